Context: an optimization exercise on an open-source flow, tuned for small area and a short achievable clock period. The choices shown serve that exercise and are no tape-out recipe. Where RTL was checked, it was by simulation tests only, not by an equivalence proof against the original. Runs are listed by start time; runs that overlapped did not see each other's results, and the first one shown may already differ from the original design. Some runs may be left out. An edit can pass the tests and still lose a function that they never use. No functional check of the RTL was part of runs 6 to 10, 12 to 16 and 18. Power figures rest on the tool's default switching activity, not on a simulated workload.

==> design.v <==
module XOR #(
    parameter WIDTH = 8
)
(
    input [WIDTH - 1:0] in_1,
    input [WIDTH - 1:0] in_2,
    output [WIDTH - 1:0] out
);
assign out = in_1 ^ in_2;
endmodule  
module NOR #(
    parameter WIDTH = 8
)(
    input [WIDTH - 1:0] in,
    output out 
);
assign out = ~(|in) ? 1 : 0;
endmodule  
module memory_cell #(
    parameter CELL_SIZE = 8,
    parameter CELL_ADDR = 0,
    parameter ADDR_SIZE = 3
)(
    input clk,
    input reset,
    input wen,
    input priority_wen,
    input lower_eq,
    input [CELL_SIZE - 1:0] input_data,
    input [CELL_SIZE - 1:0] check_data,
    input [ADDR_SIZE - 1:0] input_addr,
    output eq,
    output [ADDR_SIZE - 1:0] output_addr,
    output reg [CELL_SIZE - 1:0] output_data
);
localparam [ADDR_SIZE - 1:0] cell_addr = CELL_ADDR;
wire [CELL_SIZE - 1:0] temp_data;
XOR #(
    .WIDTH(CELL_SIZE)
) DD1 (
    .in_1(check_data),
    .in_2(output_data),
    .out(temp_data)
);
NOR #(
    .WIDTH(CELL_SIZE)
) DD2 (
    .in(temp_data),
    .out(eq)
);
assign output_addr = (eq && !lower_eq) ? cell_addr : 0;
always @(posedge clk or negedge reset) begin 
    if (!(reset)) output_data <= 0;
    else if (((wen) && (cell_addr <= input_addr)) || priority_wen) output_data <= input_data; 
end
endmodule  
module LU_cache #(
    parameter CELL_SIZE = 8,
    parameter CELL_COUNT = 128,
    parameter CELL_ADDR_SIZE = 7
)
(
    input clk,
    input reset,
    input [CELL_SIZE - 1:0] data_in,
    input new_data,
    output [CELL_COUNT * CELL_SIZE - 1:0] data_out
);
wire [CELL_ADDR_SIZE - 1:0] addr;  
wire [CELL_COUNT - 1:0][CELL_ADDR_SIZE-1:0] addr_array;
wire eq;
wire [CELL_COUNT - 1:0] eq_array;
wire [CELL_COUNT - 1:0] lower_eq_array;
wire priority_wen;
genvar i;
generate 
    for (i = 0; i < CELL_COUNT; i = i + 1) begin : memory_cel_modules
        if (i == 0) begin
            assign lower_eq_array[i] = 1'b0;
            memory_cell #(
                .CELL_SIZE(CELL_SIZE),
                .ADDR_SIZE(CELL_ADDR_SIZE),
                .CELL_ADDR(i)
            ) CELL (
                .clk(clk),
                .reset(reset),
                .wen(new_data),
                .priority_wen(priority_wen),
                .lower_eq(lower_eq_array[i]),
                .input_data(data_in),
                .check_data(data_in),
                .input_addr(addr),
                .eq(eq_array[i]),
                .output_addr(addr_array[i]),
                .output_data(data_out[i*CELL_SIZE +: CELL_SIZE])
            );
        end else begin
            assign lower_eq_array[i] = |eq_array[i-1:0];
            memory_cell #(
                .CELL_SIZE(CELL_SIZE),
                .ADDR_SIZE(CELL_ADDR_SIZE),
                .CELL_ADDR(i)
            ) CELL (
                .clk(clk),
                .reset(reset),
                .wen(new_data),
                .priority_wen(priority_wen),
                .lower_eq(lower_eq_array[i]),
                .input_data(data_out[(i-1)*CELL_SIZE +: CELL_SIZE]),
                .check_data(data_in),
                .input_addr(addr),
                .eq(eq_array[i]),
                .output_addr(addr_array[i]),
                .output_data(data_out[i*CELL_SIZE +: CELL_SIZE])
            );
        end
    end
endgenerate
assign priority_wen = (!eq & new_data) ? 1 : 0;
assign eq = |eq_array;
genvar bit_idx;
generate
    for (bit_idx = 0; bit_idx < CELL_ADDR_SIZE; bit_idx = bit_idx + 1) begin : or_bit
        wire [CELL_COUNT-1:0] or_inputs;
        for (i = 0; i < CELL_COUNT; i = i + 1) begin : collect_bits
            assign or_inputs[i] = addr_array[i][bit_idx];
        end
        assign addr[bit_idx] = |or_inputs;
    end
endgenerate
endmodule  
==> run.sh <==
#!/bin/bash
# synth_recipe.tcl (not shown) runs the flow's synth.tcl, then flattens the netlist and writes it again
# the make line also repeats each setting of config.mk as NAME=value (left out here)
make -C /OpenROAD-flow-scripts/flow DESIGN_CONFIG=/design/flow/config.mk WORK_HOME=/design/flow/orfs CLKGATE_MAP_FILE= SYNTH_SCRIPT=/design/flow/synth_recipe.tcl finish
==> config.mk <==
export PLATFORM = sky130hd
export DESIGN_NAME = LU_cache
export DESIGN_NICKNAME = LU_cache
export VERILOG_FILES = /design/flow/design.v
export SDC_FILE = /design/flow/constraint.sdc
export NUM_CORES = 4
export LEC_CHECK = 0
export CAP_MARGIN = 20
export CORE_MARGIN = 2
export CORE_UTILIZATION = 40
export SLEW_MARGIN = 20
==> constraint.sdc <==
create_clock -name core_clock -period 7.0 [get_ports {clk}]
set_input_delay 1.4000 -clock core_clock [delete_from_list [all_inputs] [get_ports {clk}]]
set_output_delay 1.4000 -clock core_clock [all_outputs]
set_load 0.01 [all_outputs]
==> results.sh, run 1 <==
export IMPL_status="timing/DRC/antenna clean"
export IMPL_drt_iter0_markers=3337
export IMPL_fin_skew_ns=0.04045
export IMPL_pwr_density_cell_mw_per_mm2=401.3
export IMPL_period_minus_slack_ns=6.373
export IMPL_cts_made_buffers=112
export IMPL_wl_met3_um=16470
export IMPL_avgSynthCellArea_um2=12.42
export IMPL_ir_drop_v=0.0002769
export IMPL_place_area_mm2=0.06777
export IMPL_die_w_um=372.7
export IMPL_antenna_found_initial=2
export IMPL_setup_viol=0
export IMPL_arrival_ns=7.01
export IMPL_synth_top_family_by_area="multiplexers"
export IMPL_netlist_top_cells_area="dfrtp_1 (47%), mux2_2 (20%), xor2_1 (9.7%), xnor2_1 (6.8%), nor4_1 (1.8%)"
export IMPL_synth_ff_type="dfrtp_1"
export IMPL_dp_hpwl_um=182600
export IMPL_largest_register="memory_cel_modules.genblk1.CELL.output_data"
export IMPL_slew_headroom_pct=32.92
export IMPL_cts_htree_levels=3
export IMPL_drive_above_1_share_pct=26.24
export IMPL_crit_buf_inv=3
export IMPL_grt_setup_unrepaired="false"
export IMPL_syn_area_mm2=0.05437
export IMPL_largest_register_ffs=1024
export IMPL_ys_ff_latch=1024
export IMPL_yosys_area_share_simple_pct=8.542
export IMPL_ant_nets=0
export IMPL_nets=5555
export IMPL_slowest_delay_ns=0.74
export IMPL_worstMarginPinSlew_ns=0.9994
export IMPL_wirelength_um=233800
export IMPL_start_util_pct=40.24
export IMPL_die_h_um=372.7
export IMPL_vias=41900
export IMPL_cpLargestDelayFamily="simple AND/OR/NAND/NOR gates"
export IMPL_grt_pass1_wl_um=333100
export IMPL_ys_async_sr_fraction_pct=100.0
export IMPL_hold_class="flop to flop"
export IMPL_cp_required_ns=7.64
export IMPL_cts_hold_buf=0
export IMPL_yosys_top_cells_count="dfrtp_1 (1024), mux2_2 (943), xor2_1 (600), xnor2_1 (424), nand2_1 (233)"
export IMPL_via_per_inst=5.645
export IMPL_area_growth_pct=31.76
export IMPL_critPathMaxFanout=30
export IMPL_synth_fa_ha_area_share_pct=0
export IMPL_fp_row_count=135
export IMPL_wl_per_cell_um=31.50
export IMPL_reg_largest_list="memory_cel_modules.genblk1.CELL.output_data x1024"
export IMPL_critPathLaunchType="primary input"
export IMPL_critPathKind="primary input to flop"
export IMPL_critPathLaunch="data_in[2]"
export IMPL_ctsLongestPathBuffers=3
export IMPL_clkTransAtPathRegs_ns=0.06
export IMPL_cts_sink_count=1024
export IMPL_clk_latency_ns=0.76
export IMPL_fmax_mhz=156.9
export IMPL_gp_congestion=0.9464
export IMPL_yosysWarnings=128
export IMPL_postCtsSetupRepairBufs=0
export IMPL_fin_cells=7423
export IMPL_total_leakage_power_uw=0.03170
export IMPL_wirelength_met1_um=94760
export IMPL_pre_cts_ws_ns=-0.04020
export IMPL_path_cells="buf_8 > buf_12 > xnor2_1 > nand4_1 > nor2_1 > or4b_1 > buf_4 > or4_1 > a311oi_1 > o31a_1 > o21ai_0 > and3_2 > o311ai_1 > and2_1 > mux2_2"
export IMPL_io_pins=1035
export IMPL_seq_area_frac_synth_pct=47.13
export IMPL_synthXorXnorAreaFrac_pct=16.50
export IMPL_fin_ws_ns=0.6275
export IMPL_core_area_mm2=0.1351
export IMPL_hold_violations=0
export IMPL_yosys_cell_types_count=105
export IMPL_synth_area_leader_cell="dfrtp_1"
export IMPL_top_layer_used="met5"
export IMPL_die_area_mm2=0.1389
export IMPL_root_buffer="clkbuf_16"
export IMPL_dp_cells=7211
export IMPL_setup_tns_ns=0
export IMPL_yosysMostFrequentCell="dfrtp_1"
export IMPL_synth_compound_area_share_pct=4.536
export IMPL_finalMaxSlewViolations=0
export IMPL_grt_overflow=0
export IMPL_grt_max_degree=152
export IMPL_syn_inst=4379
export IMPL_synthMuxAreaShare_pct=20.48
export IMPL_cts_resized=0
export IMPL_synth_edf_count=0
export IMPL_wl_met2_um=111800
export IMPL_cts_tree="done"
export IMPL_fin_area_mm2=0.07164
export IMPL_syn_nets=4390
export IMPL_end_kind="flop"
export IMPL_drc=0
export IMPL_critical_path_slowest_cell="or4_1"
export IMPL_first_pass_iters=5
export IMPL_power_uw=28750
export IMPL_io_buffers=1034
export IMPL_grt_pass1_vias=42367
export IMPL_yosys_area_top_type_share_pct=47.13
export IMPL_post_route_period_util_pct=91.04
export IMPL_max_cap_violations=0
export IMPL_gr_usage_all_layers_pct=33.01
-- final timing paths --
check	to	slack [ns]	cells after the start
worst max-delay path	flop	0.63	15
worst min-delay path	flop	0.55	2
worst max register to register	flop	1.28	13
worst min register to register	flop	0.55	2
max in group asynchronous	async pin	4.76	2
min in group asynchronous	async pin	0.64	1
-- cell families after synthesis --
kind of cell / Yosys count
xor+xnor: 1024
compound gates: 296
flops: 1024
buf+inv: 209
simple gates: 838
mux: 988
-- layer usage --
layer,up-vias,global-route usage (%)
met3,415,8.069
met1,21945,41.16
met5,-,0
li1,17911,-
met2,1625,54.74
met4,4,13.48
-- cell usage in the layout, fill, tap and decap left out, types with 25 or more instances in the layout --
cell and count:
xnor2_1 424, o21ai_0 45, mux2_1 41, nand3_1 34, clkbuf_1 28, a21oi_1 39, nand2_1 232, nand4_1 137
buf_4 165, mux2_2 943, clkdlybuf4s50_1 1024, and2_1 32, nor4_1 160, xor2_1 600, clkbuf_16 114, dfrtp_1 1024
nor2_1 110, buf_12 49, a21oi_2 25
-- where the power goes --
part | internal [uW] | switching [uW] | total, uW
combinational | 6400 | 6810 | 13200
sequential | 7120 | 2140 | 9270
clock | 3660 | 2610 | 6270
-- per-stage QoR --
stage	hold WS, ns	util [%]
after floorplan	0.5498	-
after global placement	0.5322	50.15
after detailed placement	0.5344	50.15
after CTS	0.5496	53.01
after global routing	0.5863	53.01
final	0.5495	53.01
-- worst register-to-register path, stage by stage (launching register included) --
cell and delay, ns:
dfrtp_1 0.47, xor2_1 0.18, nor4_1 0.08, and2_1 0.14
or4b_1 0.63, buf_4 0.23, or4_1 0.75, a311oi_1 0.72
o31a_1 0.32, o21ai_0 0.23, and3_2 0.34, o311ai_1 0.66
and2_1 0.50, mux2_2 0.39
-- final cells by class --
type / count / area (um2)
inverters: 12 / 45.04
repair buffers: 1248 / 12610
fillers: 12062 / 63490
well taps: 1781 / 2228
diodes: 2 / 5.005
clock buffers: 163 / 3247
flip-flops and latches: 1024 / 25620
multi-input cells: 3146 / 27260
clock inverters: 47 / 618.1
==> inputs of run 2 (changes only) <==
==> design.v (replaced) <==
module prefix_or #(
    parameter N = 128,
    parameter L = 7     
)(
    input  [N - 1:0] in,
    output [N - 1:0] out
);
wire [(L + 1) * N - 1:0] lvl;
assign lvl[N - 1:0] = in;
genvar l, i;
generate
    for (l = 0; l < L; l = l + 1) begin : level
        for (i = 0; i < N; i = i + 1) begin : bitn
            if ((i >> l) & 1)
                assign lvl[(l + 1) * N + i] = lvl[l * N + i] | lvl[l * N + ((i >> l) << l) - 1];
            else
                assign lvl[(l + 1) * N + i] = lvl[l * N + i];
        end
    end
endgenerate
assign out = {lvl[L * N +: N - 1], 1'b0};
endmodule  
module LU_cache #(
    parameter CELL_SIZE = 8,
    parameter CELL_COUNT = 128,
    parameter CELL_ADDR_SIZE = 7
)
(
    input clk,
    input reset,
    input [CELL_SIZE - 1:0] data_in,
    input new_data,
    output [CELL_COUNT * CELL_SIZE - 1:0] data_out
);
reg  [CELL_COUNT * CELL_SIZE - 1:0] cells;
wire [CELL_COUNT - 1:0] eq;
wire [CELL_COUNT - 1:0] below;    
wire [CELL_COUNT * CELL_SIZE - 1:0] shifted = {cells[(CELL_COUNT - 1) * CELL_SIZE - 1:0], data_in};
assign data_out = cells;
genvar j;
generate
    for (j = 0; j < CELL_COUNT; j = j + 1) begin : cmp
        assign eq[j] = cells[j * CELL_SIZE +: CELL_SIZE] == data_in;
    end
endgenerate
prefix_or #(.N(CELL_COUNT), .L(CELL_ADDR_SIZE)) PO (.in(eq), .out(below));
generate
    for (j = 0; j < CELL_COUNT; j = j + 1) begin : cl
        always @(posedge clk or negedge reset) begin
            if (!reset) cells[j * CELL_SIZE +: CELL_SIZE] <= 0;
            else if (new_data && !below[j])
                cells[j * CELL_SIZE +: CELL_SIZE] <= shifted[j * CELL_SIZE +: CELL_SIZE];
        end
    end
endgenerate
endmodule  
==> run 2 against run 1 <==
- wire length decreased by 13%
- highest routed layer is now met4
- synthesized cell count down 12%
- still clean
- first-iteration DRC count down 30%
==> results.sh, run 2 <==
export IMPL_hold_violations=0
export IMPL_yosys_cell_types_count=74
export IMPL_core_area_mm2=0.1292
export IMPL_die_h_um=364.2
export IMPL_avgSynthCellArea_um2=13.49
export IMPL_end_kind="flop"
export IMPL_start_util_pct=40.18
export IMPL_vias=36341
export IMPL_pwr_density_cell_mw_per_mm2=278.1
export IMPL_cts_hold_buf=0
export IMPL_status="timing/DRC/antenna clean"
export IMPL_ctsLongestPathBuffers=3
export IMPL_die_area_mm2=0.1326
export IMPL_synth_area_leader_cell="dfrtp_1"
export IMPL_hold_start="cells[1017]"
export IMPL_synth_ff_type="dfrtp_1"
export IMPL_area_growth_pct=30.53
export IMPL_grt_setup_unrepaired="false"
export IMPL_root_buffer="clkbuf_16"
export IMPL_rrSetupSlack_ns=2.63
export IMPL_final_common_cell="clkdlybuf4s50_1"
export IMPL_syn_inst=3847
export IMPL_cts_htree_levels=3
export IMPL_rr_worst_depth=9
export IMPL_yosysWarnings=1
export IMPL_drt_iter0_markers=2331
export IMPL_clk_latency_ns=0.74
export IMPL_netlist_top_cells_area="dfrtp_1 (49%), mux2_2 (21%), xor2_1 (8.9%), xnor2_1 (8.3%), nor4_1 (1.7%)"
export IMPL_period_minus_slack_ns=5.368
export IMPL_hold_class="flop to flop"
export IMPL_critPathLaunchType="primary input"
export IMPL_ys_ff_latch=1024
export IMPL_max_cap_violations=0
export IMPL_via_per_inst=5.372
export IMPL_hold_path_end="cells[1017]"
export IMPL_wirelength_um=204500
export IMPL_yosysMostFrequentCell="dfrtp_1"
export IMPL_r2r_end="cells[296]"
export IMPL_synth_edf_count=0
export IMPL_setup_tns_ns=0
export IMPL_io_pins=1035
export IMPL_ys_async_sr_fraction_pct=100.0
export IMPL_cts_tree="done"
export IMPL_antenna_found_initial=4
export IMPL_cts_resized=0
export IMPL_die_w_um=364.2
export IMPL_cts_sink_count=1024
export IMPL_reg_largest_list="cells x1024"
export IMPL_arrival_ns=5.99
export IMPL_grt_max_degree=150
export IMPL_dp_hpwl_um=155200
export IMPL_syn_area_mm2=0.05189
export IMPL_nets=4940
export IMPL_clkTransAtPathRegs_ns=0.06
export IMPL_syn_nets=3858
export IMPL_critPathKind="primary input to flop"
export IMPL_gp_congestion=0.9015
export IMPL_cts_made_buffers=116
export IMPL_place_area_mm2=0.06392
export IMPL_hold_slack_ns=0.5038
export IMPL_largest_register="cells"
export IMPL_yosys_top_cells_count="dfrtp_1 (1024), mux2_2 (949), xor2_1 (526), xnor2_1 (490), nor4_1 (144)"
export IMPL_fin_area_mm2=0.06773
export IMPL_yosys_area_top_type_share_pct=49.38
export IMPL_gr_usage_all_layers_pct=30.15
export IMPL_fin_skew_ns=0.04184
export IMPL_cp_required_ns=7.62
export IMPL_io_buffers=1034
export IMPL_worstMarginPinSlew_ns=0.9879
export IMPL_grt_pass1_wl_um=289900
export IMPL_post_route_period_util_pct=76.68
export IMPL_first_pass_iters=7
export IMPL_slew_headroom_pct=33.53
export IMPL_finalMaxSlewViolations=0
export IMPL_final_cell_mix="clkdlybuf4s50_1 (1025), dfrtp_1 (1024), mux2_2 (949)"
export IMPL_total_leakage_power_uw=0.03031
export IMPL_setup_viol=0
export IMPL_critPathMaxFanout=41
export IMPL_ir_drop_v=0.0003366
export IMPL_drc=0
export IMPL_fp_row_count=132
export IMPL_grt_pass1_vias=37423
export IMPL_largest_register_ffs=1024
export IMPL_seq_area_frac_synth_pct=49.38
export IMPL_ant_nets=0
export IMPL_hold_depth=1
export IMPL_rr_startpoint="cells[6]"
export IMPL_grt_overflow=0
export IMPL_wl_per_cell_um=30.23
export IMPL_fmax_mhz=186.3
export IMPL_drive_above_1_share_pct=27.14
export IMPL_postCtsSetupRepairBufs=0
-- run 2: logic make-up (layout without fill, tap and decap cells) --
family | count (synthesis) | in the layout | synth area share (%)
simple gates | 580 | 580 | 7.470
mux | 1016 | 1016 | 22.34
buf+inv | 163 | 1338 | 2.908
other cells | 0 | 1 | 0
compound gates | 48 | 48 | 0.7571
flops | 1024 | 1024 | 49.38
xor+xnor | 1016 | 1016 | 17.15
-- run 2: worst max-delay path, stage by stage --
cell	delay [ns]
buf_8	0.36
buf_12	0.40
xnor2_1	0.12
nand4_1	0.13
o22ai_1	0.33
or4b_1	0.74
nor3_1	0.29
nand4_2	0.59
or4_1	0.98
mux2_4	0.40
-- run 2: final cells by class --
type / instances / area (um2)
Antenna cell: 1 / 2.502
Clock buffer: 174 / 3445
Clock inverter: 37 / 367.9
Fill cell: 11383 / 61420
Inverter: 2 / 7.507
Multi-Input combinational cell: 2660 / 24790
Sequential cell: 1024 / 25620
Tap cell: 1742 / 2180
Timing Repair Buffer: 1125 / 11320
-- run 2: power breakdown --
group | internal [uW] | switching, uW | leakage (uW) | total (uW)
Clock | 3600 | 2580 | 0.00190 | 6170
Sequential | 6480 | 989 | 0.0140 | 7470
Combinational | 2650 | 2540 | 0.0144 | 5190
Total | 12700 | 6110 | 0.0303 | 18800
-- run 2: worst max-delay path by stage --
stage               start    endpoint  slack, ns  cells after the start
2_1_floorplan  data_in[6]  cells[248]       2.66                     12
6_report       data_in[3]  cells[935]       1.63                     10
5_1_grt        data_in[3]  cells[723]       1.59                     10
3_3_place_gp   data_in[3]  cells[724]       0.81                     10
4_1_cts        data_in[3]  cells[721]       1.59                     10
3_5_place_dp   data_in[3]  cells[720]       0.83                     10
-- run 2: metrics by stage --
stage	power, uW	std cells	setup slack [ns]	util (%)
3_5_place_dp	12770	6553	0.8296	49.49
5_1_grt	19580	6764	1.594	52.44
4_1_cts	18990	6764	1.592	52.44
6_report	18840	6765	1.632	52.44
2_1_floorplan	10350	3847	2.664	-
3_3_place_gp	12750	6553	0.8097	49.49
-- run 2: metal layers --
layer	up-vias	wire length, um	GRT usage (%)
met5	-	0	0
li1	15781	-	-
met3	265	13230	7.614
met4	0	7087	9.715
met2	1085	102600	52.18
met1	19210	81610	36.62
==> inputs of run 3 (changes only) <==
==> flow/run.sh (new file) <==
#!/bin/bash
# Standard ORFS layout, but port buffers are the smallest buffer (buf_1)
# instead of the cell buffer_ports picks by default.
set -euo pipefail
bash standard.sh "BUFFER_PORTS_ARGS=-buffer_cell sky130_fd_sc_hd__buf_1" finish > standard.log 2>&1
==> standard.sh (new file) <==
#!/bin/bash
# synth_recipe.tcl (not shown) runs the flow's synth.tcl, then flattens the netlist and writes it again
# the make line also repeats each setting of config.mk as NAME=value (left out here)
make -C /OpenROAD-flow-scripts/flow DESIGN_CONFIG=/design/flow/config.mk WORK_HOME=/design/flow/orfs CLKGATE_MAP_FILE= SYNTH_SCRIPT=/design/flow/synth_recipe.tcl "${@:-finish}"
removed: run.sh
==> run 3 against run 2 <==
- still clean on timing, DRC and antenna
- power decreased by 2.4%
- die area stayed put
- non-clock buffer count is 37 higher
==> results.sh, run 3 <==
export IMPL_final_common_cell="buf_1"
export IMPL_synth_edf_count=0
export IMPL_ctsLongestPathBuffers=3
export IMPL_fin_area_mm2=0.06178
export IMPL_fin_cells=6801
export IMPL_slew_headroom_pct=31.14
export IMPL_drc=0
export IMPL_grt_pass1_wl_um=283100
export IMPL_hold_class="flop to flop"
export IMPL_die_h_um=364.2
export IMPL_grt_setup_unrepaired="false"
export IMPL_cts_hold_buf=0
export IMPL_fmax_mhz=181.9
export IMPL_drt_iter0_markers=2299
export IMPL_netlist_top_cells_area="dfrtp_1 (49%), mux2_2 (21%), xor2_1 (8.9%), xnor2_1 (8.3%), nor4_1 (1.7%)"
export IMPL_arrival_ns=6.11
export IMPL_core_area_mm2=0.1292
export IMPL_ys_async_sr_fraction_pct=100.0
export IMPL_hold_start="cells[1018]"
export IMPL_ys_ff_latch=1024
export IMPL_synth_ff_type="dfrtp_1"
export IMPL_grt_pass1_vias=37256
export IMPL_io_buffers=1034
export IMPL_rr_startpoint="cells[368]"
export IMPL_slowest_delay_ns=0.66
export IMPL_area_growth_pct=19.06
export IMPL_avgSynthCellArea_um2=13.49
export IMPL_wirelength_um=199800
export IMPL_syn_nets=3858
export IMPL_rrSetupSlack_ns=2.56
export IMPL_setup_viol=0
export IMPL_vias=36861
export IMPL_root_buffer="clkbuf_16"
export IMPL_syn_inst=3847
export IMPL_power_uw=18380
export IMPL_status="timing/DRC/antenna clean"
export IMPL_yosys_top_cells_count="dfrtp_1 (1024), mux2_2 (949), xor2_1 (526), xnor2_1 (490), nor4_1 (144)"
export IMPL_yosys_area_top_type_share_pct=49.38
export IMPL_gr_usage_all_layers_pct=29.33
export IMPL_ir_drop_v=0.0002286
export IMPL_end_kind="flop"
export IMPL_cts_sink_count=1024
export IMPL_fin_util_pct=47.84
export IMPL_largest_register_ffs=1024
export IMPL_synth_area_leader_cell="dfrtp_1"
export IMPL_grt_max_degree=170
export IMPL_reg_largest_list="cells x1024"
export IMPL_gp_congestion=0.8942
export IMPL_cts_resized=0
export IMPL_dp_hpwl_um=154200
export IMPL_clkTransAtPathRegs_ns=0.06
export IMPL_die_area_mm2=0.1326
export IMPL_rr_worst_depth=10
export IMPL_wl_per_cell_um=29.37
export IMPL_yosys_cell_types_count=74
export IMPL_via_per_inst=5.420
export IMPL_first_pass_iters=7
export IMPL_period_minus_slack_ns=5.497
export IMPL_hold_depth=1
export IMPL_antenna_found_initial=6
export IMPL_yosysWarnings=1
export IMPL_place_area_mm2=0.05779
export IMPL_critical_path_slowest_cell="a211oi_1"
export IMPL_dp_cells=6590
export IMPL_crit_path_end="cells[786]"
export IMPL_path_cells="clkbuf_4 > buf_4 > xor2_1 > nor4_1 > a22o_1 > a211oi_1 > or4b_4 > nor4_4 > buf_12 > buf_4 > nand4_2 > mux2_2"
export IMPL_cts_htree_levels=3
export IMPL_worstMarginPinSlew_ns=1.033
export IMPL_critPathLaunchType="primary input"
export IMPL_r2r_end="cells[786]"
export IMPL_postCtsSetupRepairBufs=0
export IMPL_start_util_pct=40.18
export IMPL_final_cell_mix="buf_1 (1025), dfrtp_1 (1024), mux2_2 (949)"
export IMPL_cts_made_buffers=112
export IMPL_die_w_um=364.2
export IMPL_cp_common_cell="buf_4"
export IMPL_drive_above_1_share_pct=27.75
export IMPL_fp_row_count=132
export IMPL_total_leakage_power_uw=0.02823
export IMPL_nets=4973
export IMPL_critPathLaunch="data_in[0]"
export IMPL_critPathMaxFanout=37
export IMPL_cts_tree="done"
export IMPL_finalMaxSlewViolations=0
export IMPL_syn_area_mm2=0.05189
export IMPL_hold_violations=0
export IMPL_io_pins=1035
export IMPL_grt_overflow=0
export IMPL_ant_nets=0
export IMPL_max_cap_violations=0
export IMPL_setup_tns_ns=0
export IMPL_clk_latency_ns=0.75
export IMPL_critPathKind="primary input to flop"
export IMPL_largest_register="cells"
export IMPL_seq_area_frac_synth_pct=49.38
export IMPL_pwr_density_cell_mw_per_mm2=297.5
export IMPL_cp_required_ns=7.61
export IMPL_fin_skew_ns=0.04729
export IMPL_post_route_period_util_pct=78.53
export IMPL_yosysMostFrequentCell="dfrtp_1"
-- run 3: report_power, final --
part	switching, uW	leakage, uW	internal [uW]
registers	938	0.0140	6480
clock network	2610	0.00197	3800
logic	2560	0.0123	1990
-- run 3: logic make-up (layout without fill, tap and decap cells) --
logic type | after synthesis | in the layout | synth area share (%)
xor gates and xnor gates | 1016 | 1016 | 17.15
and+or+nand+nor | 580 | 580 | 7.470
AOI/OAI and AO/OA | 48 | 48 | 0.7571
other | 0 | 3 | 0
muxes | 1016 | 1016 | 22.34
buffers and inverters | 163 | 1372 | 2.908
DFF | 1024 | 1024 | 49.38
-- run 3: how the worst min path moves through the flow --
stage | end | slack, ns
floorplan | cells[1016] | 0.55
global placement | cells[1019] | 0.49
detailed placement | cells[1018] | 0.50
CTS | cells[1018] | 0.51
global route | cells[1018] | 0.53
finish | cells[1018] | 0.51
-- run 3: critical path: cells and delay by family --
family | cells | cell delay [ns]
buffers and inverters | 4 | 1.63
AOI/OAI and AO/OA | 2 | 0.96
xor gates and xnor gates | 1 | 0.28
muxes | 1 | 0.39
and+or+nand+nor | 4 | 1.30
-- run 3: metrics by stage --
step,setup WS (ns),hold slack (ns)
final,1.503,0.5133
after global routing,1.349,0.5251
after CTS,1.435,0.5137
after detailed placement,0.6841,0.4998
after global placement,0.6517,0.4913
after floorplan,2.664,0.5500
-- run 3: layer usage --
metal  track usage, %  part of all wire, %  up-vias
li1                 -                    -    15868
met1            35.48                   39    19425
met2            50.56                   50     1250
met3            7.011                  6.7      318
met4            10.91                  4.0        0
met5                0                    0        -
-- run 3: final cells by class --
type | count | area (um2)
repair buffers | 1162 | 5189
fillers | 11940 | 67370
clock buffers | 165 | 3313
flip-flops and latches | 1024 | 25620
clock inverters | 43 | 673.1
diodes | 3 | 7.507
multi-input cells | 2660 | 24790
well taps | 1742 | 2180
inverters | 2 | 7.507
==> inputs of run 4 (changes only) <==
==> run.sh (new file) <==
#!/bin/bash
# synth_recipe.tcl (not shown) runs the flow's synth.tcl, then flattens the netlist and writes it again
# the make line also repeats each setting of config.mk as NAME=value (left out here)
make -C /OpenROAD-flow-scripts/flow DESIGN_CONFIG=/design/flow/config.mk WORK_HOME=/design/flow/orfs CLKGATE_MAP_FILE= SYNTH_SCRIPT=/design/flow/synth_recipe.tcl finish
--- a/config.mk
+++ b/config.mk
@@ -5,7 +5,9 @@
 export SDC_FILE = /design/flow/constraint.sdc
 export NUM_CORES = 4
 export LEC_CHECK = 0
+export ABC_CLOCK_PERIOD_IN_PS = 4000
 export CAP_MARGIN = 20
 export CORE_MARGIN = 2
 export CORE_UTILIZATION = 40
+export CTS_BUF_LIST = sky130_fd_sc_hd__clkbuf_4 sky130_fd_sc_hd__clkbuf_8
 export SLEW_MARGIN = 20
removed: flow/run.sh
removed: standard.sh
==> run 4 against run 3 <==
- largest power group unchanged
- core utilization grew 4.7 points
- final cell count is 1.1% higher
- first-iteration DRC count is 4.3% higher
- sequential share of layout area shrank 3.7 points
- critical path type unchanged
- count of clock-buffer cells in the layout is 131 higher
- still clean on timing, DRC and antenna
==> results.sh, run 4 <==
export IMPL_drc=0
export IMPL_ir_drop_v=0.0002343
export IMPL_yosys_area_top_type_share_pct=49.38
export IMPL_drt_iter0_markers=2399
export IMPL_reg_largest_list="cells x1024"
export IMPL_gr_usage_all_layers_pct=30.36
export IMPL_grt_max_degree=150
export IMPL_synth_ff_type="dfrtp_1"
export IMPL_ys_async_sr_fraction_pct=100.0
export IMPL_final_common_cell="clkdlybuf4s50_1"
export IMPL_hold_slack_ns=0.5041
export IMPL_core_area_mm2=0.1292
export IMPL_nets=5008
export IMPL_via_per_inst=5.348
export IMPL_pwr_share_seq_pct=40.1
export IMPL_max_cap_violations=0
export IMPL_avgSynthCellArea_um2=13.49
export IMPL_path_cells="buf_8 > buf_12 > xnor2_1 > nand4_1 > o22ai_1 > or4b_1 > nor3_1 > nand4_2 > or4_1 > mux2_4"
export IMPL_grt_setup_unrepaired="false"
export IMPL_clk_latency_ns=0.89
export IMPL_grt_pass1_wl_um=291700
export IMPL_drive_above_1_share_pct=29.24
export IMPL_arrival_ns=5.95
export IMPL_setup_tns_ns=0
export IMPL_first_pass_iters=5
export IMPL_fin_util_pct=52.49
export IMPL_vias=36772
export IMPL_seq_area_frac_synth_pct=49.38
export IMPL_root_buffer="clkbuf_8"
export IMPL_finalMaxSlewViolations=0
export IMPL_cts_tree="done"
export IMPL_largest_register="cells"
export IMPL_grt_overflow=0
export IMPL_critPathLaunchType="primary input"
export IMPL_hold_class="flop to flop"
export IMPL_cellInternalPower_uw=12480
export IMPL_io_buffers=1034
export IMPL_cts_sink_count=1024
export IMPL_cp_depth=10
export IMPL_cts_made_buffers=184
export IMPL_fmax_mhz=192.4
export IMPL_fp_row_count=132
export IMPL_crit_buf_inv=2
export IMPL_die_h_um=364.2
export IMPL_clkTransAtPathRegs_ns=0.06
export IMPL_switchingPower_uw=6139
export IMPL_wl_per_cell_um=29.87
export IMPL_gp_congestion=0.9015
export IMPL_start_util_pct=40.18
export IMPL_syn_inst=3847
export IMPL_yosys_top_cells_count="dfrtp_1 (1024), mux2_2 (949), xor2_1 (526), xnor2_1 (490), nor4_1 (144)"
export IMPL_slew_headroom_pct=33.45
export IMPL_setup_viol=0
export IMPL_yosysMostFrequentCell="dfrtp_1"
export IMPL_total_leakage_power_uw=0.03049
export IMPL_p_sw_share_pct=32.96
export IMPL_cts_resized=0
export IMPL_ant_nets=0
export IMPL_hold_depth=1
export IMPL_final_cell_mix="clkdlybuf4s50_1 (1025), dfrtp_1 (1024), mux2_2 (949)"
export IMPL_status="timing/DRC/antenna clean"
export IMPL_pwr_density_cell_mw_per_mm2=274.7
export IMPL_netlist_top_cells_area="dfrtp_1 (49%), mux2_2 (21%), xor2_1 (8.9%), xnor2_1 (8.3%), nor4_1 (1.7%)"
export IMPL_cts_hold_buf=0
export IMPL_antenna_found_initial=8
export IMPL_p_comb_share_pct=27.9
export IMPL_cts_htree_levels=4
export IMPL_cp_required_ns=7.76
export IMPL_cpLargestDelayFamily="simple AND/OR/NAND/NOR gates"
export IMPL_dp_hpwl_um=155200
export IMPL_critPathKind="primary input to flop"
export IMPL_worstMarginPinSlew_ns=0.9900
export IMPL_io_pins=1035
export IMPL_die_area_mm2=0.1326
export IMPL_synth_edf_count=0
export IMPL_critPathMaxFanout=41
export IMPL_synth_area_leader_cell="dfrtp_1"
export IMPL_period_minus_slack_ns=5.199
export IMPL_grt_pass1_vias=38138
export IMPL_post_route_period_util_pct=74.27
export IMPL_fin_skew_ns=0.04646
export IMPL_syn_nets=3858
export IMPL_syn_area_mm2=0.05189
export IMPL_critical_path_slowest_cell="or4_1"
export IMPL_ys_ff_latch=1024
export IMPL_pre_cts_ws_ns=0.8296
export IMPL_yosysWarnings=1
export IMPL_die_w_um=364.2
export IMPL_yosys_cell_types_count=74
export IMPL_pwr_share_clk_pct=32.0
export IMPL_rr_worst_depth=9
export IMPL_slowest_delay_ns=0.98
export IMPL_postCtsSetupRepairBufs=0
export IMPL_wirelength_um=205400
export IMPL_fin_ws_ns=1.801
export IMPL_end_kind="flop"
export IMPL_largest_register_ffs=1024
export IMPL_ctsLongestPathBuffers=3
export IMPL_hold_violations=0
export IMPL_area_growth_pct=30.65
## run 4: changes by cell type in the layout (fill, tap and decap cells not counted), sizes merged
cell,before,now
diode,3,4
bufinv,14,0
clkdlybuf4s50,0,1025
buf,1153,100
clkbuf,174,296
clkinv,23,17
## run 4: power groups by stage
stage               sequential, uW  combinational (uW)  clock (uW)
global placement              7580                5170           0
CTS                           7470                5230        6080
global route                  7530                5540        6340
detailed placement            7560                5200           0
floorplan                     7390                2970           0
finish                        7470                5190        5960
## run 4: layout make-up
cell class                 instances  area, um2
clock inverter                    23      141.4
multi-input combinational       2660      24790
timing repair buffer            1125      11320
clock buffer                     296       3730
tap                             1742       2180
fill                           11478      61360
antenna                            4      10.01
sequential                      1024      25620
inverter                           2      7.507
## run 4: logic make-up after synthesis
kind of cell,synth area share (%)
buffers and inverters,2.908
xor gates and xnor gates,17.15
muxes,22.34
DFF,49.38
AOI/OAI and AO/OA,0.7571
and+or+nand+nor,7.470
## run 4: worst register-to-register path: stages, from the launching register on
cell	delay (ns)
dfrtp_1	0.55
xnor2_1	0.22
nand4_1	0.11
o21ai_2	0.16
a41oi_1	0.61
and4_1	0.44
buf_4	0.26
nand4_1	0.60
nor2_1	0.85
mux2_2	0.42
## run 4: worst paths after layout
kind                              from     endpoint  slack, ns
setup reg to reg              cells[6]   cells[296]       2.67
setup / recovery            data_in[3]   cells[935]       1.80
max in group asynchronous        reset   cells[735]       5.01
hold / removal             cells[1017]  cells[1017]       0.50
min in group asynchronous        reset   cells[868]       0.54
hold reg to reg            cells[1017]  cells[1017]       0.50
## run 4: metrics by stage
| step | instances | total power [uW] | area (um2) |
|---|---|---|---|
| 6_report | 6876 | 18620 | 67800 |
| 5_1_grt | 6874 | 19420 | 67790 |
| 4_1_cts | 6872 | 18790 | 67790 |
| 3_5_place_dp | 6553 | 12770 | 63920 |
| 3_3_place_gp | 6553 | 12750 | 63920 |
| 2_1_floorplan | 3847 | 10350 | 51890 |
## run 4: routing by layer
metal  track usage (%)  share of wire (%)  vias to the layer above
li1                  -                  -                    15937
met1             36.20                 40                    19361
met2             51.74                 49                     1158
met3             8.580                7.0                      316
met4             11.72                4.0                        0
met5                 0                  0                        -
==> inputs of run 5 (changes only) <==
==> flow/run.sh (new file) <==
#!/bin/bash
# Standard ORFS layout with two netlist-level changes:
#  - after the standard synthesis, 2:1 muxes sharing a select are remapped
#    to a22o_1 cells plus one shared select inverter (flow/mux2a22o.py);
#  - port buffers are buf_1 instead of the cell buffer_ports picks by default.
set -euo pipefail
R=orfs/results/sky130hd/LU_cache/base
bash standard.sh synth > synth.log 2>&1
openroad -python -no_init -exit flow/mux2a22o.py $R/1_synth.odb $R/1_synth_a22o.odb > remap.log 2>&1
mv $R/1_synth_a22o.odb $R/1_synth.odb
bash standard.sh "BUFFER_PORTS_ARGS=-buffer_cell sky130_fd_sc_hd__buf_1" finish > layout.log 2>&1
==> flow/mux2a22o.py (new file) <==
# Replace each 2:1 mux cell (mux2_*) whose select drives two or more muxes
# with an a22o_1 (X = S&A1 | Sn&A0), Sn coming from one shared inverter
# per select net.  Usage: openroad -python -no_init mux2a22o.py IN.odb OUT.odb
import sys
import odb

db = odb.dbDatabase.create()
odb.read_db(db, sys.argv[1])
block = db.getChip().getBlock()
a22o = db.findMaster("sky130_fd_sc_hd__a22o_1")
inv = db.findMaster("sky130_fd_sc_hd__inv_1")

groups = {}
for inst in block.getInsts():
    if inst.getMaster().getName().startswith("sky130_fd_sc_hd__mux2_"):
        s = inst.findITerm("S").getNet()
        groups.setdefault(s.getName(), (s, []))[1].append(inst)

n_mux = n_inv = 0
for name, (s, muxes) in groups.items():
    if len(muxes) < 2:
        continue
    sn = None
    for it in s.getITerms():
        m = it.getInst().getMaster().getName()
        if (m.startswith("sky130_fd_sc_hd__inv_") or m.startswith("sky130_fd_sc_hd__clkinv_")) \
                and it.getMTerm().getName() == "A":
            sn = it.getInst().findITerm("Y").getNet()
            break
    if sn is None:
        n_inv += 1
        sn = odb.dbNet.create(block, "mux_seln_%d" % n_inv)
        iv = odb.dbInst.create(block, inv, "mux_selinv_%d" % n_inv)
        iv.findITerm("A").connect(s)
        iv.findITerm("Y").connect(sn)
    for m in muxes:
        a0 = m.findITerm("A0").getNet()
        a1 = m.findITerm("A1").getNet()
        x = m.findITerm("X").getNet()
        nm = m.getName()
        odb.dbInst.destroy(m)
        n_mux += 1
        g = odb.dbInst.create(block, a22o, "a22o_%d" % n_mux)
        g.findITerm("A1").connect(s)
        g.findITerm("A2").connect(a1)
        g.findITerm("B1").connect(sn)
        g.findITerm("B2").connect(a0)
        g.findITerm("X").connect(x)

print("mux2a22o: replaced %d muxes, added %d inverters" % (n_mux, n_inv))
odb.write_db(db, sys.argv[2])
==> standard.sh (new file) <==
#!/bin/bash
# synth_recipe.tcl (not shown) runs the flow's synth.tcl, then flattens the netlist and writes it again
# the make line also repeats each setting of config.mk as NAME=value (left out here)
make -C /OpenROAD-flow-scripts/flow DESIGN_CONFIG=/design/flow/config.mk WORK_HOME=/design/flow/orfs CLKGATE_MAP_FILE= SYNTH_SCRIPT=/design/flow/synth_recipe.tcl "${@:-finish}"
==> config.mk (replaced) <==
export PLATFORM = sky130hd
export DESIGN_NAME = LU_cache
export DESIGN_NICKNAME = LU_cache
export VERILOG_FILES = /design/flow/design.v
export SDC_FILE = /design/flow/constraint.sdc
export NUM_CORES = 4
export LEC_CHECK = 0
export CAP_MARGIN = 20
export CORE_MARGIN = 2
export CORE_UTILIZATION = 55
export SETUP_SLACK_MARGIN = 3.5
export SLEW_MARGIN = 20
removed: run.sh
==> run 5 against run 4 <==
- largest cell class unchanged
- worst setup slack improved by 1.2 ns
- critical path depth up 5
- flip-flop and latch count stayed put
==> results.sh, run 5 <==
export IMPL_fmax_mhz=251.9
export IMPL_gr_usage_all_layers_pct=45.17
export IMPL_fin_skew_ns=0.02689
export IMPL_pwr_share_seq_pct=38.1
export IMPL_avgSynthCellArea_um2=12.50
export IMPL_finalMaxSlewViolations=0
export IMPL_n_antenna_cell=0
export IMPL_drc=0
export IMPL_wirelength_um=218000
export IMPL_grt_pass1_vias=41499
export IMPL_drt_iter0_markers=5303
export IMPL_largest_register_ffs=1024
export IMPL_gp_congestion=0.9188
export IMPL_setup_viol=0
export IMPL_die_w_um=304.5
export IMPL_cts_sink_count=1024
export IMPL_hold_violations=0
export IMPL_grt_pass1_wl_um=307600
export IMPL_antenna_found_initial=0
export IMPL_syn_nets=3985
export IMPL_area_growth_pct=30.78
export IMPL_ant_nets=0
export IMPL_end_kind="flop"
export IMPL_power_uw=18640
export IMPL_worstMarginPinSlew_ns=1.139
export IMPL_die_area_mm2=0.09274
export IMPL_cellInternalPower_uw=12100
export IMPL_cts_tree="done"
export IMPL_total_leakage_power_uw=0.02929
export IMPL_cts_htree_levels=3
export IMPL_core_area_mm2=0.08974
export IMPL_fp_row_count=110
export IMPL_clkTransAtPathRegs_ns=0.06
export IMPL_syn_area_mm2=0.04968
export IMPL_max_cap_violations=0
export IMPL_root_buffer="clkbuf_16"
export IMPL_p_sw_share_pct=35.09
export IMPL_largest_register="cells"
export IMPL_drive_above_1_share_pct=17.27
export IMPL_slew_headroom_pct=23.75
export IMPL_syn_inst=3974
export IMPL_io_pins=1035
export IMPL_ir_drop_v=0.0002520
export IMPL_setup_tns_ns=0
export IMPL_final_cell_mix="buf_1 (1025), dfrtp_1 (1024), a22o_1 (1019)"
export IMPL_grt_setup_unrepaired="true"
export IMPL_grt_max_degree=123
export IMPL_critPathMaxFanout=12
export IMPL_critPathKind="primary input to flop"
export IMPL_cts_hold_buf=0
export IMPL_die_h_um=304.5
export IMPL_grt_overflow=0
export IMPL_dp_hpwl_um=145400
export IMPL_first_pass_iters=7
export IMPL_reg_largest_list="cells x1024"
export IMPL_fill_cells=6482
export IMPL_critPathLaunchType="primary input"
export IMPL_period_minus_slack_ns=3.970
export IMPL_vias=43582
export IMPL_io_buffers=1034
export IMPL_cp_required_ns=7.58
export IMPL_final_common_cell="buf_1"
export IMPL_hold_class="flop to flop"
export IMPL_nets=5395
export IMPL_arrival_ns=4.55
export IMPL_pwr_share_clk_pct=32.3
export IMPL_cts_made_buffers=110
export IMPL_start_util_pct=55.36
export IMPL_post_route_period_util_pct=56.72
export IMPL_clk_latency_ns=0.71
export IMPL_pwr_density_cell_mw_per_mm2=287.0
export IMPL_p_comb_share_pct=29.6
export IMPL_switchingPower_uw=6542
export IMPL_ctsLongestPathBuffers=3
export IMPL_wl_per_cell_um=32.79
export IMPL_via_per_inst=6.557
export IMPL_status="timing/DRC/antenna clean"
export IMPL_yosysWarnings=1
-- run 5: path summary, 6_finish.rpt --
check                            start          end  slack, ns  cells past startpoint
setup / recovery            data_in[2]   cells[578]       3.03                     15
hold / removal             cells[1018]  cells[1018]       0.52                      1
setup reg to reg            cells[388]   cells[578]       3.52                     12
hold reg to reg            cells[1018]  cells[1018]       0.52                      1
max in group asynchronous        reset   cells[164]       4.70                      3
min in group asynchronous        reset  cells[1016]       0.75                      1
-- run 5: power groups by stage --
stage / clock network (uW) / registers [uW] / logic (uW)
after global placement: 0 / 7180 / 3760
after floorplan: 0 / 7110 / 2470
final: 6010 / 7110 / 5520
after CTS: 6030 / 7070 / 5030
after detailed placement: 0 / 7170 / 3800
after global routing: 6270 / 7140 / 5810
-- run 5: metal layers --
| layer | vias up | global-route usage, % | wire length [um] |
|---|---|---|---|
| met5 | - | 0 | 0 |
| met4 | 0 | 29.89 | 18750 |
| met3 | 708 | 12.67 | 21750 |
| met2 | 2656 | 70.91 | 100100 |
| met1 | 22327 | 54.65 | 77360 |
| li1 | 17891 | - | - |
-- run 5: worst max-delay path, stage by stage --
cell and delay [ns]:
clkbuf_16 0.16, buf_4 0.20, buf_12 0.20, xor2_1 0.15, nor4_1 0.10, a22o_1 0.27
a211oi_2 0.22, or4b_4 0.52, nor4_4 0.25, buf_6 0.16, buf_12 0.12, buf_12 0.12
buf_16 0.17, nand4bb_4 0.20, a22o_1 0.29
-- run 5: cell type report --
type	instances	area (um2)	area share, %
repair buffers	1404	8982	13.83
flip-flops and latches	1024	25620	39.44
inverters	129	763.2	1.175
multi-input cells	2715	24410	37.57
well taps	1176	1471	2.265
clock inverters	38	409.1	0.6298
clock buffers	161	3308	5.092
-- run 5: metrics by stage --
stage               std cells  setup slack, ns  hold WS, ns  util, %  cell area [um2]
finish                   6647            3.030       0.5188    72.40            64960
detailed placement       6102            1.080       0.5029    61.04            54770
CTS                      6564            3.099       0.5167    70.90            63620
global route             6647            2.980       0.5395    72.40            64960
floorplan                3974            2.841       0.5461        -            50160
global placement         6102            1.117       0.4935    61.04            54770
-- run 5: timing repair --
action / in CTS / in global routing
setup endpoints to repair: 992 / 870
setup buffers: 183 / 62
gates resized for setup: 412 / 112
pin swaps: 83 / 70
gates cloned: 80 / 21
==> inputs of run 6 (changes only) <==
--- a/design.v
+++ b/design.v
@@ -1,3 +1,14 @@
+module sel_mux #(
+    parameter W = 8
+)(
+    input s,
+    input sn,
+    input [W - 1:0] a,
+    input [W - 1:0] b,
+    output [W - 1:0] x
+);
+assign x = ({W{s}} & a) | ({W{sn}} & b);
+endmodule  
 module prefix_or #(
     parameter N = 128,
     parameter L = 7     
@@ -33,8 +44,11 @@
     output [CELL_COUNT * CELL_SIZE - 1:0] data_out
 );
 reg  [CELL_COUNT * CELL_SIZE - 1:0] cells;
+wire [CELL_COUNT * CELL_SIZE - 1:0] cells_next;
 wire [CELL_COUNT - 1:0] eq;
 wire [CELL_COUNT - 1:0] below;    
+wire [CELL_COUNT - 1:0] shift = {CELL_COUNT{new_data}} & ~below;
+wire [CELL_COUNT - 1:0] hold = ~shift;
 wire [CELL_COUNT * CELL_SIZE - 1:0] shifted = {cells[(CELL_COUNT - 1) * CELL_SIZE - 1:0], data_in};
 assign data_out = cells;
 genvar j;
@@ -45,12 +59,18 @@
 endgenerate
 prefix_or #(.N(CELL_COUNT), .L(CELL_ADDR_SIZE)) PO (.in(eq), .out(below));
 generate
-    for (j = 0; j < CELL_COUNT; j = j + 1) begin : cl
-        always @(posedge clk or negedge reset) begin
-            if (!reset) cells[j * CELL_SIZE +: CELL_SIZE] <= 0;
-            else if (new_data && !below[j])
-                cells[j * CELL_SIZE +: CELL_SIZE] <= shifted[j * CELL_SIZE +: CELL_SIZE];
-        end
+    for (j = 0; j < CELL_COUNT; j = j + 1) begin : nxt
+        sel_mux #(.W(CELL_SIZE)) M (
+            .s(shift[j]),
+            .sn(hold[j]),
+            .a(shifted[j * CELL_SIZE +: CELL_SIZE]),
+            .b(cells[j * CELL_SIZE +: CELL_SIZE]),
+            .x(cells_next[j * CELL_SIZE +: CELL_SIZE])
+        );
     end
 endgenerate
+always @(posedge clk or negedge reset) begin
+    if (!reset) cells <= 0;
+    else cells <= cells_next;
+end
 endmodule  
==> flow/run.sh (replaced) <==
#!/bin/bash
# Standard ORFS layout, except that port buffers are buf_1 instead of the
# cell buffer_ports picks by default.
set -euo pipefail
bash standard.sh "BUFFER_PORTS_ARGS=-buffer_cell sky130_fd_sc_hd__buf_1" finish > layout.log 2>&1
--- a/config.mk
+++ b/config.mk
@@ -8,5 +8,8 @@
 export CAP_MARGIN = 20
 export CORE_MARGIN = 2
 export CORE_UTILIZATION = 55
+export CTS_CLUSTER_DIAMETER = 60
+export CTS_CLUSTER_SIZE = 30
 export SETUP_SLACK_MARGIN = 3.5
 export SLEW_MARGIN = 20
+export SYNTH_HIERARCHICAL = 1
removed: flow/mux2a22o.py
==> run 6 against run 5 <==
- register-to-register slack got worse by 0.33 ns
- via count fell by 3.9%
- area after synthesis rose by 2.8%
- clock power fell by 12%
- global-route usage fell by 3.1 points
- non-clock buffer count fell by 118
- clock skew rose by 0.0057 ns
- still clean
- largest cell class unchanged
- worst setup slack got worse by 0.43 ns
- final cell count barely moved
- critical endpoint is now cells[982]
==> results.sh, run 6 <==
export IMPL_cts_sink_count=1024
export IMPL_wirelength_um=206600
export IMPL_fp_row_count=111
export IMPL_root_buffer="clkbuf_16"
export IMPL_ant_nets=0
export IMPL_rrSetupSlack_ns=3.19
export IMPL_wl_per_cell_um=31.09
export IMPL_first_pass_iters=6
export IMPL_arrival_ns=5.02
export IMPL_ir_drop_v=0.0001799
export IMPL_cts_made_buffers=85
export IMPL_grt_pass1_wl_um=292200
export IMPL_via_per_inst=6.305
export IMPL_fill_cells=7050
export IMPL_critPathKind="primary input to flop"
export IMPL_largest_register_ffs=1024
export IMPL_cts_tree="done"
export IMPL_grt_pass1_vias=39642
export IMPL_avgSynthCellArea_um2=11.86
export IMPL_fin_util_pct=67.95
export IMPL_setup_tns_ns=0
export IMPL_reg_largest_list="cells x1024"
export IMPL_period_minus_slack_ns=4.399
export IMPL_dp_cells=6277
export IMPL_dp_hpwl_um=141800
export IMPL_hold_start="cells[1023]"
export IMPL_fin_cells=6645
export IMPL_fmax_mhz=227.3
export IMPL_cts_htree_levels=3
export IMPL_syn_nets=4319
export IMPL_core_area_mm2=0.09180
export IMPL_max_cap_violations=0
export IMPL_total_leakage_power_uw=0.02629
export IMPL_grt_max_degree=126
export IMPL_fin_skew_ns=0.03256
export IMPL_antenna_found_initial=2
export IMPL_n_antenna_cell=0
export IMPL_status="timing/DRC/antenna clean"
export IMPL_hold_class="flop to flop"
export IMPL_hold_violations=0
export IMPL_rr_worst_depth=13
export IMPL_final_seq_area_mm2=0.02562
export IMPL_nets=5345
export IMPL_ctsLongestPathBuffers=3
export IMPL_drt_iter0_markers=4444
export IMPL_clk_latency_ns=0.70
export IMPL_r2r_end="cells[982]"
export IMPL_die_h_um=308.7
export IMPL_die_w_um=308.7
export IMPL_yosysWarnings=7
export IMPL_syn_inst=4308
export IMPL_cts_hold_buf=0
export IMPL_critPathLaunch="data_in[2]"
export IMPL_setup_viol=0
export IMPL_critPathLaunchType="primary input"
export IMPL_final_cell_mix="a22o_1 (1024), dfrtp_1 (1024), buf_1 (1024)"
export IMPL_drc=0
export IMPL_syn_area_mm2=0.05107
export IMPL_grt_setup_unrepaired="true"
export IMPL_io_pins=1035
export IMPL_clkTransAtPathRegs_ns=0.08
export IMPL_end_kind="flop"
export IMPL_post_route_period_util_pct=62.84
export IMPL_start_util_pct=55.64
export IMPL_drive_above_1_share_pct=14.48
export IMPL_die_area_mm2=0.09531
export IMPL_crit_path_end="cells[982]"
export IMPL_gp_congestion=0.9380
export IMPL_pwr_density_cell_mw_per_mm2=280.6
export IMPL_critPathMaxFanout=10
export IMPL_area_growth_pct=22.13
export IMPL_worstMarginPinSlew_ns=1.265
export IMPL_io_buffers=1034
export IMPL_grt_overflow=0
export IMPL_hold_slack_ns=0.5161
export IMPL_finalMaxSlewViolations=0
export IMPL_multiInputGateArea_mm2=0.02358
export IMPL_slew_headroom_pct=15.69
export IMPL_gr_usage_all_layers_pct=42.07
export IMPL_power_uw=17500
export IMPL_rr_startpoint="cells[367]"
export IMPL_largest_register="cells"
export IMPL_cp_required_ns=7.62
export IMPL_vias=41896
run 6: cell count changes in the layout (fill, tap and decap cells not counted), sizes merged, moves of 30 or more:
cell,delta
xor2,-526
xnor2,+526
inv,+32
nand3,-30
nand2b,+171
nand4,+80
buf,-115
nor2,+88
nand2,-70
clkbuf,-74
nor4,-132
run 6: worst min-delay path by stage:
stage / slack (ns) / cells after the start / end
detailed placement: 0.49 / 1 / cells[1019]
global placement: 0.49 / 1 / cells[1022]
CTS: 0.51 / 1 / cells[1019]
global route: 0.53 / 1 / cells[1017]
finish: 0.52 / 1 / cells[1023]
floorplan: 0.53 / 1 / cells[1016]
run 6: where the power goes:
group          total [uW]  switching, uW  internal (uW)
sequential           7040            710           6330
combinational        5210           3020           2190
clock                5260           2620           2640
run 6: critical path, cell delays in order:
cell and delay [ns]:
clkbuf_16 0.16, bufbuf_16 0.30, xnor2_1 0.12, nand4_1 0.10
nor2_2 0.05, or4_4 0.49, or3_4 0.42, or4_4 0.59
nor3_4 0.17, buf_12 0.16, inv_8 0.05, or4_4 0.42
nand2b_4 0.19, clkinvlp_4 0.21, a22o_1 0.16
run 6: final cells by class:
cell class                      instances  share of cell area [%]
Clock inverter                         63                   1.268
Timing Repair Buffer                 1286                   12.31
Multi-Input combinational cell       2797                   37.79
Sequential cell                      1024                   41.08
Tap cell                             1243                   2.493
Clock buffer                           92                   3.601
Inverter                              140                   1.456
run 6: routing by layer:
| metal | share of wire, % | track usage (%) | up-vias |
|---|---|---|---|
| met5 | 0.013 | 0 | - |
| met4 | 7.9 | 27.59 | 4 |
| met1 | 37 | 52.16 | 21329 |
| met3 | 10 | 12.72 | 612 |
| met2 | 45 | 63.95 | 2277 |
| li1 | - | - | 17674 |
run 6: through the flow:
step | worst slack [ns] | cell area, um2
2_1_floorplan | 2.523 | 52010
3_3_place_gp | 0.8623 | 54900
3_5_place_dp | 0.8021 | 54900
4_1_cts | 2.680 | 61150
5_1_grt | 2.499 | 62380
6_report | 2.601 | 62380
run 6: repair_timing:
item | 4_1_cts | 5_1_grt
gates resized for setup | 393 | 162
cloned | 60 | 23
endpoints found under the setup margin | 970 | 960
pin swaps | 62 | 117
setup buffers | 83 | 47
==> inputs of run 7 (changes only) <==
--- a/design.v
+++ b/design.v
@@ -16,20 +16,38 @@
     input  [N - 1:0] in,
     output [N - 1:0] out
 );
-wire [(L + 1) * N - 1:0] lvl;
-assign lvl[N - 1:0] = in;
-genvar l, i;
+localparam NG = N / 4;     
+localparam NB = N / 16;    
+wire [N - 1:0]  lg;        
+wire [NG - 1:0] g;         
+wire [NG - 1:0] lb;        
+wire [NB - 1:0] b;         
+wire [NB - 1:0] pb;        
+genvar i;
 generate
-    for (l = 0; l < L; l = l + 1) begin : level
-        for (i = 0; i < N; i = i + 1) begin : bitn
-            if ((i >> l) & 1)
-                assign lvl[(l + 1) * N + i] = lvl[l * N + i] | lvl[l * N + ((i >> l) << l) - 1];
-            else
-                assign lvl[(l + 1) * N + i] = lvl[l * N + i];
+    for (i = 0; i < NG; i = i + 1) begin : grp
+        assign lg[4 * i]     = 1'b0;
+        assign lg[4 * i + 1] = in[4 * i];
+        assign lg[4 * i + 2] = in[4 * i] | in[4 * i + 1];
+        assign lg[4 * i + 3] = in[4 * i] | in[4 * i + 1] | in[4 * i + 2];
+        assign g[i] = |in[4 * i +: 4];
+    end
+    for (i = 0; i < NB; i = i + 1) begin : blk
+        assign lb[4 * i]     = 1'b0;
+        assign lb[4 * i + 1] = g[4 * i];
+        assign lb[4 * i + 2] = g[4 * i] | g[4 * i + 1];
+        assign lb[4 * i + 3] = g[4 * i] | g[4 * i + 1] | g[4 * i + 2];
+        assign b[i] = |g[4 * i +: 4];
+        if (i == 0) begin : first
+            assign pb[i] = 1'b0;
+        end else begin : rest
+            assign pb[i] = |b[i - 1:0];
         end
     end
+    for (i = 0; i < N; i = i + 1) begin : o
+        assign out[i] = pb[i / 16] | lb[i / 4] | lg[i];
+    end
 endgenerate
-assign out = {lvl[L * N +: N - 1], 1'b0};
 endmodule  
 module LU_cache #(
     parameter CELL_SIZE = 8,
==> run 7 against run 6 <==
- still clean
- sequential share of layout area up 0.64 points
- clock skew up 0.0035 ns
- global-route usage down 0.97 points
- highest routed layer unchanged
==> results.sh, run 7 <==
export IMPL_final_cell_mix="a22o_1 (1024), dfrtp_1 (1024), buf_1 (1024)"
export IMPL_drive_above_1_share_pct=13.86
export IMPL_max_cap_violations=0
export IMPL_post_route_period_util_pct=59.66
export IMPL_vias=41679
export IMPL_slowest_delay_ns=0.57
export IMPL_root_buffer="clkbuf_16"
export IMPL_ant_nets=0
export IMPL_arrival_ns=4.74
export IMPL_clkTransAtPathRegs_ns=0.07
export IMPL_cts_made_buffers=84
export IMPL_grt_pass1_vias=39053
export IMPL_ctsLongestPathBuffers=3
export IMPL_critical_path_slowest_cell="or4_4"
export IMPL_die_h_um=308.9
export IMPL_gr_usage_all_layers_pct=41.10
export IMPL_start_util_pct=55.61
export IMPL_cpLargestDelayFamily="simple AND/OR/NAND/NOR gates"
export IMPL_syn_nets=4316
export IMPL_cts_htree_levels=3
export IMPL_largest_register_ffs=1024
export IMPL_wirelength_um=204000
export IMPL_end_kind="flop"
export IMPL_antenna_found_initial=4
export IMPL_ir_drop_v=0.0002460
export IMPL_hold_violations=0
export IMPL_syn_area_mm2=0.05113
export IMPL_grt_max_degree=171
export IMPL_grt_pass1_wl_um=286100
export IMPL_reg_largest_list="cells x1024"
export IMPL_fmax_mhz=239.5
export IMPL_cp_common_cell="buf_12"
export IMPL_slew_headroom_pct=12.00
export IMPL_place_area_mm2=0.05512
export IMPL_grt_overflow=0
export IMPL_die_w_um=308.9
export IMPL_path_cells="clkbuf_16 > buf_16 > buf_8 > xnor2_2 > nand4_1 > nor2_2 > or4_4 > nor4_4 > buf_4 > nand4_1 > buf_6 > nor3_4 > buf_12 > buf_12 > buf_12 > buf_4 > nand3_2 > nand2b_4 > a22o_1"
export IMPL_critPathMaxFanout=7
export IMPL_finalMaxSlewViolations=0
export IMPL_cp_required_ns=7.57
export IMPL_period_minus_slack_ns=4.176
export IMPL_cts_sink_count=1024
export IMPL_avgSynthCellArea_um2=11.88
export IMPL_setup_tns_ns=0
export IMPL_fp_row_count=111
export IMPL_drc=0
export IMPL_hold_class="flop to flop"
export IMPL_io_buffers=1034
export IMPL_pwr_density_cell_mw_per_mm2=280.5
export IMPL_via_per_inst=6.310
export IMPL_critPathLaunchType="primary input"
export IMPL_critPathKind="primary input to flop"
export IMPL_io_pins=1035
export IMPL_first_pass_iters=5
export IMPL_fin_area_mm2=0.06142
export IMPL_crit_buf_inv=9
export IMPL_grt_setup_unrepaired="true"
export IMPL_gp_congestion=1.017
export IMPL_setup_viol=0
export IMPL_cts_hold_buf=0
export IMPL_largest_register="cells"
export IMPL_dp_hpwl_um=142700
export IMPL_die_area_mm2=0.09542
export IMPL_clk_latency_ns=0.69
export IMPL_total_leakage_power_uw=0.02576
export IMPL_core_area_mm2=0.09194
export IMPL_nets=5302
export IMPL_drt_iter0_markers=4377
export IMPL_wl_per_cell_um=30.89
export IMPL_area_growth_pct=20.13
export IMPL_cts_tree="done"
export IMPL_worstMarginPinSlew_ns=1.320
export IMPL_status="timing/DRC/antenna clean"
export IMPL_syn_inst=4305
export IMPL_yosysWarnings=7
export IMPL_fin_skew_ns=0.03608
==> run 7: changes by cell type in the layout (fill, tap and decap cells not counted), moves of 8 or more <==
| cell | delta |
|---|---|
| inv_2 | +11 |
| buf_16 | -28 |
| clkinvlp_4 | +22 |
| nand3_2 | +8 |
| nand2b_4 | +8 |
| nor4_1 | +8 |
| inv_6 | -9 |
| nand2b_2 | -13 |
| nand3b_1 | -9 |
| inv_1 | -12 |
| inv_4 | -18 |
| nand3_1 | -9 |
==> run 7: worst paths after layout <==
kind | start | end | slack (ns) | cells after the start
max in group asynchronous | reset | cells[168] | 4.53 | 2
hold / removal | cells[1018] | cells[1018] | 0.51 | 1
min in group asynchronous | reset | cells[693] | 0.89 | 1
setup / recovery | data_in[0] | cells[763] | 2.82 | 19
setup reg to reg | cells[0] | cells[565] | 3.32 | 15
hold reg to reg | cells[1018] | cells[1018] | 0.51 | 1
==> run 7: worst register-to-register path, stage by stage, from the launching register on <==
cell and delay [ns]:
dfrtp_1 0.67, xnor2_4 0.19, nand4_1 0.12, nor2_2 0.06, or4_4 0.59, nor3_4 0.14
buf_6 0.16, inv_8 0.06, nor2_4 0.10, buf_12 0.14, inv_8 0.06, or3_4 0.42
or3_4 0.35, nand2b_4 0.19, clkinvlp_4 0.20, a22o_1 0.17
==> run 7: power breakdown <==
part           internal (uW)  switching (uW)  total, uW
clock                   2600            2550       5150
sequential              6330             760       7090
combinational           2150            2850       5000
total                  11100            6160      17200
==> run 7: cell type report <==
cell class | count | area (um2)
Fill cell | 7314 | 30520
Sequential cell | 1024 | 25620
Multi-Input combinational cell | 2793 | 23540
Timing Repair Buffer | 1255 | 6859
Clock buffer | 99 | 2260
Tap cell | 1243 | 1555
Inverter | 133 | 874.6
Clock inverter | 57 | 713.2
Antenna cell | 1 | 2.502
==> run 7: what timing repair did <==
item                                    4_1_cts  5_1_grt
resized for setup                           299      146
endpoints found under the setup margin      986      970
pin swaps                                    92      114
gates cloned                                 39       24
buffers inserted                             53       51
==> run 7: layer usage <==
layer	wire length (um)	track usage (%)	up-vias
li1	-	-	17582
met1	77890	53.58	21257
met2	90500	60.77	2290
met3	20030	11.12	546
met4	15590	26.29	4
met5	26	0	-
==> run 7: stage by stage <==
stage	hold WS (ns)	setup slack, ns	power (uW)	std cells	util, %
after floorplan	0.5323	2.727	10490	4305	-
after global placement	0.4883	1.033	11060	6281	59.95
after detailed placement	0.4882	0.9370	11090	6281	59.95
after CTS	0.5077	2.874	16760	6529	65.52
after global routing	0.5261	2.778	17880	6605	66.81
final	0.5112	2.824	17230	6605	66.81
==> inputs of run 8 (changes only) <==
==> flow/run.sh (replaced) <==
#!/bin/bash
# Standard ORFS layout, except that port buffers are buf_1 instead of the
# cell buffer_ports picks by default, and timing is repaired after CTS only
# (no second repair after global routing).
set -euo pipefail
bash standard.sh "BUFFER_PORTS_ARGS=-buffer_cell sky130_fd_sc_hd__buf_1" SKIP_INCREMENTAL_REPAIR=1 finish > layout.log 2>&1
--- a/config.mk
+++ b/config.mk
@@ -8,8 +8,6 @@
 export CAP_MARGIN = 20
 export CORE_MARGIN = 2
 export CORE_UTILIZATION = 55
-export CTS_CLUSTER_DIAMETER = 60
-export CTS_CLUSTER_SIZE = 30
-export SETUP_SLACK_MARGIN = 3.5
+export SETUP_SLACK_MARGIN = 2.5
 export SLEW_MARGIN = 20
 export SYNTH_HIERARCHICAL = 1
==> run 8 against run 7 <==
- still clean on timing, DRC and antenna
- first-iteration DRC count shrank 3.6%
- synthesized cell count is the same
- power fell by 1.7%
- register-to-register slack got worse by 0.19 ns
- sequential power about the same
- core utilization is 3.1 points lower
==> results.sh, run 8 <==
export IMPL_path_cells="clkbuf_8 > buf_12 > buf_12 > xnor2_1 > nand4_1 > nor2_1 > nor4_1 > buf_4 > and3_1 > nand4_1 > buf_4 > nor3_4 > buf_6 > nand4b_1 > nand2b_1 > inv_1 > a22o_1"
export IMPL_grt_pass1_vias=38095
export IMPL_multiInputGateArea_mm2=0.02207
export IMPL_core_area_mm2=0.09194
export IMPL_cp_required_ns=7.64
export IMPL_slowest_delay_ns=0.41
export IMPL_nets=5150
export IMPL_start_util_pct=55.61
export IMPL_largest_register_ffs=1024
export IMPL_avgSynthCellArea_um2=11.88
export IMPL_via_per_inst=6.210
export IMPL_critPathKind="primary input to flop"
export IMPL_critPathMaxFanout=28
export IMPL_pwr_density_cell_mw_per_mm2=289.4
export IMPL_end_kind="flop"
export IMPL_hold_violations=0
export IMPL_syn_inst=4305
export IMPL_fin_util_pct=63.66
export IMPL_cts_made_buffers=109
export IMPL_final_cell_mix="a22o_1 (1024), dfrtp_1 (1024), buf_1 (1024)"
export IMPL_ir_drop_v=0.0002361
export IMPL_clk_latency_ns=0.71
export IMPL_worstMarginPinSlew_ns=1.212
export IMPL_post_route_period_util_pct=66.51
export IMPL_die_h_um=308.9
export IMPL_drive_above_1_share_pct=6.631
export IMPL_cts_hold_buf=0
export IMPL_drt_iter0_markers=4219
export IMPL_status="timing/DRC/antenna clean"
export IMPL_cts_resized=71
export IMPL_gr_usage_all_layers_pct=39.11
export IMPL_max_cap_violations=0
export IMPL_clkTransAtPathRegs_ns=0.06
export IMPL_io_pins=1035
export IMPL_fin_skew_ns=0.03111
export IMPL_final_seq_area_mm2=0.02562
export IMPL_cts_tree="done"
export IMPL_grt_pass1_wl_um=275700
export IMPL_total_leakage_power_uw=0.02503
export IMPL_wl_per_cell_um=29.45
export IMPL_die_w_um=308.9
export IMPL_arrival_ns=5.29
export IMPL_setup_tns_ns=0
export IMPL_first_pass_iters=6
export IMPL_cts_htree_levels=3
export IMPL_ctsLongestPathBuffers=3
export IMPL_reg_largest_list="cells x1024"
export IMPL_yosysWarnings=7
export IMPL_period_minus_slack_ns=4.655
export IMPL_root_buffer="clkbuf_16"
export IMPL_syn_nets=4316
export IMPL_grt_overflow=0
export IMPL_finalMaxSlewViolations=0
export IMPL_largest_register="cells"
export IMPL_hold_class="flop to flop"
export IMPL_fp_row_count=111
export IMPL_dp_hpwl_um=142300
export IMPL_io_buffers=1034
export IMPL_critical_path_slowest_cell="nor4_1"
export IMPL_ant_nets=0
export IMPL_critPathLaunchType="primary input"
export IMPL_slew_headroom_pct=19.23
export IMPL_setup_viol=0
export IMPL_syn_area_mm2=0.05113
export IMPL_fmax_mhz=214.8
export IMPL_fill_cells=7614
export IMPL_drc=0
export IMPL_grt_max_degree=150
export IMPL_vias=40222
export IMPL_die_area_mm2=0.09542
export IMPL_wirelength_um=190700
export IMPL_rrSetupSlack_ns=3.13
export IMPL_gp_congestion=0.9382
export IMPL_area_growth_pct=14.48
export IMPL_cts_sink_count=1024
export IMPL_postCtsSetupRepairBufs=5
export IMPL_antenna_found_initial=0
[run 8: power breakdown]
group          switching (uW)  leakage [uW]  internal [uW]
clock                    2470       0.00184           3490
sequential                718        0.0142           6340
combinational            2530       0.00899           1410
total                    5710        0.0250          11200
[run 8: final timing paths]
| check | start | endpoint | cells past startpoint |
|---|---|---|---|
| setup / recovery | data_in[2] | cells[840] | 17 |
| hold reg to reg | cells[940] | cells[948] | 1 |
| setup reg to reg | cells[15] | cells[840] | 14 |
| max in group asynchronous | reset | cells[705] | 3 |
| hold / removal | cells[940] | cells[948] | 1 |
| min in group asynchronous | reset | cells[124] | 1 |
[run 8: through the flow]
step	cell area, um2	power [uW]	instances	hold WS [ns]	worst slack, ns
after floorplan	51160	10150	4305	0.5323	2.508
after global placement	54430	10900	6263	0.5552	0.8173
after detailed placement	54430	10930	6263	0.5501	0.7710
after CTS	58530	16910	6476	0.5642	2.502
after global routing	58530	17610	6476	0.5881	2.146
final	58530	16940	6477	0.5722	2.345
[run 8: final cells by class]
class	count	share of cell area (%)
antenna	1	0.004275
clock buffer	169	5.699
clock inverter	36	0.6178
inverter	133	0.8529
multi-input combinational	2754	37.71
sequential	1024	43.78
tap	1243	2.657
timing repair buffer	1117	8.685
[run 8: critical path: cells and delay by family]
kind | cells | cell delay (ns)
xor gates and xnor gates | 1 | 0.09
and+or+nand+nor | 8 | 1.72
buffers and inverters | 7 | 1.83
AOI/OAI and AO/OA | 1 | 0.20
[run 8: routing by layer]
layer / vias to the layer above / track usage [%] / share of wire, %
met3: 449 / 12.04 / 10
met1: 20669 / 50.24 / 38
li1: 17154 / - / -
met5: - / 0 / 0
met2: 1950 / 58.69 / 45
met4: 0 / 22.62 / 6.6
==> inputs of run 9 (changes only) <==
--- a/config.mk
+++ b/config.mk
@@ -8,6 +8,6 @@
 export CAP_MARGIN = 20
 export CORE_MARGIN = 2
 export CORE_UTILIZATION = 55
-export SETUP_SLACK_MARGIN = 2.5
+export SETUP_SLACK_MARGIN = 3.0
 export SLEW_MARGIN = 20
 export SYNTH_HIERARCHICAL = 1
==> run 9 against run 8 <==
- still clean
- synthesized cell count stayed put
- area after synthesis unchanged
- sequential share of layout area is 0.76 points lower
- clock skew decreased by 0.0031 ns
- sequential power barely moved
- count of clock-buffer cells in the layout shrank 10
==> results.sh, run 9 <==
export IMPL_status="timing/DRC/antenna clean"
export IMPL_cts_tree="done"
export IMPL_syn_nets=4316
export IMPL_gr_usage_all_layers_pct=40.45
export IMPL_critical_path_slowest_cell="or4_4"
export IMPL_power_uw=17150
export IMPL_die_area_mm2=0.09542
export IMPL_slowest_delay_ns=0.61
export IMPL_ir_drop_v=0.0002194
export IMPL_area_growth_pct=16.52
export IMPL_ctsLongestPathBuffers=3
export IMPL_switchingPower_uw=5719
export IMPL_antenna_found_initial=0
export IMPL_grt_pass1_wl_um=281300
export IMPL_critPathLaunchType="primary input"
export IMPL_avgSynthCellArea_um2=11.88
export IMPL_dp_hpwl_um=140700
export IMPL_end_kind="flop"
export IMPL_ant_nets=0
export IMPL_hold_violations=0
export IMPL_setup_viol=0
export IMPL_wl_per_cell_um=30.38
export IMPL_cp_required_ns=7.62
export IMPL_cp_common_cell="buf_4"
export IMPL_clk_latency_ns=0.70
export IMPL_core_area_mm2=0.09194
export IMPL_worstMarginPinSlew_ns=1.061
export IMPL_crit_buf_inv=6
export IMPL_fin_cells=6486
export IMPL_post_route_period_util_pct=60.28
export IMPL_final_cell_mix="a22o_1 (1024), dfrtp_1 (1024), buf_1 (1024)"
export IMPL_clkTransAtPathRegs_ns=0.06
export IMPL_cts_htree_levels=3
export IMPL_cellInternalPower_uw=11430
export IMPL_rr_worst_depth=13
export IMPL_fin_skew_ns=0.02803
export IMPL_critPathKind="primary input to flop"
export IMPL_period_minus_slack_ns=4.220
export IMPL_drt_iter0_markers=4344
export IMPL_first_pass_iters=5
export IMPL_total_leakage_power_uw=0.02546
export IMPL_root_buffer="clkbuf_16"
export IMPL_largest_register_ffs=1024
export IMPL_drc=0
export IMPL_hold_depth=1
export IMPL_pwr_density_cell_mw_per_mm2=287.8
export IMPL_fin_util_pct=64.80
export IMPL_cpLargestDelayFamily="simple AND/OR/NAND/NOR gates"
export IMPL_p_comb_share_pct=24.5
export IMPL_reg_largest_list="cells x1024"
export IMPL_cts_hold_buf=0
export IMPL_pwr_share_clk_pct=34.2
export IMPL_grt_max_degree=150
export IMPL_start_util_pct=55.61
export IMPL_cp_depth=16
export IMPL_finalMaxSlewViolations=0
export IMPL_cts_resized=129
export IMPL_max_cap_violations=0
export IMPL_cts_sink_count=1024
export IMPL_grt_overflow=0
export IMPL_cts_made_buffers=109
export IMPL_path_cells="clkbuf_16 > buf_16 > xnor2_1 > nand4_1 > nor2_1 > or4_4 > nor4_4 > buf_4 > buf_4 > nand2_2 > nor3_4 > buf_4 > nand3b_1 > nand2b_1 > inv_2 > a22o_1"
export IMPL_p_sw_share_pct=33.35
export IMPL_yosysWarnings=7
export IMPL_wirelength_um=197000
export IMPL_grt_pass1_vias=38453
export IMPL_drive_above_1_share_pct=8.451
export IMPL_pwr_share_seq_pct=41.3
export IMPL_io_buffers=1034
export IMPL_nets=5176
export IMPL_postCtsSetupRepairBufs=23
export IMPL_fp_row_count=111
export IMPL_hold_class="flop to flop"
export IMPL_critPathMaxFanout=19
export IMPL_largest_register="cells"
export IMPL_slew_headroom_pct=29.24
export IMPL_dp_cells=6250
export IMPL_die_h_um=308.9
export IMPL_setup_tns_ns=0
export IMPL_arrival_ns=4.84
export IMPL_syn_inst=4305
export IMPL_io_pins=1035
export IMPL_via_per_inst=6.227
export IMPL_fmax_mhz=237.0
export IMPL_gp_congestion=0.9504
export IMPL_syn_area_mm2=0.05113
export IMPL_vias=40387
export IMPL_die_w_um=308.9
run 9: worst reg2reg max path, delay by kind of cell (launching register included):
family | cells | cell delay (ns)
AO/OA/AOI/OAI | 1 | 0.21
XOR/XNOR | 1 | 0.16
buffers and inverters | 3 | 0.63
flip-flops | 1 | 0.45
AND/OR/NAND/NOR | 8 | 2.08
run 9: power groups by stage:
stage               logic (uW)  registers (uW)  clock network [uW]
floorplan                 3320            7090                   0
global placement          3880            7150                   0
detailed placement        3910            7150                   0
CTS                       4160            7050                5910
global route              4520            7110                6170
finish                    4200            7070                5870
run 9: per-layer routing:
metal	GRT usage [%]	up-vias	part of all wire, %	wire length, um
met5	0	-	0	0
met4	27.21	0	8.0	15720
met3	11.41	556	9.7	19080
met2	61.08	2085	45	87990
met1	50.79	20497	38	74230
li1	-	17249	-	-
run 9: cell type report:
class | count | area (um2)
Fill cell | 7452 | 32370
Antenna cell | 1 | 2.502
Multi-Input combinational cell | 2755 | 22530
Clock inverter | 29 | 330.3
Sequential cell | 1024 | 25620
Tap cell | 1243 | 1555
Inverter | 133 | 545.5
Clock buffer | 159 | 3281
Timing Repair Buffer | 1142 | 5710
run 9: path summary, 6_finish.rpt:
path,startpoint,slack (ns),to
max in group asynchronous,reset,4.60,cells[43]
min in group asynchronous,reset,0.87,cells[704]
setup reg to reg,cells[13],3.42,cells[239]
hold reg to reg,cells[1021],0.50,cells[1021]
hold / removal,cells[1021],0.50,cells[1021]
setup / recovery,data_in[0],2.78,cells[680]
run 9: per-stage QoR:
| stage | hold slack [ns] | instance area [um2] | setup slack [ns] |
|---|---|---|---|
| after floorplan | 0.5323 | 51930 | 2.727 |
| after global routing | 0.5170 | 59570 | 2.685 |
| after CTS | 0.5007 | 59570 | 2.949 |
| final | 0.4965 | 59570 | 2.780 |
| after global placement | 0.4831 | 54730 | 0.7480 |
| after detailed placement | 0.4870 | 54730 | 0.7327 |
==> inputs of run 10 (changes only) <==
==> flow/run.sh (replaced) <==
#!/bin/bash
# Standard ORFS layout with these changes:
#  - port buffers are buf_1 instead of the cell buffer_ports picks by default;
#  - the slow AND/OR cells (and*, or*) are added to the don't-use list, so
#    synthesis and repair build logic from NAND/NOR/AOI cells;

set -euo pipefail
DU="sky130_fd_sc_hd__probe_p_8 sky130_fd_sc_hd__probec_p_8 sky130_fd_sc_hd__lpflow_bleeder_1 sky130_fd_sc_hd__lpflow_clkbufkapwr_1 sky130_fd_sc_hd__lpflow_clkbufkapwr_16 sky130_fd_sc_hd__lpflow_clkbufkapwr_2 sky130_fd_sc_hd__lpflow_clkbufkapwr_4 sky130_fd_sc_hd__lpflow_clkbufkapwr_8 sky130_fd_sc_hd__lpflow_clkinvkapwr_1 sky130_fd_sc_hd__lpflow_clkinvkapwr_16 sky130_fd_sc_hd__lpflow_clkinvkapwr_2 sky130_fd_sc_hd__lpflow_clkinvkapwr_4 sky130_fd_sc_hd__lpflow_clkinvkapwr_8 sky130_fd_sc_hd__lpflow_decapkapwr_12 sky130_fd_sc_hd__lpflow_decapkapwr_3 sky130_fd_sc_hd__lpflow_decapkapwr_4 sky130_fd_sc_hd__lpflow_decapkapwr_6 sky130_fd_sc_hd__lpflow_decapkapwr_8 sky130_fd_sc_hd__lpflow_inputiso0n_1 sky130_fd_sc_hd__lpflow_inputiso0p_1 sky130_fd_sc_hd__lpflow_inputiso1n_1 sky130_fd_sc_hd__lpflow_inputiso1p_1 sky130_fd_sc_hd__lpflow_inputisolatch_1 sky130_fd_sc_hd__lpflow_isobufsrc_1 sky130_fd_sc_hd__lpflow_isobufsrc_16 sky130_fd_sc_hd__lpflow_isobufsrc_2 sky130_fd_sc_hd__lpflow_isobufsrc_4 sky130_fd_sc_hd__lpflow_isobufsrc_8 sky130_fd_sc_hd__lpflow_isobufsrckapwr_16 sky130_fd_sc_hd__lpflow_lsbuf_lh_hl_isowell_tap_1 sky130_fd_sc_hd__lpflow_lsbuf_lh_hl_isowell_tap_2 sky130_fd_sc_hd__lpflow_lsbuf_lh_hl_isowell_tap_4 sky130_fd_sc_hd__lpflow_lsbuf_lh_isowell_4 sky130_fd_sc_hd__lpflow_lsbuf_lh_isowell_tap_1 sky130_fd_sc_hd__lpflow_lsbuf_lh_isowell_tap_2 sky130_fd_sc_hd__lpflow_lsbuf_lh_isowell_tap_4"
EX=" sky130_fd_sc_hd__or2_0 sky130_fd_sc_hd__or2_1 sky130_fd_sc_hd__or2_2 sky130_fd_sc_hd__or2_4 sky130_fd_sc_hd__or3_1 sky130_fd_sc_hd__or3_2 sky130_fd_sc_hd__or3_4 sky130_fd_sc_hd__or4_1 sky130_fd_sc_hd__or4_2 sky130_fd_sc_hd__or4_4 sky130_fd_sc_hd__or2b_1 sky130_fd_sc_hd__or2b_2 sky130_fd_sc_hd__or2b_4 sky130_fd_sc_hd__or3b_1 sky130_fd_sc_hd__or3b_2 sky130_fd_sc_hd__or3b_4 sky130_fd_sc_hd__or4b_1 sky130_fd_sc_hd__or4b_2 sky130_fd_sc_hd__or4b_4 sky130_fd_sc_hd__or4bb_1 sky130_fd_sc_hd__or4bb_2 sky130_fd_sc_hd__or4bb_4 sky130_fd_sc_hd__and2_0 sky130_fd_sc_hd__and2_1 sky130_fd_sc_hd__and2_2 sky130_fd_sc_hd__and2_4 sky130_fd_sc_hd__and3_1 sky130_fd_sc_hd__and3_2 sky130_fd_sc_hd__and3_4 sky130_fd_sc_hd__and4_1 sky130_fd_sc_hd__and4_2 sky130_fd_sc_hd__and4_4 sky130_fd_sc_hd__and2b_1 sky130_fd_sc_hd__and2b_2 sky130_fd_sc_hd__and2b_4 sky130_fd_sc_hd__and3b_1 sky130_fd_sc_hd__and3b_2 sky130_fd_sc_hd__and3b_4 sky130_fd_sc_hd__and4b_1 sky130_fd_sc_hd__and4b_2 sky130_fd_sc_hd__and4b_4 sky130_fd_sc_hd__and4bb_1 sky130_fd_sc_hd__and4bb_2 sky130_fd_sc_hd__and4bb_4"
bash standard.sh "BUFFER_PORTS_ARGS=-buffer_cell sky130_fd_sc_hd__buf_1" "DONT_USE_CELLS=$DU $EX" finish > layout.log 2>&1
==> run 10 against run 9 <==
- critical path depth shrank 2
- final area rose by 2.1%
- die area grew 1.2%
- combinational power increased by 7.1%
- first-iteration DRC count is 5.1% higher
- power grew 3.1%
==> results.sh, run 10 <==
export IMPL_dp_hpwl_um=142300
export IMPL_ir_drop_v=0.0002410
export IMPL_grt_pass1_wl_um=283700
export IMPL_largest_register="cells"
export IMPL_syn_nets=4346
export IMPL_arrival_ns=4.57
export IMPL_period_minus_slack_ns=4.002
export IMPL_fill_cells=7630
export IMPL_hold_class="flop to flop"
export IMPL_die_area_mm2=0.09655
export IMPL_avgSynthCellArea_um2=11.94
export IMPL_first_pass_iters=5
export IMPL_cts_made_buffers=110
export IMPL_antenna_found_initial=1
export IMPL_pwr_density_cell_mw_per_mm2=290.5
export IMPL_path_cells="clkbuf_16 > buf_16 > xnor2_1 > nand4_1 > nor2_1 > nor2_1 > nand3_2 > nand4bb_4 > nor3b_4 > buf_6 > buf_12 > nand4b_1 > nand2b_2 > a22o_1"
export IMPL_drc=0
export IMPL_gp_congestion=0.9896
export IMPL_drt_iter0_markers=4565
export IMPL_cp_required_ns=7.57
export IMPL_root_buffer="clkbuf_16"
export IMPL_status="timing/DRC/antenna clean"
export IMPL_grt_pass1_vias=38794
export IMPL_hold_violations=0
export IMPL_reg_largest_list="cells x1024"
export IMPL_fin_skew_ns=0.02777
export IMPL_ctsLongestPathBuffers=3
export IMPL_critPathMaxFanout=22
export IMPL_io_pins=1035
export IMPL_gr_usage_all_layers_pct=39.59
export IMPL_pwr_share_clk_pct=34.3
export IMPL_total_leakage_power_uw=0.02587
export IMPL_syn_inst=4335
export IMPL_critPathKind="primary input to flop"
export IMPL_largest_register_ffs=1024
export IMPL_power_uw=17670
export IMPL_wirelength_um=201700
export IMPL_wl_per_cell_um=30.64
export IMPL_post_route_period_util_pct=57.16
export IMPL_critPathLaunchType="primary input"
export IMPL_die_h_um=310.7
export IMPL_grt_setup_unrepaired="true"
export IMPL_via_per_inst=6.274
export IMPL_fin_ws_ns=2.998
export IMPL_final_cell_mix="a22o_1 (1024), dfrtp_1 (1024), buf_1 (1024)"
export IMPL_pre_cts_ws_ns=0.8419
export IMPL_core_area_mm2=0.09333
export IMPL_setup_tns_ns=0
export IMPL_grt_max_degree=133
export IMPL_start_util_pct=55.44
export IMPL_p_comb_share_pct=25.4
export IMPL_grt_overflow=0
export IMPL_vias=41295
export IMPL_pwr_share_seq_pct=40.3
export IMPL_ant_nets=0
export IMPL_max_cap_violations=0
export IMPL_fmax_mhz=249.9
export IMPL_nets=5253
export IMPL_finalMaxSlewViolations=0
export IMPL_p_sw_share_pct=33.91
export IMPL_slew_headroom_pct=10.37
export IMPL_die_w_um=310.7
export IMPL_worstMarginPinSlew_ns=1.344
export IMPL_area_growth_pct=17.59
export IMPL_yosysWarnings=7
export IMPL_slowest_delay_ns=0.48
export IMPL_clkTransAtPathRegs_ns=0.06
export IMPL_n_antenna_cell=0
export IMPL_end_kind="flop"
export IMPL_switchingPower_uw=5993
export IMPL_critical_path_slowest_cell="nor2_1"
export IMPL_cp_common_cell="nor2_1"
export IMPL_syn_area_mm2=0.05174
export IMPL_drive_above_1_share_pct=10.59
export IMPL_cts_sink_count=1024
export IMPL_fp_row_count=112
export IMPL_cellInternalPower_uw=11680
export IMPL_cts_tree="done"
export IMPL_io_buffers=1034
export IMPL_clk_latency_ns=0.71
export IMPL_cts_htree_levels=3
export IMPL_setup_viol=0
[run 10: path summary, 6_finish.rpt]
kind | startpoint | endpoint | slack, ns | cells past startpoint
worst max-delay path | data_in[3] | cells[797] | 3.00 | 14
worst min-delay path | cells[1021] | cells[1021] | 0.51 | 1
worst max register to register | cells[251] | cells[797] | 3.71 | 12
worst min register to register | cells[1021] | cells[1021] | 0.51 | 1
max in group asynchronous | reset | cells[751] | 4.50 | 3
min in group asynchronous | reset | cells[138] | 0.79 | 1
[run 10: power groups by stage]
stage,Clock [uW],Sequential (uW),Combinational (uW)
3_5_place_dp,0,7180,3850
4_1_cts,6100,7070,4100
3_3_place_gp,0,7180,3810
5_1_grt,6360,7130,4810
2_1_floorplan,0,7090,3210
6_report,6060,7110,4500
[run 10: layout make-up]
class | count | area (um2) | area share, %
clock buffer | 154 | 3201 | 5.260
clock inverter | 44 | 539.3 | 0.8863
timing repair buffer | 1182 | 6284 | 10.33
sequential | 1024 | 25620 | 42.11
multi-input combinational | 2780 | 22910 | 37.65
inverter | 144 | 718.2 | 1.180
tap | 1254 | 1569 | 2.579
[run 10: worst max-delay path: cells and delay by family]
kind | cells | cell delay [ns]
compound gates | 1 | 0.27
simple gates | 8 | 1.97
xor+xnor | 1 | 0.14
buf+inv | 4 | 0.73
[run 10: what timing repair did]
| action | 4_1_cts | 5_1_grt |
|---|---|---|
| cloned | 10 | 24 |
| setup buffers | 26 | 16 |
| gates resized for setup | 165 | 174 |
| hold buffers | 0 | 0 |
| setup endpoints to repair | 917 | 824 |
| pin swaps | 15 | 12 |
[run 10: through the flow]
step	util [%]	hold WS [ns]	area (um2)	cells
finish	65.19	0.5073	60840	6582
global route	65.19	0.5153	60840	6582
CTS	63.99	0.4991	59720	6542
detailed placement	58.82	0.4790	54890	6308
global placement	58.82	0.4787	54890	6308
floorplan	-	0.5323	52120	4335
[run 10: routing by layer]
layer / vias up / track usage, % / part of all wire, %
li1: 17499 / - / -
met2: 2142 / 59.69 / 45
met4: 2 / 22.88 / 6.9
met1: 21153 / 51.70 / 39
met5: - / 0 / 0.0035
met3: 499 / 10.56 / 9.3
==> inputs of run 11 (changes only) <==
==> design.v (replaced) <==
module prefix_or #(
    parameter N = 128,
    parameter L = 7     
)(
    input  [N - 1:0] in,
    output [N - 1:0] out
);
wire [(L + 1) * N - 1:0] lvl;
assign lvl[N - 1:0] = in;
genvar l, i;
generate
    for (l = 0; l < L; l = l + 1) begin : level
        for (i = 0; i < N; i = i + 1) begin : bitn
            if ((i >> l) & 1)
                assign lvl[(l + 1) * N + i] = lvl[l * N + i] | lvl[l * N + ((i >> l) << l) - 1];
            else
                assign lvl[(l + 1) * N + i] = lvl[l * N + i];
        end
    end
endgenerate
assign out = {lvl[L * N +: N - 1], 1'b0};
endmodule  
module LU_cache #(
    parameter CELL_SIZE = 8,
    parameter CELL_COUNT = 128,
    parameter CELL_ADDR_SIZE = 7
)
(
    input clk,
    input reset,
    input [CELL_SIZE - 1:0] data_in,
    input new_data,
    output [CELL_COUNT * CELL_SIZE - 1:0] data_out
);
reg  [CELL_COUNT * CELL_SIZE - 1:0] cells;
wire [CELL_COUNT - 1:0] eq;
wire [CELL_COUNT - 1:0] below;    
wire [CELL_COUNT * CELL_SIZE - 1:0] shifted = {cells[(CELL_COUNT - 1) * CELL_SIZE - 1:0], data_in};
assign data_out = cells;
genvar j;
generate
    for (j = 0; j < CELL_COUNT; j = j + 1) begin : cmp
        assign eq[j] = cells[j * CELL_SIZE +: CELL_SIZE] == data_in;
    end
endgenerate
prefix_or #(.N(CELL_COUNT), .L(CELL_ADDR_SIZE)) PO (.in(eq), .out(below));
generate
    for (j = 0; j < CELL_COUNT; j = j + 1) begin : cl
        always @(posedge clk or negedge reset) begin
            if (!reset) cells[j * CELL_SIZE +: CELL_SIZE] <= 0;
            else if (new_data && !below[j])
                cells[j * CELL_SIZE +: CELL_SIZE] <= shifted[j * CELL_SIZE +: CELL_SIZE];
        end
    end
endgenerate
endmodule  
==> flow/run.sh (replaced) <==
#!/bin/bash
# Standard ORFS layout with two netlist-level changes:
#  - after the standard synthesis, 2:1 muxes sharing a select are remapped
#    to a22o_1 cells plus one shared select inverter (flow/mux2a22o.py);
#  - port buffers are buf_1 instead of the cell buffer_ports picks by default.
set -euo pipefail
R=orfs/results/sky130hd/LU_cache/base
bash standard.sh synth > synth.log 2>&1
openroad -python -no_init -exit flow/mux2a22o.py $R/1_synth.odb $R/1_synth_a22o.odb > remap.log 2>&1
mv $R/1_synth_a22o.odb $R/1_synth.odb
bash standard.sh "BUFFER_PORTS_ARGS=-buffer_cell sky130_fd_sc_hd__buf_1" finish > layout.log 2>&1
==> flow/mux2a22o.py (new file) <==
# Replace each 2:1 mux cell (mux2_*) whose select drives two or more muxes
# with an a22o_1 (X = S&A1 | Sn&A0), Sn coming from one shared inverter
# per select net.  Usage: openroad -python -no_init mux2a22o.py IN.odb OUT.odb
import sys
import odb

db = odb.dbDatabase.create()
odb.read_db(db, sys.argv[1])
block = db.getChip().getBlock()
a22o = db.findMaster("sky130_fd_sc_hd__a22o_1")
inv = db.findMaster("sky130_fd_sc_hd__inv_1")

groups = {}
for inst in block.getInsts():
    if inst.getMaster().getName().startswith("sky130_fd_sc_hd__mux2_"):
        s = inst.findITerm("S").getNet()
        groups.setdefault(s.getName(), (s, []))[1].append(inst)

n_mux = n_inv = 0
for name, (s, muxes) in groups.items():
    if len(muxes) < 2:
        continue
    sn = None
    for it in s.getITerms():
        m = it.getInst().getMaster().getName()
        if (m.startswith("sky130_fd_sc_hd__inv_") or m.startswith("sky130_fd_sc_hd__clkinv_")) \
                and it.getMTerm().getName() == "A":
            sn = it.getInst().findITerm("Y").getNet()
            break
    if sn is None:
        n_inv += 1
        sn = odb.dbNet.create(block, "mux_seln_%d" % n_inv)
        iv = odb.dbInst.create(block, inv, "mux_selinv_%d" % n_inv)
        iv.findITerm("A").connect(s)
        iv.findITerm("Y").connect(sn)
    for m in muxes:
        a0 = m.findITerm("A0").getNet()
        a1 = m.findITerm("A1").getNet()
        x = m.findITerm("X").getNet()
        nm = m.getName()
        odb.dbInst.destroy(m)
        n_mux += 1
        g = odb.dbInst.create(block, a22o, "a22o_%d" % n_mux)
        g.findITerm("A1").connect(s)
        g.findITerm("A2").connect(a1)
        g.findITerm("B1").connect(sn)
        g.findITerm("B2").connect(a0)
        g.findITerm("X").connect(x)

print("mux2a22o: replaced %d muxes, added %d inverters" % (n_mux, n_inv))
odb.write_db(db, sys.argv[2])
--- a/config.mk
+++ b/config.mk
@@ -8,6 +8,5 @@
 export CAP_MARGIN = 20
 export CORE_MARGIN = 2
 export CORE_UTILIZATION = 55
-export SETUP_SLACK_MARGIN = 3.0
+export SETUP_SLACK_MARGIN = 2.5
 export SLEW_MARGIN = 20
-export SYNTH_HIERARCHICAL = 1
==> run 11 against run 10 <==
- combinational power is 15% lower
- area after synthesis is 4.0% lower
- non-clock buffer count is 35 lower
- die area is 3.9% lower
- worst setup slack worse by 0.40 ns
- register-to-register slack worse by 0.37 ns
- synthesized cell count is 8.3% lower
- count of clock-buffer cells in the layout is 9 higher
- core utilization is 0.31 points higher
- flip-flop and latch count stayed put
- critical path depth is 2 lower
- final cell count is 3.9% lower
==> results.sh, run 11 <==
export IMPL_status="timing/DRC/antenna clean"
export IMPL_max_cap_violations=0
export IMPL_cellInternalPower_uw=11070
export IMPL_syn_area_mm2=0.04968
export IMPL_yosysWarnings=1
export IMPL_rr_worst_depth=11
export IMPL_p_comb_share_pct=22.9
export IMPL_die_area_mm2=0.09274
export IMPL_nets=5081
export IMPL_p_sw_share_pct=34.07
export IMPL_n_antenna_cell=0
export IMPL_hold_path_end="cells[1021]"
export IMPL_grt_max_degree=165
export IMPL_fin_cells=6328
export IMPL_pwr_share_clk_pct=34.6
export IMPL_fill_cells=7209
export IMPL_drt_iter0_markers=3936
export IMPL_fmax_mhz=227.4
export IMPL_switchingPower_uw=5717
export IMPL_ctsLongestPathBuffers=3
export IMPL_grt_pass1_vias=38574
export IMPL_r2r_end="cells[815]"
export IMPL_cts_htree_levels=3
export IMPL_critPathMaxFanout=34
export IMPL_ir_drop_v=0.0002977
export IMPL_dp_hpwl_um=146000
export IMPL_grt_setup_unrepaired="true"
export IMPL_die_h_um=304.5
export IMPL_io_buffers=1034
export IMPL_pwr_density_cell_mw_per_mm2=285.5
export IMPL_die_w_um=304.5
export IMPL_final_common_cell="buf_1"
export IMPL_setup_tns_ns=0
export IMPL_wirelength_um=195700
export IMPL_hold_start="cells[1021]"
export IMPL_area_growth_pct=18.32
export IMPL_clk_latency_ns=0.71
export IMPL_critPathKind="primary input to flop"
export IMPL_cp_required_ns=7.63
export IMPL_post_route_period_util_pct=62.82
export IMPL_place_area_mm2=0.05444
export IMPL_grt_pass1_wl_um=282900
export IMPL_final_cell_mix="buf_1 (1025), dfrtp_1 (1024), a22o_1 (1020)"
export IMPL_clkTransAtPathRegs_ns=0.06
export IMPL_setup_viol=0
export IMPL_cts_made_buffers=107
export IMPL_dp_cells=6112
export IMPL_pre_cts_ws_ns=0.9818
export IMPL_syn_inst=3974
export IMPL_drc=0
export IMPL_avgSynthCellArea_um2=12.50
export IMPL_syn_nets=3985
export IMPL_reg_largest_list="cells x1024"
export IMPL_wl_per_cell_um=30.93
export IMPL_fin_skew_ns=0.03062
export IMPL_start_util_pct=55.36
export IMPL_period_minus_slack_ns=4.397
export IMPL_drive_above_1_share_pct=8.696
export IMPL_fp_row_count=110
export IMPL_hold_depth=1
export IMPL_io_pins=1035
export IMPL_cts_hold_buf=0
export IMPL_critPathLaunchType="primary input"
export IMPL_largest_register="cells"
export IMPL_vias=40291
export IMPL_slew_headroom_pct=22.39
export IMPL_pwr_share_seq_pct=42.5
export IMPL_fin_ws_ns=2.603
export IMPL_rrSetupSlack_ns=3.34
export IMPL_worstMarginPinSlew_ns=1.160
export IMPL_end_kind="flop"
export IMPL_rr_startpoint="cells[385]"
export IMPL_cts_sink_count=1024
export IMPL_gp_congestion=0.9351
export IMPL_fin_area_mm2=0.05878
export IMPL_arrival_ns=5.03
export IMPL_power_uw=16780
export IMPL_finalMaxSlewViolations=0
export IMPL_antenna_found_initial=1
export IMPL_grt_overflow=0
export IMPL_hold_violations=0
export IMPL_root_buffer="clkbuf_16"
export IMPL_largest_register_ffs=1024
export IMPL_cts_tree="done"
export IMPL_hold_class="flop to flop"
export IMPL_total_leakage_power_uw=0.02666
export IMPL_first_pass_iters=5
export IMPL_via_per_inst=6.367
export IMPL_ant_nets=0
export IMPL_gr_usage_all_layers_pct=41.33
export IMPL_core_area_mm2=0.08974
## run 11: power groups by stage
stage | combinational [uW] | sequential [uW] | clock (uW)
final | 3840 | 7130 | 5810
after global routing | 4150 | 7160 | 6100
after CTS | 3680 | 7110 | 5850
after floorplan | 2320 | 7110 | 0
after global placement | 3540 | 7210 | 0
after detailed placement | 3580 | 7200 | 0
## run 11: worst max-delay path by stage
stage | from | depth (start not counted) | to
after floorplan | data_in[6] | 13 | cells[248]
after global placement | data_in[7] | 12 | cells[740]
after detailed placement | data_in[7] | 11 | cells[884]
after CTS | data_in[4] | 12 | cells[626]
after global routing | data_in[3] | 12 | cells[884]
final | data_in[3] | 12 | cells[884]
## run 11: repair_timing
action | in CTS | in global routing
endpoints found under the setup margin | 837 | 613
endpoints found under the hold margin | 0 | 0
gates cloned | 2 | 0
pin swaps | 7 | 6
gates resized for setup | 55 | 64
setup buffers | 12 | 11
## run 11: layout make-up
cell class	instances	area [um2]	share of cell area (%)
Tap cell	1176	1471	2.503
Timing Repair Buffer	1147	5186	8.823
Sequential cell	1024	25620	43.59
Inverter	129	563.0	0.9579
Clock buffer	163	3161	5.377
Clock inverter	28	385.4	0.6556
Multi-Input combinational cell	2661	22390	38.09
## run 11: per-stage QoR
step | utilization [%] | hold slack, ns
after global placement | 60.67 | 0.5006
final | 65.50 | 0.5140
after CTS | 65.10 | 0.5135
after global routing | 65.50 | 0.5288
after floorplan | - | 0.5461
after detailed placement | 60.67 | 0.5008
## run 11: per-layer routing
layer | track usage (%) | part of all wire, % | vias to the layer above | wire (um)
li1 | - | - | 17033 | -
met3 | 11.93 | 9.0 | 493 | 17680
met5 | 0 | 0 | - | 0
met1 | 50.80 | 37 | 20801 | 73260
met4 | 23.37 | 6.7 | 0 | 13110
met2 | 65.54 | 47 | 1964 | 91650
## run 11: critical path, cell delays in order
cell and delay, ns:
clkbuf_16 0.28, buf_4 0.25, buf_6 0.36, xor2_1 0.19, nor4_1 0.09, a22oi_1 0.27
and3_1 0.31, and3_2 0.35, nand4_4 0.33, or4_4 0.70, inv_1 0.23, a22o_1 0.18
==> inputs of run 12 (changes only) <==
==> design.v: back to that of run 7 <==
==> flow/run.sh: back to that of run 10 <==
--- a/config.mk
+++ b/config.mk
@@ -7,6 +7,9 @@
 export LEC_CHECK = 0
 export CAP_MARGIN = 20
 export CORE_MARGIN = 2
-export CORE_UTILIZATION = 55
-export SETUP_SLACK_MARGIN = 2.5
+export CORE_UTILIZATION = 70
+export CTS_BUF_LIST = sky130_fd_sc_hd__clkbuf_8
+export CTS_CLUSTER_SIZE = 25
+export SETUP_SLACK_MARGIN = 3.0
 export SLEW_MARGIN = 20
+export SYNTH_HIERARCHICAL = 1
removed: flow/mux2a22o.py
==> run 12 against run 11 <==
- the run now fails in 3_2_place_iop
- area after synthesis rose by 4.2%
- synthesized cell count rose by 9.1%
==> results.sh, run 12 <==
export IMPL_status="did not finish"
export IMPL_haltStage="3_2_place_iop"
export IMPL_error="[ERROR PPL-0024] Number of IO pins (1035) exceeds maximum number of available positions (994). Increase the die perimeter from 1103.54um to 1407.60um."
export IMPL_die_h_um=275.9
export IMPL_die_w_um=275.9
export IMPL_avgSynthCellArea_um2=11.94
export IMPL_syn_area_mm2=0.05174
export IMPL_syn_inst=4335
export IMPL_syn_nets=4346
export IMPL_yosysWarnings=7
export IMPL_start_util_pct=70.80
export IMPL_fp_row_count=99
==> inputs of run 13 (changes only) <==
==> design.v (replaced) <==
module sel_mux #(
    parameter W = 8
)(
    input s,
    input sn,
    input [W - 1:0] a,
    input [W - 1:0] b,
    output [W - 1:0] x
);
assign x = ({W{s}} & a) | ({W{sn}} & b);
endmodule  
module eq_cmp #(
    parameter W = 8
)(
    input [W - 1:0] a,
    input [W - 1:0] b,
    output eq
);
assign eq = a == b;
endmodule  
module g_nor #(
    parameter N = 2
)(
    input [N - 1:0] a,
    output y
);
assign y = ~(|a);
endmodule  
module g_nand #(
    parameter N = 2
)(
    input [N - 1:0] a,
    output y
);
assign y = ~(&a);
endmodule  
module hold_gate #(
    parameter HAS_G = 1,
    parameter INV_G = 0,
    parameter HAS_B = 1,
    parameter INV_B = 0,
    parameter HAS_P = 1,
    parameter HAS_Q = 0
)(
    input nd,
    input g,
    input b,
    input p,
    input q,
    output hold
);
wire gt = HAS_G ? (INV_G ? ~g : g) : 1'b1;
wire bt = HAS_B ? (INV_B ? ~b : b) : 1'b1;
wire pt = HAS_P ? p : 1'b1;
wire qt = HAS_Q ? q : 1'b1;
assign hold = ~(nd & gt & bt & pt & qt);
endmodule  
module LU_cache #(
    parameter CELL_SIZE = 8,
    parameter CELL_COUNT = 128,
    parameter CELL_ADDR_SIZE = 7
)
(
    input clk,
    input reset,
    input [CELL_SIZE - 1:0] data_in,
    input new_data,
    output [CELL_COUNT * CELL_SIZE - 1:0] data_out
);
localparam NG = CELL_COUNT / 4;     
localparam NB = CELL_COUNT / 16;    
reg  [CELL_COUNT * CELL_SIZE - 1:0] cells;
wire [CELL_COUNT * CELL_SIZE - 1:0] cells_next;
wire [CELL_COUNT * CELL_SIZE - 1:0] shifted = {cells[(CELL_COUNT - 1) * CELL_SIZE - 1:0], data_in};
wire [CELL_COUNT - 1:0] eq;
wire [CELL_COUNT - 1:0] hold;
wire [CELL_COUNT - 1:0] shift;
assign data_out = cells;
genvar i;
generate
    for (i = 0; i < CELL_COUNT; i = i + 1) begin : cmp
        eq_cmp #(.W(CELL_SIZE)) C (
            .a(cells[i * CELL_SIZE +: CELL_SIZE]), .b(data_in), .eq(eq[i]));
    end
endgenerate
wire [NG - 1:0] z2, z3, zg;
generate
    for (i = 0; i < NG; i = i + 1) begin : grp
        g_nor #(.N(2)) N2 (.a(eq[4 * i +: 2]), .y(z2[i]));
        g_nor #(.N(3)) N3 (.a(eq[4 * i +: 3]), .y(z3[i]));
        g_nor #(.N(4)) N4 (.a(eq[4 * i +: 4]), .y(zg[i]));
    end
endgenerate
wire [NB - 1:0] a2, a3, ab;
generate
    for (i = 0; i < NB; i = i + 1) begin : blk
        g_nand #(.N(2)) A2 (.a(zg[4 * i +: 2]), .y(a2[i]));
        g_nand #(.N(3)) A3 (.a(zg[4 * i +: 3]), .y(a3[i]));
        g_nand #(.N(4)) A4 (.a(zg[4 * i +: 4]), .y(ab[i]));
    end
endgenerate
wire [NB - 1:0] np, nq;
assign np[0] = 1'b1;
assign nq[4:0] = 5'b11111;
g_nor #(.N(1)) P1 (.a(ab[0:0]), .y(np[1]));
g_nor #(.N(2)) P2 (.a(ab[1:0]), .y(np[2]));
g_nor #(.N(3)) P3 (.a(ab[2:0]), .y(np[3]));
g_nor #(.N(4)) P4 (.a(ab[3:0]), .y(np[4]));
g_nor #(.N(1)) Q5 (.a(ab[4:4]), .y(nq[5]));
g_nor #(.N(2)) Q6 (.a(ab[5:4]), .y(nq[6]));
g_nor #(.N(3)) Q7 (.a(ab[6:4]), .y(nq[7]));
assign np[7:5] = {3{np[4]}};
generate
    for (i = 0; i < CELL_COUNT; i = i + 1) begin : sel
        localparam integer T = i % 4;           
        localparam integer K = (i / 4) % 4;     
        localparam integer M = i / 16;          
        wire gterm = (T == 0) ? 1'b1 : (T == 1) ? eq[i - 1] : (T == 2) ? z2[i / 4] : z3[i / 4];
        wire bterm = (K == 0) ? 1'b1 : (K == 1) ? zg[i / 4 - 1] : (K == 2) ? a2[i / 16] : a3[i / 16];
        hold_gate #(
            .HAS_G(T != 0), .INV_G(T == 1),
            .HAS_B(K != 0), .INV_B(K >= 2),
            .HAS_P(M != 0), .HAS_Q(M >= 5)
        ) H (
            .nd(new_data), .g(gterm), .b(bterm), .p(np[M]), .q(nq[M]),
            .hold(hold[i])
        );
        g_nor #(.N(1)) S (.a(hold[i +: 1]), .y(shift[i]));
        sel_mux #(.W(CELL_SIZE)) MX (
            .s(shift[i]),
            .sn(hold[i]),
            .a(shifted[i * CELL_SIZE +: CELL_SIZE]),
            .b(cells[i * CELL_SIZE +: CELL_SIZE]),
            .x(cells_next[i * CELL_SIZE +: CELL_SIZE])
        );
    end
endgenerate
always @(posedge clk or negedge reset) begin
    if (!reset) cells <= 0;
    else cells <= cells_next;
end
endmodule  
--- a/config.mk
+++ b/config.mk
@@ -7,9 +7,7 @@
 export LEC_CHECK = 0
 export CAP_MARGIN = 20
 export CORE_MARGIN = 2
-export CORE_UTILIZATION = 70
-export CTS_BUF_LIST = sky130_fd_sc_hd__clkbuf_8
-export CTS_CLUSTER_SIZE = 25
+export CORE_UTILIZATION = 55
 export SETUP_SLACK_MARGIN = 3.0
 export SLEW_MARGIN = 20
 export SYNTH_HIERARCHICAL = 1
==> run 13 against run 12 <==
- now clean on timing, DRC and antenna
- area after synthesis is 3.0% lower
- synthesized cell count is 5.0% lower
==> results.sh, run 13 <==
export IMPL_root_buffer="clkbuf_16"
export IMPL_p_sw_share_pct=33.81
export IMPL_period_minus_slack_ns=3.982
export IMPL_rr_startpoint="cells[3]"
export IMPL_syn_inst=4117
export IMPL_finalMaxSlewViolations=0
export IMPL_hold_class="flop to flop"
export IMPL_via_per_inst=6.307
export IMPL_end_kind="flop"
export IMPL_switchingPower_uw=5789
export IMPL_slowest_delay_ns=0.36
export IMPL_max_cap_violations=0
export IMPL_wl_per_cell_um=30.18
export IMPL_largest_register="cells"
export IMPL_rr_worst_depth=12
export IMPL_first_pass_iters=5
export IMPL_p_comb_share_pct=24.4
export IMPL_avgSynthCellArea_um2=12.19
export IMPL_vias=40782
export IMPL_critical_path_slowest_cell="nor4_4"
export IMPL_yosysWarnings=7
export IMPL_path_cells="clkbuf_16 > buf_4 > xnor2_1 > nand4_1 > nor2_1 > nor4_4 > nand4_1 > buf_4 > nor4_4 > buf_6 > buf_4 > clkbuf_16 > nand4b_1 > buf_4 > a22o_1"
export IMPL_fill_cells=7239
export IMPL_worstMarginPinSlew_ns=1.055
export IMPL_syn_nets=4128
export IMPL_dp_hpwl_um=137400
export IMPL_largest_register_ffs=1024
export IMPL_drc=0
export IMPL_nets=5211
export IMPL_crit_buf_inv=7
export IMPL_core_area_mm2=0.09029
export IMPL_cts_htree_levels=3
export IMPL_grt_pass1_vias=38325
export IMPL_gp_congestion=0.9504
export IMPL_area_growth_pct=19.04
export IMPL_ctsLongestPathBuffers=3
export IMPL_fin_skew_ns=0.03399
export IMPL_io_pins=1035
export IMPL_total_leakage_power_uw=0.02520
export IMPL_slew_headroom_pct=29.66
export IMPL_hold_start="cells[1017]"
export IMPL_pwr_share_seq_pct=41.3
export IMPL_power_uw=17120
export IMPL_r2r_end="cells[254]"
export IMPL_final_cell_mix="a22o_1 (1024), dfrtp_1 (1024), buf_1 (1024)"
export IMPL_hold_violations=0
export IMPL_io_buffers=1034
export IMPL_gr_usage_all_layers_pct=39.16
export IMPL_die_h_um=306.1
export IMPL_status="timing/DRC/antenna clean"
export IMPL_clkTransAtPathRegs_ns=0.06
export IMPL_cts_sink_count=1024
export IMPL_syn_area_mm2=0.05020
export IMPL_critPathKind="primary input to flop"
export IMPL_cellInternalPower_uw=11330
export IMPL_cp_required_ns=7.57
export IMPL_drt_iter0_markers=4094
export IMPL_grt_pass1_wl_um=273400
export IMPL_setup_tns_ns=0
export IMPL_die_w_um=306.1
export IMPL_cp_depth=15
export IMPL_die_area_mm2=0.09371
export IMPL_n_antenna_cell=0
export IMPL_cts_tree="done"
export IMPL_clk_latency_ns=0.71
export IMPL_fmax_mhz=251.1
export IMPL_cts_hold_buf=0
export IMPL_grt_overflow=0
export IMPL_pwr_share_clk_pct=34.3
export IMPL_antenna_found_initial=1
export IMPL_critPathLaunchType="primary input"
export IMPL_fp_row_count=110
export IMPL_setup_viol=0
export IMPL_ir_drop_v=0.0002849
export IMPL_grt_setup_unrepaired="true"
export IMPL_wirelength_um=195200
export IMPL_drive_above_1_share_pct=9.735
export IMPL_reg_largest_list="cells x1024"
export IMPL_post_route_period_util_pct=56.89
export IMPL_grt_max_degree=157
export IMPL_critPathMaxFanout=36
export IMPL_pwr_density_cell_mw_per_mm2=286.5
export IMPL_arrival_ns=4.55
export IMPL_start_util_pct=55.61
export IMPL_cp_common_cell="buf_4"
export IMPL_crit_path_end="cells[876]"
export IMPL_ant_nets=0
export IMPL_cpLargestDelayFamily="buffers and inverters"
export IMPL_cts_made_buffers=110
export IMPL_rrSetupSlack_ns=3.74
export IMPL_critPathLaunch="data_in[0]"
-- run 13: area by class of cell --
type | count | area (um2) | share of cell area (%)
Clock inverter | 32 | 329.1 | 0.5506
Tap cell | 1176 | 1471 | 2.462
Timing Repair Buffer | 1227 | 6391 | 10.69
Clock buffer | 170 | 3292 | 5.508
Multi-Input combinational cell | 2698 | 22120 | 37.02
Sequential cell | 1024 | 25620 | 42.88
Inverter | 139 | 529.3 | 0.8856
-- run 13: metal layers --
layer / GRT usage (%) / up-vias / share of wire (%)
li1: - / 17365 / -
met1: 49.41 / 20910 / 38
met2: 61.58 / 2033 / 46
met3: 10.50 / 472 / 9.5
met4: 21.47 / 2 / 6.6
met5: 0 / - / 0.0067
-- run 13: how the worst min path moves through the flow --
stage | depth (start not counted) | slack [ns] | end
2_1_floorplan | 1 | 0.53 | cells[1016]
3_3_place_gp | 1 | 0.48 | cells[1020]
3_5_place_dp | 1 | 0.49 | cells[1022]
4_1_cts | 1 | 0.50 | cells[1022]
5_1_grt | 1 | 0.53 | cells[1017]
6_report | 1 | 0.50 | cells[1017]
-- run 13: metrics by stage --
| step | worst slack [ns] | std cells | hold slack, ns | utilization, % | instance area [um2] |
|---|---|---|---|---|---|
| after floorplan | 2.268 | 4117 | 0.5323 | - | 50300 |
| after global placement | 1.091 | 6128 | 0.4807 | 60.13 | 54290 |
| after detailed placement | 1.048 | 6128 | 0.4871 | 60.13 | 54290 |
| after CTS | 3.001 | 6396 | 0.5025 | 65.22 | 58890 |
| after global routing | 2.967 | 6466 | 0.5267 | 66.19 | 59760 |
| final | 3.018 | 6466 | 0.5001 | 66.19 | 59760 |
-- run 13: power groups by stage --
stage          combinational, uW  sequential (uW)  clock, uW
2_1_floorplan               2730             7100          0
3_3_place_gp                3500             7160          0
3_5_place_dp                3550             7150          0
4_1_cts                     3850             7050       5920
5_1_grt                     4450             7110       6170
6_report                    4170             7080       5870
-- run 13: repair_timing --
| item | CTS | global route |
|---|---|---|
| gates resized for setup | 84 | 43 |
| setup buffers | 60 | 52 |
| cloned | 6 | 18 |
| setup endpoints to repair | 896 | 859 |
| pin swaps | 37 | 21 |
==> inputs of run 14 (changes only) <==
==> design.v: back to that of run 7 <==
--- a/config.mk
+++ b/config.mk
@@ -8,6 +8,8 @@
 export CAP_MARGIN = 20
 export CORE_MARGIN = 2
 export CORE_UTILIZATION = 55
+export CTS_BUF_LIST = sky130_fd_sc_hd__clkbuf_8
+export CTS_CLUSTER_SIZE = 25
 export SETUP_SLACK_MARGIN = 3.0
 export SLEW_MARGIN = 20
 export SYNTH_HIERARCHICAL = 1
==> run 14 against run 13 <==
- non-clock buffer count shrank 80
- flip-flop and latch count is the same
- synthesized cell count grew 5.3%
- sequential power is essentially flat
- via count grew 0.97%
- clock skew shrank 0.0047 ns
- die area grew 3.0%
- largest cell class unchanged
- largest power group unchanged
==> results.sh, run 14 <==
export IMPL_status="timing/DRC/antenna clean"
export IMPL_largest_register="cells"
export IMPL_avgSynthCellArea_um2=11.94
export IMPL_critical_path_slowest_cell="nor4_4"
export IMPL_gr_usage_all_layers_pct=39.27
export IMPL_drt_iter0_markers=4189
export IMPL_path_cells="clkbuf_16 > buf_16 > buf_4 > xnor2_1 > nand4_1 > nor2_1 > nor4_4 > nand4b_1 > buf_4 > buf_4 > nor4_1 > nor3b_4 > buf_4 > buf_6 > nand3_1 > nand2b_2 > a22o_1"
export IMPL_post_route_period_util_pct=57.25
export IMPL_fp_row_count=112
export IMPL_hold_class="flop to flop"
export IMPL_rrSetupSlack_ns=3.51
export IMPL_cp_common_cell="buf_4"
export IMPL_fin_ws_ns=2.993
export IMPL_fmax_mhz=249.5
export IMPL_antenna_found_initial=2
export IMPL_ant_nets=0
export IMPL_first_pass_iters=5
export IMPL_hold_start="cells[1021]"
export IMPL_final_cell_mix="a22o_1 (1024), dfrtp_1 (1024), buf_1 (1024)"
export IMPL_hold_violations=0
export IMPL_rr_worst_depth=13
export IMPL_cpLargestDelayFamily="simple AND/OR/NAND/NOR gates"
export IMPL_io_pins=1035
export IMPL_critPathKind="primary input to flop"
export IMPL_slew_headroom_pct=34.91
export IMPL_cts_made_buffers=172
export IMPL_pre_cts_ws_ns=0.8419
export IMPL_rr_startpoint="cells[130]"
export IMPL_drive_above_1_share_pct=9.477
export IMPL_area_growth_pct=14.80
export IMPL_fin_area_mm2=0.05940
export IMPL_grt_max_degree=133
export IMPL_nets=5276
export IMPL_critPathLaunchType="primary input"
export IMPL_wirelength_um=196200
export IMPL_reg_largest_list="cells x1024"
export IMPL_hold_slack_ns=0.4991
export IMPL_start_util_pct=55.44
export IMPL_die_area_mm2=0.09655
export IMPL_cts_sink_count=1024
export IMPL_worstMarginPinSlew_ns=0.9764
export IMPL_place_area_mm2=0.05489
export IMPL_yosysWarnings=7
export IMPL_via_per_inst=6.195
export IMPL_syn_inst=4335
export IMPL_clk_latency_ns=0.87
export IMPL_core_area_mm2=0.09333
export IMPL_drc=0
export IMPL_cts_tree="done"
export IMPL_period_minus_slack_ns=4.007
export IMPL_slowest_delay_ns=0.39
export IMPL_setup_tns_ns=0
export IMPL_root_buffer="clkbuf_8"
export IMPL_clkTransAtPathRegs_ns=0.06
export IMPL_ctsLongestPathBuffers=3
export IMPL_grt_pass1_vias=39180
export IMPL_syn_area_mm2=0.05174
export IMPL_setup_viol=0
export IMPL_grt_overflow=0
export IMPL_die_w_um=310.7
export IMPL_power_uw=16550
export IMPL_grt_pass1_wl_um=281400
export IMPL_hold_path_end="cells[1021]"
export IMPL_pwr_density_cell_mw_per_mm2=278.7
export IMPL_syn_nets=4346
export IMPL_dp_hpwl_um=142300
export IMPL_fin_skew_ns=0.02930
export IMPL_gp_congestion=0.9896
export IMPL_arrival_ns=4.75
export IMPL_die_h_um=310.7
export IMPL_end_kind="flop"
export IMPL_total_leakage_power_uw=0.02563
export IMPL_cts_htree_levels=4
export IMPL_critPathMaxFanout=23
export IMPL_largest_register_ffs=1024
export IMPL_crit_buf_inv=7
export IMPL_io_buffers=1034
export IMPL_vias=41178
export IMPL_grt_setup_unrepaired="true"
export IMPL_r2r_end="cells[828]"
export IMPL_wl_per_cell_um=29.51
export IMPL_ir_drop_v=0.0002293
export IMPL_finalMaxSlewViolations=0
export IMPL_cp_required_ns=7.74
export IMPL_hold_depth=1
export IMPL_max_cap_violations=0
run 14: cell count changes in the layout (fill, tap and decap cells not counted), moves of 25 or more:
cell,before,now
clkbuf_1,32,0
nor3_2,33,3
nand2b_1,3,92
clkbuf_16,134,12
nand4_1,299,264
inv_2,63,38
buf_4,132,61
clkbuf_8,25,217
inv_1,74,146
nand2b_4,0,28
run 14: repair_timing:
action | 4_1_cts | 5_1_grt
cloned | 4 | 7
setup endpoints to repair | 896 | 797
hold buffers | 0 | 0
buffers inserted | 13 | 13
pin swaps | 9 | 9
resized for setup | 75 | 123
run 14: worst max-delay path by stage:
stage	start	endpoint	cells after the start
after global placement	data_in[5]	cells[570]	14
after CTS	data_in[1]	cells[828]	14
after detailed placement	data_in[3]	cells[542]	14
after global routing	data_in[1]	cells[699]	18
after floorplan	data_in[6]	cells[496]	15
final	data_in[1]	cells[703]	17
run 14: layout make-up:
cell class	count	area, um2
tap	1254	1569
sequential	1024	25620
clock inverter	85	385.4
inverter	144	618.1
clock buffer	216	2973
antenna	1	2.502
timing repair buffer	1147	5598
fill	7833	33930
multi-input combinational	2776	22630
run 14: where the power goes:
group          internal (uW)  switching (uW)  total (uW)  leakage [uW]
Sequential              6340             775        7110        0.0142
Combinational           1580            2600        4190       0.00947
Clock                   2790            2470        5250       0.00196
run 14: metrics by stage:
stage | std cells | utilization [%]
finish | 6647 | 63.65
global route | 6647 | 63.65
CTS | 6626 | 63.01
detailed placement | 6308 | 58.82
global placement | 6308 | 58.82
floorplan | 4335 | -
run 14: layer usage:
layer / routed length [um] / global-route usage (%) / up-vias
li1: - / - / 17500
met1: 76780 / 51.13 / 20940
met2: 88140 / 59.26 / 2241
met3: 18440 / 10.72 / 495
met4: 12770 / 22.54 / 2
met5: 13 / 0 / -
==> inputs of run 15 (changes only) <==
==> design.v: back to that of run 13 <==
--- a/config.mk
+++ b/config.mk
@@ -8,8 +8,6 @@
 export CAP_MARGIN = 20
 export CORE_MARGIN = 2
 export CORE_UTILIZATION = 55
-export CTS_BUF_LIST = sky130_fd_sc_hd__clkbuf_8
-export CTS_CLUSTER_SIZE = 25
-export SETUP_SLACK_MARGIN = 3.0
+export SETUP_SLACK_MARGIN = 3.6
 export SLEW_MARGIN = 20
 export SYNTH_HIERARCHICAL = 1
==> run 15 against run 14 <==
- via count grew 4.4%
- critical endpoint is now cells[879]
- critical path type unchanged
- fmax grew 5.7%
- register-to-register slack gained 0.34 ns
- count of clock-buffer cells in the layout shrank 47
- largest cell class unchanged
- worst setup slack gained 0.22 ns
- non-clock buffer count grew 302
==> results.sh, run 15 <==
export IMPL_status="timing/DRC/antenna clean"
export IMPL_via_per_inst=6.412
export IMPL_end_kind="flop"
export IMPL_wl_met3_um=22110
export IMPL_period_minus_slack_ns=3.791
export IMPL_slew_headroom_pct=23.00
export IMPL_grt_pass1_wl_um=293200
export IMPL_cts_made_buffers=108
export IMPL_hold_violations=0
export IMPL_critPathLaunchType="primary input"
export IMPL_io_pins=1035
export IMPL_slowest_delay_ns=0.29
export IMPL_post_route_period_util_pct=54.16
export IMPL_syn_inst=4117
export IMPL_arrival_ns=4.37
export IMPL_first_pass_iters=5
export IMPL_p_comb_share_pct=29.3
export IMPL_yosysWarnings=7
export IMPL_wirelength_um=211400
export IMPL_core_area_mm2=0.09029
export IMPL_finalMaxSlewViolations=0
export IMPL_grt_pass1_vias=40058
export IMPL_cts_hold_buf=0
export IMPL_final_cell_mix="a22o_1 (1024), dfrtp_1 (1024), buf_1 (1024)"
export IMPL_clkTransAtPathRegs_ns=0.06
export IMPL_pwr_density_cell_mw_per_mm2=291.1
export IMPL_avgSynthCellArea_um2=12.19
export IMPL_syn_area_mm2=0.05020
export IMPL_p_sw_share_pct=33.99
export IMPL_wirelength_met1_um=75830
export IMPL_critical_path_slowest_cell="nor4_4"
export IMPL_die_area_mm2=0.09371
export IMPL_cp_required_ns=7.58
export IMPL_multiInputGateArea_mm2=0.02289
export IMPL_syn_nets=4128
export IMPL_fill_cells=6609
export IMPL_die_w_um=306.1
export IMPL_max_cap_violations=0
export IMPL_grt_setup_unrepaired="true"
export IMPL_worstMarginPinSlew_ns=1.155
export IMPL_start_util_pct=55.61
export IMPL_pre_cts_ws_ns=1.154
export IMPL_cts_tree="done"
export IMPL_top_layer_used="met4"
export IMPL_nets=5447
export IMPL_reg_largest_list="cells x1024"
export IMPL_largest_register_ffs=1024
export IMPL_ctsLongestPathBuffers=3
export IMPL_grt_overflow=0
export IMPL_hold_class="flop to flop"
export IMPL_fin_ws_ns=3.209
export IMPL_wl_per_cell_um=31.55
export IMPL_ir_drop_v=0.0003291
export IMPL_area_growth_pct=27.51
export IMPL_final_seq_area_mm2=0.02562
export IMPL_fin_skew_ns=0.02240
export IMPL_fp_row_count=110
export IMPL_place_area_mm2=0.05428
export IMPL_root_buffer="clkbuf_16"
export IMPL_vias=42971
export IMPL_cpLargestDelayFamily="buffers and inverters"
export IMPL_critPathMaxFanout=8
export IMPL_crit_buf_inv=8
export IMPL_critPathKind="primary input to flop"
export IMPL_drc=0
export IMPL_grt_max_degree=163
export IMPL_cp_common_cell="buf_6"
export IMPL_fmax_mhz=263.8
export IMPL_clk_latency_ns=0.70
export IMPL_fin_util_pct=70.90
export IMPL_pwr_share_clk_pct=32.6
export IMPL_antenna_found_initial=0
export IMPL_gr_usage_all_layers_pct=42.64
export IMPL_setup_viol=0
export IMPL_fin_area_mm2=0.06401
export IMPL_wl_met2_um=95780
export IMPL_cts_sink_count=1024
export IMPL_cellInternalPower_uw=12300
export IMPL_switchingPower_uw=6335
export IMPL_drive_above_1_share_pct=15.62
export IMPL_io_buffers=1034
export IMPL_dp_hpwl_um=139600
export IMPL_pwr_share_seq_pct=38.1
export IMPL_path_cells="clkbuf_16 > buf_16 > buf_4 > xnor2_1 > nand4_1 > nor2_1 > nor4_4 > nand4_1 > buf_6 > nor4_4 > buf_6 > buf_12 > buf_16 > nand4b_1 > buf_6 > a22o_1"
export IMPL_drt_iter0_markers=4621
export IMPL_gp_congestion=0.9447
export IMPL_die_h_um=306.1
export IMPL_setup_tns_ns=0
export IMPL_ant_nets=0
export IMPL_largest_register="cells"
export IMPL_cts_htree_levels=3
export IMPL_total_leakage_power_uw=0.02701
## run 15: power groups by stage
stage / clock [uW] / combinational [uW] / sequential, uW
5_1_grt: 6350 / 5760 / 7130
6_report: 6070 / 5460 / 7100
2_1_floorplan: 0 / 2730 / 7100
4_1_cts: 6090 / 4650 / 7070
3_3_place_gp: 0 / 3500 / 7170
3_5_place_dp: 0 / 3550 / 7170
## run 15: per-layer routing
metal,up-vias,GRT usage (%)
li1,17935,-
met1,21889,51.82
met2,2456,65.90
met3,691,13.19
met4,0,27.83
met5,-,0
## run 15: worst reg2reg max path, cell delays in order (launching register included)
cell and delay [ns]:
dfrtp_1 0.46, xnor2_1 0.16, nand4_1 0.11, nor2_2 0.08, nor4_4 0.26, buf_4 0.18
nand4_1 0.11, buf_6 0.17, nor4_4 0.28, buf_6 0.24, buf_12 0.13, buf_16 0.15
nand4b_1 0.26, buf_6 0.26, a22o_1 0.18
## run 15: timing repair
action	CTS	global route
resized for setup	363	239
setup buffers	185	93
setup endpoints to repair	968	934
pin swaps	97	194
cloned	46	42
## run 15: final timing paths
check / to / startpoint / slack, ns / depth (start not counted)
worst max-delay path: cells[879] / data_in[3] / 3.21 / 16
worst max register to register: cells[879] / cells[133] / 3.85 / 14
min in group asynchronous: cells[1] / reset / 0.82 / 1
max in group asynchronous: cells[948] / reset / 4.72 / 3
worst min register to register: cells[1019] / cells[1019] / 0.51 / 1
worst min-delay path: cells[1019] / cells[1019] / 0.51 / 1
## run 15: final cells by class
type | count | area share (%)
sequential | 1024 | 40.03
multi-input combinational | 2714 | 35.76
timing repair buffer | 1449 | 14.79
clock buffer | 169 | 5.215
tap | 1176 | 2.299
inverter | 139 | 1.253
clock inverter | 30 | 0.6528
antenna | 1 | 0.003909
## run 15: per-stage QoR
stage	hold WS, ns	std cells	total power, uW
5_1_grt	0.5133	6701	19250
4_1_cts	0.5001	6566	17820
2_1_floorplan	0.5323	4117	9835
3_5_place_dp	0.4805	6136	10720
3_3_place_gp	0.4792	6136	10670
6_report	0.5103	6702	18640
==> inputs of run 16 (changes only) <==
--- a/config.mk
+++ b/config.mk
@@ -8,6 +8,8 @@
 export CAP_MARGIN = 20
 export CORE_MARGIN = 2
 export CORE_UTILIZATION = 55
+export CTS_BUF_LIST = sky130_fd_sc_hd__clkbuf_8
+export CTS_CLUSTER_SIZE = 25
 export SETUP_SLACK_MARGIN = 3.6
 export SLEW_MARGIN = 20
 export SYNTH_HIERARCHICAL = 1
==> run 16 against run 15 <==
- flip-flop and latch count is the same
- final cell count grew 0.24%
- via count shrank 0.83%
- synthesized cell count is the same
- die area is the same
==> results.sh, run 16 <==
export IMPL_critPathMaxFanout=9
export IMPL_grt_overflow=0
export IMPL_status="timing/DRC/antenna clean"
export IMPL_syn_nets=4128
export IMPL_grt_setup_unrepaired="true"
export IMPL_post_route_period_util_pct=52.18
export IMPL_fill_cells=6924
export IMPL_path_cells="clkbuf_16 > buf_16 > buf_12 > buf_12 > xnor2_1 > nand4_1 > nor2_2 > nor4_4 > nand4_1 > nor3_4 > buf_6 > nor2b_4 > nand4b_1 > buf_6 > a22o_1"
export IMPL_multiInputGateArea_mm2=0.02252
export IMPL_worstMarginPinSlew_ns=0.9845
export IMPL_clkTransAtPathRegs_ns=0.06
export IMPL_via_per_inst=6.344
export IMPL_drt_iter0_markers=4539
export IMPL_total_leakage_power_uw=0.02658
export IMPL_antenna_found_initial=3
export IMPL_die_h_um=306.1
export IMPL_reg_largest_list="cells x1024"
export IMPL_gp_congestion=0.9447
export IMPL_vias=42616
export IMPL_io_pins=1035
export IMPL_yosysWarnings=7
export IMPL_cts_made_buffers=171
export IMPL_setup_tns_ns=0
export IMPL_cts_sink_count=1024
export IMPL_end_kind="flop"
export IMPL_hold_slack_ns=0.5070
export IMPL_grt_pass1_vias=40139
export IMPL_ctsLongestPathBuffers=3
export IMPL_arrival_ns=4.38
export IMPL_pwr_density_cell_mw_per_mm2=282.1
export IMPL_fmax_mhz=273.8
export IMPL_die_area_mm2=0.09371
export IMPL_setup_viol=0
export IMPL_avgSynthCellArea_um2=12.19
export IMPL_slew_headroom_pct=34.37
export IMPL_max_cap_violations=0
export IMPL_wirelength_um=206100
export IMPL_place_area_mm2=0.05428
export IMPL_power_uw=17590
export IMPL_syn_inst=4117
export IMPL_cpLargestDelayFamily="simple AND/OR/NAND/NOR gates"
export IMPL_clk_latency_ns=0.87
export IMPL_fin_cells=6718
export IMPL_cts_tree="done"
export IMPL_wl_per_cell_um=30.68
export IMPL_largest_register_ffs=1024
export IMPL_finalMaxSlewViolations=0
export IMPL_critical_path_slowest_cell="nor4_4"
export IMPL_largest_register="cells"
export IMPL_area_growth_pct=24.18
export IMPL_slowest_delay_ns=0.35
export IMPL_critPathLaunchType="primary input"
export IMPL_dp_hpwl_um=139600
export IMPL_io_buffers=1034
export IMPL_nets=5415
export IMPL_crit_buf_inv=6
export IMPL_cts_htree_levels=4
export IMPL_period_minus_slack_ns=3.653
export IMPL_grt_pass1_wl_um=291900
export IMPL_grt_max_degree=163
export IMPL_ant_nets=0
export IMPL_hold_class="flop to flop"
export IMPL_root_buffer="clkbuf_8"
export IMPL_critPathKind="primary input to flop"
export IMPL_die_w_um=306.1
export IMPL_gr_usage_all_layers_pct=42.56
export IMPL_first_pass_iters=6
export IMPL_hold_violations=0
export IMPL_ir_drop_v=0.0003111
export IMPL_rrSetupSlack_ns=3.82
export IMPL_fin_skew_ns=0.04192
export IMPL_final_seq_area_mm2=0.02562
export IMPL_fin_area_mm2=0.06234
export IMPL_core_area_mm2=0.09029
export IMPL_drive_above_1_share_pct=14.60
export IMPL_final_cell_mix="a22o_1 (1024), dfrtp_1 (1024), buf_1 (1024)"
export IMPL_drc=0
export IMPL_dp_cells=6136
export IMPL_cp_required_ns=7.73
export IMPL_start_util_pct=55.61
export IMPL_syn_area_mm2=0.05020
export IMPL_fp_row_count=110
run 16: path summary, 6_finish.rpt:
path,startpoint,endpoint,cells past startpoint
setup / recovery,data_in[1],cells[1001],15
hold / removal,cells[1019],cells[1019],1
setup reg to reg,cells[74],cells[800],13
hold reg to reg,cells[1019],cells[1019],1
max in group asynchronous,reset,cells[897],2
min in group asynchronous,reset,cells[4],1
run 16: metal layers:
| metal | vias to the layer above | global-route usage [%] | share of wire (%) |
|---|---|---|---|
| met2 | 2384 | 65.98 | 46 |
| met3 | 636 | 13.11 | 10 |
| met1 | 21718 | 51.61 | 36 |
| met5 | - | 0 | 0 |
| met4 | 0 | 27.68 | 7.8 |
| li1 | 17878 | - | - |
run 16: final cells by class:
cell class | count | area share [%]
inverter | 139 | 1.148
timing repair buffer | 1365 | 13.42
clock inverter | 86 | 0.8951
tap | 1176 | 2.360
clock buffer | 224 | 4.945
sequential | 1024 | 41.10
multi-input combinational | 2703 | 36.13
antenna | 1 | 0.004014
run 16: repair_timing:
item / in CTS / in global routing
endpoints found under the setup margin: 960 / 806
buffers inserted: 156 / 49
gates cloned: 49 / 17
pin swaps: 87 / 111
gates resized for setup: 276 / 174
hold buffers: 0 / 0
run 16: where the power goes:
part           switching (uW)  internal (uW)  total, uW
Combinational            2890           1970       4860
Sequential                759           6340       7100
Clock                    2520           3110       5630
Total                    6170          11400      17600
run 16: stage by stage:
step | setup slack [ns] | utilization, %
6_report | 3.347 | 69.05
5_1_grt | 3.311 | 69.05
4_1_cts | 3.484 | 67.72
3_5_place_dp | 1.154 | 60.12
3_3_place_gp | 1.165 | 60.12
2_1_floorplan | 2.268 | -
run 16: worst register-to-register path: cells and delay by family, from the launching register on:
| kind | cells | cell delay, ns |
|---|---|---|
| xor+xnor | 1 | 0.19 |
| simple gates | 6 | 1.14 |
| compound gates | 1 | 0.19 |
| buf+inv | 5 | 1.00 |
| flops | 1 | 0.52 |
==> inputs of run 17 (changes only) <==
==> design.v (replaced) <==
module sel_mux #(
    parameter W = 8
)(
    input s,
    input sn,
    input [W - 1:0] a,
    input [W - 1:0] b,
    output [W - 1:0] x
);
assign x = ({W{s}} & a) | ({W{sn}} & b);
endmodule  
module ne_cmp #(
    parameter W = 4
)(
    input [W - 1:0] a,
    input [W - 1:0] b,
    output ne
);
assign ne = a != b;
endmodule  
module g_nor #(
    parameter N = 2
)(
    input [N - 1:0] a,
    output y
);
assign y = ~(|a);
endmodule  
module g_nand #(
    parameter N = 2
)(
    input [N - 1:0] a,
    output y
);
assign y = ~(&a);
endmodule  
module g_oai22 (
    input a1,
    input a2,
    input b1,
    input b2,
    output y
);
assign y = ~((a1 | a2) & (b1 | b2));
endmodule  
module pre_gate #(
    parameter HAS_P = 1,
    parameter HAS_Q = 0,
    parameter BMODE = 1
)(
    input p,
    input q,
    input b,
    output pa
);
wire pt = HAS_P ? p : 1'b1;
wire qt = HAS_Q ? q : 1'b1;
wire bt = (BMODE == 0) ? 1'b1 : (BMODE == 1) ? b : ~b;
assign pa = ~(pt & qt & bt);
endmodule  
module hold_gate #(
    parameter HAS_G = 1,
    parameter HAS_P = 1,
    parameter P_ANY = 1
)(
    input nd,
    input g,
    input p,
    output hold
);
wire gt = HAS_G ? g : 1'b1;
wire pt = HAS_P ? (P_ANY ? ~p : p) : 1'b1;
assign hold = ~(nd & gt & pt);
endmodule  
module LU_cache #(
    parameter CELL_SIZE = 8,
    parameter CELL_COUNT = 128,
    parameter CELL_ADDR_SIZE = 7
)
(
    input clk,
    input reset,
    input [CELL_SIZE - 1:0] data_in,
    input new_data,
    output [CELL_COUNT * CELL_SIZE - 1:0] data_out
);
localparam NG = CELL_COUNT / 4;     
localparam NB = CELL_COUNT / 16;    
localparam H = CELL_SIZE / 2;
reg  [CELL_COUNT * CELL_SIZE - 1:0] cells;
wire [CELL_COUNT * CELL_SIZE - 1:0] cells_next;
wire [CELL_COUNT * CELL_SIZE - 1:0] shifted = {cells[(CELL_COUNT - 1) * CELL_SIZE - 1:0], data_in};
wire [CELL_COUNT - 1:0] ml, mh;     
wire [CELL_COUNT - 1:0] hold;
wire [CELL_COUNT - 1:0] shift;
assign data_out = cells;
genvar i;
generate
    for (i = 0; i < CELL_COUNT; i = i + 1) begin : cmp
        ne_cmp #(.W(H)) L (.a(cells[i * CELL_SIZE +: H]), .b(data_in[H - 1:0]), .ne(ml[i]));
        ne_cmp #(.W(CELL_SIZE - H)) U (.a(cells[i * CELL_SIZE + H +: CELL_SIZE - H]),
                                        .b(data_in[CELL_SIZE - 1:H]), .ne(mh[i]));
    end
endgenerate
wire [NG - 1:0] e0, e2, y01, y23, n1, n2, n3, zg;
generate
    for (i = 0; i < NG; i = i + 1) begin : grp
        g_nor  #(.N(2)) E0 (.a({mh[4 * i], ml[4 * i]}), .y(e0[i]));
        g_nor  #(.N(2)) E2 (.a({mh[4 * i + 2], ml[4 * i + 2]}), .y(e2[i]));
        g_oai22        Y01 (.a1(ml[4 * i]), .a2(mh[4 * i]), .b1(ml[4 * i + 1]), .b2(mh[4 * i + 1]), .y(y01[i]));
        g_oai22        Y23 (.a1(ml[4 * i + 2]), .a2(mh[4 * i + 2]), .b1(ml[4 * i + 3]), .b2(mh[4 * i + 3]), .y(y23[i]));
        g_nor  #(.N(1)) N1 (.a(e0[i +: 1]), .y(n1[i]));
        g_nor  #(.N(1)) N2 (.a(y01[i +: 1]), .y(n2[i]));
        g_nor  #(.N(2)) N3 (.a({e2[i], y01[i]}), .y(n3[i]));
        g_nor  #(.N(2)) ZG (.a({y23[i], y01[i]}), .y(zg[i]));
    end
endgenerate
wire [NB - 1:0] a2, a3, ab;
generate
    for (i = 0; i < NB; i = i + 1) begin : blk
        g_nand #(.N(2)) A2 (.a(zg[4 * i +: 2]), .y(a2[i]));
        g_nand #(.N(3)) A3 (.a(zg[4 * i +: 3]), .y(a3[i]));
        g_nand #(.N(4)) A4 (.a(zg[4 * i +: 4]), .y(ab[i]));
    end
endgenerate
wire [NB - 1:0] np, nq;
assign np[0] = 1'b1;
assign nq[4:0] = 5'b11111;
g_nor #(.N(1)) P1 (.a(ab[0:0]), .y(np[1]));
g_nor #(.N(2)) P2 (.a(ab[1:0]), .y(np[2]));
g_nor #(.N(3)) P3 (.a(ab[2:0]), .y(np[3]));
g_nor #(.N(4)) P4 (.a(ab[3:0]), .y(np[4]));
g_nor #(.N(1)) Q5 (.a(ab[4:4]), .y(nq[5]));
g_nor #(.N(2)) Q6 (.a(ab[5:4]), .y(nq[6]));
g_nor #(.N(3)) Q7 (.a(ab[6:4]), .y(nq[7]));
assign np[7:5] = {3{np[4]}};
wire [NG - 1:0] pa;
generate
    for (i = 0; i < NG; i = i + 1) begin : pre
        localparam integer K = i % 4;     
        localparam integer M = i / 4;     
        wire bterm = (K == 0) ? 1'b1 : (K == 1) ? zg[i - 1] : (K == 2) ? a2[M] : a3[M];
        if (M == 0 || (K == 0 && M < 5)) begin : none
            assign pa[i] = 1'b0;          
        end else begin : gate
            pre_gate #(.HAS_P(M != 0), .HAS_Q(M >= 5), .BMODE(K == 0 ? 0 : K == 1 ? 1 : 2)) G (
                .p(np[M]), .q(nq[M]), .b(bterm), .pa(pa[i]));
        end
    end
endgenerate
generate
    for (i = 0; i < CELL_COUNT; i = i + 1) begin : sel
        localparam integer T = i % 4;           
        localparam integer K = (i / 4) % 4;     
        localparam integer M = i / 16;          
        wire gterm = (T == 0) ? 1'b1 : (T == 1) ? n1[i / 4] : (T == 2) ? n2[i / 4] : n3[i / 4];
        wire pterm = (M == 0) ? ((K == 0) ? 1'b1 : (K == 1) ? zg[i / 4 - 1] : (K == 2) ? a2[0] : a3[0])
                   : (K == 0 && M < 5) ? np[M] : pa[i / 4];
        localparam PANY = (M == 0) ? (K >= 2) : !(K == 0 && M < 5);
        hold_gate #(
            .HAS_G(T != 0),
            .HAS_P(M != 0 || K != 0), .P_ANY(PANY)
        ) HG (
            .nd(new_data), .g(gterm), .p(pterm), .hold(hold[i])
        );
        g_nor #(.N(1)) S (.a(hold[i +: 1]), .y(shift[i]));
        sel_mux #(.W(CELL_SIZE)) MX (
            .s(shift[i]),
            .sn(hold[i]),
            .a(shifted[i * CELL_SIZE +: CELL_SIZE]),
            .b(cells[i * CELL_SIZE +: CELL_SIZE]),
            .x(cells_next[i * CELL_SIZE +: CELL_SIZE])
        );
    end
endgenerate
always @(posedge clk or negedge reset) begin
    if (!reset) cells <= 0;
    else cells <= cells_next;
end
endmodule  
--- a/config.mk
+++ b/config.mk
@@ -8,8 +8,6 @@
 export CAP_MARGIN = 20
 export CORE_MARGIN = 2
 export CORE_UTILIZATION = 55
-export CTS_BUF_LIST = sky130_fd_sc_hd__clkbuf_8
-export CTS_CLUSTER_SIZE = 25
 export SETUP_SLACK_MARGIN = 3.6
 export SLEW_MARGIN = 20
 export SYNTH_HIERARCHICAL = 1
==> run 17 against run 16 <==
- combinational power is 1% higher
- non-clock buffer count is 11 lower
- clock skew is 0.017 ns lower
- worst setup slack worse by 0.21 ns
- synthesized cell count is 0.51% higher
- worst hold slack worse by 0.0079 ns
- critical path type unchanged
- final area is 0.49% lower
- count of clock-buffer cells in the layout is 60 lower
- critical path depth is 1 lower
- clock power is 8.0% higher
- largest power group unchanged
- wire length is 1.9% lower
- sequential power is 0.6% lower
- critical endpoint is now cells[1019]
==> results.sh, run 17 <==
export IMPL_final_cell_mix="a22o_1 (1024), dfrtp_1 (1024), buf_1 (1024)"
export IMPL_cts_made_buffers=111
export IMPL_start_util_pct=55.45
export IMPL_largest_register="cells"
export IMPL_grt_pass1_vias=39789
export IMPL_gp_congestion=0.9586
export IMPL_syn_nets=4149
export IMPL_yosysWarnings=7
export IMPL_grt_max_degree=170
export IMPL_gr_usage_all_layers_pct=42.47
export IMPL_grt_overflow=0
export IMPL_drc=0
export IMPL_largest_register_ffs=1024
export IMPL_wl_per_cell_um=30.56
export IMPL_cpLargestDelayFamily="simple AND/OR/NAND/NOR gates"
export IMPL_grt_setup_unrepaired="true"
export IMPL_arrival_ns=4.45
export IMPL_n_antenna_cell=0
export IMPL_reg_largest_list="cells x1024"
export IMPL_critical_path_slowest_cell="nand3b_1"
export IMPL_io_pins=1035
export IMPL_multiInputGateArea_mm2=0.02202
export IMPL_io_buffers=1034
export IMPL_fp_row_count=110
export IMPL_critPathKind="primary input to flop"
export IMPL_critPathLaunchType="primary input"
export IMPL_fin_skew_ns=0.02539
export IMPL_core_area_mm2=0.09001
export IMPL_syn_area_mm2=0.04991
export IMPL_fill_cells=6960
export IMPL_total_leakage_power_uw=0.02609
export IMPL_nets=5361
export IMPL_ant_nets=0
export IMPL_finalMaxSlewViolations=0
export IMPL_via_per_inst=6.344
export IMPL_path_cells="clkbuf_16 > buf_16 > buf_4 > xnor2_1 > nand4_1 > o22ai_2 > nor2_2 > nand4_1 > buf_4 > nor3_4 > nand3b_1 > nand3b_1 > buf_4 > a22o_1"
export IMPL_end_kind="flop"
export IMPL_first_pass_iters=6
export IMPL_hold_slack_ns=0.4991
export IMPL_clkTransAtPathRegs_ns=0.06
export IMPL_dp_hpwl_um=137700
export IMPL_critPathMaxFanout=11
export IMPL_cts_tree="done"
export IMPL_clk_latency_ns=0.71
export IMPL_hold_class="flop to flop"
export IMPL_root_buffer="clkbuf_16"
export IMPL_drt_iter0_markers=4775
export IMPL_drive_above_1_share_pct=13.08
export IMPL_setup_tns_ns=0
export IMPL_die_w_um=305.2
export IMPL_grt_pass1_wl_um=290100
export IMPL_cp_depth=14
export IMPL_syn_inst=4138
export IMPL_ctsLongestPathBuffers=3
export IMPL_rr_worst_depth=13
export IMPL_cts_hold_buf=0
export IMPL_vias=41990
export IMPL_max_cap_violations=0
export IMPL_cts_htree_levels=3
export IMPL_slew_headroom_pct=30.12
export IMPL_cp_common_cell="buf_4"
export IMPL_hold_violations=0
export IMPL_status="timing/DRC/antenna clean"
export IMPL_die_area_mm2=0.09317
export IMPL_avgSynthCellArea_um2=12.06
export IMPL_worstMarginPinSlew_ns=1.048
export IMPL_area_growth_pct=24.30
export IMPL_setup_viol=0
export IMPL_hold_depth=1
export IMPL_crit_buf_inv=5
export IMPL_final_seq_area_mm2=0.02562
export IMPL_period_minus_slack_ns=3.860
export IMPL_cp_required_ns=7.59
export IMPL_ir_drop_v=0.0002673
export IMPL_post_route_period_util_pct=55.14
export IMPL_die_h_um=305.2
export IMPL_fmax_mhz=259.1
export IMPL_antenna_found_initial=4
export IMPL_pwr_density_cell_mw_per_mm2=291.3
export IMPL_wirelength_um=202300
export IMPL_cts_sink_count=1024
export IMPL_power_uw=18070
export IMPL_slowest_delay_ns=0.42
[run 17: cell type report]
| type | count | share of cell area (%) |
|---|---|---|
| flip-flops and latches | 1024 | 41.31 |
| multi-input cells | 2664 | 35.50 |
| repair buffers | 1354 | 13.29 |
| clock buffers | 164 | 5.337 |
| well taps | 1176 | 2.372 |
| inverters | 195 | 1.440 |
| clock inverters | 42 | 0.7543 |
[run 17: path summary, 6_finish.rpt]
kind | start | end | slack [ns]
setup / recovery | data_in[6] | cells[1019] | 3.14
hold / removal | cells[1021] | cells[1021] | 0.50
setup reg to reg | cells[130] | cells[1019] | 3.84
hold reg to reg | cells[1021] | cells[1021] | 0.50
max in group asynchronous | reset | cells[219] | 4.62
min in group asynchronous | reset | cells[14] | 0.83
[run 17: routing by layer]
layer / GRT usage, % / up-vias / share of wire, % / wire (um)
li1: - / 17630 / - / -
met5: 0 / - / 0 / 0
met1: 53.63 / 21425 / 37 / 74890
met3: 11.95 / 551 / 10 / 20730
met4: 26.44 / 0 / 7.8 / 15760
met2: 64.85 / 2384 / 45 / 90900
[run 17: power by group]
group / internal [uW] / total, uW / switching, uW
Sequential: 6340 / 7060 / 722
Combinational: 2130 / 4930 / 2800
Clock: 3590 / 6080 / 2480
Total: 12100 / 18100 / 6010
[run 17: timing repair]
| item | in CTS | in global routing |
|---|---|---|
| setup endpoints to repair | 987 | 891 |
| resized for setup | 294 | 123 |
| pin swaps | 37 | 56 |
| buffers inserted | 174 | 51 |
| cloned | 41 | 3 |
[run 17: per-stage QoR]
stage               cells  instance area (um2)  util [%]  worst slack, ns
finish               6619                62040     68.92            3.140
global route         6619                62040     68.92            3.103
CTS                  6565                61170     67.96            3.292
detailed placement   6144                53980     59.97            1.163
global placement     6144                53980     59.97            1.183
floorplan            4138                50410         -            3.377
==> inputs of run 18 (changes only) <==
==> design.v: back to that of run 13 <==
--- a/config.mk
+++ b/config.mk
@@ -8,6 +8,8 @@
 export CAP_MARGIN = 20
 export CORE_MARGIN = 2
 export CORE_UTILIZATION = 55
-export SETUP_SLACK_MARGIN = 3.6
+export CTS_CLUSTER_DIAMETER = 100
+export CTS_CLUSTER_SIZE = 20
+export SETUP_SLACK_MARGIN = 3.0
 export SLEW_MARGIN = 20
 export SYNTH_HIERARCHICAL = 1
==> run 18 against run 17 <==
- power down 18%
- critical path type unchanged
- clock power decreased by 42%
- still clean on timing, DRC and antenna
- first-iteration DRC count fell by 17%
- via count fell by 3.5%
==> results.sh, run 18 <==
export IMPL_drive_above_1_share_pct=8.296
export IMPL_use_met3_pct=9.878
export IMPL_n_antenna_cell=0
export IMPL_io_pins=1035
export IMPL_hold_class="flop to flop"
export IMPL_largest_register="cells"
export IMPL_total_leakage_power_uw=0.02430
export IMPL_area_growth_pct=15.38
export IMPL_critPathKind="primary input to flop"
export IMPL_worstMarginPinSlew_ns=1.026
export IMPL_largest_register_ffs=1024
export IMPL_busiest_layer="met2"
export IMPL_final_cell_mix="a22o_1 (1024), dfrtp_1 (1024), buf_1 (1024)"
export IMPL_drt_iter0_markers=3951
export IMPL_grt_overflow=0
export IMPL_grt_pass1_vias=37913
export IMPL_start_util_pct=55.61
export IMPL_max_cap_violations=0
export IMPL_grt_pass1_wl_um=271100
export IMPL_cts_hold_buf=0
export IMPL_critPathLaunchType="primary input"
export IMPL_root_buffer="clkbuf_16"
export IMPL_setup_tns_ns=0
export IMPL_use_met2_pct=61.30
export IMPL_die_w_um=306.1
export IMPL_critPathMaxFanout=27
export IMPL_vias=40506
export IMPL_cts_htree_levels=2
export IMPL_die_h_um=306.1
export IMPL_ant_nets=0
export IMPL_hold_depth=1
export IMPL_post_route_period_util_pct=56.37
export IMPL_gr_usage_all_layers_pct=38.89
export IMPL_met1_usage_pct=49.00
export IMPL_hold_slack_ns=0.5073
export IMPL_via_per_inst=6.370
export IMPL_wirelength_um=195100
export IMPL_end_kind="flop"
export IMPL_clkTransAtPathRegs_ns=0.09
export IMPL_die_area_mm2=0.09371
export IMPL_setup_viol=0
export IMPL_antenna_found_initial=0
export IMPL_avgSynthCellArea_um2=12.19
export IMPL_dp_hpwl_um=137400
export IMPL_wl_per_cell_um=30.68
export IMPL_grt_max_degree=157
export IMPL_critical_path_slowest_cell="nand4b_1"
export IMPL_clk_latency_ns=0.72
export IMPL_fp_row_count=110
export IMPL_fmax_mhz=253.4
export IMPL_arrival_ns=4.59
export IMPL_slew_headroom_pct=31.62
export IMPL_core_area_mm2=0.09029
export IMPL_fin_util_pct=64.16
export IMPL_status="timing/DRC/antenna clean"
export IMPL_hold_violations=0
export IMPL_gp_congestion=0.9504
export IMPL_cp_required_ns=7.64
export IMPL_ctsLongestPathBuffers=3
export IMPL_pwr_density_cell_mw_per_mm2=255.0
export IMPL_yosysWarnings=7
export IMPL_ir_drop_v=0.0002648
export IMPL_fin_skew_ns=0.02706
export IMPL_cts_made_buffers=57
export IMPL_path_cells="clkbuf_16 > buf_12 > xnor2_1 > nand4_1 > nor2_1 > nor4_2 > buf_4 > nand4_1 > buf_4 > nor4_4 > buf_6 > buf_16 > nand4b_1 > inv_2 > a22o_1"
export IMPL_period_minus_slack_ns=3.946
export IMPL_finalMaxSlewViolations=0
export IMPL_cts_tree="done"
export IMPL_slowest_delay_ns=0.37
export IMPL_syn_inst=4117
export IMPL_rr_worst_depth=12
export IMPL_drc=0
export IMPL_reg_largest_list="cells x1024"
export IMPL_cts_sink_count=1024
export IMPL_syn_nets=4128
export IMPL_syn_area_mm2=0.05020
export IMPL_nets=5191
export IMPL_grt_setup_unrepaired="true"
export IMPL_io_buffers=1034
export IMPL_first_pass_iters=6
## run 18: cell types whose count changed in the layout (fill, tap and decap cells not counted), moves of 40 or more
cell / before / now
nand3b_1: 84 / 19
clkbuf_16: 122 / 81
nor2_1: 109 / 158
o22ai_1: 40 / 0
buf_6: 100 / 17
## run 18: final cells by class
cell class,count,area (um2)
fill,7407,32360
sequential,1024,25620
multi-input combinational,2698,22120
timing repair buffer,1260,6630
clock buffer,59,1476
tap,1176,1471
inverter,139,551.8
clock inverter,3,55.05
## run 18: worst max-delay path: cells and delay by family
family	cells	cell delay (ns)
XOR/XNOR	1	0.12
AND/OR/NAND/NOR	6	1.12
AO/OA/AOI/OAI	1	0.17
buffers and inverters	7	1.65
## run 18: per-stage QoR
step | instances | total power [uW] | cell area (um2) | setup WS (ns)
2_1_floorplan | 4117 | 9835 | 50300 | 2.268
3_3_place_gp | 6128 | 10650 | 54290 | 1.091
3_5_place_dp | 6128 | 10700 | 54290 | 1.048
4_1_cts | 6266 | 14470 | 56810 | 3.001
5_1_grt | 6359 | 15340 | 57930 | 2.948
6_report | 6359 | 14770 | 57930 | 3.054
## run 18: layer usage
metal	share of wire, %	vias to the layer above	wire, um
met5	0	-	0
met4	7.1	0	13810
met3	9.5	471	18620
met2	46	2010	89680
met1	37	20765	72960
li1	-	17260	-
## run 18: what timing repair did
item	CTS	global route
pin swaps	38	26
buffers inserted	71	69
endpoints found under the hold margin	0	0
cloned	5	24
setup endpoints to repair	896	876
resized for setup	86	48
## run 18: worst paths after layout
check	from	endpoint	slack [ns]
max	data_in[1]	cells[605]	3.05
min	cells[1017]	cells[1017]	0.51
max reg2reg	cells[2]	cells[237]	3.75
min reg2reg	cells[1017]	cells[1017]	0.51
max in group asynchronous	reset	cells[977]	4.68
min in group asynchronous	reset	cells[14]	0.84
## run 18: power breakdown
part	internal, uW	total, uW	switching, uW
Clock	1530	3530	1990
Sequential	6330	7060	735
Combinational	1570	4180	2610
Total	9430	14800	5340
==> inputs of run 19 (changes only) <==
==> design.v: back to that of run 17 <==
==> run 19 against run 18 <==
- critical path type unchanged
- die area shrank 0.58%
- largest power group unchanged
- sequential share of layout area grew 1.1 points
- worst hold slack got worse by 0.011 ns
==> results.sh, run 19 <==
export IMPL_busiest_layer="met2"
export IMPL_antenna_found_initial=1
export IMPL_cts_sink_count=1024
export IMPL_io_buffers=1034
export IMPL_ant_nets=0
export IMPL_fin_skew_ns=0.03650
export IMPL_slew_headroom_pct=34.63
export IMPL_die_h_um=305.2
export IMPL_cp_common_cell="nand4_1"
export IMPL_cts_htree_levels=2
export IMPL_arrival_ns=4.60
export IMPL_fp_row_count=110
export IMPL_die_w_um=305.2
export IMPL_gp_congestion=1.041
export IMPL_ir_drop_v=0.0002185
export IMPL_hold_depth=1
export IMPL_pwr_density_cell_mw_per_mm2=261.8
export IMPL_wl_per_cell_um=29.75
export IMPL_largest_register_ffs=1024
export IMPL_finalMaxSlewViolations=0
export IMPL_yosysWarnings=7
export IMPL_avgSynthCellArea_um2=12.06
export IMPL_final_cell_mix="a22o_1 (1024), dfrtp_1 (1024), buf_1 (1024)"
export IMPL_core_area_mm2=0.09001
export IMPL_path_cells="clkbuf_16 > xnor2_1 > nand4_1 > o22ai_1 > nor2_2 > nand4_1 > buf_4 > nor4_4 > buf_12 > nand2_1 > nand3b_1 > inv_2 > a22o_1"
export IMPL_use_met3_pct=9.020
export IMPL_via_per_inst=6.334
export IMPL_total_leakage_power_uw=0.02355
export IMPL_rr_worst_depth=12
export IMPL_hold_violations=0
export IMPL_die_area_mm2=0.09317
export IMPL_clkTransAtPathRegs_ns=0.09
export IMPL_grt_pass1_vias=37187
export IMPL_fmax_mhz=252.7
export IMPL_wirelength_um=187400
export IMPL_period_minus_slack_ns=3.958
export IMPL_cts_tree="done"
export IMPL_drt_iter0_markers=3996
export IMPL_reg_largest_list="cells x1024"
export IMPL_setup_tns_ns=0
export IMPL_status="timing/DRC/antenna clean"
export IMPL_post_route_period_util_pct=56.54
export IMPL_start_util_pct=55.45
export IMPL_critPathLaunchType="primary input"
export IMPL_ctsLongestPathBuffers=3
export IMPL_critPathKind="primary input to flop"
export IMPL_worstMarginPinSlew_ns=0.9806
export IMPL_grt_pass1_wl_um=268300
export IMPL_drc=0
export IMPL_grt_setup_unrepaired="true"
export IMPL_met1_usage_pct=50.87
export IMPL_critical_path_slowest_cell="nor2_2"
export IMPL_grt_max_degree=164
export IMPL_cts_hold_buf=0
export IMPL_use_met2_pct=59.30
export IMPL_syn_inst=4138
export IMPL_cts_made_buffers=57
export IMPL_area_growth_pct=13.14
export IMPL_setup_viol=0
export IMPL_max_cap_violations=0
export IMPL_dp_hpwl_um=141000
export IMPL_vias=39899
export IMPL_largest_register="cells"
export IMPL_root_buffer="clkbuf_16"
export IMPL_critPathMaxFanout=40
export IMPL_drive_above_1_share_pct=6.012
export IMPL_syn_area_mm2=0.04991
export IMPL_nets=5132
export IMPL_hold_class="flop to flop"
export IMPL_clk_latency_ns=0.71
export IMPL_grt_overflow=0
export IMPL_fin_util_pct=62.73
export IMPL_n_antenna_cell=0
export IMPL_cp_required_ns=7.64
export IMPL_io_pins=1035
export IMPL_end_kind="flop"
export IMPL_syn_nets=4149
export IMPL_gr_usage_all_layers_pct=38.64
export IMPL_slowest_delay_ns=0.46
export IMPL_first_pass_iters=5
## run 19: final timing paths
path                        startpoint          end  slack [ns]
setup / recovery            data_in[0]   cells[656]        3.04
hold / removal             cells[1016]  cells[1016]        0.50
setup reg to reg              cells[7]   cells[656]        3.59
hold reg to reg            cells[1016]  cells[1016]        0.50
max in group asynchronous        reset   cells[235]        4.65
min in group asynchronous        reset   cells[673]        0.83
## run 19: cell type report
cell class,instances,area [um2]
flip-flops and latches,1024,25620
repair buffers,1179,5562
fillers,7518,33550
clock buffers,59,1476
multi-input cells,2664,21570
clock inverters,2,25.02
inverters,195,735.7
well taps,1176,1471
## run 19: worst max-delay path, delay by kind of cell
kind	cells	cell delay, ns
and+or+nand+nor	6	1.57
buffers and inverters	4	0.95
AOI/OAI and AO/OA	2	0.31
xor gates and xnor gates	1	0.23
## run 19: report_power, final
group	internal, uW	switching, uW
sequential	6320	805
combinational	1460	2690
clock	1500	2000
## run 19: repair_timing
action,CTS,global route
buffers inserted,30,45
endpoints found under the setup margin,896,775
pin swaps,5,5
hold endpoints to repair,0,0
gates resized for setup,92,60
gates cloned,0,6
## run 19: routing by layer
layer | up-vias | part of all wire (%)
li1 | 17023 | -
met1 | 20428 | 39
met2 | 2021 | 45
met3 | 427 | 9.3
met4 | 0 | 6.6
met5 | - | 0
## run 19: through the flow
stage | std cells | area (um2) | power, uW | hold WS [ns] | setup slack [ns]
2_1_floorplan | 4138 | 49920 | 9837 | 0.5323 | 3.204
3_3_place_gp | 6157 | 53930 | 10940 | 0.4820 | 1.030
3_5_place_dp | 6157 | 53930 | 10980 | 0.4797 | 0.9980
4_1_cts | 6248 | 55830 | 14540 | 0.5013 | 2.988
5_1_grt | 6299 | 56470 | 15310 | 0.5232 | 2.962
6_report | 6299 | 56470 | 14780 | 0.4963 | 3.042
==> inputs of run 20 (changes only) <==
--- a/config.mk
+++ b/config.mk
@@ -8,8 +8,8 @@
 export CAP_MARGIN = 20
 export CORE_MARGIN = 2
 export CORE_UTILIZATION = 55
-export CTS_CLUSTER_DIAMETER = 100
-export CTS_CLUSTER_SIZE = 20
+export CTS_CLUSTER_DIAMETER = 150
+export CTS_CLUSTER_SIZE = 30
 export SETUP_SLACK_MARGIN = 3.0
 export SLEW_MARGIN = 20
 export SYNTH_HIERARCHICAL = 1
==> run 20 against run 19 <==
- non-clock buffer count rose by 5
- area after synthesis unchanged
- critical path type unchanged
- highest routed layer unchanged
- still clean
- combinational power is essentially flat
==> results.sh, run 20 <==
export IMPL_status="timing/DRC/antenna clean"
export IMPL_grt_max_degree=164
export IMPL_gr_usage_all_layers_pct=38.51
export IMPL_nets=5119
export IMPL_fin_area_mm2=0.05602
export IMPL_pwr_density_cell_mw_per_mm2=254.3
export IMPL_pwr_share_seq_pct=50.1
export IMPL_rr_startpoint="cells[36]"
export IMPL_max_cap_violations=0
export IMPL_first_pass_iters=6
export IMPL_pre_cts_ws_ns=0.9980
export IMPL_critPathLaunch="data_in[3]"
export IMPL_gp_congestion=1.041
export IMPL_vias=39594
export IMPL_critPathLaunchType="primary input"
export IMPL_cts_tree="done"
export IMPL_reg_largest_list="cells x1024"
export IMPL_critical_path_slowest_cell="nor3_4"
export IMPL_clkTransAtPathRegs_ns=0.11
export IMPL_avgSynthCellArea_um2=12.06
export IMPL_place_area_mm2=0.05393
export IMPL_setup_tns_ns=0
export IMPL_core_area_mm2=0.09001
export IMPL_cp_required_ns=7.57
export IMPL_via_per_inst=6.301
export IMPL_ctsLongestPathBuffers=3
export IMPL_die_h_um=305.2
export IMPL_p_sw_share_pct=37.72
export IMPL_largest_register="cells"
export IMPL_p_comb_share_pct=29.2
export IMPL_cts_sink_count=1024
export IMPL_path_cells="clkbuf_16 > buf_12 > buf_6 > xnor2_1 > nand4_1 > o22ai_1 > nor2_2 > nand4_1 > nor3_4 > nand3b_1 > nand3b_1 > buf_4 > a22o_1"
export IMPL_slowest_delay_ns=0.39
export IMPL_wl_per_cell_um=29.65
export IMPL_cellInternalPower_uw=8871
export IMPL_ant_nets=0
export IMPL_hold_violations=0
export IMPL_start_util_pct=55.45
export IMPL_switchingPower_uw=5373
export IMPL_antenna_found_initial=1
export IMPL_grt_pass1_vias=37000
export IMPL_fill_cells=7535
export IMPL_arrival_ns=4.55
export IMPL_pwr_share_clk_pct=20.7
export IMPL_yosysWarnings=7
export IMPL_ir_drop_v=0.0002337
export IMPL_dp_hpwl_um=141000
export IMPL_io_buffers=1034
export IMPL_hold_start="cells[1020]"
export IMPL_largest_register_ffs=1024
export IMPL_n_antenna_cell=0
export IMPL_worstMarginPinSlew_ns=0.9674
export IMPL_syn_inst=4138
export IMPL_final_cell_mix="a22o_1 (1024), dfrtp_1 (1024), buf_1 (1024)"
export IMPL_io_pins=1035
export IMPL_fp_row_count=110
export IMPL_syn_nets=4149
export IMPL_cts_htree_levels=2
export IMPL_syn_area_mm2=0.04991
export IMPL_wirelength_um=186300
export IMPL_cts_made_buffers=40
export IMPL_root_buffer="clkbuf_16"
export IMPL_setup_viol=0
export IMPL_period_minus_slack_ns=3.985
export IMPL_clk_latency_ns=0.67
export IMPL_fin_skew_ns=0.04543
export IMPL_total_leakage_power_uw=0.02334
export IMPL_area_growth_pct=12.24
export IMPL_critPathKind="primary input to flop"
export IMPL_fin_ws_ns=3.015
export IMPL_fmax_mhz=250.9
export IMPL_end_kind="flop"
export IMPL_drc=0
export IMPL_critPathMaxFanout=19
export IMPL_grt_overflow=0
export IMPL_die_area_mm2=0.09317
export IMPL_post_route_period_util_pct=56.93
export IMPL_drive_above_1_share_pct=5.756
export IMPL_slew_headroom_pct=35.51
export IMPL_hold_class="flop to flop"
export IMPL_fin_util_pct=62.24
export IMPL_grt_pass1_wl_um=267100
export IMPL_finalMaxSlewViolations=0
export IMPL_drt_iter0_markers=3927
export IMPL_grt_setup_unrepaired="false"
export IMPL_die_w_um=305.2
## run 20: per-layer routing
metal / global-route usage (%) / share of wire (%) / vias up
li1: - / - / 16973
met1: 51.09 / 40 / 20337
met2: 59.07 / 45 / 1895
met3: 8.784 / 8.7 / 389
met4: 20.63 / 6.6 / 0
met5: 0 / 0 / -
## run 20: worst paths after layout
| kind | to | cells after the start | slack, ns |
|---|---|---|---|
| worst max-delay path | cells[979] | 13 | 3.02 |
| min in group asynchronous | cells[675] | 1 | 0.85 |
| worst min-delay path | cells[1020] | 1 | 0.51 |
| worst max register to register | cells[727] | 12 | 3.76 |
| worst min register to register | cells[1020] | 1 | 0.51 |
| max in group asynchronous | cells[253] | 2 | 4.64 |
## run 20: critical path, delay by kind of cell
kind | cells | cell delay (ns)
xor gates and xnor gates | 1 | 0.10
and+or+nand+nor | 6 | 1.67
buffers and inverters | 4 | 0.93
AOI/OAI and AO/OA | 2 | 0.35
## run 20: final cells by class
class                   instances  area [um2]  area share [%]
inverters                     195       732.0           1.307
well taps                    1176        1471           2.627
multi-input cells            2663       21560           38.48
clock buffers                  41        1026           1.831
repair buffers               1184        5577           9.955
clock inverters                 1       30.03         0.05360
flip-flops and latches       1024       25620           45.74
## run 20: power by group through the flow
stage	clock, uW	combinational [uW]	sequential, uW
finish	2950	4160	7130
floorplan	0	2740	7100
CTS	3000	3930	7090
global placement	0	3730	7210
global route	3180	4420	7170
detailed placement	0	3770	7200
## run 20: repair_timing
| action | 4_1_cts | 5_1_grt |
|---|---|---|
| endpoints found under the setup margin | 896 | 728 |
| cloned | 0 | 4 |
| resized for setup | 98 | 53 |
| hold buffers | 0 | 0 |
| pin swaps | 5 | 6 |
| buffers inserted | 38 | 43 |
## run 20: metrics by stage
step | hold WS, ns | total power, uW | std cells
finish | 0.5064 | 14240 | 6284
global route | 0.5295 | 14760 | 6284
CTS | 0.5071 | 14020 | 6237
detailed placement | 0.4797 | 10980 | 6157
global placement | 0.4820 | 10940 | 6157
floorplan | 0.5323 | 9837 | 4138
==> inputs of run 21 (changes only) <==
--- a/config.mk
+++ b/config.mk
@@ -8,8 +8,8 @@
 export CAP_MARGIN = 20
 export CORE_MARGIN = 2
 export CORE_UTILIZATION = 55
-export CTS_CLUSTER_DIAMETER = 150
-export CTS_CLUSTER_SIZE = 30
-export SETUP_SLACK_MARGIN = 3.0
+export CTS_CLUSTER_DIAMETER = 100
+export CTS_CLUSTER_SIZE = 20
+export SETUP_SLACK_MARGIN = 3.3
 export SLEW_MARGIN = 20
 export SYNTH_HIERARCHICAL = 1
==> run 21 against run 20 <==
- flip-flop and latch count unchanged
- count of clock-buffer cells in the layout increased by 19
- final area grew 4.3%
- critical endpoint is now cells[986]
- largest cell class unchanged
- highest routed layer unchanged
==> results.sh, run 21 <==
export IMPL_largest_register_ffs=1024
export IMPL_status="timing/DRC/antenna clean"
export IMPL_dp_hpwl_um=141300
export IMPL_critPathKind="primary input to flop"
export IMPL_syn_area_mm2=0.04991
export IMPL_fmax_mhz=259.5
export IMPL_die_h_um=305.2
export IMPL_cpLargestDelayFamily="simple AND/OR/NAND/NOR gates"
export IMPL_wirelength_um=199200
export IMPL_n_antenna_cell=0
export IMPL_fin_cells=6394
export IMPL_grt_overflow=0
export IMPL_pwr_share_seq_pct=47.0
export IMPL_grt_setup_unrepaired="true"
export IMPL_pwr_share_clk_pct=23.5
export IMPL_drc=0
export IMPL_slowest_delay_ns=0.34
export IMPL_worstMarginPinSlew_ns=1.119
export IMPL_cts_hold_buf=0
export IMPL_p_comb_share_pct=29.5
export IMPL_cellInternalPower_uw=9603
export IMPL_largest_register="cells"
export IMPL_wl_per_cell_um=31.15
export IMPL_critPathMaxFanout=5
export IMPL_area_growth_pct=17.09
export IMPL_start_util_pct=55.45
export IMPL_setup_tns_ns=0
export IMPL_gr_usage_all_layers_pct=41.29
export IMPL_root_buffer="clkbuf_16"
export IMPL_fill_cells=7432
export IMPL_drive_above_1_share_pct=8.950
export IMPL_period_minus_slack_ns=3.854
export IMPL_cp_required_ns=7.59
export IMPL_yosysWarnings=7
export IMPL_vias=40787
export IMPL_post_route_period_util_pct=55.05
export IMPL_crit_buf_inv=6
export IMPL_syn_inst=4138
export IMPL_ctsLongestPathBuffers=3
export IMPL_critPathLaunchType="primary input"
export IMPL_avgSynthCellArea_um2=12.06
export IMPL_hold_violations=0
export IMPL_fp_row_count=110
export IMPL_cts_sink_count=1024
export IMPL_cts_htree_levels=2
export IMPL_grt_max_degree=168
export IMPL_multiInputGateArea_mm2=0.02178
export IMPL_setup_viol=0
export IMPL_power_uw=15000
export IMPL_die_w_um=305.2
export IMPL_die_area_mm2=0.09317
export IMPL_p_sw_share_pct=35.98
export IMPL_ir_drop_v=0.0003477
export IMPL_hold_class="flop to flop"
export IMPL_antenna_found_initial=1
export IMPL_reg_largest_list="cells x1024"
export IMPL_ant_nets=0
export IMPL_drt_iter0_markers=4268
export IMPL_gp_congestion=0.9412
export IMPL_final_seq_area_mm2=0.02562
export IMPL_total_leakage_power_uw=0.02445
export IMPL_path_cells="clkbuf_16 > buf_12 > buf_4 > xnor2_1 > nand4_1 > o22ai_2 > nor2_2 > nand4_1 > nor4_4 > buf_6 > buf_12 > nand3b_1 > nand3b_1 > buf_6 > a22o_1"
export IMPL_arrival_ns=4.45
export IMPL_nets=5226
export IMPL_cts_tree="done"
export IMPL_finalMaxSlewViolations=0
export IMPL_clk_latency_ns=0.72
export IMPL_final_cell_mix="a22o_1 (1024), dfrtp_1 (1024), buf_1 (1024)"
export IMPL_io_buffers=1034
export IMPL_cts_made_buffers=57
export IMPL_fin_skew_ns=0.03137
export IMPL_io_pins=1035
export IMPL_critical_path_slowest_cell="nor4_4"
export IMPL_syn_nets=4149
export IMPL_max_cap_violations=0
export IMPL_first_pass_iters=5
export IMPL_end_kind="flop"
export IMPL_dp_cells=6148
export IMPL_grt_pass1_vias=38318
export IMPL_core_area_mm2=0.09001
export IMPL_slew_headroom_pct=25.42
export IMPL_switchingPower_uw=5397
export IMPL_via_per_inst=6.379
export IMPL_pwr_density_cell_mw_per_mm2=256.7
export IMPL_grt_pass1_wl_um=283100
export IMPL_clkTransAtPathRegs_ns=0.08
[run 21: cell count changes in the layout (fill, tap and decap cells not counted), sizes merged]
cell      before   now
buf         1176  1243
inv          195   196
clkinv         1     0
clkbuf        49    78
clkinvlp       0     1
nand3b        84    85
bufbuf         0    12
[run 21: per-stage QoR]
| step | hold WS (ns) | worst slack, ns | util, % | area [um2] |
|---|---|---|---|---|
| after floorplan | 0.5323 | 3.335 | - | 49920 |
| after global placement | 0.4802 | 1.291 | 59.91 | 53920 |
| after detailed placement | 0.4852 | 1.214 | 59.91 | 53920 |
| after CTS | 0.5036 | 3.221 | 64.09 | 57690 |
| after global routing | 0.5282 | 3.141 | 64.92 | 58440 |
| final | 0.5005 | 3.146 | 64.92 | 58440 |
[run 21: worst paths after layout]
kind,start,end,slack [ns],cells past startpoint
max in group asynchronous,reset,cells[280],4.70,3
min reg2reg,cells[1021],cells[1021],0.50,1
max reg2reg,cells[133],cells[986],3.81,12
max,data_in[3],cells[986],3.15,15
min in group asynchronous,reset,cells[21],0.78,1
min,cells[1021],cells[1021],0.50,1
[run 21: power by group through the flow]
stage               Clock, uW  Combinational, uW  Sequential, uW
global route             3760               4700            7100
floorplan                   0               2740            7100
CTS                      3560               4100            7020
global placement            0               3530            7140
detailed placement          0               3570            7140
finish                   3520               4420            7060
[run 21: repair_timing]
action	CTS	global route
resized for setup	194	145
setup endpoints to repair	929	765
cloned	25	14
buffers inserted	123	22
pin swaps	25	120
[run 21: layout make-up]
class / instances / share of cell area (%)
clock buffer: 60 / 2.533
inverter: 195 / 1.417
clock inverter: 2 / 0.04282
sequential: 1024 / 43.85
multi-input combinational: 2664 / 37.27
timing repair buffer: 1273 / 12.37
tap: 1176 / 2.518
[run 21: worst reg2reg max path, delay by kind of cell, from the launching register on]
family | cells | cell delay, ns
and+or+nand+nor | 6 | 1.46
buffers and inverters | 3 | 0.61
DFF | 1 | 0.51
AOI/OAI and AO/OA | 2 | 0.32
xor gates and xnor gates | 1 | 0.18
[run 21: routing by layer]
metal | global-route usage [%] | up-vias | share of wire, %
met2 | 62.57 | 2138 | 45
met3 | 11.34 | 460 | 10
met4 | 24.16 | 0 | 7.1
met1 | 53.35 | 20968 | 38
li1 | - | 17221 | -
met5 | 0 | - | 0
==> inputs of run 22 (changes only) <==
--- a/config.mk
+++ b/config.mk
@@ -7,9 +7,9 @@
 export LEC_CHECK = 0
 export CAP_MARGIN = 20
 export CORE_MARGIN = 2
-export CORE_UTILIZATION = 55
-export CTS_CLUSTER_DIAMETER = 100
-export CTS_CLUSTER_SIZE = 20
-export SETUP_SLACK_MARGIN = 3.3
+export CORE_UTILIZATION = 60
+export CTS_CLUSTER_DIAMETER = 120
+export CTS_CLUSTER_SIZE = 25
+export SETUP_SLACK_MARGIN = 3.0
 export SLEW_MARGIN = 20
 export SYNTH_HIERARCHICAL = 1
==> run 22 against run 21 <==
- power shrank 3.3%
- still clean
- worst hold slack gained 0.011 ns
- core utilization grew 4.5 points
- fmax shrank 3.8%
- critical path type unchanged
- count of clock-buffer cells in the layout shrank 10
- combinational power shrank 3%
- final area shrank 2.3%
- via count grew 0.53%
- flip-flop and latch count is the same
==> results.sh, run 22 <==
export IMPL_wirelength_um=195500
export IMPL_syn_nets=4149
export IMPL_largest_register_ffs=1024
export IMPL_wl_per_cell_um=31.33
export IMPL_first_pass_iters=7
export IMPL_rr_startpoint="cells[116]"
export IMPL_area_growth_pct=14.40
export IMPL_nets=5178
export IMPL_grt_setup_unrepaired="false"
export IMPL_cts_tree="done"
export IMPL_yosysWarnings=7
export IMPL_fill_cells=6435
export IMPL_reg_largest_list="cells x1024"
export IMPL_ant_nets=0
export IMPL_end_kind="flop"
export IMPL_finalMaxSlewViolations=0
export IMPL_fin_skew_ns=0.03212
export IMPL_hold_depth=1
export IMPL_ctsLongestPathBuffers=3
export IMPL_core_area_mm2=0.08224
export IMPL_post_route_period_util_pct=57.23
export IMPL_die_area_mm2=0.08550
export IMPL_drive_above_1_share_pct=6.481
export IMPL_rrSetupSlack_ns=3.66
export IMPL_arrival_ns=4.53
export IMPL_max_cap_violations=0
export IMPL_hold_path_end="cells[1016]"
export IMPL_cts_sink_count=1024
export IMPL_power_uw=14500
export IMPL_die_w_um=292.4
export IMPL_drc=0
export IMPL_io_buffers=1034
export IMPL_critPathLaunchType="primary input"
export IMPL_grt_pass1_vias=37780
export IMPL_status="timing/DRC/antenna clean"
export IMPL_start_util_pct=60.69
export IMPL_syn_area_mm2=0.04991
export IMPL_gp_congestion=1.099
export IMPL_syn_inst=4138
export IMPL_ir_drop_v=0.0002522
export IMPL_wl_met2_um=84390
export IMPL_largest_register="cells"
export IMPL_top_layer_used="met5"
export IMPL_r2r_end="cells[757]"
export IMPL_cp_required_ns=7.53
export IMPL_final_seq_area_mm2=0.02562
export IMPL_cts_made_buffers=46
export IMPL_drt_iter0_markers=4425
export IMPL_hold_start="cells[1016]"
export IMPL_pwr_density_cell_mw_per_mm2=253.9
export IMPL_setup_tns_ns=0
export IMPL_grt_overflow=0
export IMPL_clkTransAtPathRegs_ns=0.09
export IMPL_die_h_um=292.4
export IMPL_hold_violations=0
export IMPL_grt_pass1_wl_um=269400
export IMPL_cts_htree_levels=2
export IMPL_worstMarginPinSlew_ns=0.9587
export IMPL_grt_max_degree=162
export IMPL_period_minus_slack_ns=4.006
export IMPL_io_pins=1035
export IMPL_vias=41005
export IMPL_critPathMaxFanout=15
export IMPL_critPathKind="primary input to flop"
export IMPL_slew_headroom_pct=36.09
export IMPL_fp_row_count=105
export IMPL_wirelength_met1_um=72530
export IMPL_wl_met3_um=22220
export IMPL_multiInputGateArea_mm2=0.02165
export IMPL_avgSynthCellArea_um2=12.06
export IMPL_gr_usage_all_layers_pct=42.60
export IMPL_total_leakage_power_uw=0.02398
export IMPL_final_cell_mix="a22o_1 (1024), dfrtp_1 (1024), buf_1 (1024)"
export IMPL_fmax_mhz=249.6
export IMPL_dp_hpwl_um=141100
export IMPL_clk_latency_ns=0.66
export IMPL_root_buffer="clkbuf_16"
export IMPL_via_per_inst=6.571
export IMPL_hold_class="flop to flop"
export IMPL_rr_worst_depth=14
export IMPL_setup_viol=0
export IMPL_antenna_found_initial=5
## run 22: layout make-up
| cell class | instances | area share, % |
|---|---|---|
| Multi-Input combinational cell | 2663 | 37.92 |
| Sequential cell | 1024 | 44.88 |
| Clock buffer | 50 | 2.154 |
| Tap cell | 1070 | 2.345 |
| Timing Repair Buffer | 1237 | 11.42 |
| Inverter | 195 | 1.282 |
| Antenna cell | 1 | 0.004383 |
## run 22: worst max-delay path by stage
stage | from | end | slack [ns]
3_3_place_gp | data_in[5] | cells[1022] | 1.36
3_5_place_dp | data_in[5] | cells[1023] | 1.30
2_1_floorplan | data_in[7] | cells[680] | 3.20
4_1_cts | data_in[3] | cells[1013] | 2.96
5_1_grt | data_in[2] | cells[805] | 2.97
6_report | data_in[0] | cells[757] | 2.99
## run 22: worst max-delay path: stages
cell	delay (ns)
clkbuf_16	0.21
clkbuf_16	0.26
xnor2_1	0.15
nand4_1	0.12
o22ai_1	0.14
nor2_1	0.19
nand4_1	0.11
buf_4	0.19
nor4_4	0.27
buf_6	0.17
buf_6	0.12
buf_12	0.15
nand3b_1	0.22
nand3b_1	0.36
buf_6	0.23
a22o_1	0.19
## run 22: routing by layer
layer	vias to the layer above	global-route usage, %
met3	561	11.53
met2	2566	62.45
met5	-	0
met4	2	27.58
met1	20773	56.08
li1	17103	-
## run 22: through the flow
step | setup slack [ns] | std cells | utilization, % | hold WS (ns) | area [um2]
floorplan | 3.204 | 4138 | - | 0.5323 | 49920
global placement | 1.358 | 6058 | 65.49 | 0.4800 | 53860
detailed placement | 1.299 | 6058 | 65.49 | 0.4886 | 53860
CTS | 2.961 | 6164 | 67.86 | 0.5100 | 55810
global route | 2.968 | 6239 | 69.42 | 0.5455 | 57100
finish | 2.994 | 6240 | 69.43 | 0.5115 | 57100
## run 22: repair_timing
action,CTS,global route
hold buffers,0,0
buffers inserted,53,50
pin swaps,9,21
cloned,3,25
setup endpoints to repair,896,758
resized for setup,66,103
## run 22: report_power, final
| group | leakage (uW) | switching, uW | internal, uW | total (uW) |
|---|---|---|---|---|
| Clock | 0.000605 | 1880 | 1250 | 3130 |
| Combinational | 0.00919 | 2770 | 1510 | 4280 |
| Sequential | 0.0142 | 757 | 6330 | 7080 |
| Total | 0.0240 | 5400 | 9090 | 14500 |
==> inputs of run 23 (changes only) <==
--- a/design.v
+++ b/design.v
@@ -57,20 +57,6 @@
 wire qt = HAS_Q ? q : 1'b1;
 wire bt = (BMODE == 0) ? 1'b1 : (BMODE == 1) ? b : ~b;
 assign pa = ~(pt & qt & bt);
-endmodule  
-module hold_gate #(
-    parameter HAS_G = 1,
-    parameter HAS_P = 1,
-    parameter P_ANY = 1
-)(
-    input nd,
-    input g,
-    input p,
-    output hold
-);
-wire gt = HAS_G ? g : 1'b1;
-wire pt = HAS_P ? (P_ANY ? ~p : p) : 1'b1;
-assign hold = ~(nd & gt & pt);
 endmodule  
 module LU_cache #(
     parameter CELL_SIZE = 8,
@@ -134,36 +120,58 @@
 g_nor #(.N(2)) Q6 (.a(ab[5:4]), .y(nq[6]));
 g_nor #(.N(3)) Q7 (.a(ab[6:4]), .y(nq[7]));
 assign np[7:5] = {3{np[4]}};
-wire [NG - 1:0] pa;
+wire [NG - 1:0] pa, pn;
 generate
     for (i = 0; i < NG; i = i + 1) begin : pre
         localparam integer K = i % 4;     
         localparam integer M = i / 4;     
         wire bterm = (K == 0) ? 1'b1 : (K == 1) ? zg[i - 1] : (K == 2) ? a2[M] : a3[M];
-        if (M == 0 || (K == 0 && M < 5)) begin : none
+        if (M == 0 && K == 0) begin : first
             assign pa[i] = 1'b0;          
+            assign pn[i] = 1'b1;          
+        end else if (M == 0 && K == 1) begin : zg0
+            assign pn[i] = zg[i - 1];
+            g_nor #(.N(1)) IA (.a(pn[i +: 1]), .y(pa[i]));
+        end else if (M == 0) begin : ab0
+            assign pa[i] = bterm;
+            g_nor #(.N(1)) IN (.a(pa[i +: 1]), .y(pn[i]));
+        end else if (K == 0 && M < 5) begin : blk
+            assign pn[i] = np[M];
+            g_nor #(.N(1)) IA (.a(pn[i +: 1]), .y(pa[i]));
         end else begin : gate
             pre_gate #(.HAS_P(M != 0), .HAS_Q(M >= 5), .BMODE(K == 0 ? 0 : K == 1 ? 1 : 2)) G (
                 .p(np[M]), .q(nq[M]), .b(bterm), .pa(pa[i]));
+            g_nor #(.N(1)) IN (.a(pa[i +: 1]), .y(pn[i]));
         end
     end
 endgenerate
+wire [NG - 1:0] g3a;
+generate
+    for (i = 0; i < NG; i = i + 1) begin : g3
+        g_nor #(.N(1)) I3 (.a(n3[i +: 1]), .y(g3a[i]));
+    end
+endgenerate
+wire new_data_n;
+g_nor #(.N(1)) NDN (.a(new_data), .y(new_data_n));
 generate
     for (i = 0; i < CELL_COUNT; i = i + 1) begin : sel
         localparam integer T = i % 4;           
-        localparam integer K = (i / 4) % 4;     
-        localparam integer M = i / 16;          
-        wire gterm = (T == 0) ? 1'b1 : (T == 1) ? n1[i / 4] : (T == 2) ? n2[i / 4] : n3[i / 4];
-        wire pterm = (M == 0) ? ((K == 0) ? 1'b1 : (K == 1) ? zg[i / 4 - 1] : (K == 2) ? a2[0] : a3[0])
-                   : (K == 0 && M < 5) ? np[M] : pa[i / 4];
-        localparam PANY = (M == 0) ? (K >= 2) : !(K == 0 && M < 5);
-        hold_gate #(
-            .HAS_G(T != 0),
-            .HAS_P(M != 0 || K != 0), .P_ANY(PANY)
-        ) HG (
-            .nd(new_data), .g(gterm), .p(pterm), .hold(hold[i])
-        );
-        g_nor #(.N(1)) S (.a(hold[i +: 1]), .y(shift[i]));
+        localparam integer HAS_P = (i >= 4);
+        wire gn = (T == 1) ? n1[i / 4] : (T == 2) ? n2[i / 4] : n3[i / 4];
+        wire ga = (T == 1) ? e0[i / 4] : (T == 2) ? y01[i / 4] : g3a[i / 4];
+        if (T == 0 && !HAS_P) begin : c0
+            g_nor  #(.N(1)) HG (.a(new_data), .y(hold[i]));
+            assign shift[i] = new_data;
+        end else if (T == 0) begin : t0
+            g_nand #(.N(2)) HG (.a({pn[i / 4], new_data}), .y(hold[i]));
+            g_nor  #(.N(2)) SG (.a({pa[i / 4], new_data_n}), .y(shift[i]));
+        end else if (!HAS_P) begin : g0
+            g_nand #(.N(2)) HG (.a({gn, new_data}), .y(hold[i]));
+            g_nor  #(.N(2)) SG (.a({ga, new_data_n}), .y(shift[i]));
+        end else begin : full
+            g_nand #(.N(3)) HG (.a({gn, pn[i / 4], new_data}), .y(hold[i]));
+            g_nor  #(.N(3)) SG (.a({ga, pa[i / 4], new_data_n}), .y(shift[i]));
+        end
         sel_mux #(.W(CELL_SIZE)) MX (
             .s(shift[i]),
             .sn(hold[i]),
--- a/config.mk
+++ b/config.mk
@@ -7,9 +7,9 @@
 export LEC_CHECK = 0
 export CAP_MARGIN = 20
 export CORE_MARGIN = 2
-export CORE_UTILIZATION = 60
-export CTS_CLUSTER_DIAMETER = 120
-export CTS_CLUSTER_SIZE = 25
-export SETUP_SLACK_MARGIN = 3.0
+export CORE_UTILIZATION = 55
+export CTS_CLUSTER_DIAMETER = 100
+export CTS_CLUSTER_SIZE = 20
+export SETUP_SLACK_MARGIN = 3.4
 export SLEW_MARGIN = 20
 export SYNTH_HIERARCHICAL = 1
==> run 23 against run 22 <==
- count of clock-buffer cells in the layout rose by 7
- clock skew barely moved
- sequential power fell by 0.7%
- area after synthesis rose by 1.1%
- final cell count rose by 3.4%
- core utilization fell by 3.1 points
- synthesized cell count rose by 1.5%
- wire length rose by 4.3%
- critical path depth rose by 2
- flip-flop and latch count did not move
- critical endpoint is now cells[692]
==> results.sh, run 23 <==
export IMPL_cts_sink_count=1024
export IMPL_largest_register_ffs=1024
export IMPL_reg_largest_list="cells x1024"
export IMPL_cts_made_buffers=57
export IMPL_die_w_um=306.9
export IMPL_ir_drop_v=0.0002101
export IMPL_cpLargestDelayFamily="buffers and inverters"
export IMPL_drt_iter0_markers=4336
export IMPL_nets=5277
export IMPL_p_comb_share_pct=33.0
export IMPL_antenna_found_initial=0
export IMPL_p_sw_share_pct=37.50
export IMPL_setup_tns_ns=0
export IMPL_post_route_period_util_pct=53.48
export IMPL_wl_per_cell_um=31.61
export IMPL_pwr_share_clk_pct=22.0
export IMPL_grt_setup_unrepaired="true"
export IMPL_rrSetupSlack_ns=3.92
export IMPL_grt_overflow=0
export IMPL_cts_tree="done"
export IMPL_switchingPower_uw=5860
export IMPL_crit_buf_inv=9
export IMPL_fmax_mhz=267.1
export IMPL_clk_latency_ns=0.69
export IMPL_gr_usage_all_layers_pct=42.14
export IMPL_syn_inst=4201
export IMPL_grt_max_degree=147
export IMPL_hold_path_end="cells[1019]"
export IMPL_critPathMaxFanout=8
export IMPL_path_cells="clkbuf_16 > buf_16 > buf_12 > buf_4 > xnor2_1 > nand4_1 > o22ai_4 > nor2_4 > nand4_1 > nor4_4 > buf_6 > buf_12 > buf_16 > nand3_4 > buf_6 > nor3_4 > buf_6 > a22o_1"
export IMPL_io_pins=1035
export IMPL_fp_row_count=111
export IMPL_cts_hold_buf=0
export IMPL_fin_cells=6452
export IMPL_final_cell_mix="a22o_1 (1024), dfrtp_1 (1024), buf_1 (1024)"
export IMPL_dp_hpwl_um=141100
export IMPL_arrival_ns=4.35
export IMPL_first_pass_iters=5
export IMPL_dp_cells=6227
export IMPL_drc=0
export IMPL_start_util_pct=55.31
export IMPL_yosysWarnings=7
export IMPL_critPathKind="primary input to flop"
export IMPL_worstMarginPinSlew_ns=1.125
export IMPL_slowest_delay_ns=0.22
export IMPL_finalMaxSlewViolations=0
export IMPL_r2r_end="cells[692]"
export IMPL_max_cap_violations=0
export IMPL_cp_common_cell="buf_6"
export IMPL_io_buffers=1034
export IMPL_critical_path_slowest_cell="nor2_4"
export IMPL_syn_nets=4212
export IMPL_clkTransAtPathRegs_ns=0.08
export IMPL_status="timing/DRC/antenna clean"
export IMPL_cellInternalPower_uw=9767
export IMPL_total_leakage_power_uw=0.02495
export IMPL_cts_htree_levels=2
export IMPL_via_per_inst=6.492
export IMPL_n_antenna_cell=0
export IMPL_drive_above_1_share_pct=11.20
export IMPL_syn_area_mm2=0.05047
export IMPL_gp_congestion=0.9913
export IMPL_hold_violations=0
export IMPL_wirelength_um=203900
export IMPL_hold_class="flop to flop"
export IMPL_rr_startpoint="cells[96]"
export IMPL_core_area_mm2=0.09125
export IMPL_pwr_density_cell_mw_per_mm2=258.1
export IMPL_end_kind="flop"
export IMPL_hold_start="cells[1019]"
export IMPL_grt_pass1_wl_um=290600
export IMPL_ctsLongestPathBuffers=3
export IMPL_largest_register="cells"
export IMPL_die_h_um=306.9
export IMPL_area_growth_pct=19.98
export IMPL_pwr_share_seq_pct=45.0
export IMPL_setup_viol=0
export IMPL_die_area_mm2=0.09420
export IMPL_ant_nets=0
export IMPL_root_buffer="clkbuf_16"
export IMPL_grt_pass1_vias=39334
export IMPL_slew_headroom_pct=25.03
export IMPL_vias=41886
export IMPL_fin_skew_ns=0.03252
export IMPL_period_minus_slack_ns=3.744
export IMPL_hold_depth=1
export IMPL_rr_worst_depth=15
export IMPL_critPathLaunchType="primary input"
export IMPL_avgSynthCellArea_um2=12.01
export IMPL_cp_required_ns=7.61
export IMPL_fill_cells=7253
[run 23: cell type report]
| class | instances | area, um2 | area share (%) |
|---|---|---|---|
| Clock buffer | 57 | 1426 | 2.356 |
| Clock inverter | 2 | 21.27 | 0.03513 |
| Inverter | 131 | 614.3 | 1.015 |
| Multi-Input combinational cell | 2790 | 24070 | 39.76 |
| Sequential cell | 1024 | 25620 | 42.32 |
| Tap cell | 1186 | 1484 | 2.451 |
| Timing Repair Buffer | 1262 | 7306 | 12.07 |
[run 23: per-layer routing]
layer	track usage [%]	part of all wire, %	up-vias
li1	-	-	17570
met1	52.57	37	21647
met3	13.48	11	526
met5	0	0	-
met4	26.45	7.8	0
met2	63.70	45	2143
[run 23: how the worst max path moves through the flow]
stage | start | endpoint | slack (ns) | cells after the start
floorplan | new_data | cells[144] | 3.09 | 4
global placement | data_in[5] | cells[1017] | 1.13 | 13
detailed placement | data_in[0] | cells[316] | 1.11 | 12
CTS | data_in[2] | cells[955] | 3.36 | 16
global route | data_in[2] | cells[1013] | 3.17 | 17
finish | data_in[2] | cells[692] | 3.26 | 18
[run 23: through the flow]
step	area, um2	power [uW]	util, %	setup WS (ns)	hold slack, ns
after floorplan	50520	10000	-	3.091	0.5323
after global placement	54550	10890	59.79	1.127	0.4910
after detailed placement	54550	10930	59.79	1.106	0.4820
after CTS	59230	15030	64.91	3.356	0.5104
after global routing	60550	16220	66.36	3.175	0.5423
final	60550	15630	66.36	3.256	0.5117
[run 23: timing repair]
action | in CTS | in global routing
gates cloned | 39 | 1
setup endpoints to repair | 896 | 843
setup buffers | 72 | 54
endpoints found under the hold margin | 0 | 0
gates resized for setup | 323 | 173
pin swaps | 108 | 348
[run 23: power by group through the flow]
stage,logic (uW),registers [uW],clock network [uW]
finish,5160,7030,3440
global route,5470,7070,3680
CTS,4560,7000,3460
detailed placement,3810,7120,0
global placement,3770,7120,0
floorplan,2910,7100,0
==> inputs of run 24 (changes only) <==
==> design.v: back to that of run 17 <==
--- a/config.mk
+++ b/config.mk
@@ -10,6 +10,7 @@
 export CORE_UTILIZATION = 55
 export CTS_CLUSTER_DIAMETER = 100
 export CTS_CLUSTER_SIZE = 20
-export SETUP_SLACK_MARGIN = 3.4
+export PLACE_DENSITY = 0.72
+export SETUP_SLACK_MARGIN = 3.0
 export SLEW_MARGIN = 20
 export SYNTH_HIERARCHICAL = 1
==> run 24 against run 23 <==
- still clean
- fmax down 6.6%
- register-to-register slack got worse by 0.17 ns
- power fell by 5.6%
- flip-flop and latch count did not move
- global-route usage decreased by 4.2 points
- first-iteration DRC count up 10%
- die area down 1.1%
- clock skew rose by 0.0039 ns
- area after synthesis shrank 1.1%
- final area down 5.6%
==> results.sh, run 24 <==
export IMPL_fp_row_count=110
export IMPL_worstMarginPinSlew_ns=1.045
export IMPL_wl_per_cell_um=29.70
export IMPL_ir_drop_v=0.0002666
export IMPL_avgSynthCellArea_um2=12.06
export IMPL_largest_register="cells"
export IMPL_hold_path_end="cells[1023]"
export IMPL_largest_register_ffs=1024
export IMPL_fin_cells=6327
export IMPL_clkTransAtPathRegs_ns=0.08
export IMPL_dp_cells=6153
export IMPL_cts_hold_buf=0
export IMPL_ctsLongestPathBuffers=3
export IMPL_fmax_mhz=249.6
export IMPL_rrSetupSlack_ns=3.75
export IMPL_dp_hpwl_um=133700
export IMPL_busiest_layer="met2"
export IMPL_wirelength_um=187900
export IMPL_r2r_end="cells[846]"
export IMPL_critPathKind="primary input to flop"
export IMPL_vias=40663
export IMPL_pwr_share_clk_pct=23.7
export IMPL_cts_made_buffers=57
export IMPL_area_growth_pct=14.51
export IMPL_die_h_um=305.2
export IMPL_post_route_period_util_pct=57.24
export IMPL_p_comb_share_pct=28.6
export IMPL_period_minus_slack_ns=4.007
export IMPL_drt_iter0_markers=4788
export IMPL_fin_area_mm2=0.05715
export IMPL_critPathLaunch="data_in[3]"
export IMPL_rr_startpoint="cells[263]"
export IMPL_syn_nets=4149
export IMPL_gr_usage_all_layers_pct=37.98
export IMPL_status="timing/DRC/antenna clean"
export IMPL_pwr_density_cell_mw_per_mm2=258.1
export IMPL_yosysWarnings=7
export IMPL_core_area_mm2=0.09001
export IMPL_hold_start="cells[1023]"
export IMPL_cts_sink_count=1024
export IMPL_critPathLaunchType="primary input"
export IMPL_cts_htree_levels=2
export IMPL_hold_class="flop to flop"
export IMPL_critPathMaxFanout=8
export IMPL_grt_overflow=0
export IMPL_first_pass_iters=5
export IMPL_start_util_pct=55.45
export IMPL_arrival_ns=4.59
export IMPL_die_w_um=305.2
export IMPL_grt_pass1_wl_um=265200
export IMPL_gp_congestion=0.9802
export IMPL_switchingPower_uw=5404
export IMPL_met1_usage_pct=48.92
export IMPL_slew_headroom_pct=30.31
export IMPL_fin_util_pct=63.49
export IMPL_grt_max_degree=151
export IMPL_pwr_share_seq_pct=47.8
export IMPL_ant_nets=0
export IMPL_root_buffer="clkbuf_16"
export IMPL_hold_violations=0
export IMPL_hold_depth=1
export IMPL_place_area_mm2=0.05398
export IMPL_syn_inst=4138
export IMPL_final_cell_mix="a22o_1 (1024), dfrtp_1 (1024), buf_1 (1024)"
export IMPL_pre_cts_ws_ns=1.200
export IMPL_fill_cells=7206
export IMPL_clk_latency_ns=0.72
export IMPL_total_leakage_power_uw=0.02396
export IMPL_use_met2_pct=57.87
export IMPL_fin_skew_ns=0.03645
export IMPL_syn_area_mm2=0.04991
export IMPL_cp_required_ns=7.58
export IMPL_end_kind="flop"
export IMPL_setup_viol=0
export IMPL_antenna_found_initial=2
export IMPL_drive_above_1_share_pct=5.845
export IMPL_use_met3_pct=9.498
export IMPL_p_sw_share_pct=36.64
export IMPL_max_cap_violations=0
export IMPL_cts_tree="done"
export IMPL_nets=5156
export IMPL_die_area_mm2=0.09317
export IMPL_reg_largest_list="cells x1024"
export IMPL_grt_pass1_vias=38250
export IMPL_rr_worst_depth=13
export IMPL_finalMaxSlewViolations=0
export IMPL_cellInternalPower_uw=9346
export IMPL_io_buffers=1034
export IMPL_drc=0
export IMPL_setup_tns_ns=0
export IMPL_grt_setup_unrepaired="true"
export IMPL_fin_ws_ns=2.993
export IMPL_io_pins=1035
export IMPL_via_per_inst=6.427
-- run 24: power by group through the flow --
stage	combinational, uW	sequential [uW]	clock (uW)
global placement	3650	7130	0
finish	4210	7050	3490
detailed placement	3730	7130	0
CTS	3900	7020	3520
global route	4460	7100	3710
floorplan	2740	7100	0
-- run 24: repair_timing --
item / in CTS / in global routing
cloned: 7 / 14
setup endpoints to repair: 896 / 631
setup buffers: 35 / 53
pin swaps: 6 / 15
gates resized for setup: 52 / 64
-- run 24: per-stage QoR --
stage                     hold slack, ns  power (uW)
after floorplan                   0.5323        9837
after CTS                         0.5031       14450
after detailed placement          0.4808       10860
final                             0.5001       14750
after global placement            0.4770       10780
after global routing              0.5103       15270
-- run 24: how the worst max path moves through the flow --
stage | to | slack (ns) | cells past startpoint
2_1_floorplan | cells[680] | 3.20 | 10
3_3_place_gp | cells[854] | 1.23 | 14
3_5_place_dp | cells[509] | 1.20 | 13
4_1_cts | cells[791] | 3.00 | 15
5_1_grt | cells[846] | 2.98 | 16
6_report | cells[846] | 2.99 | 16
-- run 24: metal layers --
layer / vias to the layer above / wire length (um)
li1: 17091 / -
met1: 20649 / 70760
met2: 2395 / 84260
met3: 526 / 19050
met4: 2 / 13850
met5: - / 10
-- run 24: layout make-up --
cell class / instances / area (um2) / area share (%)
multi-input cells: 2663 / 21560 / 37.72
flip-flops and latches: 1024 / 25620 / 44.84
inverters: 195 / 732.0 / 1.281
repair buffers: 1204 / 6242 / 10.92
clock inverters: 3 / 25.02 / 0.04379
clock buffers: 61 / 1494 / 2.614
well taps: 1176 / 1471 / 2.575
diodes: 1 / 2.502 / 0.004379
-- run 24: worst max-delay path, stage by stage --
cell and delay (ns):
clkbuf_16 0.16, buf_16 0.17, buf_16 0.17, xnor2_2 0.13
nand4_1 0.14, o22ai_2 0.13, nor2_1 0.15, buf_4 0.17
nand4_1 0.27, nor4_4 0.30, buf_6 0.18, buf_12 0.15
nand3b_1 0.23, nand3b_1 0.38, buf_4 0.24, a22o_1 0.17
==> inputs of run 25 (changes only) <==
--- a/config.mk
+++ b/config.mk
@@ -10,7 +10,7 @@
 export CORE_UTILIZATION = 55
 export CTS_CLUSTER_DIAMETER = 100
 export CTS_CLUSTER_SIZE = 20
-export PLACE_DENSITY = 0.72
-export SETUP_SLACK_MARGIN = 3.0
+export SETUP_SLACK_MARGIN = 3.3
 export SLEW_MARGIN = 20
 export SYNTH_HIERARCHICAL = 1
+export TNS_END_PERCENT = 0
==> run 25 against run 24 <==
- highest routed layer is now met4
- clock power hardly changed
- clock skew is 0.0018 ns lower
- global-route usage is 2.5 points higher
- still clean
==> results.sh, run 25 <==
export IMPL_status="timing/DRC/antenna clean"
export IMPL_p_sw_share_pct=35.95
export IMPL_grt_pass1_vias=37787
export IMPL_dp_hpwl_um=141300
export IMPL_cts_sink_count=1024
export IMPL_pwr_share_clk_pct=24.0
export IMPL_syn_nets=4149
export IMPL_wirelength_um=195200
export IMPL_cts_made_buffers=57
export IMPL_max_cap_violations=0
export IMPL_met1_usage_pct=52.52
export IMPL_clkTransAtPathRegs_ns=0.08
export IMPL_use_met2_pct=61.30
export IMPL_cts_tree="done"
export IMPL_critPathKind="primary input to flop"
export IMPL_busiest_layer="met2"
export IMPL_place_area_mm2=0.05392
export IMPL_fin_area_mm2=0.05732
export IMPL_ant_nets=0
export IMPL_clk_latency_ns=0.72
export IMPL_setup_tns_ns=0
export IMPL_drc=0
export IMPL_grt_overflow=0
export IMPL_grt_max_degree=168
export IMPL_finalMaxSlewViolations=0
export IMPL_setup_viol=0
export IMPL_critical_path_slowest_cell="nand2b_1"
export IMPL_cellInternalPower_uw=9407
export IMPL_n_antenna_cell=0
export IMPL_fin_skew_ns=0.03467
export IMPL_hold_class="flop to flop"
export IMPL_slew_headroom_pct=26.29
export IMPL_io_buffers=1034
export IMPL_period_minus_slack_ns=3.928
export IMPL_wl_per_cell_um=30.79
export IMPL_critPathMaxFanout=14
export IMPL_hold_violations=0
export IMPL_total_leakage_power_uw=0.02398
export IMPL_ctsLongestPathBuffers=3
export IMPL_drt_iter0_markers=4167
export IMPL_gp_congestion=0.9412
export IMPL_end_kind="flop"
export IMPL_slowest_delay_ns=0.37
export IMPL_nets=5173
export IMPL_avgSynthCellArea_um2=12.06
export IMPL_root_buffer="clkbuf_16"
export IMPL_use_met3_pct=11.38
export IMPL_syn_area_mm2=0.04991
export IMPL_worstMarginPinSlew_ns=1.106
export IMPL_antenna_found_initial=1
export IMPL_arrival_ns=4.58
export IMPL_largest_register="cells"
export IMPL_cts_hold_buf=0
export IMPL_core_area_mm2=0.09001
export IMPL_final_cell_mix="a22o_1 (1024), dfrtp_1 (1024), buf_1 (1024)"
export IMPL_p_comb_share_pct=28.0
export IMPL_yosysWarnings=7
export IMPL_fmax_mhz=254.6
export IMPL_drive_above_1_share_pct=7.047
export IMPL_first_pass_iters=6
export IMPL_path_cells="clkbuf_16 > buf_16 > buf_4 > xnor2_1 > nand4_1 > o22ai_1 > nor2_2 > nand4_1 > nor4_4 > buf_6 > clkbuf_16 > nand3_1 > nand2b_1 > inv_2 > a22o_1"
export IMPL_die_h_um=305.2
export IMPL_via_per_inst=6.333
export IMPL_post_route_period_util_pct=56.12
export IMPL_grt_pass1_wl_um=278700
export IMPL_start_util_pct=55.45
export IMPL_die_area_mm2=0.09317
export IMPL_switchingPower_uw=5279
export IMPL_gr_usage_all_layers_pct=40.49
export IMPL_pwr_share_seq_pct=48.0
export IMPL_cp_required_ns=7.65
export IMPL_grt_setup_unrepaired="true"
export IMPL_pwr_density_cell_mw_per_mm2=256.2
export IMPL_ir_drop_v=0.0003487
export IMPL_fp_row_count=110
export IMPL_largest_register_ffs=1024
export IMPL_cts_htree_levels=2
export IMPL_reg_largest_list="cells x1024"
export IMPL_vias=40156
export IMPL_die_w_um=305.2
export IMPL_syn_inst=4138
export IMPL_area_growth_pct=14.85
export IMPL_critPathLaunchType="primary input"
export IMPL_io_pins=1035
==> run 25: what timing repair did <==
item                       in CTS  in global routing
setup endpoints to repair     929                877
pin swaps                       9                 17
gates cloned                   13                  8
setup buffers                  78                 32
resized for setup             142                 48
==> run 25: path summary, 6_finish.rpt <==
check / startpoint / end / slack, ns / cells after the start
worst max register to register: cells[163] / cells[677] / 3.77 / 12
worst max-delay path: data_in[0] / cells[677] / 3.07 / 15
worst min-delay path: cells[1021] / cells[1021] / 0.50 / 1
max in group asynchronous: reset / cells[854] / 4.67 / 2
min in group asynchronous: reset / cells[22] / 0.78 / 1
worst min register to register: cells[1021] / cells[1021] / 0.50 / 1
==> run 25: routing by layer <==
| layer | wire length [um] | up-vias |
|---|---|---|
| met2 | 87290 | 1984 |
| met3 | 19050 | 441 |
| li1 | - | 17099 |
| met5 | 0 | - |
| met1 | 75580 | 20632 |
| met4 | 13300 | 0 |
==> run 25: stage by stage <==
step | hold WS [ns] | power [uW] | utilization (%) | worst slack, ns | cells
floorplan | 0.5323 | 9837 | - | 3.335 | 4138
global placement | 0.4802 | 10670 | 59.91 | 1.291 | 6148
detailed placement | 0.4852 | 10700 | 59.91 | 1.214 | 6148
CTS | 0.5036 | 14510 | 63.07 | 3.117 | 6301
global route | 0.5282 | 15250 | 63.68 | 3.043 | 6341
finish | 0.5000 | 14690 | 63.68 | 3.072 | 6341
==> run 25: power by group through the flow <==
stage / sequential, uW / combinational (uW) / clock [uW]
4_1_cts: 7020 / 3930 / 3560
5_1_grt: 7090 / 4390 / 3770
2_1_floorplan: 7100 / 2740 / 0
3_5_place_dp: 7140 / 3570 / 0
6_report: 7050 / 4120 / 3520
3_3_place_gp: 7140 / 3530 / 0
==> run 25: critical path, delay by kind of cell <==
family	cells	cell delay (ns)
AND/OR/NAND/NOR	6	1.52
buffers and inverters	6	1.19
AO/OA/AOI/OAI	2	0.29
XOR/XNOR	1	0.12
==> run 25: area by class of cell <==
cell class | count | area [um2]
timing repair buffer | 1221 | 6374
sequential | 1024 | 25620
clock buffer | 60 | 1480
fill | 7613 | 32690
tap | 1176 | 1471
clock inverter | 2 | 25.02
inverter | 195 | 740.7
multi-input combinational | 2663 | 21600
==> inputs of run 26 (changes only) <==
--- a/config.mk
+++ b/config.mk
@@ -10,7 +10,7 @@
 export CORE_UTILIZATION = 55
 export CTS_CLUSTER_DIAMETER = 100
 export CTS_CLUSTER_SIZE = 20
-export SETUP_SLACK_MARGIN = 3.3
+export PLACE_DENSITY = 0.85
+export SETUP_SLACK_MARGIN = 3.0
 export SLEW_MARGIN = 20
 export SYNTH_HIERARCHICAL = 1
-export TNS_END_PERCENT = 0
==> run 26 against run 25 <==
- sequential share of layout area shrank 0.27 points
- register-to-register slack lost 0.28 ns
- non-clock buffer count grew 14
- final area grew 0.62%
- via count grew 5.9%
- critical path type unchanged
- critical path depth grew 1
- first-iteration DRC count grew 42%
- area after synthesis is the same
- clock skew shrank 0.012 ns
==> results.sh, run 26 <==
export IMPL_setup_viol=0
export IMPL_cts_sink_count=1024
export IMPL_pwr_share_seq_pct=47.5
export IMPL_core_area_mm2=0.09001
export IMPL_fin_ws_ns=2.887
export IMPL_top_layer_used="met5"
export IMPL_cp_required_ns=7.59
export IMPL_die_area_mm2=0.09317
export IMPL_die_w_um=305.2
export IMPL_cellInternalPower_uw=9461
export IMPL_critPathKind="primary input to flop"
export IMPL_fin_skew_ns=0.02277
export IMPL_fp_row_count=110
export IMPL_total_leakage_power_uw=0.02417
export IMPL_fill_cells=6781
export IMPL_die_h_um=305.2
export IMPL_largest_register_ffs=1024
export IMPL_hold_violations=0
export IMPL_syn_area_mm2=0.04991
export IMPL_p_comb_share_pct=28.8
export IMPL_arrival_ns=4.70
export IMPL_wl_per_cell_um=30.40
export IMPL_area_growth_pct=15.56
export IMPL_ant_nets=0
export IMPL_pre_cts_ws_ns=1.100
export IMPL_syn_inst=4138
export IMPL_pwr_share_clk_pct=23.8
export IMPL_final_cell_mix="a22o_1 (1024), dfrtp_1 (1024), buf_1 (1024)"
export IMPL_grt_max_degree=155
export IMPL_antenna_found_initial=4
export IMPL_wl_met2_um=83650
export IMPL_reg_largest_list="cells x1024"
export IMPL_nets=5188
export IMPL_p_sw_share_pct=36.74
export IMPL_worstMarginPinSlew_ns=1.098
export IMPL_period_minus_slack_ns=4.113
export IMPL_post_route_period_util_pct=58.76
export IMPL_dp_hpwl_um=133200
export IMPL_wirelength_um=193400
export IMPL_status="timing/DRC/antenna clean"
export IMPL_io_pins=1035
export IMPL_start_util_pct=55.45
export IMPL_fin_cells=6361
export IMPL_critPathLaunch="data_in[0]"
export IMPL_critPathMaxFanout=20
export IMPL_grt_overflow=0
export IMPL_finalMaxSlewViolations=0
export IMPL_drive_above_1_share_pct=7.194
export IMPL_syn_nets=4149
export IMPL_hold_class="flop to flop"
export IMPL_max_cap_violations=0
export IMPL_root_buffer="clkbuf_16"
export IMPL_cts_made_buffers=58
export IMPL_ctsLongestPathBuffers=3
export IMPL_switchingPower_uw=5494
export IMPL_multiInputGateArea_mm2=0.02164
export IMPL_gp_congestion=0.9903
export IMPL_dp_cells=6149
export IMPL_avgSynthCellArea_um2=12.06
export IMPL_fin_util_pct=64.07
export IMPL_vias=42518
export IMPL_clk_latency_ns=0.70
export IMPL_wirelength_met1_um=67450
export IMPL_slew_headroom_pct=26.77
export IMPL_hold_slack_ns=0.5019
export IMPL_rr_startpoint="cells[3]"
export IMPL_wl_met3_um=23950
export IMPL_hold_start="cells[1017]"
export IMPL_cts_tree="done"
export IMPL_critPathLaunchType="primary input"
export IMPL_grt_pass1_vias=39727
export IMPL_drc=0
export IMPL_cts_hold_buf=0
export IMPL_final_seq_area_mm2=0.02562
export IMPL_n_antenna_cell=0
export IMPL_clkTransAtPathRegs_ns=0.08
export IMPL_grt_pass1_wl_um=274400
export IMPL_via_per_inst=6.684
export IMPL_end_kind="flop"
export IMPL_gr_usage_all_layers_pct=39.26
export IMPL_first_pass_iters=6
export IMPL_ir_drop_v=0.0002538
export IMPL_setup_tns_ns=0
export IMPL_largest_register="cells"
export IMPL_yosysWarnings=7
export IMPL_cts_htree_levels=2
export IMPL_grt_setup_unrepaired="true"
export IMPL_drt_iter0_markers=5918
export IMPL_pwr_density_cell_mw_per_mm2=259.3
export IMPL_fmax_mhz=243.1
export IMPL_io_buffers=1034
## run 26: per-layer routing
| layer | global-route usage [%] | vias to the layer above |
|---|---|---|
| li1 | - | 17127 |
| met1 | 48.95 | 21166 |
| met2 | 58.02 | 3407 |
| met3 | 11.07 | 814 |
| met4 | 30.11 | 4 |
| met5 | 0 | - |
## run 26: power by group through the flow
stage | logic [uW] | clock network (uW) | registers (uW)
3_5_place_dp | 3670 | 0 | 7160
6_report | 4300 | 3560 | 7100
5_1_grt | 4530 | 3790 | 7120
2_1_floorplan | 2740 | 0 | 7100
3_3_place_gp | 3550 | 0 | 7150
4_1_cts | 4000 | 3570 | 7050
## run 26: final timing paths
kind	end	slack, ns	cells past startpoint
worst max-delay path	cells[723]	2.89	16
worst min-delay path	cells[1017]	0.50	1
worst max register to register	cells[723]	3.49	15
worst min register to register	cells[1017]	0.50	1
max in group asynchronous	cells[58]	4.57	3
min in group asynchronous	cells[428]	0.80	1
## run 26: critical path, stage by stage
cell and delay, ns:
clkbuf_16 0.17, buf_12 0.15, buf_12 0.17, xnor2_1 0.15, nand4_1 0.13, o22ai_1 0.15
nor2_2 0.31, nand4_1 0.34, nor4_4 0.28, buf_6 0.17, buf_6 0.10, buf_12 0.14
nand3b_1 0.19, nand3b_1 0.34, buf_4 0.27, a22o_1 0.19
## run 26: layout make-up
type | count | area share (%)
multi-input combinational | 2663 | 37.52
sequential | 1024 | 44.43
clock buffer | 62 | 2.671
timing repair buffer | 1235 | 11.45
tap | 1176 | 2.551
inverter | 195 | 1.291
clock inverter | 6 | 0.08678
## run 26: what timing repair did
item	in CTS	in global routing
buffers inserted	58	58
cloned	16	12
pin swaps	8	46
endpoints found under the setup margin	896	693
gates resized for setup	118	58
## run 26: stage by stage
step | power [uW] | instance area (um2)
after floorplan | 9837 | 49920
after global placement | 10700 | 53950
after detailed placement | 10830 | 53950
after CTS | 14620 | 56680
after global routing | 15440 | 57670
final | 14960 | 57670
==> inputs of run 27 (changes only) <==
--- a/config.mk
+++ b/config.mk
@@ -8,9 +8,8 @@
 export CAP_MARGIN = 20
 export CORE_MARGIN = 2
 export CORE_UTILIZATION = 55
-export CTS_CLUSTER_DIAMETER = 100
-export CTS_CLUSTER_SIZE = 20
-export PLACE_DENSITY = 0.85
+export CTS_CLUSTER_DIAMETER = 120
+export CTS_CLUSTER_SIZE = 25
 export SETUP_SLACK_MARGIN = 3.0
 export SLEW_MARGIN = 20
 export SYNTH_HIERARCHICAL = 1
==> run 27 against run 26 <==
- count of clock-buffer cells in the layout shrank 14
- critical endpoint is now cells[658]
- worst hold slack gained 0.0035 ns
- wire length down 2.9%
- still clean
==> results.sh, run 27 <==
export IMPL_status="timing/DRC/antenna clean"
export IMPL_pwr_density_cell_mw_per_mm2=256.4
export IMPL_grt_max_degree=164
export IMPL_fill_cells=7525
export IMPL_rr_worst_depth=12
export IMPL_max_cap_violations=0
export IMPL_r2r_end="cells[658]"
export IMPL_dp_hpwl_um=141000
export IMPL_cellInternalPower_uw=9008
export IMPL_clk_latency_ns=0.65
export IMPL_cts_tree="done"
export IMPL_ir_drop_v=0.0001964
export IMPL_critPathLaunchType="primary input"
export IMPL_cts_made_buffers=46
export IMPL_grt_setup_unrepaired="true"
export IMPL_largest_register="cells"
export IMPL_fmax_mhz=255.8
export IMPL_root_buffer="clkbuf_16"
export IMPL_hold_class="flop to flop"
export IMPL_area_growth_pct=12.68
export IMPL_cts_htree_levels=2
export IMPL_pwr_share_clk_pct=21.6
export IMPL_end_kind="flop"
export IMPL_slew_headroom_pct=35.03
export IMPL_hold_depth=1
export IMPL_setup_viol=0
export IMPL_hold_violations=0
export IMPL_largest_register_ffs=1024
export IMPL_grt_pass1_vias=37085
export IMPL_post_route_period_util_pct=55.84
export IMPL_io_pins=1035
export IMPL_gp_congestion=1.041
export IMPL_first_pass_iters=6
export IMPL_fin_util_pct=62.48
export IMPL_rr_startpoint="cells[7]"
export IMPL_die_w_um=305.2
export IMPL_core_area_mm2=0.09001
export IMPL_arrival_ns=4.50
export IMPL_finalMaxSlewViolations=0
export IMPL_pwr_share_seq_pct=49.5
export IMPL_total_leakage_power_uw=0.02343
export IMPL_syn_nets=4149
export IMPL_n_antenna_cell=0
export IMPL_critPathMaxFanout=21
export IMPL_vias=40120
export IMPL_clkTransAtPathRegs_ns=0.10
export IMPL_rrSetupSlack_ns=3.76
export IMPL_yosysWarnings=7
export IMPL_wl_per_cell_um=29.86
export IMPL_reg_largest_list="cells x1024"
export IMPL_wirelength_um=187800
export IMPL_setup_tns_ns=0
export IMPL_p_sw_share_pct=37.51
export IMPL_avgSynthCellArea_um2=12.06
export IMPL_place_area_mm2=0.05393
export IMPL_grt_overflow=0
export IMPL_drt_iter0_markers=4207
export IMPL_die_h_um=305.2
export IMPL_die_area_mm2=0.09317
export IMPL_io_buffers=1034
export IMPL_critPathKind="primary input to flop"
export IMPL_via_per_inst=6.378
export IMPL_syn_area_mm2=0.04991
export IMPL_drc=0
export IMPL_period_minus_slack_ns=3.909
export IMPL_ant_nets=0
export IMPL_ctsLongestPathBuffers=3
export IMPL_worstMarginPinSlew_ns=0.9745
export IMPL_switchingPower_uw=5408
export IMPL_syn_inst=4138
export IMPL_fin_area_mm2=0.05624
export IMPL_p_comb_share_pct=29.0
export IMPL_cts_sink_count=1024
export IMPL_hold_path_end="cells[1020]"
export IMPL_start_util_pct=55.45
export IMPL_final_cell_mix="a22o_1 (1024), dfrtp_1 (1024), buf_1 (1024)"
export IMPL_hold_start="cells[1020]"
export IMPL_grt_pass1_wl_um=267600
export IMPL_fin_skew_ns=0.02992
export IMPL_cp_required_ns=7.59
export IMPL_nets=5124
export IMPL_cts_hold_buf=0
export IMPL_gr_usage_all_layers_pct=38.47
export IMPL_drive_above_1_share_pct=5.944
export IMPL_fp_row_count=110
export IMPL_antenna_found_initial=1
run 27: repair_timing:
action	4_1_cts	5_1_grt
gates cloned	0	6
setup buffers	43	35
resized for setup	101	65
pin swaps	7	5
endpoints found under the setup margin	896	737
run 27: layout make-up:
type / count / area (um2) / area share (%)
Clock inverter: 1 / 8.758 / 0.01557
Clock buffer: 48 / 1180 / 2.098
Multi-Input combinational cell: 2664 / 21590 / 38.39
Tap cell: 1176 / 1471 / 2.616
Inverter: 195 / 735.7 / 1.308
Sequential cell: 1024 / 25620 / 45.56
Timing Repair Buffer: 1182 / 5628 / 10.01
run 27: worst max-delay path: stages:
cell and delay (ns):
buf_12 0.19, buf_16 0.24, xnor2_1 0.10, nand4_1 0.13
o22ai_1 0.14, nor2_2 0.31, nand4_1 0.13, buf_4 0.18
nor4_4 0.30, buf_12 0.23, nand2_1 0.13, nand3b_1 0.42
inv_2 0.29, a22o_1 0.17
run 27: how the worst max path moves through the flow:
stage | from | end | slack, ns | cells after the start
2_1_floorplan | data_in[7] | cells[680] | 3.20 | 10
3_3_place_gp | data_in[3] | cells[798] | 1.03 | 13
3_5_place_dp | data_in[3] | cells[827] | 1.0 | 13
4_1_cts | data_in[0] | cells[993] | 2.99 | 13
5_1_grt | data_in[6] | cells[746] | 2.99 | 14
6_report | data_in[6] | cells[658] | 3.09 | 14
run 27: routing by layer:
layer	vias up	GRT usage [%]	wire length (um)
met5	-	0	0
met4	0	20.06	12660
met3	416	8.292	16380
met2	2033	59.30	84670
met1	20655	51.33	74100
li1	17016	-	-
run 27: power by group through the flow:
stage	Clock [uW]	Sequential (uW)	Combinational [uW]
6_report	3110	7130	4170
5_1_grt	3330	7170	4420
4_1_cts	3140	7090	3940
3_5_place_dp	0	7200	3770
3_3_place_gp	0	7210	3730
2_1_floorplan	0	7100	2740
run 27: through the flow:
step                hold slack (ns)  power, uW  worst slack (ns)  cells
floorplan                    0.5323       9837             3.204   4138
global placement             0.4820      10940             1.030   6157
detailed placement           0.4797      10980            0.9980   6157
CTS                          0.5038      14180             2.995   6249
global route                 0.5259      14920             2.988   6290
finish                       0.5054      14420             3.091   6290
==> inputs of run 28 (changes only) <==
--- a/config.mk
+++ b/config.mk
@@ -10,6 +10,6 @@
 export CORE_UTILIZATION = 55
 export CTS_CLUSTER_DIAMETER = 120
 export CTS_CLUSTER_SIZE = 25
-export SETUP_SLACK_MARGIN = 3.0
+export SETUP_SLACK_MARGIN = 3.2
 export SLEW_MARGIN = 20
 export SYNTH_HIERARCHICAL = 1
==> run 28 against run 27 <==
- sequential power hardly changed
- combinational power is 7.9% higher
- clock skew is 0.0053 ns lower
- power is 2.3% higher
- wire length is 4.3% higher
- core utilization is 1.7 points higher
- worst setup slack worse by 0.094 ns
- largest cell class unchanged
==> results.sh, run 28 <==
export IMPL_gp_congestion=1.041
export IMPL_wirelength_um=196000
export IMPL_finalMaxSlewViolations=0
export IMPL_worstMarginPinSlew_ns=0.9592
export IMPL_rr_startpoint="cells[23]"
export IMPL_vias=40801
export IMPL_via_per_inst=6.379
export IMPL_p_comb_share_pct=30.5
export IMPL_die_area_mm2=0.09317
export IMPL_clkTransAtPathRegs_ns=0.10
export IMPL_drc=0
export IMPL_ir_drop_v=0.0001957
export IMPL_setup_viol=0
export IMPL_avgSynthCellArea_um2=12.06
export IMPL_slowest_delay_ns=0.30
export IMPL_setup_tns_ns=0
export IMPL_r2r_end="cells[969]"
export IMPL_cellInternalPower_uw=9190
export IMPL_fill_cells=7405
export IMPL_end_kind="flop"
export IMPL_cts_tree="done"
export IMPL_rr_worst_depth=14
export IMPL_largest_register_ffs=1024
export IMPL_ctsLongestPathBuffers=3
export IMPL_area_growth_pct=15.83
export IMPL_switchingPower_uw=5561
export IMPL_fin_skew_ns=0.02466
export IMPL_wl_per_cell_um=30.64
export IMPL_drt_iter0_markers=4495
export IMPL_grt_pass1_wl_um=270700
export IMPL_fin_util_pct=64.23
export IMPL_io_pins=1035
export IMPL_syn_inst=4138
export IMPL_die_h_um=305.2
export IMPL_total_leakage_power_uw=0.02417
export IMPL_p_sw_share_pct=37.70
export IMPL_clk_latency_ns=0.65
export IMPL_io_buffers=1034
export IMPL_ant_nets=0
export IMPL_first_pass_iters=7
export IMPL_syn_area_mm2=0.04991
export IMPL_hold_slack_ns=0.5030
export IMPL_grt_setup_unrepaired="true"
export IMPL_root_buffer="clkbuf_16"
export IMPL_cts_htree_levels=2
export IMPL_critPathLaunchType="primary input"
export IMPL_rrSetupSlack_ns=3.61
export IMPL_period_minus_slack_ns=4.003
export IMPL_nets=5229
export IMPL_core_area_mm2=0.09001
export IMPL_hold_class="flop to flop"
export IMPL_fmax_mhz=249.8
export IMPL_antenna_found_initial=3
export IMPL_max_cap_violations=0
export IMPL_grt_max_degree=164
export IMPL_post_route_period_util_pct=57.18
export IMPL_critPathLaunch="data_in[4]"
export IMPL_critPathMaxFanout=14
export IMPL_pwr_density_cell_mw_per_mm2=255.2
export IMPL_arrival_ns=4.53
export IMPL_dp_hpwl_um=141000
export IMPL_reg_largest_list="cells x1024"
export IMPL_hold_start="cells[1020]"
export IMPL_gr_usage_all_layers_pct=39.08
export IMPL_cp_required_ns=7.53
export IMPL_slew_headroom_pct=36.05
export IMPL_largest_register="cells"
export IMPL_die_w_um=305.2
export IMPL_cp_common_cell="buf_4"
export IMPL_cts_sink_count=1024
export IMPL_hold_violations=0
export IMPL_grt_pass1_vias=37329
export IMPL_grt_overflow=0
export IMPL_cts_made_buffers=46
export IMPL_critPathKind="primary input to flop"
export IMPL_syn_nets=4149
export IMPL_cpLargestDelayFamily="buffers and inverters"
export IMPL_crit_buf_inv=9
export IMPL_fp_row_count=110
export IMPL_hold_depth=1
export IMPL_start_util_pct=55.45
export IMPL_pwr_share_clk_pct=21.1
export IMPL_drive_above_1_share_pct=8.603
export IMPL_path_cells="clkbuf_16 > buf_16 > buf_4 > buf_4 > xnor2_1 > nand4_1 > o22ai_1 > nor2_2 > nand4_1 > buf_4 > nor4_4 > buf_4 > clkbuf_16 > buf_12 > nand3b_1 > nand3b_1 > buf_6 > a22o_1"
export IMPL_yosysWarnings=7
export IMPL_critical_path_slowest_cell="nand3b_1"
export IMPL_status="timing/DRC/antenna clean"
export IMPL_pwr_share_seq_pct=48.4
export IMPL_hold_path_end="cells[1020]"
export IMPL_cts_hold_buf=0
export IMPL_final_cell_mix="a22o_1 (1024), dfrtp_1 (1024), buf_1 (1024)"
[run 28: what timing repair did]
action                                  CTS  global route
gates resized for setup                 141           149
endpoints found under the setup margin  958           818
buffers inserted                         58           101
pin swaps                                 9            58
cloned                                    5            25
[run 28: how the worst max path moves through the flow]
stage / to / slack, ns / cells after the start
after floorplan: cells[680] / 3.20 / 10
after global placement: cells[798] / 1.03 / 13
after detailed placement: cells[827] / 1.0 / 13
after CTS: cells[1004] / 3.19 / 14
after global routing: cells[969] / 2.97 / 16
final: cells[969] / 3.00 / 18
[run 28: layer usage]
layer | GRT usage (%) | share of wire, % | up-vias
li1 | - | - | 17209
met1 | 51.56 | 39 | 20923
met2 | 59.97 | 45 | 2216
met3 | 9.110 | 9.9 | 451
met4 | 21.31 | 6.6 | 2
met5 | 0 | 0.0071 | -
[run 28: through the flow]
stage	power [uW]	area, um2	instances	setup WS [ns]
3_5_place_dp	10980	53930	6157	0.9980
6_report	14750	57810	6396	2.997
3_3_place_gp	10940	53930	6157	1.030
4_1_cts	14250	56030	6269	3.190
5_1_grt	15240	57810	6396	2.971
2_1_floorplan	9837	49920	4138	3.204
[run 28: power groups by stage]
stage	combinational [uW]	clock, uW	sequential (uW)
detailed placement	3770	0	7200
floorplan	2740	0	7100
CTS	4020	3140	7090
finish	4500	3110	7140
global placement	3730	0	7210
global route	4740	3330	7170
[run 28: area by class of cell]
class / instances / area, um2 / area share (%)
antenna: 1 / 2.502 / 0.004329
clock buffer: 48 / 1180 / 2.041
clock inverter: 1 / 8.758 / 0.01515
inverter: 195 / 792.0 / 1.370
multi-input combinational: 2663 / 21800 / 37.70
sequential: 1024 / 25620 / 44.32
tap: 1176 / 1471 / 2.545
timing repair buffer: 1288 / 6935 / 12.00
==> inputs of run 29 (changes only) <==
==> design.v: back to that of run 23 <==
--- a/config.mk
+++ b/config.mk
@@ -10,6 +10,6 @@
 export CORE_UTILIZATION = 55
 export CTS_CLUSTER_DIAMETER = 120
 export CTS_CLUSTER_SIZE = 25
-export SETUP_SLACK_MARGIN = 3.2
+export SETUP_SLACK_MARGIN = 3.4
 export SLEW_MARGIN = 20
 export SYNTH_HIERARCHICAL = 1
==> run 29 against run 28 <==
- combinational power increased by 7.8%
- non-clock buffer count down 51
- die area increased by 1.1%
- global-route usage increased by 2.7 points
- still clean on timing, DRC and antenna
- critical path depth fell by 5
- largest cell class unchanged
- critical endpoint is now cells[1020]
- final area rose by 3.2%
- sequential power shrank 2%
==> results.sh, run 29 <==
export IMPL_grt_setup_unrepaired="true"
export IMPL_pwr_density_cell_mw_per_mm2=252.0
export IMPL_grt_overflow=0
export IMPL_fmax_mhz=268.5
export IMPL_start_util_pct=55.31
export IMPL_total_leakage_power_uw=0.02462
export IMPL_critPathLaunchType="primary input"
export IMPL_finalMaxSlewViolations=0
export IMPL_critical_path_slowest_cell="nor3_4"
export IMPL_io_buffers=1034
export IMPL_crit_buf_inv=4
export IMPL_path_cells="clkbuf_16 > buf_12 > xnor2_1 > nand4_1 > o22ai_1 > nor2_1 > nand4_1 > nor3_4 > buf_4 > nand3b_1 > buf_4 > nor3_4 > a22o_1"
export IMPL_period_minus_slack_ns=3.725
export IMPL_critPathKind="primary input to flop"
export IMPL_cpLargestDelayFamily="simple AND/OR/NAND/NOR gates"
export IMPL_via_per_inst=6.474
export IMPL_fin_ws_ns=3.275
export IMPL_core_area_mm2=0.09125
export IMPL_critPathMaxFanout=38
export IMPL_syn_area_mm2=0.05047
export IMPL_ctsLongestPathBuffers=3
export IMPL_syn_nets=4212
export IMPL_dp_hpwl_um=141100
export IMPL_reg_largest_list="cells x1024"
export IMPL_yosysWarnings=7
export IMPL_ant_nets=0
export IMPL_hold_class="flop to flop"
export IMPL_cts_hold_buf=0
export IMPL_slew_headroom_pct=26.76
export IMPL_clkTransAtPathRegs_ns=0.09
export IMPL_cts_made_buffers=46
export IMPL_first_pass_iters=5
export IMPL_root_buffer="clkbuf_16"
export IMPL_cts_htree_levels=2
export IMPL_wl_per_cell_um=31.49
export IMPL_largest_register="cells"
export IMPL_setup_viol=0
export IMPL_max_cap_violations=0
export IMPL_arrival_ns=4.31
export IMPL_die_w_um=306.9
export IMPL_drc=0
export IMPL_drt_iter0_markers=4356
export IMPL_setup_tns_ns=0
export IMPL_nets=5241
export IMPL_cts_tree="done"
export IMPL_vias=41557
export IMPL_antenna_found_initial=1
export IMPL_cp_required_ns=7.58
export IMPL_ir_drop_v=0.0002210
export IMPL_final_cell_mix="a22o_1 (1024), dfrtp_1 (1024), buf_1 (1024)"
export IMPL_drive_above_1_share_pct=10.19
export IMPL_die_area_mm2=0.09420
export IMPL_end_kind="flop"
export IMPL_die_h_um=306.9
export IMPL_clk_latency_ns=0.65
export IMPL_grt_pass1_vias=39041
export IMPL_syn_inst=4201
export IMPL_fp_row_count=111
export IMPL_wirelength_um=202100
export IMPL_status="timing/DRC/antenna clean"
export IMPL_worstMarginPinSlew_ns=1.099
export IMPL_grt_pass1_wl_um=288000
export IMPL_area_growth_pct=18.24
export IMPL_slowest_delay_ns=0.36
export IMPL_fin_skew_ns=0.02564
export IMPL_hold_violations=0
export IMPL_io_pins=1035
export IMPL_pre_cts_ws_ns=1.106
export IMPL_grt_max_degree=147
export IMPL_largest_register_ffs=1024
export IMPL_cts_sink_count=1024
export IMPL_avgSynthCellArea_um2=12.01
export IMPL_post_route_period_util_pct=53.21
export IMPL_gr_usage_all_layers_pct=41.77
export IMPL_gp_congestion=0.9913
run 29: worst paths after layout:
check | startpoint | to | slack [ns] | cells past startpoint
worst max-delay path | data_in[6] | cells[1020] | 3.27 | 13
worst min-delay path | cells[1023] | cells[1023] | 0.52 | 1
worst max register to register | cells[96] | cells[659] | 3.93 | 12
worst min register to register | cells[1023] | cells[1023] | 0.52 | 1
max in group asynchronous | reset | cells[222] | 4.49 | 3
min in group asynchronous | reset | cells[14] | 0.90 | 1
run 29: area by class of cell:
type                    instances  area (um2)
well taps                    1186        1484
inverters                     131       566.8
clock buffers                  50        1230
repair buffers               1237        6983
flip-flops and latches       1024       25620
diodes                          1       2.502
multi-input cells            2790       23780
fillers                      7438       31570
run 29: where the power goes:
part,switching (uW),internal (uW)
logic,3040,1810
clock network,1900,1250
registers,706,6330
total,5650,9390
run 29: routing by layer:
metal | vias to the layer above | GRT usage [%] | part of all wire, %
li1 | 17501 | - | -
met1 | 21420 | 52.27 | 37
met2 | 2112 | 63.54 | 45
met3 | 524 | 13.42 | 11
met4 | 0 | 24.89 | 7.3
met5 | - | 0 | 0
run 29: through the flow:
step                hold slack (ns)  cells  util, %  total power (uW)  instance area (um2)
floorplan                    0.5323   4201        -             10000                50520
global placement             0.4910   6227    59.79             10890                54550
detailed placement           0.4820   6227    59.79             10930                54550
CTS                          0.5094   6381    64.31             14670                58680
global route                 0.5456   6419    65.40             15600                59670
finish                       0.5246   6419    65.40             15040                59670
run 29: timing repair:
action	4_1_cts	5_1_grt
setup endpoints to repair	903	766
resized for setup	282	128
cloned	39	1
setup buffers	65	36
pin swaps	123	230
==> inputs of run 30 (changes only) <==
--- a/config.mk
+++ b/config.mk
@@ -10,6 +10,6 @@
 export CORE_UTILIZATION = 55
 export CTS_CLUSTER_DIAMETER = 120
 export CTS_CLUSTER_SIZE = 25
-export SETUP_SLACK_MARGIN = 3.4
+export SETUP_SLACK_MARGIN = 3.2
 export SLEW_MARGIN = 20
 export SYNTH_HIERARCHICAL = 1
==> run 30 against run 29 <==
- still clean
- wire length shrank 1.1%
- sequential share of layout area increased by 0.55 points
- count of clock-buffer cells in the layout unchanged
- power down 1.3%
- highest routed layer is now met5
- synthesized cell count stayed put
- critical endpoint unchanged
==> results.sh, run 30 <==
export IMPL_worstMarginPinSlew_ns=1.169
export IMPL_rrSetupSlack_ns=3.91
export IMPL_grt_max_degree=147
export IMPL_cts_sink_count=1024
export IMPL_start_util_pct=55.31
export IMPL_clkTransAtPathRegs_ns=0.09
export IMPL_wirelength_um=199900
export IMPL_dp_cells=6227
export IMPL_reg_largest_list="cells x1024"
export IMPL_critPathLaunchType="primary input"
export IMPL_rr_worst_depth=12
export IMPL_hold_class="flop to flop"
export IMPL_io_pins=1035
export IMPL_drt_iter0_markers=4205
export IMPL_die_w_um=306.9
export IMPL_fin_cells=6394
export IMPL_grt_pass1_wl_um=281300
export IMPL_drive_above_1_share_pct=9.183
export IMPL_core_area_mm2=0.09125
export IMPL_cts_tree="done"
export IMPL_pwr_density_cell_mw_per_mm2=251.8
export IMPL_fmax_mhz=267.6
export IMPL_avgSynthCellArea_um2=12.01
export IMPL_yosysWarnings=7
export IMPL_max_cap_violations=0
export IMPL_critPathKind="primary input to flop"
export IMPL_root_buffer="clkbuf_16"
export IMPL_antenna_found_initial=3
export IMPL_status="timing/DRC/antenna clean"
export IMPL_period_minus_slack_ns=3.737
export IMPL_nets=5214
export IMPL_fin_skew_ns=0.03050
export IMPL_final_cell_mix="a22o_1 (1024), dfrtp_1 (1024), buf_1 (1024)"
export IMPL_syn_inst=4201
export IMPL_grt_pass1_vias=38484
export IMPL_first_pass_iters=5
export IMPL_grt_setup_unrepaired="false"
export IMPL_total_leakage_power_uw=0.02429
export IMPL_clk_latency_ns=0.66
export IMPL_grt_overflow=0
export IMPL_io_buffers=1034
export IMPL_die_area_mm2=0.09420
export IMPL_setup_tns_ns=0
export IMPL_syn_nets=4212
export IMPL_cts_hold_buf=0
export IMPL_critPathMaxFanout=20
export IMPL_end_kind="flop"
export IMPL_cts_made_buffers=46
export IMPL_drc=0
export IMPL_via_per_inst=6.444
export IMPL_largest_register_ffs=1024
export IMPL_hold_depth=1
export IMPL_cts_htree_levels=2
export IMPL_dp_hpwl_um=141100
export IMPL_wl_per_cell_um=31.27
export IMPL_vias=41206
export IMPL_post_route_period_util_pct=53.38
export IMPL_hold_violations=0
export IMPL_arrival_ns=4.27
export IMPL_area_growth_pct=16.74
export IMPL_fill_cells=7542
export IMPL_gr_usage_all_layers_pct=40.53
export IMPL_slew_headroom_pct=22.06
export IMPL_die_h_um=306.9
export IMPL_cp_required_ns=7.54
export IMPL_setup_viol=0
export IMPL_largest_register="cells"
export IMPL_fp_row_count=111
export IMPL_syn_area_mm2=0.05047
export IMPL_ant_nets=0
export IMPL_ir_drop_v=0.0002181
export IMPL_finalMaxSlewViolations=0
export IMPL_ctsLongestPathBuffers=3
export IMPL_gp_congestion=0.9913
-- run 30: critical path, cell delays in order --
cell	delay (ns)
clkbuf_16	0.23
buf_6	0.26
buf_6	0.28
xnor2_1	0.15
nand4_1	0.14
o22ai_1	0.43
nor2_1	0.15
nand4_1	0.24
nor3_4	0.05
buf_4	0.18
nand3b_1	0.11
buf_6	0.17
nor3_4	0.05
buf_4	0.17
a22o_1	0.22
-- run 30: path summary, 6_finish.rpt --
path	start	endpoint
max reg2reg	cells[7]	cells[191]
max in group asynchronous	reset	cells[220]
min reg2reg	cells[1023]	cells[1023]
min	cells[1023]	cells[1023]
max	data_in[4]	cells[1020]
min in group asynchronous	reset	cells[14]
-- run 30: power breakdown --
| part | switching [uW] | total [uW] | internal (uW) |
|---|---|---|---|
| clock | 1910 | 3170 | 1250 |
| sequential | 707 | 7030 | 6330 |
| combinational | 2960 | 4640 | 1680 |
-- run 30: timing repair --
item,in CTS,in global routing
endpoints found under the setup margin,896,732
gates cloned,20,11
pin swaps,56,92
setup buffers,23,59
gates resized for setup,195,140
-- run 30: through the flow --
step | total power, uW | util, % | setup WS (ns) | hold slack [ns] | area [um2]
2_1_floorplan | 10000 | - | 3.091 | 0.5323 | 50520
3_3_place_gp | 10890 | 59.79 | 1.127 | 0.4910 | 54550
3_5_place_dp | 10930 | 59.79 | 1.106 | 0.4820 | 54550
4_1_cts | 14430 | 62.94 | 3.165 | 0.5094 | 57430
5_1_grt | 15400 | 64.56 | 3.197 | 0.5430 | 58910
6_report | 14840 | 64.57 | 3.264 | 0.5226 | 58920
-- run 30: area by class of cell --
class / count / area [um2] / share of cell area [%]
clock buffer: 50 / 1230 / 2.088
antenna: 3 / 7.507 / 0.01274
tap: 1186 / 1484 / 2.519
multi-input combinational: 2790 / 23520 / 39.93
sequential: 1024 / 25620 / 43.49
timing repair buffer: 1210 / 6501 / 11.03
inverter: 131 / 546.8 / 0.9280
-- run 30: per-layer routing --
layer / up-vias / global-route usage [%] / wire length, um
met4: 2 / 23.35 / 14060
li1: 17429 / - / -
met1: 21228 / 50.91 / 73850
met5: - / 0 / 13
met2: 2069 / 62.15 / 90540
met3: 478 / 12.53 / 21460

[what the ideal ports hide]
How much do the figures lean on ideal ports? The routed layouts below were timed once more, with nothing changed but the port constraints. Step 1 (the two cells are an assumption about what drives the block):
set clk [get_ports {clk}]
set_driving_cell -lib_cell sky130_fd_sc_hd__clkbuf_16 $clk
set_driving_cell -lib_cell sky130_fd_sc_hd__buf_2 [delete_from_list [all_inputs] $clk]
Step 2 also shifts input and output timing later by t, the mid clock arrival at the registers, as if the neighbouring blocks saw the same clock. Slacks: no drivers / after step 1 / after step 2; pairs: no drivers / after step 1.
run	shift t [ns]	setup slack, ns	worst setup path after step 2
run 1	0.823	0.627 / 0.653 / -0.170	input to register
run 2	0.802	1.632 / 1.663 / 0.861	input to register
run 3	0.802	1.503 / 1.558 / 0.755	input to register
run 4	0.943	1.801 / 1.834 / 0.891	input to register
run 5	0.774	3.030 / 2.846 / 2.071	input to register
run 6	0.760	2.601 / 2.464 / 1.704	input to register
run 7	0.753	2.824 / 2.656 / 1.903	input to register
run 8	0.778	2.345 / 2.379 / 1.602	input to register
run 9	0.764	2.780 / 2.669 / 1.905	input to register
run 10	0.774	2.998 / 2.841 / 2.067	input to register
run 11	0.772	2.603 / 2.623 / 1.851	input to register
run 13	0.774	3.018 / 2.813 / 2.039	input to register
run 14	0.931	2.993 / 2.867 / 1.935	input to register
run 15	0.771	3.209 / 2.996 / 2.225	input to register
run 16	0.917	3.347 / 3.130 / 2.213	input to register
run 17	0.770	3.140 / 2.906 / 2.136	input to register
run 18	0.776	3.054 / 2.816 / 2.040	input to register
run 19	0.766	3.042 / 2.859 / 2.093	input to register
run 20	0.728	3.015 / 2.792 / 2.065	input to register
run 21	0.780	3.146 / 2.948 / 2.168	input to register
run 22	0.720	2.994 / 2.769 / 2.049	input to register
run 23	0.748	3.256 / 3.036 / 2.288	input to register
run 24	0.774	2.993 / 2.747 / 1.973	input to register
run 25	0.776	3.072 / 2.841 / 2.065	input to register
run 26	0.758	2.887 / 2.629 / 1.871	input to register
run 27	0.708	3.091 / 2.851 / 2.143	input to register
run 28	0.712	2.997 / 2.726 / 2.014	input to register
run 29	0.714	3.275 / 3.030 / 2.315	input to register
run 30	0.720	3.263 / 3.000 / 2.281	input to register
With both steps, setup timing fails in run 1, where it was met with ideal ports. The setup slack of run 16, which loses most, moves by -0.217 ns with the drivers and by -1.134 ns with both steps.
